Context: an optimization exercise on an open-source flow, tuned for small area, a short achievable clock period and few clock cycles per item. The choices shown serve that exercise and are no tape-out recipe.
At most, simulation tests tie the RTL to the original design; equivalence was not proved.
Order is by start time. A run may have started before the one above it ended, and the first run may already hold edits.
The series may have gaps, and a smaller design here may also do less where the tests do not look.
Function not checked in runs 5, 12 to 14, 20, 29 and 33: the RTL went through the layout flow alone.

`design/flow/config.mk`:
```
export PLATFORM = sky130hd
export DESIGN_NAME = square_root_float
export DESIGN_NICKNAME = square_root_float
export VERILOG_FILES = /design/flow/design.v
export SDC_FILE = /design/flow/constraint.sdc
export NUM_CORES = 4
export LEC_CHECK = 0
export CAP_MARGIN = 20
export CORE_MARGIN = 2
export CORE_UTILIZATION = 40
export SLEW_MARGIN = 20
```
`design/flow/constraint.sdc`:
```
create_clock -name core_clock -period 11.0 [get_ports {clk}]
set_input_delay 2.2000 -clock core_clock [delete_from_list [all_inputs] [get_ports {clk}]]
set_output_delay 2.2000 -clock core_clock [all_outputs]
set_load 0.01 [all_outputs]
```
`design/flow/design.v`:
```
module register_param #(
    parameter BIT_LENGTH = 2048
) (
    input clk, rst,
    input load,
    input [BIT_LENGTH - 1 : 0] parIn,
    output reg [BIT_LENGTH - 1 : 0] parOut
);
    always@(posedge clk, posedge rst) begin
        if (rst == 1)
            parOut <= 0;
        else begin
            if (load == 1)
                parOut <= parIn;
        end
    end
endmodule
module adder #(
    parameter BIT_LENGTH = 32
) (
    input signed [BIT_LENGTH - 1 : 0] in1, in2,
    input mode,  
    output signed [BIT_LENGTH - 1 : 0] out
);
    assign out = (mode == 1) ? (in1 + in2) : (in1 - in2);
endmodule
module square_root_cordic_DP #(
    parameter NUM_ITER = 16
) (
    input clk, rst,
    input [31:0] u,
    input loadS, loadE, loadM,
    input loadE_out,
    input [1:0] src_x,
    input src_y,
    input loadX, loadY,
    input init_cnt, en_cnt,
    output [31:0] out,
    output co, repeat_iter, neg, zero_flag, one_flag
);
    wire [7:0] E_val, E_in;
    wire [8:0] shift_E;
    wire [8:0] out_sub_E;
    assign E_in = u[30:23];
    register_param #(.BIT_LENGTH(8)) E_Reg(
        .clk(clk),
        .rst(rst),
        .load(loadE),
        .parIn(E_in),
        .parOut(E_val)
    );
    wire [7:0] E_out;
    register_param #(.BIT_LENGTH(8)) E_out_Reg(
        .clk(clk),
        .rst(rst),
        .load(loadE_out),
        .parIn(shift_E[7:0]),
        .parOut(E_out)
    );
    assign out_sub_E = $unsigned(9'd127) + $unsigned(E_val);
    assign shift_E = out_sub_E >> 1;
    wire [22:0] M_val, M_in;
    assign M_in = u[22:0];
    register_param #(.BIT_LENGTH(23)) M_Reg(
        .clk(clk),
        .rst(rst),
        .load(loadM),
        .parIn(M_in),
        .parOut(M_val)
    );
    wire S_val, S_in;
    assign S_in = u[31];
    register_param #(.BIT_LENGTH(1)) S_Reg(
        .clk(clk),
        .rst(rst),
        .load(loadS),
        .parIn(S_in),
        .parOut(S_val)
    );
    assign neg = (S_val == 1'b1) ? 1'b1 : 1'b0;
    wire signed [26:0] x_y_in, x_0, y_0;
    assign x_y_in = (E_val[0] == 1) ? {4'b0001, M_val} : {3'b001, M_val, 1'b0};
    assign x_0 = x_y_in + {5'b0, 1'b1, 21'b0};  
    assign y_0 = x_y_in - {5'b0, 1'b1, 21'b0};  
    assign one_flag = (x_y_in == {4'b0001, 23'b0}) ? 1'b1 : 1'b0;
    wire signed [26:0] x_in, y_in, x_val, y_val;
    register_param #(.BIT_LENGTH(27)) X_Reg(
        .clk(clk),
        .rst(rst),
        .load(loadX),
        .parIn(x_in),
        .parOut(x_val)
    );
    register_param #(.BIT_LENGTH(27)) Y_Reg(
        .clk(clk),
        .rst(rst),
        .load(loadY),
        .parIn(y_in),
        .parOut(y_val)
    );
    wire phi_vector; 
    assign phi_vector = (y_val[26] == 1) ? 1'b1 : 1'b0;
    wire signed [26:0] x_shift, y_shift, out_adder_x, out_adder_y;
    adder #(.BIT_LENGTH(27)) X_Adder(
        .in1(x_val),
        .in2(y_shift),
        .mode(phi_vector),
        .out(out_adder_x)
    );
    adder #(.BIT_LENGTH(27)) Y_Adder(
        .in1(y_val),
        .in2(x_shift),
        .mode(phi_vector),
        .out(out_adder_y)
    );
    reg [$clog2(NUM_ITER) : 0] iter;
    always @(posedge clk, posedge rst) begin
        if (rst == 1)
            iter <= 0;
        else begin
            if (init_cnt == 1)
                iter <= 1;
            else if (en_cnt == 1)
                iter <= iter + 1;
        end
    end
    assign co = (iter == NUM_ITER) ? 1'b1 : 1'b0;
    assign repeat_iter = (iter == 4 || iter == 13) ? 1'b1 : 1'b0;
    assign x_shift = x_val >>> iter;
    assign y_shift = y_val >>> iter;
    wire signed [26:0] x_scaled;
    wire signed [53:0] product;
    assign product = x_val * {27'b0001_0011_0101_0001_1110_1000_100};
    assign x_scaled = product[49:23];
    assign x_in = (src_x == 2'b00) ? x_0 :
                  (src_x == 2'b01) ? out_adder_x :
                  (src_x == 2'b10) ? x_scaled :
                  27'b0;
    assign y_in = (src_y == 1'b0) ? y_0 : out_adder_y;
    assign zero_flag = ({S_val, E_val, M_val} == 0) ? 1 : 0;
    assign out[31] = S_val;
    assign out[30:23] = (zero_flag == 1) ? E_val : E_out;
    assign out[22:0] = (zero_flag == 1 || one_flag == 1) ? M_val : x_val[22:0];
endmodule
module square_root_cordic_CU (
    input clk, rst,
    input start,
    input co, repeat_iter, neg, zero_flag, one_flag,
    output reg loadS, loadE, loadM,
    output reg loadE_out,
    output reg [1:0] src_x,
    output reg src_y,
    output reg loadX, loadY,
    output reg init_cnt, en_cnt,
    output reg done, neg_flag
);
    parameter [3:0] IDLE = 0, INIT = 1, EXP = 2, NEG = 3, CALC = 4, REPEAT = 5, SCALE = 6, DONE = 7, ONE = 8;
    reg [3:0] ps, ns;
    always @(ps, start, neg, repeat_iter, co, zero_flag, one_flag) begin
        case (ps)
            IDLE: ns = (start == 1) ? INIT : IDLE;
            INIT: ns = (start == 1) ? INIT : EXP;
            EXP: ns = (neg == 1) ? NEG :
                      (zero_flag == 1) ? DONE : 
                      (one_flag == 1) ? ONE : CALC;
            NEG: ns = IDLE;
            ONE: ns = DONE;
            CALC: ns = (co == 1) ? SCALE :(repeat_iter == 1 ? REPEAT : CALC);
            REPEAT: ns = CALC;
            SCALE: ns = DONE;
            DONE: ns = IDLE; 
            default: ns = IDLE;
        endcase
    end
    always @(ps, repeat_iter) begin
        loadS = 0;
        loadE = 0;
        loadM = 0;
        loadE_out = 0;
        src_x = 0;
        src_y = 0;
        loadX = 0;
        loadY = 0;
        init_cnt = 0;
        en_cnt = 0;
        done = 0;
        neg_flag = 0;
        case (ps)
            IDLE: ;
            INIT: begin
                loadS = 1;
                loadE = 1;
                loadM = 1;
            end
            EXP: begin
                src_x = 2'b00;
                src_y = 0;
                loadX = 1;
                loadY = 1;
                init_cnt = 1;
            end 
            NEG: begin
                done = 1;
                neg_flag = 1;
            end
            CALC: begin
                en_cnt = ~repeat_iter;
                src_x = 2'b01;
                src_y = 1;
                loadX = 1;
                loadY = 1;
            end
            REPEAT: begin
                en_cnt = 1;
                src_x = 2'b01;
                src_y = 1;
                loadX = 1;
                loadY = 1;
            end
            SCALE: begin
                src_x = 2'b10;
                loadX = 1;
                loadE_out = 1;
            end
            ONE: begin
                loadE_out = 1;
            end
            DONE: done = 1;
            default: ;
        endcase
    end
    always @(posedge clk or posedge rst) begin
        if (rst == 1)
            ps <= IDLE;
        else 
            ps <= ns;
    end
endmodule
module square_root_float #(
    parameter NUM_ITER = 16
) (
    input clk, rst,
    input start,
    input [31:0] u,
    output [31:0] out,
    output done, neg_flag
);
    wire loadS, loadE, loadM;
    wire loadE_out;
    wire [1:0] src_x;
    wire src_y;
    wire loadX, loadY;
    wire init_cnt, en_cnt;
    wire co, repeat_iter, neg, zero_flag, one_flag;
    square_root_cordic_DP #(.NUM_ITER(NUM_ITER) ) DP (
        .clk(clk),
        .rst(rst),
        .u(u),
        .loadS(loadS),
        .loadE(loadE),
        .loadM(loadM),
        .loadE_out(loadE_out),
        .src_x(src_x),
        .src_y(src_y),
        .loadX(loadX),
        .loadY(loadY),
        .init_cnt(init_cnt),
        .en_cnt(en_cnt),
        .out(out),
        .co(co),
        .repeat_iter(repeat_iter),
        .neg(neg),
        .zero_flag(zero_flag),
        .one_flag(one_flag)
    );
    square_root_cordic_CU CU (
        .clk(clk),
        .rst(rst),
        .start(start),
        .co(co),
        .repeat_iter(repeat_iter),
        .neg(neg),
        .zero_flag(zero_flag),
        .one_flag(one_flag),
        .loadS(loadS),
        .loadE(loadE),
        .loadM(loadM),
        .loadE_out(loadE_out),
        .src_x(src_x),
        .src_y(src_y),
        .loadX(loadX),
        .loadY(loadY),
        .init_cnt(init_cnt),
        .en_cnt(en_cnt),
        .done(done),
        .neg_flag(neg_flag)
    );
endmodule
```
`design/flow/run.sh`:
```
#!/bin/bash
# synth_recipe.tcl (not shown) runs the flow's synth.tcl, then flattens the netlist and writes it again
# the make line also repeats each setting of config.mk as NAME=value (left out here)
make -C /OpenROAD-flow-scripts/flow DESIGN_CONFIG=/design/flow/config.mk WORK_HOME=/design/flow/orfs CLKGATE_MAP_FILE= SYNTH_SCRIPT=/design/flow/synth_recipe.tcl finish
```
==> flow_summary.yaml, run 1 <==
setup_path:
  cp-start-kind: "register"
  critPathTopFamily: "adder cells"
  reg2reg_from: "DP.X_Reg.parOut[10]"
  cp_slowest_cell: "dfrtp_1"
  cpPeakStageDelay_ns: 0.93
  critPathBufInv: 4
  crit_chain: "ha_1, inv_1, fa_1, fa_1, inv_1, ha_1, inv_1, fa_1, inv_1, fa_1, ha_1, ha_1, a21oi_1, o21ai_0, a211oi_1, o21a_1, a21oi_1, a31oi_1, o21ai_0, a221oi_1, mux2i_1, o211ai_1"
  end_kind: "register"
  reg2reg_to: "DP.X_Reg.parOut[26]"
  cp_max_fo: 17
  path_class: "reg -> reg"
  reg2reg_slack_ns: 3.35
  cp_data_required_time_ns: 11.25
  reg2reg_depth: 22
  cp.arrival_ns: 7.90
route:
  drt_pass1_iterations: 5
  via_count: 17300
  postRouteAntennaNets: 0
  avgRoutedWirePerCell_um: 22.5
  routed_wl_mm: 67.1
  via_per_inst: 5.80
  remaining_drc_errors: 0
  drtIter0Drc: 1502
finish:
  area_delta_synth_final_pct: 8.10
  num_antenna_cells: 0
  nets: 2831
  finish.utilization: 0.435
  drive_gt1_frac: 0.0760
  fillers: 5193
die:
  ioPinCount: 69
  die_area_um2: 54500
  die_h_um: 233
  die_x_um: 233
  core.rowCount: 84
  start_util: 0.402
  core-area_um2: 52300
clock_tree:
  postCtsHoldBufs: 0
  htree_levels: 3
  cts_resized: 0
  cts_root_buf: "clkbuf_16"
  numCtsBuffers: 9
  clkLatencyLatePin_ns: 0.39
  post-cts-setup-buffer-count: 0
  clkTransAtPathRegs_ns: 0.08
  cts_tree: "built"
  cts.sinks: 103
  clk_path_buf_depth: 2
place:
  pre_cts_ws_ns: 3.30
  dp_hpwl_mm: 53.5
  place.gp.congestion: 1.01
  io_buffers: 68
synth:
  synth_edf_count: 0
  yosys.cell_types.count: 87
  avgSynthCellArea_um2: 9.29
  synth.largest_area_cell: "fa_1"
  postSynth.asyncResetShare: 1.00
  syn_nets: 2813
  synth_area_leaders: "fa_1 (20%), ha_1 (18%), dfrtp_1 (12%)"
  yosys_warnings: 6
  netlist_area_um2: 21100
  yosysTopAreaCellShare: 0.199
  seq_area_frac_synth: 0.122
  synth-seq-cells: 103
  postSynthCellCount: 2267
  ys.flop_type: "dfrtp_1"
global_routing:
  gr-total-overflow: 0
  grt_start_max_net_pins: 75
  grt_pass1_wl_mm: 105
  grt_antenna_before_repair: 0
  grt_use_total: 0.253
  met2_usage: 0.416
  grt_pass1_vias: 17800
  use_met3: 0.0331
  grt_busiest_layer: "met2"
  gr-usage-met1: 0.339
sta:
  period_share: 0.696
  finClkSkew_ns: 0.0169
  fin_ws_ns: 3.35
  worst_pin_slew_ns: 1.23
  finalSetupTns_ns: 0
  whs_ns: 0.521
  rsz0062_at_grt: "no"
  finalHoldViolCount: 0
  max_slew_margin: 0.177
  finalCriticalPeriod_ns: 7.65
  fmax_ghz: 0.131
  setup_viol: 0
  drv_slew: 0
hold_path:
  min-delay-start: "DP.E_out_Reg.parOut[6]"
  hold_end: "DP.E_out_Reg.parOut[6]"
  hp-class: "reg -> reg"
  whs_path_depth: 1
run:
  cap_viol_max_count: 0
outcome:
  status: "finished clean"
==> cell usage in the layout, fill, tap and decap left out, types with 22 or more instances in the layout <==
| master | count |
|---|---|
| a31oi_1 | 28 |
| fa_1 | 209 |
| o21ai_0 | 101 |
| dfrtp_1 | 100 |
| nor2_1 | 131 |
| mux4_2 | 50 |
| nor3_1 | 24 |
| xor2_1 | 47 |
| buf_4 | 28 |
| and2_1 | 39 |
| a21o_1 | 45 |
| nand2_1 | 119 |
| mux2_2 | 42 |
| nor2b_1 | 28 |
| ha_1 | 302 |
| a21oi_1 | 130 |
| xnor2_1 | 71 |
| o211ai_1 | 27 |
| mux2i_1 | 67 |
| a211oi_1 | 22 |
| inv_1 | 303 |
| clkdlybuf4s50_1 | 68 |
==> worst reg2reg max path: cells and delay by family (launching register included) <==
kind	cells	cell delay, ns
fa+ha+maj	8	3.12
compound gates	9	2.91
flops	1	0.93
buf+inv	4	0.29
mux	1	0.28
==> kinds of logic after synthesis <==
family | after synthesis | share of synthesized area
adder cells (fa/ha/maj) | 511 | 0.378
XOR/XNOR | 118 | 0.0491
flip-flops | 103 | 0.122
AND/OR/NAND/NOR | 470 | 0.111
buffers and inverters | 397 | 0.0746
AO/OA/AOI/OAI | 506 | 0.156
multiplexers | 162 | 0.110
==> state kept, by name, summed over array words and instances (netlist names) <==
register and count:
DP.X_Reg.parOut 27, DP.Y_Reg.parOut 27, DP.M_Reg.parOut 23, DP.E_Reg.parOut 8, DP.E_out_Reg.parOut 8, DP.iter 5, CU.ps 4, DP.S_Reg.parOut 1
==> worst max-delay path by stage <==
stage	startpoint	to	slack (ns)	cells after the start
after floorplan	DP.X_Reg.parOut[9]	DP.X_Reg.parOut[23]	4.88	19
after global placement	DP.X_Reg.parOut[11]	DP.X_Reg.parOut[26]	3.33	20
after detailed placement	DP.X_Reg.parOut[10]	DP.X_Reg.parOut[26]	3.30	22
after CTS	DP.X_Reg.parOut[10]	DP.X_Reg.parOut[26]	3.27	22
after global routing	DP.X_Reg.parOut[8]	DP.X_Reg.parOut[26]	2.81	22
final	DP.X_Reg.parOut[10]	DP.X_Reg.parOut[26]	3.35	22
==> Yosys cell counts, drive strengths merged (17+ instances only) <==
library cell	n
a211oi	23
a21o	45
a21oi	132
a31oi	28
and2	39
and3	17
buf	39
clkbuf	50
dfrtp	103
fa	209
ha	302
inv	304
mux2	43
mux2i	69
mux4	50
nand2	119
nand2b	17
nand3	19
nor2	133
nor2b	29
nor3	27
o211ai	27
o21a	17
o21ai	107
or3	17
xnor2	71
xor2	47
==> per-layer routing <==
layer	vias to the layer above	wire length, µm
li1	7978	-
met1	8580	29000
met2	615	31100
met3	114	4060
met4	0	2920
met5	-	0
==> through the flow <==
stage,cell area [µm²],cells
2_1_floorplan,21100,2267
3_3_place_gp,22400,2962
3_5_place_dp,22400,2962
4_1_cts,22800,2978
5_1_grt,22800,2978
6_report,22800,2978
==> final cells by class <==
class | instances | area, µm² | share of cell area
tap | 688 | 861 | 0.0378
inverter | 308 | 1160 | 0.0509
multi-input combinational | 1767 | 17000 | 0.745
timing repair buffer | 96 | 891 | 0.0391
clock inverter | 7 | 90.1 | 0.00396
clock buffer | 9 | 225 | 0.00989
sequential | 103 | 2580 | 0.113
Testbench counts, summed over its fixed seeds: cycles 36,800, items 1,600.
Power of run 1 is not shown: default switching activity piles up to over one toggle a cycle in this logic, so the estimate is an artifact.
==> inputs of run 2 (changes only) <==
==> design/flow/design.v (replaced) <==
module square_root_float (
    input clk, rst,
    input start,
    input [31:0] u,
    output [31:0] out,
    output done, neg_flag
);
    reg        busy;
    reg  [4:0] cnt;
    reg  [3:0] sh;           
    reg [25:0] X;            
    reg [25:0] Y;            
    reg  [7:0] e_out;
    reg        sgn, spec;
    wire [7:0]  E = u[30:23];
    wire [22:0] M = u[22:0];
    wire        m_zero = (M == 23'd0);
    wire        zero = (E == 8'd0) & m_zero;
    wire        one  = E[0] & m_zero;
    wire [8:0]  e_sum = 9'd127 + {1'b0, E};
    always @(posedge clk) begin
        sgn   <= u[31];
        spec  <= zero | one;
        e_out <= zero ? 8'd0 : e_sum[8:1];
    end
    wire [25:0] v  = E[0] ? {3'b001, M} : {2'b01, M, 1'b0};
    wire [25:0] x0 = v + 26'h020_0000;
    wire [25:0] y0 = v - 26'h020_0000;
    wire horner = (cnt >= 5'd19);
    wire copy   = (cnt >= 5'd18);
    wire fin    = (cnt == 5'd27) | ((cnt == 5'd1) & (sgn | spec));
    assign done     = busy & fin;
    assign neg_flag = sgn;
    assign out      = {sgn, e_out, Y[22:0] & {23{~spec}}};
    wire [4:0] cnt_n = busy ? cnt + 5'd1 : 5'd1;
    reg [3:0] sh_n;
    always @(*) begin
        case (cnt_n)
            5'd1:  sh_n = 4'd0;    
            5'd2:  sh_n = 4'd1;
            5'd3:  sh_n = 4'd2;
            5'd4:  sh_n = 4'd3;
            5'd5:  sh_n = 4'd3;    
            5'd6:  sh_n = 4'd4;
            5'd7:  sh_n = 4'd5;
            5'd8:  sh_n = 4'd6;
            5'd9:  sh_n = 4'd7;
            5'd10: sh_n = 4'd8;
            5'd11: sh_n = 4'd9;
            5'd12: sh_n = 4'd10;
            5'd13: sh_n = 4'd11;
            5'd14: sh_n = 4'd12;
            5'd15: sh_n = 4'd12;   
            5'd16: sh_n = 4'd13;
            5'd17: sh_n = 4'd14;
            5'd18: sh_n = 4'd15;   
            5'd19: sh_n = 4'd3;    
            5'd20: sh_n = 4'd1;    
            5'd21: sh_n = 4'd3;    
            5'd22: sh_n = 4'd2;    
            default: sh_n = 4'd1;  
        endcase
    end
    reg h_inv;
    always @(*) begin
        case (cnt)
            5'd20, 5'd21, 5'd24, 5'd25: h_inv = 1'b1;
            default: h_inv = 1'b0;
        endcase
    end
    always @(posedge clk, posedge rst) begin
        if (rst) begin
            busy <= 1'b0;
            cnt  <= 5'd0;
        end else begin
            cnt <= cnt_n;
            if (!busy)
                busy <= start;
            else if (fin)
                busy <= 1'b0;
        end
    end
    always @(posedge clk)
        sh <= sh_n;
    wire        ysgn = Y[25];
    wire        sub  = ~ysgn;
    wire signed [25:0] y_h = {Y[25], Y[25:1]};
    wire [25:0] x_h  = {1'b0, X[25:1]};
    wire [25:0] y_sh = y_h >>> sh;
    wire [25:0] x_sh = x_h >> sh;
    wire        x_inv = horner ? h_inv : sub;
    wire        x_cin = horner ? 1'b0  : sub;
    wire [25:0] xadd = X + (y_sh ^ {26{x_inv}}) + {25'd0, x_cin};
    wire [25:0] yadd = Y + (x_sh ^ {26{sub}}) + {25'd0, sub};
    always @(posedge clk) begin
        if (!busy) begin
            X <= x0;
            Y <= y0;
        end else begin
            X <= horner ? X : xadd;
            Y <= copy ? xadd : yadd;
        end
    end
endmodule
==> flow_summary.yaml, run 2 <==
global_routing:
  grt_antenna_before_repair: 0
  grt_pass1_wl_mm: 40.6
  use_met3: 0.0394
  met2_usage: 0.349
  gr-usage-met1: 0.362
  grt_start_max_net_pins: 66
  grt_use_total: 0.238
  grt_busiest_layer: "met1"
  grt_pass1_vias: 7187
  gr-total-overflow: 0
place:
  dp.cells: 1312
  dp_hpwl_mm: 20.0
  io_buffers: 68
  place.gp.congestion: 0.932
synth:
  synth_edf_count: 26
  synth.largest_area_cell: "dfxtp_1"
  synth_compound_area_frac: 0.234
  yosys.area_share.adder: 0.101
  muxShareOfSynthArea: 0.138
  ys_top_cells_by_count: "a21oi_1 (105), nand2_1 (88), nor2_1 (82)"
  synth_area_leaders: "dfxtp_1 (9.5%), ha_1 (9.4%), edfxtp_1 (9.3%)"
  postSynth.asyncResetShare: 0.0833
  synth.most_common_cell: "a21oi_1"
  yosys.cell_types.count: 78
  yosys_warnings: 1
  postSynthCellCount: 1021
  netlist_area_um2: 8390
  synth_top_family_by_area: "compound AO/OA/AOI/OAI gates"
  avgSynthCellArea_um2: 8.21
  synthXorXnorAreaFrac: 0.109
  syn_nets: 1122
  seq_area_frac_synth: 0.207
  yosysTopAreaCellShare: 0.0955
  synth-simple-area-share: 0.173
  synth-seq-cells: 72
  ys.flop_type: "dfxtp_1"
setup_path:
  cp_slowest_cell: "dfxtp_2"
  crit_chain: "inv_2, mux4_2, nor2_1, a21oi_1, xor2_1, fa_1, fa_1, nor2b_1, o211ai_1, a21oi_1, a211oi_1, o21ai_1, a311o_1, a21o_1, a21oi_1, xnor2_1, a221o_1"
  reg2reg_slack_ns: 5.63
  reg2reg_from: "sh[0]"
  cpPeakStageDelay_ns: 0.96
  end_kind: "register"
  critPathTopFamily: "compound AO/OA/AOI/OAI gates"
  path_class: "reg -> reg"
  cp_data_required_time_ns: 11.22
  critPathBufInv: 1
  reg2reg_depth: 17
  cp.arrival_ns: 5.59
  cp_common_cell: "a21oi_1"
  crit_end: "Y[24]"
  cp.depth: 17
  crit_start: "sh[0]"
  reg2reg_to: "Y[24]"
  cp-start-kind: "register"
  cp_max_fo: 43
finish:
  num_antenna_cells: 0
  final_common_cell: "a21oi_1"
  area_delta_synth_final_pct: 13.9
  fillers: 2061
  largest_registers: "X: 26 flops, Y: 26 flops, e_out: 8 flops"
  finish.utilization: 0.468
  final_cells: 1328
  nets: 1154
  final_cell_mix: "a21oi_1 (105), nand2_1 (88), nor2_1 (82)"
  drive_gt1_frac: 0.0728
route:
  drt_pass1_iterations: 5
  avgRoutedWirePerCell_um: 19.5
  drtIter0Drc: 654
  remaining_drc_errors: 0
  via_per_inst: 5.79
  via_count: 7683
  routed_wl_mm: 25.9
  postRouteAntennaNets: 0
sta:
  setup_viol: 0
  whs_ns: 0.651
  max_slew_margin: 0.306
  finalHoldViolCount: 0
  fmax_ghz: 0.186
  drv_slew: 0
  worst_pin_slew_ns: 1.04
  finalCriticalPeriod_ns: 5.37
  period_share: 0.488
  finalSetupTns_ns: 0
  rsz0062_at_grt: "no"
  finClkSkew_ns: 0.0101
outcome:
  status: "finished clean"
clock_tree:
  cts.sinks: 72
  cts_resized: 0
  clkTransAtPathRegs_ns: 0.07
  clkLatencyLatePin_ns: 0.34
  numCtsBuffers: 9
  htree_levels: 3
  post-cts-setup-buffer-count: 0
  clk_path_buf_depth: 2
  cts_root_buf: "clkbuf_16"
  cts_tree: "built"
  postCtsHoldBufs: 0
die:
  core-area_um2: 20400
  core.rowCount: 52
  start_util: 0.410
  ioPinCount: 69
  die_area_um2: 22100
  die_x_um: 149
  die_h_um: 149
hold_path:
  min-delay-start: "busy"
  hp-class: "reg -> reg"
run:
  cap_viol_max_count: 0
==> run 2: cell types whose count changed in the layout (fill, tap and decap cells not counted), sizes merged, moves of 25 or more <==
| cell | before | now |
|---|---|---|
| a21oi | 132 | 107 |
| nor2 | 133 | 82 |
| edfxtp | 0 | 26 |
| mux4 | 50 | 17 |
| ha | 302 | 63 |
| inv | 307 | 25 |
| dfrtp | 103 | 6 |
| mux2 | 43 | 10 |
| nand2 | 119 | 88 |
| fa | 209 | 3 |
| o21ai | 107 | 69 |
| dfxtp | 0 | 40 |
==> run 2: worst min-delay path: cells and delay by family (launching register included) <==
family	cells	cell delay (ns)
buf+inv	1	0.07
flops	1	0.40
simple gates	2	0.15
==> run 2: area by class of cell <==
cell class / count / area (µm²) / share of cell area
clock buffer: 10 / 229 / 0.0240
sequential: 72 / 1740 / 0.182
inverter: 25 / 93.8 / 0.00982
clock inverter: 6 / 68.8 / 0.00720
timing repair buffer: 78 / 756 / 0.0791
tap: 270 / 338 / 0.0354
multi-input combinational: 867 / 6330 / 0.663
==> run 2: kinds of logic (layout without fill, tap and decap cells) <==
kind of cell             after synthesis  after routing
XOR/XNOR                             104            104
flip-flops                            72             72
buffers and inverters                 82            119
AO/OA/AOI/OAI                        307            307
AND/OR/NAND/NOR                      297            297
adder cells (fa/ha/maj)               66             66
multiplexers                          93             93
==> run 2: worst min path at each step <==
| stage | to | slack (ns) | cells past startpoint |
|---|---|---|---|
| after CTS | busy | 0.66 | 3 |
| after global placement | busy | 0.64 | 3 |
| after floorplan | cnt[0] | 0.57 | 1 |
| final | busy | 0.65 | 3 |
| after detailed placement | busy | 0.64 | 3 |
| after global routing | busy | 0.72 | 3 |
==> run 2: metal layers <==
| layer | part of all wire | vias up |
|---|---|---|
| met3 | 0.086 | 23 |
| li1 | - | 3790 |
| met4 | 0.015 | 0 |
| met1 | 0.48 | 3586 |
| met5 | 0 | - |
| met2 | 0.42 | 284 |
==> run 2: stage by stage <==
step | instance area (µm²) | setup WS [ns]
final | 9550 | 5.63
after global routing | 9550 | 5.24
after CTS | 9550 | 4.78
after detailed placement | 9260 | 4.80
after global placement | 9260 | 4.92
after floorplan | 8390 | 6.33
Testbench counts for the RTL of run 2, summed over its fixed seeds: cycles 44,800, items 1,600.
Power of run 2 is left out for the same reason.
==> inputs of run 3 (changes only) <==
--- a/design/flow/design.v
+++ b/design/flow/design.v
@@ -8,6 +8,13 @@
     reg        busy;
-    reg  [4:0] cnt;
-    reg  [3:0] sh;           
-    reg [25:0] X;            
-    reg [25:0] Y;            
+    reg  [4:0] cnt;          
+    reg        hor;          
+    reg        cpy;          
+    reg  [3:0] shx;          
+    reg  [3:0] shy_b;        
+    reg        xinv, xcin;   
+    reg        yinv;         
+    reg        fill;         
+    reg [24:0] X;
+    reg        X25;
+    reg [24:0] Y;
     reg  [7:0] e_out;
@@ -28,5 +35,22 @@
     wire [25:0] y0 = v - 26'h020_0000;
-    wire horner = (cnt >= 5'd19);
-    wire copy   = (cnt >= 5'd18);
-    wire fin    = (cnt == 5'd27) | ((cnt == 5'd1) & (sgn | spec));
+    wire signed [24:0] y_h  = {fill, Y[24:1]};
+    wire        [24:0] x_h  = {X25, X[24:1]};
+    wire        [24:0] y_sh = y_h >>> shx;
+    wire        [24:0] x_sh = x_h >> (~shy_b);
+    wire [25:0] xs = {X, 1'b1} + {y_sh ^ {25{xinv}}, xcin};
+    wire [25:0] ys = {Y, 1'b1} + {x_sh ^ {25{yinv}}, yinv};
+    wire [24:0] xadd = xs[25:1];
+    wire [24:0] yadd = ys[25:1];
+    always @(posedge clk) begin
+        if (!busy) begin
+            X   <= x0[24:0];
+            X25 <= x0[25];
+            Y   <= y0[24:0];
+        end else begin
+            X   <= hor ? X : xadd;
+            X25 <= 1'b0;
+            Y   <= cpy ? xadd : yadd;
+        end
+    end
+    wire fin = (cnt == 5'd27) | ((cnt == 5'd1) & (sgn | spec));
     assign done     = busy & fin;
@@ -35,4 +59,8 @@
     wire [4:0] cnt_n = busy ? cnt + 5'd1 : 5'd1;
+    wire       hor_n = (cnt_n >= 5'd19);
+    wire       cpy_n = (cnt_n >= 5'd18);
     reg [3:0] sh_n;
+    reg       hinv_n;
     always @(*) begin
+        hinv_n = 1'b0;
         case (cnt_n)
@@ -57,5 +85,8 @@
             5'd19: sh_n = 4'd3;    
-            5'd20: sh_n = 4'd1;    
-            5'd21: sh_n = 4'd3;    
+            5'd20: begin sh_n = 4'd1; hinv_n = 1'b1; end   
+            5'd21: begin sh_n = 4'd3; hinv_n = 1'b1; end   
             5'd22: sh_n = 4'd2;    
+            5'd23: sh_n = 4'd1;    
+            5'd24: begin sh_n = 4'd1; hinv_n = 1'b1; end   
+            5'd25: begin sh_n = 4'd1; hinv_n = 1'b1; end   
             default: sh_n = 4'd1;  
@@ -63,8 +94,12 @@
     end
-    reg h_inv;
-    always @(*) begin
-        case (cnt)
-            5'd20, 5'd21, 5'd24, 5'd25: h_inv = 1'b1;
-            default: h_inv = 1'b0;
-        endcase
+    wire yneg_n = busy & yadd[24];
+    always @(posedge clk) begin
+        hor   <= hor_n;
+        cpy   <= cpy_n;
+        shx   <= sh_n;
+        shy_b <= ~sh_n;
+        xinv  <= hor_n ? hinv_n : ~yneg_n;
+        xcin  <= ~hor_n & ~yneg_n;
+        yinv  <= ~yneg_n;
+        fill  <= ~hor_n & yneg_n;
     end
@@ -82,23 +117,2 @@
     end
-    always @(posedge clk)
-        sh <= sh_n;
-    wire        ysgn = Y[25];
-    wire        sub  = ~ysgn;
-    wire signed [25:0] y_h = {Y[25], Y[25:1]};
-    wire [25:0] x_h  = {1'b0, X[25:1]};
-    wire [25:0] y_sh = y_h >>> sh;
-    wire [25:0] x_sh = x_h >> sh;
-    wire        x_inv = horner ? h_inv : sub;
-    wire        x_cin = horner ? 1'b0  : sub;
-    wire [25:0] xadd = X + (y_sh ^ {26{x_inv}}) + {25'd0, x_cin};
-    wire [25:0] yadd = Y + (x_sh ^ {26{sub}}) + {25'd0, sub};
-    always @(posedge clk) begin
-        if (!busy) begin
-            X <= x0;
-            Y <= y0;
-        end else begin
-            X <= horner ? X : xadd;
-            Y <= copy ? xadd : yadd;
-        end
-    end
 endmodule
==> flow_summary.yaml, run 3 <==
finish:
  nets: 1244
  area_delta_synth_final_pct: 13.0
  final_cell_mix: "nand2_1 (99), a21oi_1 (95), o21ai_0 (81)"
  final_common_cell: "nand2_1"
  fillers: 2211
  num_antenna_cells: 0
  drive_gt1_frac: 0.0672
  largest_registers: "X: 25 flops, Y: 25 flops, e_out: 8 flops"
synth:
  postSynthCellCount: 1117
  synth_area_leaders: "dfxtp_1 (11%), ha_1 (9.4%), edfxtp_1 (8.4%)"
  synth_edf_count: 25
  ys.flop_type: "dfxtp_1"
  yosys_warnings: 1
  avgSynthCellArea_um2: 8.00
  synth.most_common_cell: "nand2_1"
  syn_nets: 1220
  postSynth.asyncResetShare: 0.0741
  ys_top_cells_by_count: "nand2_1 (99), a21oi_1 (95), o21ai_0 (81)"
  seq_area_frac_synth: 0.213
  yosysTopAreaCellShare: 0.112
  synth.largest_area_cell: "dfxtp_1"
  netlist_area_um2: 8940
  yosys.cell_types.count: 76
  synth-seq-cells: 81
die:
  core.rowCount: 54
  die_x_um: 153
  start_util: 0.408
  die_area_um2: 23600
  ioPinCount: 69
  die_h_um: 153
  core-area_um2: 21900
setup_path:
  cp_slowest_cell: "dfxtp_1"
  cp_data_required_time_ns: 11.07
  cp.arrival_ns: 5.16
  end_kind: "register"
  cpPeakStageDelay_ns: 0.77
  reg2reg_slack_ns: 5.91
  cp-start-kind: "register"
  crit_chain: "inv_1, nor2_1, a21oi_1, mux2_2, mux2i_1, xnor2_1, ha_1, nand4_1, a2111oi_0, o21ai_0, a2111oi_0, or3_1, o31a_1, xnor2_1, a21oi_1"
  cp_max_fo: 23
  path_class: "reg -> reg"
run:
  cap_viol_max_count: 0
sta:
  drv_slew: 0
  setup_viol: 0
  finClkSkew_ns: 0.0161
  rsz0062_at_grt: "no"
  worst_pin_slew_ns: 1.02
  period_share: 0.463
  max_slew_margin: 0.319
  finalCriticalPeriod_ns: 5.09
  finalSetupTns_ns: 0
  whs_ns: 0.624
  fmax_ghz: 0.196
  finalHoldViolCount: 0
place:
  dp_hpwl_mm: 22.1
  io_buffers: 68
  place.gp.congestion: 1.01
clock_tree:
  postCtsHoldBufs: 0
  cts_root_buf: "clkbuf_16"
  cts_resized: 0
  numCtsBuffers: 9
  post-cts-setup-buffer-count: 0
  clkLatencyLatePin_ns: 0.35
  clkTransAtPathRegs_ns: 0.07
  clk_path_buf_depth: 2
  cts_tree: "built"
  cts.sinks: 81
  htree_levels: 3
hold_path:
  hp-class: "reg -> reg"
route:
  via_per_inst: 5.88
  postRouteAntennaNets: 0
  routed_wl_mm: 27.9
  remaining_drc_errors: 0
  avgRoutedWirePerCell_um: 19.6
  drt_pass1_iterations: 6
  via_count: 8391
  drtIter0Drc: 652
global_routing:
  grt_use_total: 0.234
  grt_start_max_net_pins: 70
  grt_pass1_vias: 7639
  grt_pass1_wl_mm: 43.8
  grt_antenna_before_repair: 0
  gr-total-overflow: 0
outcome:
  status: "finished clean"
run 3: path summary, 6_finish.rpt:
check | from | end | cells after the start
worst min register to register | cnt[2] | busy | 2
max in group asynchronous | rst | busy | 2
min in group asynchronous | rst | cnt[0] | 2
worst max-delay path | shx[0] | X[21] | 15
worst max register to register | shx[0] | X[21] | 15
worst min-delay path | cnt[2] | busy | 2
run 3: area by class of cell:
cell class | instances | area (µm²) | area share
Clock inverter | 6 | 71.3 | 0.00706
Clock buffer | 10 | 239 | 0.0237
Timing Repair Buffer | 78 | 756 | 0.0748
Tap cell | 280 | 350 | 0.0347
Inverter | 40 | 150 | 0.0149
Multi-Input combinational cell | 931 | 6630 | 0.656
Sequential cell | 81 | 1900 | 0.188
run 3: kinds of logic after synthesis:
family,share of synthesized area
adder cells (fa/ha/maj),0.0960
multiplexers,0.131
AND/OR/NAND/NOR,0.174
XOR/XNOR,0.0990
buffers and inverters,0.0455
AO/OA/AOI/OAI,0.241
flip-flops,0.213
run 3: critical path: cells and delay by family (launching register included):
| kind | cells | cell delay, ns |
|---|---|---|
| DFF | 1 | 0.77 |
| muxes | 2 | 0.50 |
| buffers and inverters | 1 | 0.50 |
| adders and majority gates | 1 | 0.42 |
| xor gates and xnor gates | 2 | 0.25 |
| AOI/OAI and AO/OA | 6 | 1.71 |
| and+or+nand+nor | 3 | 0.65 |
run 3: routing by layer:
| layer | track usage | vias to the layer above | share of wire |
|---|---|---|---|
| li1 | - | 4122 | - |
| met1 | 0.352 | 3984 | 0.49 |
| met2 | 0.357 | 258 | 0.43 |
| met3 | 0.0354 | 27 | 0.067 |
| met4 | 0.0454 | 0 | 0.013 |
| met5 | 0 | - | 0 |
run 3: per-stage QoR:
stage | util | std cells | cell area [µm²] | setup WS (ns)
2_1_floorplan | - | 1117 | 8940 | 6.76
3_3_place_gp | 0.447 | 1410 | 9790 | 6.05
3_5_place_dp | 0.447 | 1410 | 9790 | 6.06
4_1_cts | 0.461 | 1426 | 10100 | 5.88
5_1_grt | 0.461 | 1426 | 10100 | 5.56
6_report | 0.461 | 1426 | 10100 | 5.91
Testbench counts for the RTL of run 3, summed over its fixed seeds: cycles 44,800, items 1,600.
Power of run 3 is left out for the same reason.
==> inputs of run 4 (changes only) <==
--- a/design/flow/config.mk
+++ b/design/flow/config.mk
@@ -7,2 +7,3 @@
 export LEC_CHECK = 0
+export ABC_CLOCK_PERIOD_IN_PS = 3000
 export CAP_MARGIN = 20
==> flow_summary.yaml, run 4 <==
die:
  start_util: 0.408
  die_area_um2: 23600
  core-area_um2: 21900
  die_x_um: 153
  die_h_um: 153
  ioPinCount: 69
  core.rowCount: 54
synth:
  syn_nets: 1220
  synth_compound_area_frac: 0.241
  synth.largest_area_cell: "dfxtp_1"
  ys.flop_type: "dfxtp_1"
  yosys.cell_types.count: 76
  synthXorXnorAreaFrac: 0.0990
  postSynthCellCount: 1117
  netlist_area_um2: 8940
  ys_top_cells_by_count: "nand2_1 (99), a21oi_1 (95), o21ai_0 (81)"
  synth.most_common_cell: "nand2_1"
  muxShareOfSynthArea: 0.131
  yosys_warnings: 1
  yosys.area_share.adder: 0.0960
  yosysTopAreaCellShare: 0.112
  synth_area_leaders: "dfxtp_1 (11%), ha_1 (9.4%), edfxtp_1 (8.4%)"
  avgSynthCellArea_um2: 8.00
  synth_edf_count: 25
  postSynth.asyncResetShare: 0.0741
  synth_top_family_by_area: "compound AO/OA/AOI/OAI gates"
  synth-seq-cells: 81
  seq_area_frac_synth: 0.213
  synth-simple-area-share: 0.174
hold_path:
  whs_path_depth: 2
  hp-class: "reg -> reg"
  min-delay-start: "cnt[2]"
  hold_end: "busy"
sta:
  rsz0062_at_grt: "no"
  finalSetupTns_ns: 0
  max_slew_margin: 0.319
  drv_slew: 0
  period_share: 0.463
  finClkSkew_ns: 0.0161
  finalHoldViolCount: 0
  fmax_ghz: 0.196
  setup_viol: 0
  finalCriticalPeriod_ns: 5.09
  worst_pin_slew_ns: 1.02
clock_tree:
  clkLatencyLatePin_ns: 0.35
  clkTransAtPathRegs_ns: 0.07
  cts_root_buf: "clkbuf_16"
  cts.sinks: 81
  cts_tree: "built"
  post-cts-setup-buffer-count: 0
  numCtsBuffers: 9
  htree_levels: 3
  postCtsHoldBufs: 0
  cts_resized: 0
  clk_path_buf_depth: 2
place:
  dp_hpwl_mm: 22.1
  placed_area_um2: 9790
  place.gp.congestion: 1.01
  io_buffers: 68
outcome:
  status: "finished clean"
finish:
  fillers: 2211
  finish.utilization: 0.461
  area_delta_synth_final_pct: 13.0
  ff_latch_area_um2: 1900
  drive_gt1_frac: 0.0672
  nets: 1244
  final_common_cell: "nand2_1"
  num_antenna_cells: 0
  final_cell_mix: "nand2_1 (99), a21oi_1 (95), o21ai_0 (81)"
  largest_registers: "X: 25 flops, Y: 25 flops, e_out: 8 flops"
  design_area_um2: 10100
  multi_input_area_um2: 6630
global_routing:
  grt_start_max_net_pins: 70
  grt_use_total: 0.234
  grt_antenna_before_repair: 0
  grt_pass1_wl_mm: 43.8
  gr-total-overflow: 0
  grt_pass1_vias: 7639
route:
  via_per_inst: 5.88
  avgRoutedWirePerCell_um: 19.6
  postRouteAntennaNets: 0
  via_count: 8391
  routed_wl_mm: 27.9
  drt_pass1_iterations: 6
  remaining_drc_errors: 0
  drtIter0Drc: 652
setup_path:
  reg2reg_from: "shx[0]"
  reg2reg_slack_ns: 5.91
  reg2reg_to: "X[21]"
  cp_data_required_time_ns: 11.07
  end_kind: "register"
  cp_max_fo: 23
  path_class: "reg -> reg"
  cp.arrival_ns: 5.16
  reg2reg_depth: 15
  cp-start-kind: "register"
run:
  cap_viol_max_count: 0
run 4: cell counts after synthesis:
Identical to the previous run, type by type.
run 4: how the worst max path moves through the flow:
stage	from	endpoint	slack [ns]	cells after the start
3_5_place_dp	shx[0]	X[21]	6.06	13
6_report	shx[0]	X[21]	5.91	15
4_1_cts	busy	done	5.88	4
3_3_place_gp	shx[0]	X[21]	6.05	13
5_1_grt	shx[0]	X[21]	5.56	16
2_1_floorplan	shx[1]	X[21]	6.76	19
run 4: cell families (layout without fill, tap and decap cells):
logic type | after synthesis | count (layout)
AO/OA/AOI/OAI | 337 | 337
XOR/XNOR | 101 | 101
adder cells (fa/ha/maj) | 68 | 68
multiplexers | 99 | 99
buffers and inverters | 105 | 134
AND/OR/NAND/NOR | 326 | 326
flip-flops | 81 | 81
run 4: critical path: stages (launching register included):
cell and delay, ns:
dfxtp_1 0.77, inv_1 0.50, nor2_1 0.21, a21oi_1 0.07, mux2_2 0.31, mux2i_1 0.19
xnor2_1 0.12, ha_1 0.42, nand4_1 0.17, a2111oi_0 0.38, o21ai_0 0.25, a2111oi_0 0.75
or3_1 0.27, o31a_1 0.18, xnor2_1 0.13, a21oi_1 0.08
run 4: final cells by class:
| class | instances | area share |
|---|---|---|
| multi-input combinational | 931 | 0.656 |
| sequential | 81 | 0.188 |
| timing repair buffer | 78 | 0.0748 |
| tap | 280 | 0.0347 |
| clock buffer | 10 | 0.0237 |
| inverter | 40 | 0.0149 |
| clock inverter | 6 | 0.00706 |
run 4: metrics by stage:
step	hold slack [ns]	setup slack, ns	instances
6_report	0.624	5.91	1426
5_1_grt	0.682	5.56	1426
4_1_cts	0.632	5.88	1426
3_5_place_dp	0.612	6.06	1410
3_3_place_gp	0.610	6.05	1410
2_1_floorplan	0.567	6.76	1117
run 4: per-layer routing:
| metal | vias to the layer above | track usage | part of all wire |
|---|---|---|---|
| met1 | 3984 | 0.352 | 0.49 |
| met5 | - | 0 | 0 |
| met2 | 258 | 0.357 | 0.43 |
| met4 | 0 | 0.0454 | 0.013 |
| met3 | 27 | 0.0354 | 0.067 |
| li1 | 4122 | - | - |
Power of run 4 is left out for the same reason.
==> inputs of run 5 (changes only) <==
--- a/design/flow/design.v
+++ b/design/flow/design.v
@@ -11,7 +11,8 @@
     reg        cpy;          
-    reg  [3:0] shx;          
-    reg  [3:0] shy_b;        
-    reg        xinv, xcin;   
-    reg        yinv;         
-    reg        fill;         
+    reg  [3:0] shx_a, shx_b;    
+    reg  [3:0] shy_a, shy_b;    
+    reg        xinv_a, xinv_b;  
+    reg        xcin;            
+    reg        yinv_a, yinv_b;  
+    reg        fill;            
     reg [24:0] X;
@@ -37,6 +38,12 @@
     wire        [24:0] x_h  = {X25, X[24:1]};
-    wire        [24:0] y_sh = y_h >>> shx;
-    wire        [24:0] x_sh = x_h >> (~shy_b);
-    wire [25:0] xs = {X, 1'b1} + {y_sh ^ {25{xinv}}, xcin};
-    wire [25:0] ys = {Y, 1'b1} + {x_sh ^ {25{yinv}}, yinv};
+    wire        [24:0] y_sh_a = y_h >>> shx_a;
+    wire        [24:0] y_sh_b = y_h >>> (~shx_b);
+    wire        [24:0] x_sh_a = x_h >> shy_a;
+    wire        [24:0] x_sh_b = x_h >> (~shy_b);
+    wire        [24:0] y_sh = {y_sh_a[24:12], y_sh_b[11:0]};
+    wire        [24:0] x_sh = {x_sh_a[24:12], x_sh_b[11:0]};
+    wire        [24:0] xmask = {{13{xinv_a}}, {12{~xinv_b}}};
+    wire        [24:0] ymask = {{13{yinv_a}}, {12{~yinv_b}}};
+    wire [25:0] xs = {X, 1'b1} + {y_sh ^ xmask, xcin};
+    wire [25:0] ys = {Y, 1'b1} + {x_sh ^ ymask, yinv_a};
     wire [24:0] xadd = xs[25:1];
@@ -98,8 +105,12 @@
         cpy   <= cpy_n;
-        shx   <= sh_n;
-        shy_b <= ~sh_n;
-        xinv  <= hor_n ? hinv_n : ~yneg_n;
-        xcin  <= ~hor_n & ~yneg_n;
-        yinv  <= ~yneg_n;
-        fill  <= ~hor_n & yneg_n;
+        shx_a  <= sh_n;
+        shx_b  <= ~sh_n;
+        shy_a  <= sh_n;
+        shy_b  <= ~sh_n;
+        xinv_a <= hor_n ? hinv_n : ~yneg_n;
+        xinv_b <= hor_n ? ~hinv_n : yneg_n;
+        xcin   <= ~hor_n & ~yneg_n;
+        yinv_a <= ~yneg_n;
+        yinv_b <= yneg_n;
+        fill   <= ~hor_n & yneg_n;
     end
--- a/design/flow/config.mk
+++ b/design/flow/config.mk
@@ -7,3 +7,2 @@
 export LEC_CHECK = 0
-export ABC_CLOCK_PERIOD_IN_PS = 3000
 export CAP_MARGIN = 20
==> flow_summary.yaml, run 5 <==
outcome:
  status: "finished clean"
hold_path:
  whs_path_depth: 2
  hp-class: "reg -> reg"
synth:
  yosys.cell_types.count: 72
  synth_top_family_by_area: "compound AO/OA/AOI/OAI gates"
  synth_area_leaders: "dfxtp_1 (11%), mux4_2 (9.8%), ha_1 (8.7%)"
  seq_area_frac_synth: 0.202
  yosys.area_share.adder: 0.0913
  ys_top_cells_by_count: "a21oi_1 (113), nor2_1 (97), nand2_1 (74)"
  ys.flop_type: "dfxtp_1"
  netlist_area_um2: 9620
  yosysTopAreaCellShare: 0.108
  syn_nets: 1246
  synth-simple-area-share: 0.167
  synth.most_common_cell: "a21oi_1"
  postSynthCellCount: 1142
  postSynth.asyncResetShare: 0.0723
  synth_compound_area_frac: 0.223
  yosys_warnings: 1
  synth-seq-cells: 83
  muxShareOfSynthArea: 0.178
  synthXorXnorAreaFrac: 0.0920
  synth_edf_count: 25
  avgSynthCellArea_um2: 8.42
  synth.largest_area_cell: "dfxtp_1"
route:
  avgRoutedWirePerCell_um: 21.8
  routed_wl_mm: 32.4
  via_count: 9001
  remaining_drc_errors: 0
  drt_pass1_iterations: 5
  postRouteAntennaNets: 0
  via_per_inst: 6.06
  drtIter0Drc: 988
global_routing:
  grt_antenna_before_repair: 0
  grt_pass1_wl_mm: 49.3
  gr-total-overflow: 0
  grt_use_total: 0.250
  grt_start_max_net_pins: 68
  grt_pass1_vias: 8444
die:
  start_util: 0.409
  die_area_um2: 25300
  die_h_um: 159
  core-area_um2: 23500
  die_x_um: 159
  core.rowCount: 56
  ioPinCount: 69
setup_path:
  cp_data_required_time_ns: 11.26
  cp.arrival_ns: 5.50
  cp_max_fo: 50
  reg2reg_depth: 16
  end_kind: "register"
  cp-start-kind: "register"
  path_class: "reg -> reg"
finish:
  num_antenna_cells: 0
  ff_latch_area_um2: 1950
  multi_input_area_um2: 7220
  drive_gt1_frac: 0.106
  fillers: 2343
  final_common_cell: "a21oi_1"
  final_cell_mix: "a21oi_1 (113), nor2_1 (97), nand2_1 (74)"
  area_delta_synth_final_pct: 12.6
  largest_registers: "X: 25 flops, Y: 25 flops, e_out: 8 flops"
  final_cells: 1486
  nets: 1266
sta:
  drv_slew: 0
  setup_viol: 0
  worst_pin_slew_ns: 0.954
  finClkSkew_ns: 0.0124
  fmax_ghz: 0.191
  finalSetupTns_ns: 0
  whs_ns: 0.656
  finalCriticalPeriod_ns: 5.24
  period_share: 0.477
  rsz0062_at_grt: "no"
  max_slew_margin: 0.363
  finalHoldViolCount: 0
clock_tree:
  post-cts-setup-buffer-count: 0
  cts_resized: 0
  postCtsHoldBufs: 0
  numCtsBuffers: 9
  cts.sinks: 83
  clk_path_buf_depth: 2
  cts_tree: "built"
  htree_levels: 3
  clkLatencyLatePin_ns: 0.35
  cts_root_buf: "clkbuf_16"
  clkTransAtPathRegs_ns: 0.07
place:
  place.gp.congestion: 0.897
  io_buffers: 68
  dp_hpwl_mm: 24.7
  dp.cells: 1470
run:
  cap_viol_max_count: 0
[run 5: worst max-delay path: stages (launching register included)]
cell      delay (ns)
dfxtp_2         0.92
inv_1           0.71
nor3_1          0.35
a21oi_1         0.10
mux2_2          0.32
o21ai_0         0.20
xor2_1          0.25
inv_1           0.09
fa_1            0.38
nand2b_1        0.20
a21oi_1         0.25
o21ai_1         0.21
o21a_1          0.25
o21ai_0         0.29
a21oi_1         0.17
xor2_1          0.18
a221oi_1        0.28
[run 5: area by class of cell]
class / count / area share
multi-input combinational: 949 / 0.667
sequential: 83 / 0.180
timing repair buffer: 80 / 0.0712
tap: 319 / 0.0368
clock buffer: 9 / 0.0208
inverter: 39 / 0.0135
clock inverter: 7 / 0.0114
[run 5: metal layers]
layer / GRT usage / up-vias / routed length (µm)
met5: 0 / - / 0
met4: 0.0756 / 0 / 928
met2: 0.383 / 392 / 14200
met1: 0.352 / 4309 / 14300
met3: 0.0547 / 56 / 2950
li1: - / 4244 / -
[run 5: cell families after synthesis]
logic type,after synthesis
xor gates and xnor gates,101
adders and majority gates,69
and+or+nand+nor,331
DFF,83
muxes,115
buffers and inverters,110
AOI/OAI and AO/OA,333
[run 5: worst paths after layout]
| kind | startpoint | endpoint | slack [ns] |
|---|---|---|---|
| worst max-delay path | shy_b[1] | Y[19] | 5.76 |
| worst min-delay path | cnt[2] | busy | 0.66 |
| worst max register to register | shy_b[1] | Y[19] | 5.76 |
| worst min register to register | cnt[2] | busy | 0.66 |
| max in group asynchronous | rst | busy | 8.70 |
| min in group asynchronous | rst | cnt[0] | 2.09 |
[run 5: metrics by stage]
step	utilization	cell area (µm²)	worst slack (ns)
global route	0.460	10800	5.35
CTS	0.460	10800	5.92
detailed placement	0.445	10500	5.94
global placement	0.445	10500	6.05
floorplan	-	9620	6.93
finish	0.460	10800	5.76
Power of run 5 is left out for the same reason.
==> inputs of run 6 (changes only) <==
--- a/design/flow/design.v
+++ b/design/flow/design.v
@@ -11,8 +11,7 @@
     reg        cpy;          
-    reg  [3:0] shx_a, shx_b;    
-    reg  [3:0] shy_a, shy_b;    
-    reg        xinv_a, xinv_b;  
-    reg        xcin;            
-    reg        yinv_a, yinv_b;  
-    reg        fill;            
+    reg  [3:0] shx;          
+    reg  [3:0] shy_b;        
+    reg        xinv, xcin;   
+    reg        yinv;         
+    reg        fill;         
     reg [24:0] X;
@@ -38,12 +37,6 @@
     wire        [24:0] x_h  = {X25, X[24:1]};
-    wire        [24:0] y_sh_a = y_h >>> shx_a;
-    wire        [24:0] y_sh_b = y_h >>> (~shx_b);
-    wire        [24:0] x_sh_a = x_h >> shy_a;
-    wire        [24:0] x_sh_b = x_h >> (~shy_b);
-    wire        [24:0] y_sh = {y_sh_a[24:12], y_sh_b[11:0]};
-    wire        [24:0] x_sh = {x_sh_a[24:12], x_sh_b[11:0]};
-    wire        [24:0] xmask = {{13{xinv_a}}, {12{~xinv_b}}};
-    wire        [24:0] ymask = {{13{yinv_a}}, {12{~yinv_b}}};
-    wire [25:0] xs = {X, 1'b1} + {y_sh ^ xmask, xcin};
-    wire [25:0] ys = {Y, 1'b1} + {x_sh ^ ymask, yinv_a};
+    wire        [24:0] y_sh = y_h >>> shx;
+    wire        [24:0] x_sh = x_h >> (~shy_b);
+    wire [25:0] xs = {X, 1'b1} + {y_sh ^ {25{xinv}}, xcin};
+    wire [25:0] ys = {Y, 1'b1} + {x_sh ^ {25{yinv}}, yinv};
     wire [24:0] xadd = xs[25:1];
@@ -105,12 +98,8 @@
         cpy   <= cpy_n;
-        shx_a  <= sh_n;
-        shx_b  <= ~sh_n;
-        shy_a  <= sh_n;
-        shy_b  <= ~sh_n;
-        xinv_a <= hor_n ? hinv_n : ~yneg_n;
-        xinv_b <= hor_n ? ~hinv_n : yneg_n;
-        xcin   <= ~hor_n & ~yneg_n;
-        yinv_a <= ~yneg_n;
-        yinv_b <= yneg_n;
-        fill   <= ~hor_n & yneg_n;
+        shx   <= sh_n;
+        shy_b <= ~sh_n;
+        xinv  <= hor_n ? hinv_n : ~yneg_n;
+        xcin  <= ~hor_n & ~yneg_n;
+        yinv  <= ~yneg_n;
+        fill  <= ~hor_n & yneg_n;
     end
--- a/design/flow/config.mk
+++ b/design/flow/config.mk
@@ -7,5 +7,5 @@
 export LEC_CHECK = 0
-export CAP_MARGIN = 20
+export CAP_MARGIN = 50
 export CORE_MARGIN = 2
 export CORE_UTILIZATION = 40
-export SLEW_MARGIN = 20
+export SLEW_MARGIN = 70
==> flow_summary.yaml, run 6 <==
outcome:
  status: "finished clean"
synth:
  yosysTopAreaCellShare: 0.112
  ys.flop_type: "dfxtp_1"
  ys_top_cells_by_count: "nand2_1 (99), a21oi_1 (95), o21ai_0 (81)"
  netlist_area_um2: 8940
  seq_area_frac_synth: 0.213
  yosys_warnings: 1
  synth_area_leaders: "dfxtp_1 (11%), ha_1 (9.4%), edfxtp_1 (8.4%)"
  synth.largest_area_cell: "dfxtp_1"
  synth.most_common_cell: "nand2_1"
  yosys.cell_types.count: 76
  avgSynthCellArea_um2: 8.00
  synth-seq-cells: 81
  syn_nets: 1220
  postSynthCellCount: 1117
  postSynth.asyncResetShare: 0.0741
  synth_edf_count: 25
sta:
  rsz0062_at_grt: "no"
  max_slew_margin: 0.655
  finalHoldViolCount: 0
  period_share: 0.430
  setup_viol: 0
  worst_pin_slew_ns: 0.513
  whs_ns: 0.634
  finClkSkew_ns: 0.0123
  finalSetupTns_ns: 0
  finalCriticalPeriod_ns: 4.73
  fmax_ghz: 0.211
  drv_slew: 0
setup_path:
  path_class: "reg -> reg"
  cp.arrival_ns: 5.01
  crit_end: "Y[24]"
  end_kind: "register"
  cp_max_fo: 31
  cp_data_required_time_ns: 11.28
  reg2reg_depth: 13
  crit_start: "shy_b[0]"
  reg2reg_slack_ns: 6.27
  reg2reg_to: "Y[24]"
  cp-start-kind: "register"
  reg2reg_from: "shy_b[0]"
finish:
  area_delta_synth_final_pct: 15.1
  largest_registers: "X: 25 flops, Y: 25 flops, e_out: 8 flops"
  final_common_cell: "nand2_1"
  num_antenna_cells: 0
  nets: 1245
  final_cell_mix: "nand2_1 (98), a21oi_1 (95), nor2_1 (77)"
  drive_gt1_frac: 0.0968
  finish.utilization: 0.470
route:
  drt-met1-wl_mm: 13.3
  wl_met3_mm: 1.99
  drt_pass1_iterations: 5
  routed_wl_mm: 28.1
  via_per_inst: 5.91
  highest_layer: "met4"
  drtIter0Drc: 608
  remaining_drc_errors: 0
  postRouteAntennaNets: 0
  via_count: 8437
  avgRoutedWirePerCell_um: 19.7
  route.met2.wl_mm: 12.2
global_routing:
  grt_antenna_before_repair: 0
  grt_start_max_net_pins: 70
  grt_pass1_vias: 7753
  gr-total-overflow: 0
  grt_pass1_wl_mm: 43.5
  grt_use_total: 0.233
hold_path:
  min-delay-start: "cnt[2]"
  hp-class: "reg -> reg"
run:
  cap_viol_max_count: 0
die:
  start_util: 0.408
  die_x_um: 153
  die_h_um: 153
  die_area_um2: 23600
  ioPinCount: 69
  core.rowCount: 54
  core-area_um2: 21900
clock_tree:
  cts_tree: "built"
  post-cts-setup-buffer-count: 0
  cts_root_buf: "clkbuf_16"
  clkTransAtPathRegs_ns: 0.07
  clk_path_buf_depth: 2
  clkLatencyLatePin_ns: 0.35
  cts_resized: 0
  htree_levels: 3
  postCtsHoldBufs: 0
  cts.sinks: 81
  numCtsBuffers: 9
place:
  dp_hpwl_mm: 22.2
  place.gp.congestion: 1.01
  io_buffers: 68
-- run 6: worst min-delay path by stage --
stage | end | slack [ns] | depth (start not counted)
global route | cnt[0] | 0.71 | 1
global placement | busy | 0.61 | 2
CTS | busy | 0.65 | 2
finish | busy | 0.63 | 2
floorplan | cnt[0] | 0.57 | 1
detailed placement | busy | 0.63 | 2
-- run 6: cells by family after synthesis --
| logic type | after synthesis | share of synthesized area |
|---|---|---|
| and+or+nand+nor | 326 | 0.174 |
| buffers and inverters | 105 | 0.0455 |
| muxes | 99 | 0.131 |
| AOI/OAI and AO/OA | 337 | 0.241 |
| DFF | 81 | 0.213 |
| adders and majority gates | 68 | 0.0960 |
| xor gates and xnor gates | 101 | 0.0990 |
-- run 6: routing by layer --
layer,global-route usage,vias to the layer above
met4,0.0594,0
li1,-,4131
met3,0.0371,26
met5,0,-
met2,0.353,278
met1,0.345,4002
-- run 6: worst max-delay path, stage by stage, from the launching register on --
cell      delay, ns
dfxtp_1        0.32
buf_6          0.27
mux4_1         0.67
mux4_2         0.56
xor2_1         0.17
ha_1           0.33
a211oi_1       0.36
o21ai_0        0.22
a32o_1         0.32
a221o_1        0.41
a21oi_1        0.30
nor3_2         0.14
or4_1          0.48
o211ai_1       0.09
-- run 6: layout make-up --
| cell class | count | area, µm² |
|---|---|---|
| multi-input combinational | 931 | 6780 |
| sequential | 81 | 1920 |
| fill | 2218 | 11600 |
| clock buffer | 10 | 239 |
| tap | 280 | 350 |
| inverter | 40 | 158 |
| clock inverter | 6 | 47.5 |
| timing repair buffer | 79 | 795 |
-- run 6: per-stage QoR --
| step | instances | cell area (µm²) | worst slack [ns] |
|---|---|---|---|
| after global placement | 1410 | 9790 | 6.05 |
| after global routing | 1427 | 10300 | 6.01 |
| after detailed placement | 1410 | 9900 | 6.22 |
| after floorplan | 1117 | 8940 | 6.76 |
| after CTS | 1426 | 10200 | 6.21 |
| final | 1427 | 10300 | 6.27 |
Testbench counts for the RTL of run 6, summed over its fixed seeds: cycles 44,800, items 1,600.
Power of run 6 is left out for the same reason.
==> inputs of run 7 (changes only) <==
--- a/design/flow/config.mk
+++ b/design/flow/config.mk
@@ -7,5 +7,5 @@
 export LEC_CHECK = 0
-export CAP_MARGIN = 50
+export CAP_MARGIN = 80
 export CORE_MARGIN = 2
 export CORE_UTILIZATION = 40
-export SLEW_MARGIN = 70
+export SLEW_MARGIN = 90
==> flow_summary.yaml, run 7 <==
synth:
  postSynth.asyncResetShare: 0.0741
  seq_area_frac_synth: 0.213
  ys.flop_type: "dfxtp_1"
  postSynthCellCount: 1117
  ys_top_cells_by_count: "nand2_1 (99), a21oi_1 (95), o21ai_0 (81)"
  yosys.cell_types.count: 76
  synth-seq-cells: 81
  synth_area_leaders: "dfxtp_1 (11%), ha_1 (9.4%), edfxtp_1 (8.4%)"
  synth.most_common_cell: "nand2_1"
  yosys_warnings: 1
  syn_nets: 1220
  yosysTopAreaCellShare: 0.112
  avgSynthCellArea_um2: 8.00
  synth.largest_area_cell: "dfxtp_1"
  netlist_area_um2: 8940
  synth_edf_count: 25
die:
  core.rowCount: 54
  start_util: 0.408
  ioPinCount: 69
  die_h_um: 153
  die_x_um: 153
outcome:
  error: "[ERROR DPL-0038] Utilization greater than 100%, impossible to legalize"
  status: "aborted with a tool error"
  lastStage: "detailed placement"
place:
  place.gp.congestion: 1.01
  io_buffers: 68
-- run 7: worst min path at each step --
stage | from | to | slack [ns] | cells past startpoint
global placement | cnt[2] | busy | 0.61 | 2
floorplan | cnt[0] | cnt[0] | 0.57 | 1
-- run 7: cells by family after synthesis --
kind of cell | Yosys count | synth area share
AOI/OAI and AO/OA | 337 | 0.241
and+or+nand+nor | 326 | 0.174
buffers and inverters | 105 | 0.0455
xor gates and xnor gates | 101 | 0.0990
muxes | 99 | 0.131
DFF | 81 | 0.213
adders and majority gates | 68 | 0.0960
-- run 7: metrics by stage --
stage             cell area, µm²  cells  hold WS, ns
floorplan                   8940   1117        0.567
global placement            9790   1410        0.610
==> inputs of run 8 (changes only) <==
--- a/design/flow/config.mk
+++ b/design/flow/config.mk
@@ -7,5 +7,5 @@
 export LEC_CHECK = 0
-export CAP_MARGIN = 80
+export CAP_MARGIN = 50
 export CORE_MARGIN = 2
 export CORE_UTILIZATION = 40
-export SLEW_MARGIN = 90
+export SLEW_MARGIN = 80
==> flow_summary.yaml, run 8 <==
die:
  start_util: 0.408
  die_area_um2: 23600
  ioPinCount: 69
  core-area_um2: 21900
  die_x_um: 153
  die_h_um: 153
  core.rowCount: 54
synth:
  synth_edf_count: 25
  synth-seq-cells: 81
  postSynth.asyncResetShare: 0.0741
  yosysTopAreaCellShare: 0.112
  netlist_area_um2: 8940
  seq_area_frac_synth: 0.213
  synth.largest_area_cell: "dfxtp_1"
  syn_nets: 1220
  synth_area_leaders: "dfxtp_1 (11%), ha_1 (9.4%), edfxtp_1 (8.4%)"
  ys.flop_type: "dfxtp_1"
  avgSynthCellArea_um2: 8.00
  yosys_warnings: 1
  synth.most_common_cell: "nand2_1"
  postSynthCellCount: 1117
  yosys.cell_types.count: 76
  ys_top_cells_by_count: "nand2_1 (99), a21oi_1 (95), o21ai_0 (81)"
setup_path:
  cp-start-kind: "register"
  reg2reg_slack_ns: 5.22
  end_kind: "register"
  cp_data_required_time_ns: 11.10
  reg2reg_from: "shx[1]"
  path_class: "reg -> reg"
  cp_max_fo: 31
  cp.arrival_ns: 5.88
  crit_start: "shx[1]"
hold_path:
  min-delay-start: "cnt[0]"
  hp-class: "reg -> reg"
route:
  drt_pass1_iterations: 5
  avgRoutedWirePerCell_um: 19.8
  drtIter0Drc: 619
  remaining_drc_errors: 0
  via_per_inst: 5.90
  via_count: 8573
  postRouteAntennaNets: 0
  routed_wl_mm: 28.8
finish:
  multi_input_area_um2: 7220
  area_delta_synth_final_pct: 23.4
  final_cell_mix: "nand2_1 (94), a21oi_1 (90), nor2_1 (75), clkdlybuf4s50_1 (75), xnor2_1 (62)"
  nets: 1271
  num_antenna_cells: 0
  largest_registers: "X: 25 flops, Y: 25 flops, e_out: 8 flops"
  drive_gt1_frac: 0.170
  fillers: 2112
  final_common_cell: "nand2_1"
  ff_latch_area_um2: 1930
run:
  cap_viol_max_count: 0
clock_tree:
  cts_tree: "built"
  htree_levels: 3
  post-cts-setup-buffer-count: 0
  postCtsHoldBufs: 0
  clkLatencyLatePin_ns: 0.35
  numCtsBuffers: 9
  cts.sinks: 81
  clk_path_buf_depth: 2
  clkTransAtPathRegs_ns: 0.07
  cts_resized: 0
  cts_root_buf: "clkbuf_16"
sta:
  worst_pin_slew_ns: 0.336
  finalSetupTns_ns: 0
  finalHoldViolCount: 0
  finClkSkew_ns: 0.0114
  rsz0062_at_grt: "no"
  period_share: 0.526
  max_slew_margin: 0.776
  fmax_ghz: 0.173
  finalCriticalPeriod_ns: 5.79
  setup_viol: 0
  drv_slew: 0
outcome:
  status: "finished clean"
global_routing:
  grt_start_max_net_pins: 39
  grt_antenna_before_repair: 0
  grt_pass1_vias: 7903
  grt_pass1_wl_mm: 44.8
  grt_use_total: 0.239
  gr-total-overflow: 0
place:
  dp_hpwl_mm: 22.9
  io_buffers: 68
  place.gp.congestion: 1.01
==> run 8: cells by family after synthesis <==
logic type	share of synthesized area
buf+inv	0.0455
simple gates	0.174
compound gates	0.241
fa+ha+maj	0.0960
mux	0.131
xor+xnor	0.0990
flops	0.213
==> run 8: layout make-up <==
cell class              instances  share of cell area
multi-input cells             931               0.654
flip-flops and latches         81               0.175
repair buffers                105              0.0971
well taps                     280              0.0318
clock buffers                  10              0.0217
inverters                      40              0.0154
clock inverters                 6             0.00420
==> run 8: layer usage <==
metal / GRT usage / wire, µm
met5: 0 / 0
met4: 0.0507 / 478
met3: 0.0261 / 1800
met2: 0.369 / 12700
met1: 0.360 / 13700
==> run 8: final timing paths <==
path                               end  depth (start not counted)
worst max-delay path             X[21]                         20
worst min-delay path            cnt[0]                          1
worst max register to register   X[21]                         20
worst min register to register  cnt[0]                          1
max in group asynchronous         busy                          2
min in group asynchronous       cnt[0]                          2
==> run 8: worst max-delay path, cell delays in order (launching register included) <==
cell,delay (ns)
dfxtp_1,0.32
clkbuf_8,0.27
mux2_2,0.38
nor2_1,0.09
a21oi_1,0.06
mux2_2,0.29
mux2i_1,0.20
xnor2_1,0.10
ha_1,0.42
nand4_1,0.24
a2111oi_4,0.36
clkdlybuf4s50_1,0.54
o21ai_2,0.10
a2111oi_4,0.30
clkdlybuf4s50_1,0.54
clkdlybuf4s50_1,0.48
clkdlybuf4s25_1,0.27
or3_1,0.19
o31a_1,0.18
xnor2_1,0.12
a21oi_1,0.08
==> run 8: per-stage QoR <==
stage,instances,setup WS [ns],instance area (µm²),hold WS (ns),util
after floorplan,1117,6.76,8940,0.567,-
after global placement,1410,6.05,9790,0.610,0.447
after detailed placement,1432,5.35,10400,0.602,0.477
after CTS,1448,5.33,10700,0.612,0.490
after global routing,1453,4.95,11000,0.659,0.504
final,1453,5.22,11000,0.600,0.504
Power of run 8 is left out for the same reason.
==> inputs of run 9 (changes only) <==
--- a/design/flow/config.mk
+++ b/design/flow/config.mk
@@ -7,5 +7,5 @@
 export LEC_CHECK = 0
-export CAP_MARGIN = 50
+export CAP_MARGIN = 70
 export CORE_MARGIN = 2
 export CORE_UTILIZATION = 40
-export SLEW_MARGIN = 80
+export SLEW_MARGIN = 70
==> flow_summary.yaml, run 9 <==
sta:
  worst_pin_slew_ns: 0.513
  fin_ws_ns: 6.27
  fmax_ghz: 0.211
  period_share: 0.430
  drv_slew: 0
  finalCriticalPeriod_ns: 4.73
  setup_viol: 0
  max_slew_margin: 0.655
  finalHoldViolCount: 0
  finalSetupTns_ns: 0
  finClkSkew_ns: 0.0123
  rsz0062_at_grt: "no"
die:
  ioPinCount: 69
  core.rowCount: 54
  core-area_um2: 21900
  start_util: 0.408
  die_x_um: 153
  die_area_um2: 23600
  die_h_um: 153
synth:
  postSynthCellCount: 1117
  avgSynthCellArea_um2: 8.00
  ys.flop_type: "dfxtp_1"
  postSynth.asyncResetShare: 0.0741
  synth_area_leaders: "dfxtp_1 (11%), ha_1 (9.4%), edfxtp_1 (8.4%)"
  ys_top_cells_by_count: "nand2_1 (99), a21oi_1 (95), o21ai_0 (81)"
  syn_nets: 1220
  synth-seq-cells: 81
  yosysTopAreaCellShare: 0.112
  netlist_area_um2: 8940
  yosys_warnings: 1
  yosys.cell_types.count: 76
  seq_area_frac_synth: 0.213
  synth.largest_area_cell: "dfxtp_1"
  synth_edf_count: 25
  synth.most_common_cell: "nand2_1"
global_routing:
  grt_start_max_net_pins: 70
  gr-total-overflow: 0
  grt_antenna_before_repair: 0
  grt_use_total: 0.233
  grt_pass1_wl_mm: 43.5
  grt_pass1_vias: 7753
setup_path:
  reg2reg_depth: 13
  cp_max_fo: 31
  reg2reg_from: "shy_b[0]"
  path_class: "reg -> reg"
  end_kind: "register"
  reg2reg_to: "Y[24]"
  cpPeakStageDelay_ns: 0.67
  reg2reg_slack_ns: 6.27
  cp_slowest_cell: "mux4_1"
  crit_chain: "buf_6, mux4_1, mux4_2, xor2_1, ha_1, a211oi_1, o21ai_0, a32o_1, a221o_1, a21oi_1, nor3_2, or4_1, o211ai_1"
  cp_data_required_time_ns: 11.28
  cp.arrival_ns: 5.01
  cp-start-kind: "register"
finish:
  num_antenna_cells: 0
  finish.utilization: 0.470
  drive_gt1_frac: 0.0968
  design_area_um2: 10300
  area_delta_synth_final_pct: 15.1
  final_common_cell: "nand2_1"
  largest_registers: "X: 25 flops, Y: 25 flops, e_out: 8 flops"
  final_cell_mix: "nand2_1 (98), a21oi_1 (95), nor2_1 (77)"
  nets: 1245
  fillers: 2218
clock_tree:
  clkTransAtPathRegs_ns: 0.07
  cts_root_buf: "clkbuf_16"
  postCtsHoldBufs: 0
  clkLatencyLatePin_ns: 0.35
  cts.sinks: 81
  numCtsBuffers: 9
  cts_tree: "built"
  post-cts-setup-buffer-count: 0
  clk_path_buf_depth: 2
  htree_levels: 3
  cts_resized: 0
route:
  drtIter0Drc: 608
  postRouteAntennaNets: 0
  routed_wl_mm: 28.1
  remaining_drc_errors: 0
  drt_pass1_iterations: 5
  via_count: 8437
  via_per_inst: 5.91
  avgRoutedWirePerCell_um: 19.7
hold_path:
  hold_end: "busy"
  min-delay-start: "cnt[2]"
  hp-class: "reg -> reg"
  whs_path_depth: 2
run:
  cap_viol_max_count: 0
place:
  placed_area_um2: 9900
  place.gp.congestion: 1.01
  pre_cts_ws_ns: 6.22
  dp_hpwl_mm: 22.2
  io_buffers: 68
outcome:
  status: "finished clean"
==> run 9: cell counts after synthesis <==
Identical to the previous run, type by type.
==> run 9: worst max-delay path by stage <==
stage | start | endpoint | slack, ns
global route | shy_b[0] | Y[24] | 6.01
CTS | shy_b[0] | Y[24] | 6.21
detailed placement | shy_b[0] | Y[24] | 6.22
floorplan | shx[1] | X[21] | 6.76
global placement | shx[0] | X[21] | 6.05
finish | shy_b[0] | Y[24] | 6.27
==> run 9: kinds of logic after synthesis <==
logic type                 Yosys count  share of synthesized area
AOI/OAI and AO/OA                  337                      0.241
and+or+nand+nor                    326                      0.174
buffers and inverters              105                     0.0455
xor gates and xnor gates           101                     0.0990
muxes                               99                      0.131
DFF                                 81                      0.213
adders and majority gates           68                     0.0960
==> run 9: worst max-delay path, delay by kind of cell (launching register included) <==
family | cells | cell delay (ns)
AND/OR/NAND/NOR | 2 | 0.62
XOR/XNOR | 1 | 0.17
adder cells (fa/ha/maj) | 1 | 0.33
flip-flops | 1 | 0.32
AO/OA/AOI/OAI | 6 | 1.70
buffers and inverters | 1 | 0.27
multiplexers | 2 | 1.23
==> run 9: final cells by class <==
class | instances | area, µm² | share of cell area
clock buffer | 10 | 239 | 0.0232
clock inverter | 6 | 47.5 | 0.00462
inverter | 40 | 158 | 0.0153
multi-input combinational | 931 | 6780 | 0.659
sequential | 81 | 1920 | 0.186
tap | 280 | 350 | 0.0341
timing repair buffer | 79 | 795 | 0.0772
==> run 9: per-layer routing <==
metal | share of wire | track usage | wire, µm | vias to the layer above
li1 | - | - | - | 4131
met1 | 0.47 | 0.345 | 13300 | 4002
met2 | 0.43 | 0.353 | 12200 | 278
met3 | 0.071 | 0.0371 | 1990 | 26
met4 | 0.020 | 0.0594 | 569 | 0
met5 | 0 | 0 | 0 | -
==> run 9: stage by stage <==
step	hold WS, ns	std cells
after CTS	0.647	1426
after detailed placement	0.628	1410
after global routing	0.707	1427
after global placement	0.610	1410
final	0.634	1427
after floorplan	0.567	1117
Power of run 9 is left out for the same reason.
==> inputs of run 10 (changes only) <==
==> design/flow/flow/run.sh (new file) <==
#!/bin/bash
# Standard ORFS layout (standard.sh, unchanged synthesis), with the
# timing repair after floorplan, CTS and global routing asked to leave a
# setup slack margin, so that it sizes and buffers the critical paths.
set -euo pipefail
bash standard.sh SETUP_SLACK_MARGIN=7 finish > standard.log 2>&1
==> design/flow/standard.sh (new file) <==
#!/bin/bash
# synth_recipe.tcl (not shown) runs the flow's synth.tcl, then flattens the netlist and writes it again
# the make line also repeats each setting of config.mk as NAME=value (left out here)
make -C /OpenROAD-flow-scripts/flow DESIGN_CONFIG=/design/flow/config.mk WORK_HOME=/design/flow/orfs CLKGATE_MAP_FILE= SYNTH_SCRIPT=/design/flow/synth_recipe.tcl "${@:-finish}"
--- a/design/flow/config.mk
+++ b/design/flow/config.mk
@@ -7,3 +7,3 @@
 export LEC_CHECK = 0
-export CAP_MARGIN = 70
+export CAP_MARGIN = 50
 export CORE_MARGIN = 2
removed: design/flow/run.sh
==> flow_summary.yaml, run 10 <==
die:
  start_util: 0.408
  die_area_um2: 23600
  core.rowCount: 54
  die_x_um: 153
  core-area_um2: 21900
  die_h_um: 153
  ioPinCount: 69
sta:
  setup_viol: 0
  drv_slew: 0
  max_slew_margin: 0.669
  finClkSkew_ns: 0.0111
  finalHoldViolCount: 0
  worst_pin_slew_ns: 0.492
  finalCriticalPeriod_ns: 4.18
  fmax_ghz: 0.239
  rsz0062_at_grt: "yes"
  finalSetupTns_ns: 0
  period_share: 0.380
hold_path:
  hp-class: "reg -> reg"
synth:
  ys.flop_type: "dfxtp_1"
  avgSynthCellArea_um2: 8.00
  netlist_area_um2: 8940
  synth_edf_count: 25
  ys_top_cells_by_count: "nand2_1 (99), a21oi_1 (95), o21ai_0 (81)"
  syn_nets: 1220
  yosys.cell_types.count: 76
  synth_area_leaders: "dfxtp_1 (11%), ha_1 (9.4%), edfxtp_1 (8.4%)"
  yosys_warnings: 1
  seq_area_frac_synth: 0.213
  synth.most_common_cell: "nand2_1"
  synth.largest_area_cell: "dfxtp_1"
  postSynthCellCount: 1117
  postSynth.asyncResetShare: 0.0741
  yosysTopAreaCellShare: 0.112
  synth-seq-cells: 81
finish:
  num_antenna_cells: 0
  area_delta_synth_final_pct: 27.0
  final_cells: 1464
  final_common_cell: "nand2_1"
  final_cell_mix: "nand2_1 (97), a21oi_1 (80), nor2_1 (75)"
  finish.utilization: 0.519
  largest_registers: "X: 25 flops, Y: 25 flops, e_out: 8 flops"
  drive_gt1_frac: 0.210
  nets: 1282
  fillers: 2078
setup_path:
  reg2reg_to: "Y[20]"
  crit_end: "Y[20]"
  path_class: "reg -> reg"
  reg2reg_depth: 12
  cp_data_required_time_ns: 11.22
  reg2reg_slack_ns: 6.82
  cp-start-kind: "register"
  end_kind: "register"
  crit_chain: "mux4_2, mux4_2, xor2_1, ha_1, a211oi_2, o21ai_2, a32o_2, a221o_2, a31oi_4, o311ai_0, a31oi_1, a211oi_1"
  reg2reg_from: "X[15]"
  cp.arrival_ns: 4.41
  cp_slowest_cell: "mux4_2"
  crit_start: "X[15]"
  cp_max_fo: 5
  cp_common_cell: "mux4_2"
  cpPeakStageDelay_ns: 0.54
global_routing:
  grt_start_max_net_pins: 39
  grt_use_total: 0.246
  grt_pass1_wl_mm: 45.5
  grt_pass1_vias: 7985
  grt_antenna_before_repair: 0
  gr-total-overflow: 0
place:
  io_buffers: 68
  dp_hpwl_mm: 22.3
  dp.cells: 1410
  place.gp.congestion: 0.952
route:
  remaining_drc_errors: 0
  drtIter0Drc: 593
  drt_pass1_iterations: 5
  avgRoutedWirePerCell_um: 20.6
  via_count: 8659
  postRouteAntennaNets: 0
  routed_wl_mm: 30.2
  via_per_inst: 5.91
clock_tree:
  cts.sinks: 81
  htree_levels: 3
  clk_path_buf_depth: 2
  clkLatencyLatePin_ns: 0.35
  numCtsBuffers: 9
  cts_root_buf: "clkbuf_16"
  cts_tree: "built"
  clkTransAtPathRegs_ns: 0.08
run:
  cap_viol_max_count: 0
outcome:
  status: "finished clean"
-- run 10: stage by stage --
stage | cell area [µm²] | setup slack [ns] | hold WS (ns)
after floorplan | 8950 | 7.03 | 0.567
after global placement | 9790 | 6.12 | 0.609
after detailed placement | 9920 | 6.36 | 0.626
after CTS | 10900 | 6.91 | 0.627
after global routing | 11400 | 6.71 | 0.731
final | 11400 | 6.82 | 0.681
-- run 10: cell type report --
type,instances,area [µm²],share of cell area
Timing Repair Buffer,116,1210,0.107
Tap cell,280,350,0.0309
Inverter,40,164,0.0144
Clock inverter,7,52.6,0.00463
Clock buffer,9,225,0.0198
Sequential cell,81,1930,0.170
Multi-Input combinational cell,931,7410,0.653
-- run 10: logic make-up (layout without fill, tap and decap cells) --
group           count (synthesis)  count (layout)  share of synthesized area
compound gates                337             337                      0.241
xor+xnor                      101             101                     0.0990
fa+ha+maj                      68              68                     0.0960
buf+inv                       105             172                     0.0455
flops                          81              81                      0.213
mux                            99              99                      0.131
simple gates                  326             326                      0.174
-- run 10: metal layers --
| metal | global-route usage | routed length, µm |
|---|---|---|
| met4 | 0.0568 | 587 |
| met2 | 0.382 | 13400 |
| met3 | 0.0337 | 2060 |
| met1 | 0.363 | 14200 |
| met5 | 0 | 0 |
-- run 10: worst min-delay path by stage --
| stage | startpoint | end | slack [ns] | cells after the start |
|---|---|---|---|---|
| after floorplan | cnt[0] | cnt[0] | 0.57 | 1 |
| after global placement | cnt[2] | busy | 0.61 | 2 |
| after detailed placement | cnt[2] | busy | 0.63 | 2 |
| after CTS | cnt[2] | busy | 0.63 | 2 |
| after global routing | cnt[0] | cnt[0] | 0.73 | 1 |
| final | cnt[0] | cnt[0] | 0.68 | 1 |
-- run 10: timing repair --
action | CTS | global route
pin swaps | 40 | 50
gates cloned | 5 | 0
gates resized for setup | 102 | 76
setup buffers | 22 | 11
endpoints found under the setup margin | 30 | 41
hold buffers | 0 | 0
-- run 10: worst max-delay path, delay by kind of cell (launching register included) --
| kind | cells | cell delay (ns) |
|---|---|---|
| xor+xnor | 1 | 0.17 |
| compound gates | 8 | 1.96 |
| flops | 1 | 0.52 |
| fa+ha+maj | 1 | 0.34 |
| mux | 2 | 1.06 |
Power of run 10 is left out for the same reason.
==> inputs of run 11 (changes only) <==
--- a/design/flow/flow/run.sh
+++ b/design/flow/flow/run.sh
@@ -5,2 +5,2 @@
 set -euo pipefail
-bash standard.sh SETUP_SLACK_MARGIN=7 finish > standard.log 2>&1
+bash standard.sh SETUP_SLACK_MARGIN=6.3 finish > standard.log 2>&1
==> flow_summary.yaml, run 11 <==
hold_path:
  hp-class: "reg -> reg"
  min-delay-start: "cnt[2]"
  hold_end: "busy"
  whs_path_depth: 2
global_routing:
  grt_antenna_before_repair: 0
  grt_pass1_vias: 7764
  grt_start_max_net_pins: 70
  grt_use_total: 0.234
  gr-total-overflow: 0
  grt_pass1_wl_mm: 43.6
clock_tree:
  htree_levels: 3
  clkTransAtPathRegs_ns: 0.07
  cts.sinks: 81
  cts_tree: "built"
  clkLatencyLatePin_ns: 0.35
  numCtsBuffers: 9
  cts_root_buf: "clkbuf_16"
  postCtsHoldBufs: 0
  clk_path_buf_depth: 2
die:
  core-area_um2: 21900
  die_area_um2: 23600
  core.rowCount: 54
  die_h_um: 153
  ioPinCount: 69
  die_x_um: 153
  start_util: 0.408
route:
  avgRoutedWirePerCell_um: 19.7
  via_per_inst: 5.91
  remaining_drc_errors: 0
  drt_pass1_iterations: 5
  via_count: 8431
  routed_wl_mm: 28.1
  drtIter0Drc: 632
  postRouteAntennaNets: 0
setup_path:
  reg2reg_from: "shy_b[0]"
  cp_max_fo: 31
  cp_data_required_time_ns: 8.80
  reg2reg_to: "Y[22]"
  cp-start-kind: "register"
  reg2reg_slack_ns: 6.52
  cp.arrival_ns: 2.29
  crit_start: "busy"
  end_kind: "primary output"
  reg2reg_depth: 13
  path_class: "reg -> out"
synth:
  yosys_warnings: 1
  yosysTopAreaCellShare: 0.112
  synth.largest_area_cell: "dfxtp_1"
  postSynth.asyncResetShare: 0.0741
  ys_top_cells_by_count: "nand2_1 (99), a21oi_1 (95), o21ai_0 (81)"
  synth-seq-cells: 81
  synth_edf_count: 25
  avgSynthCellArea_um2: 8.00
  ys.flop_type: "dfxtp_1"
  synth.most_common_cell: "nand2_1"
  yosys.cell_types.count: 76
  synth_area_leaders: "dfxtp_1 (11%), ha_1 (9.4%), edfxtp_1 (8.4%)"
  postSynthCellCount: 1117
  seq_area_frac_synth: 0.213
  netlist_area_um2: 8940
  syn_nets: 1220
sta:
  finalSetupTns_ns: 0
  worst_pin_slew_ns: 0.497
  fmax_ghz: 0.223
  rsz0062_at_grt: "no"
  max_slew_margin: 0.666
  finalCriticalPeriod_ns: 4.49
  finClkSkew_ns: 0.0142
  finalHoldViolCount: 0
  drv_slew: 0
  period_share: 0.408
  setup_viol: 0
run:
  cap_viol_max_count: 0
outcome:
  status: "finished clean"
finish:
  drive_gt1_frac: 0.101
  ff_latch_area_um2: 1920
  num_antenna_cells: 0
  multi_input_area_um2: 6810
  area_delta_synth_final_pct: 15.5
  fillers: 2213
  final_cell_mix: "nand2_1 (98), a21oi_1 (94), nor2_1 (77)"
  final_common_cell: "nand2_1"
  nets: 1245
  largest_registers: "X: 25 flops, Y: 25 flops, e_out: 8 flops"
place:
  place.gp.congestion: 1.01
  dp_hpwl_mm: 22.2
  io_buffers: 68
==> run 11: cell type report <==
cell class                      count  share of cell area
Inverter                           40              0.0153
Tap cell                          280              0.0339
Clock inverter                      6             0.00460
Clock buffer                       10              0.0231
Multi-Input combinational cell    931               0.659
Sequential cell                    81               0.186
Timing Repair Buffer               79              0.0782
==> run 11: per-layer routing <==
layer	global-route usage	share of wire	vias to the layer above
met5	0	0	-
met4	0.0594	0.020	0
met3	0.0371	0.062	26
met2	0.354	0.43	241
met1	0.345	0.48	4040
li1	-	-	4124
==> run 11: cells by family (layout without fill, tap and decap cells) <==
logic type | after synthesis | in the layout | synth area share
fa+ha+maj | 68 | 68 | 0.0960
xor+xnor | 101 | 101 | 0.0990
simple gates | 326 | 326 | 0.174
compound gates | 337 | 337 | 0.241
buf+inv | 105 | 135 | 0.0455
flops | 81 | 81 | 0.213
mux | 99 | 99 | 0.131
==> run 11: worst max-delay path by stage <==
| stage | cells after the start | slack [ns] | to |
|---|---|---|---|
| 2_1_floorplan | 19 | 6.76 | X[21] |
| 3_3_place_gp | 13 | 6.05 | X[21] |
| 3_5_place_dp | 13 | 6.22 | Y[24] |
| 4_1_cts | 4 | 6.39 | done |
| 5_1_grt | 13 | 6.31 | Y[22] |
| 6_report | 4 | 6.51 | done |
==> run 11: critical path, stage by stage (launching register included) <==
cell and delay (ns):
dfrtp_2 0.36, buf_8 0.21, clkinv_2 0.35, a211oi_1 0.41
clkdlybuf4s50_1 0.60
==> run 11: per-stage QoR <==
stage / std cells / setup slack (ns) / hold slack, ns / instance area, µm² / util
detailed placement: 1410 / 6.22 / 0.628 / 9900 / 0.452
finish: 1427 / 6.51 / 0.635 / 10300 / 0.472
global route: 1427 / 6.31 / 0.707 / 10300 / 0.472
floorplan: 1117 / 6.76 / 0.567 / 8940 / -
global placement: 1410 / 6.05 / 0.610 / 9790 / 0.447
CTS: 1426 / 6.39 / 0.647 / 10200 / 0.466
==> run 11: timing repair <==
item                       CTS  global route
gates resized for setup      2             8
pin swaps                    0             0
setup endpoints to repair    5             9
setup buffers                0             0
Power of run 11 is left out for the same reason.
==> inputs of run 12 (changes only) <==
--- a/design/flow/design.v
+++ b/design/flow/design.v
@@ -17,3 +17,2 @@
     reg [24:0] X;
-    reg        X25;
     reg [24:0] Y;
@@ -32,7 +31,9 @@
     end
-    wire [25:0] v  = E[0] ? {3'b001, M} : {2'b01, M, 1'b0};
-    wire [25:0] x0 = v + 26'h020_0000;
-    wire [25:0] y0 = v - 26'h020_0000;
+    wire [24:0] c_odd  = {3'b001, M[22:1]} + {24'd0, M[0]};
+    wire [24:0] c_even = {2'b01, M};
+    wire [24:0] c  = E[0] ? c_odd : c_even;
+    wire [24:0] x1 = {c[24:20] + 5'd3, c[19:0]};
+    wire [24:0] y1 = {c[24:20] - 5'd3, c[19:0]};
     wire signed [24:0] y_h  = {fill, Y[24:1]};
-    wire        [24:0] x_h  = {X25, X[24:1]};
+    wire        [24:0] x_h  = {1'b0, X[24:1]};
     wire        [24:0] y_sh = y_h >>> shx;
@@ -45,8 +46,6 @@
         if (!busy) begin
-            X   <= x0[24:0];
-            X25 <= x0[25];
-            Y   <= y0[24:0];
+            X   <= x1;
+            Y   <= y1;
         end else begin
             X   <= hor ? X : xadd;
-            X25 <= 1'b0;
             Y   <= cpy ? xadd : yadd;
@@ -54,3 +53,3 @@
     end
-    wire fin = (cnt == 5'd27) | ((cnt == 5'd1) & (sgn | spec));
+    wire fin = (cnt == 5'd26) | ((cnt == 5'd1) & (sgn | spec));
     assign done     = busy & fin;
@@ -59,4 +58,4 @@
     wire [4:0] cnt_n = busy ? cnt + 5'd1 : 5'd1;
-    wire       hor_n = (cnt_n >= 5'd19);
-    wire       cpy_n = (cnt_n >= 5'd18);
+    wire       hor_n = (cnt_n >= 5'd18);
+    wire       cpy_n = (cnt_n >= 5'd17);
     reg [3:0] sh_n;
@@ -66,27 +65,26 @@
         case (cnt_n)
-            5'd1:  sh_n = 4'd0;    
-            5'd2:  sh_n = 4'd1;
-            5'd3:  sh_n = 4'd2;
-            5'd4:  sh_n = 4'd3;
-            5'd5:  sh_n = 4'd3;    
-            5'd6:  sh_n = 4'd4;
-            5'd7:  sh_n = 4'd5;
-            5'd8:  sh_n = 4'd6;
-            5'd9:  sh_n = 4'd7;
-            5'd10: sh_n = 4'd8;
-            5'd11: sh_n = 4'd9;
-            5'd12: sh_n = 4'd10;
-            5'd13: sh_n = 4'd11;
+            5'd1: sh_n = 4'd1;    
+            5'd2: sh_n = 4'd2;
+            5'd3: sh_n = 4'd3;
+            5'd4: sh_n = 4'd3;    
+            5'd5: sh_n = 4'd4;
+            5'd6: sh_n = 4'd5;
+            5'd7: sh_n = 4'd6;
+            5'd8: sh_n = 4'd7;
+            5'd9: sh_n = 4'd8;
+            5'd10: sh_n = 4'd9;
+            5'd11: sh_n = 4'd10;
+            5'd12: sh_n = 4'd11;
+            5'd13: sh_n = 4'd12;    
             5'd14: sh_n = 4'd12;
-            5'd15: sh_n = 4'd12;   
-            5'd16: sh_n = 4'd13;
-            5'd17: sh_n = 4'd14;
-            5'd18: sh_n = 4'd15;   
-            5'd19: sh_n = 4'd3;    
-            5'd20: begin sh_n = 4'd1; hinv_n = 1'b1; end   
-            5'd21: begin sh_n = 4'd3; hinv_n = 1'b1; end   
-            5'd22: sh_n = 4'd2;    
-            5'd23: sh_n = 4'd1;    
+            5'd15: sh_n = 4'd13;
+            5'd16: sh_n = 4'd14;
+            5'd17: sh_n = 4'd15;    
+            5'd18: sh_n = 4'd3;    
+            5'd19: begin sh_n = 4'd1; hinv_n = 1'b1; end   
+            5'd20: begin sh_n = 4'd3; hinv_n = 1'b1; end   
+            5'd21: sh_n = 4'd2;    
+            5'd22: sh_n = 4'd1;    
+            5'd23: begin sh_n = 4'd1; hinv_n = 1'b1; end   
             5'd24: begin sh_n = 4'd1; hinv_n = 1'b1; end   
-            5'd25: begin sh_n = 4'd1; hinv_n = 1'b1; end   
             default: sh_n = 4'd1;  
==> flow_summary.yaml, run 12 <==
outcome:
  status: "finished clean"
route:
  wl_met3_mm: 1.68
  route.met2.wl_mm: 12.3
  remaining_drc_errors: 0
  postRouteAntennaNets: 0
  routed_wl_mm: 28.2
  drt-met1-wl_mm: 13.9
  via_per_inst: 5.84
  drt_pass1_iterations: 5
  highest_layer: "met4"
  via_count: 8581
  avgRoutedWirePerCell_um: 19.2
  drtIter0Drc: 644
synth:
  yosys.cell_types.count: 75
  synth_area_leaders: "dfxtp_1 (11%), ha_1 (9.9%), edfxtp_1 (8.2%)"
  seq_area_frac_synth: 0.206
  synth.most_common_cell: "nand2_1"
  syn_nets: 1259
  netlist_area_um2: 9120
  synth-seq-cells: 80
  synth.largest_area_cell: "dfxtp_1"
  avgSynthCellArea_um2: 7.93
  yosysTopAreaCellShare: 0.108
  ys.flop_type: "dfxtp_1"
  postSynthCellCount: 1151
  synth_edf_count: 25
  postSynth.asyncResetShare: 0.0750
  ys_top_cells_by_count: "nand2_1 (114), a21oi_1 (98), nor2_1 (88)"
  yosys_warnings: 1
setup_path:
  crit_start: "u[4]"
  crit_end: "Y[24]"
  cp-start-kind: "input port"
  reg2reg_from: "shx[1]"
  path_class: "in -> reg"
  reg2reg_depth: 16
  reg2reg_to: "Y[11]"
  reg2reg_slack_ns: 6.54
  cp_max_fo: 8
  end_kind: "register"
  cp_data_required_time_ns: 11.30
  cp.arrival_ns: 4.95
clock_tree:
  cts_root_buf: "clkbuf_16"
  numCtsBuffers: 9
  clkTransAtPathRegs_ns: 0.06
  clk_path_buf_depth: 2
  cts.sinks: 80
  cts_tree: "built"
  htree_levels: 3
  clkLatencyLatePin_ns: 0.36
  postCtsHoldBufs: 0
global_routing:
  grt_antenna_before_repair: 0
  gr-total-overflow: 0
  grt_pass1_vias: 7948
  grt_pass1_wl_mm: 44.0
  grt_use_total: 0.234
  grt_start_max_net_pins: 68
place:
  placed_area_um2: 10100
  io_buffers: 68
  dp.cells: 1448
  pre_cts_ws_ns: 5.64
  place.gp.congestion: 0.963
  dp_hpwl_mm: 22.5
run:
  cap_viol_max_count: 0
sta:
  rsz0062_at_grt: "yes"
  period_share: 0.423
  setup_viol: 0
  finalCriticalPeriod_ns: 4.65
  finalSetupTns_ns: 0
  drv_slew: 0
  finalHoldViolCount: 0
  fmax_ghz: 0.215
  finClkSkew_ns: 0.00986
  worst_pin_slew_ns: 0.440
  max_slew_margin: 0.703
  fin_ws_ns: 6.35
die:
  start_util: 0.405
  core-area_um2: 22500
  die_h_um: 155
  core.rowCount: 55
  ioPinCount: 69
  die_x_um: 155
  die_area_um2: 24000
finish:
  area_delta_synth_final_pct: 16.2
  final_cells: 1470
  drive_gt1_frac: 0.0979
  num_antenna_cells: 0
  final_common_cell: "nand2_1"
  largest_registers: "X: 25 flops, Y: 25 flops, e_out: 8 flops"
  final_cell_mix: "nand2_1 (114), a21oi_1 (94), nor2_1 (85)"
  nets: 1288
  design_area_um2: 10600
hold_path:
  hp-class: "reg -> reg"
[run 12: metal layers]
| metal | GRT usage | up-vias |
|---|---|---|
| met3 | 0.0290 | 26 |
| li1 | - | 4245 |
| met1 | 0.346 | 4035 |
| met2 | 0.364 | 275 |
| met4 | 0.0538 | 0 |
| met5 | 0 | - |
[run 12: critical path, cell delays in order]
cell             delay [ns]
clkdlybuf4s50_1        0.62
and4_4                 0.30
nand3_4                0.11
buf_12                 0.17
nor4_4                 0.34
a21oi_1                0.11
a211o_1                0.35
ha_2                   0.22
nor4_2                 0.27
a21oi_1                0.06
a21bo_2                0.20
[run 12: cells by family after synthesis]
family	share of synthesized area
DFF	0.206
xor gates and xnor gates	0.106
adders and majority gates	0.101
muxes	0.116
and+or+nand+nor	0.174
AOI/OAI and AO/OA	0.249
buffers and inverters	0.0475
[run 12: cell type report]
class	count	area [µm²]
Timing Repair Buffer	84	876
Clock buffer	12	258
Clock inverter	4	27.5
Multi-Input combinational cell	964	7030
Tap cell	285	357
Fill cell	2215	11900
Sequential cell	80	1900
Inverter	41	159
[run 12: worst min-delay path by stage]
stage	startpoint	cells past startpoint	to	slack, ns
final	cnt[2]	2	busy	0.63
after global routing	cnt[2]	2	busy	0.69
after CTS	cnt[2]	2	busy	0.64
after detailed placement	cnt[2]	2	busy	0.62
after global placement	cnt[2]	2	busy	0.62
after floorplan	cpy	2	Y[22]	0.56
[run 12: metrics by stage]
step	hold WS (ns)	utilization
floorplan	0.564	-
global placement	0.617	0.442
detailed placement	0.623	0.447
CTS	0.639	0.461
global route	0.692	0.471
finish	0.631	0.471
[run 12: repair_timing]
| item | 4_1_cts | 5_1_grt |
|---|---|---|
| endpoints found under the setup margin | 8 | 13 |
| gates resized for setup | 10 | 30 |
| pin swaps | 2 | 9 |
| setup buffers | 0 | 4 |
Power of run 12 is left out for the same reason.
==> inputs of run 13 (changes only) <==
==> design/flow/design.v (replaced) <==
module adder #(
    parameter W = 25
) (
    input  [W - 1 : 0] a, b,
    input              cin,
    output [W - 1 : 0] s
);
    localparam L = $clog2(W);
    wire [W - 1 : 0] p0 = a ^ b;
    wire [W - 1 : 0] g  [0 : L];
    wire [W - 1 : 0] p  [0 : L];
    assign g[0] = {a[W - 1 : 1] & b[W - 1 : 1], (a[0] & b[0]) | (p0[0] & cin)};
    assign p[0] = p0;
    genvar l, i;
    generate
        for (l = 0; l < L; l = l + 1) begin : lvl
            for (i = 0; i < W; i = i + 1) begin : col
                if ((i >> l) % 2 == 1) begin : cmb
                    assign g[l + 1][i] = g[l][i] | (p[l][i] & g[l][((i >> l) << l) - 1]);
                    assign p[l + 1][i] = p[l][i] & p[l][((i >> l) << l) - 1];
                end else begin : thru
                    assign g[l + 1][i] = g[l][i];
                    assign p[l + 1][i] = p[l][i];
                end
            end
        end
    endgenerate
    assign s = p0 ^ {g[L][W - 2 : 0], cin};
endmodule
module square_root_float (
    input clk, rst,
    input start,
    input [31:0] u,
    output [31:0] out,
    output done, neg_flag
);
    reg        busy;
    reg  [4:0] cnt;          
    reg        hor;          
    reg        cpy;          
    reg  [3:0] sh;           
    reg        xinv, xcin;   
    reg        fill;         
    reg [24:0] X;
    reg        X25;
    reg [24:0] Y;
    reg  [7:0] e_out;
    reg        sgn, spec;
    wire [7:0]  E = u[30:23];
    wire [22:0] M = u[22:0];
    wire        m_zero = (M == 23'd0);
    wire        zero = (E == 8'd0) & m_zero;
    wire        one  = E[0] & m_zero;
    wire [8:0]  e_sum = 9'd127 + {1'b0, E};
    always @(posedge clk) begin
        sgn   <= u[31];
        spec  <= zero | one;
        e_out <= zero ? 8'd0 : e_sum[8:1];
    end
    wire [25:0] v  = E[0] ? {3'b001, M} : {2'b01, M, 1'b0};
    wire [25:0] x0 = v + 26'h020_0000;
    wire [25:0] y0 = v - 26'h020_0000;
    wire signed [24:0] y_h  = {fill, Y[24:1]};
    wire        [24:0] x_h  = {X25, X[24:1]};
    wire        [24:0] y_sh = y_h >>> sh;
    wire        [24:0] x_sh = x_h >> sh;
    wire [24:0] xadd, yadd;
    adder #(.W(25)) X_Adder (.a(X), .b(y_sh ^ {25{xinv}}), .cin(xcin), .s(xadd));
    adder #(.W(25)) Y_Adder (.a(Y), .b(x_sh ^ {25{xinv}}), .cin(xinv), .s(yadd));
    always @(posedge clk) begin
        if (!busy) begin
            X   <= x0[24:0];
            X25 <= x0[25];
            Y   <= y0[24:0];
        end else begin
            X   <= hor ? X : xadd;
            X25 <= 1'b0;
            Y   <= cpy ? xadd : yadd;
        end
    end
    wire fin = (cnt == 5'd27) | ((cnt == 5'd1) & (sgn | spec));
    assign done     = busy & fin;
    assign neg_flag = sgn;
    assign out      = {sgn, e_out, Y[22:0] & {23{~spec}}};
    wire [4:0] cnt_n = busy ? cnt + 5'd1 : 5'd1;
    wire       hor_n = (cnt_n >= 5'd19);
    wire       cpy_n = (cnt_n >= 5'd18);
    reg [3:0] sh_n;
    reg       hinv_n;
    always @(*) begin
        hinv_n = 1'b0;
        case (cnt_n)
            5'd1:  sh_n = 4'd0;    
            5'd2:  sh_n = 4'd1;
            5'd3:  sh_n = 4'd2;
            5'd4:  sh_n = 4'd3;
            5'd5:  sh_n = 4'd3;    
            5'd6:  sh_n = 4'd4;
            5'd7:  sh_n = 4'd5;
            5'd8:  sh_n = 4'd6;
            5'd9:  sh_n = 4'd7;
            5'd10: sh_n = 4'd8;
            5'd11: sh_n = 4'd9;
            5'd12: sh_n = 4'd10;
            5'd13: sh_n = 4'd11;
            5'd14: sh_n = 4'd12;
            5'd15: sh_n = 4'd12;   
            5'd16: sh_n = 4'd13;
            5'd17: sh_n = 4'd14;
            5'd18: sh_n = 4'd15;   
            5'd19: sh_n = 4'd3;    
            5'd20: begin sh_n = 4'd1; hinv_n = 1'b1; end   
            5'd21: begin sh_n = 4'd3; hinv_n = 1'b1; end   
            5'd22: sh_n = 4'd2;    
            5'd23: sh_n = 4'd1;    
            5'd24: begin sh_n = 4'd1; hinv_n = 1'b1; end   
            5'd25: begin sh_n = 4'd1; hinv_n = 1'b1; end   
            default: sh_n = 4'd1;  
        endcase
    end
    wire yneg_n = busy & yadd[24];
    always @(posedge clk) begin
        hor   <= hor_n;
        cpy   <= cpy_n;
        sh    <= sh_n;
        xinv  <= hor_n ? hinv_n : ~yneg_n;
        xcin  <= ~hor_n & ~yneg_n;
        fill  <= ~hor_n & yneg_n;
    end
    always @(posedge clk, posedge rst) begin
        if (rst) begin
            busy <= 1'b0;
            cnt  <= 5'd0;
        end else begin
            cnt <= cnt_n;
            if (!busy)
                busy <= start;
            else if (fin)
                busy <= 1'b0;
        end
    end
endmodule
==> flow_summary.yaml, run 13 <==
outcome:
  status: "finished clean"
finish:
  nets: 1127
  fillers: 2038
  final_common_cell: "nand2_1"
  num_antenna_cells: 0
  largest_registers: "X: 25 flops, Y: 25 flops, e_out: 8 flops"
  area_delta_synth_final_pct: 17.5
  drive_gt1_frac: 0.108
  final_cell_mix: "nand2_1 (100), a21oi_1 (84), nor2_1 (78)"
die:
  start_util: 0.405
  die_h_um: 147
  core-area_um2: 20200
  core.rowCount: 52
  die_area_um2: 21600
  die_x_um: 147
  ioPinCount: 69
synth:
  ys_top_cells_by_count: "nand2_1 (101), a21oi_1 (85), nor2_1 (78)"
  yosys_warnings: 2
  seq_area_frac_synth: 0.220
  synth.largest_area_cell: "dfxtp_1"
  yosysTopAreaCellShare: 0.110
  avgSynthCellArea_um2: 8.30
  postSynthCellCount: 985
  netlist_area_um2: 8170
  ys.flop_type: "dfxtp_1"
  yosys.cell_types.count: 76
  synth_edf_count: 25
  synth-seq-cells: 76
  syn_nets: 1091
  synth_area_leaders: "dfxtp_1 (11%), edfxtp_1 (9.2%), ha_1 (9.2%)"
  synth.most_common_cell: "nand2_1"
  postSynth.asyncResetShare: 0.0789
clock_tree:
  clkLatencyLatePin_ns: 0.35
  htree_levels: 3
  clk_path_buf_depth: 2
  cts.sinks: 76
  postCtsHoldBufs: 0
  numCtsBuffers: 9
  cts_tree: "built"
  clkTransAtPathRegs_ns: 0.06
  cts_root_buf: "clkbuf_16"
hold_path:
  hold_end: "busy"
  whs_path_depth: 2
  min-delay-start: "cnt[2]"
  hp-class: "reg -> reg"
setup_path:
  end_kind: "register"
  reg2reg_slack_ns: 6.57
  reg2reg_to: "Y[24]"
  cp.arrival_ns: 4.67
  cp_max_fo: 44
  cp-start-kind: "register"
  reg2reg_from: "sh[0]"
  path_class: "reg -> reg"
  reg2reg_depth: 15
  cp_data_required_time_ns: 11.24
global_routing:
  grt_use_total: 0.223
  gr-total-overflow: 0
  grt_start_max_net_pins: 63
  grt_pass1_vias: 6780
  grt_antenna_before_repair: 0
  grt_pass1_wl_mm: 37.4
route:
  via_count: 7325
  remaining_drc_errors: 0
  drt_pass1_iterations: 5
  avgRoutedWirePerCell_um: 18.6
  postRouteAntennaNets: 0
  via_per_inst: 5.66
  routed_wl_mm: 24.0
  drtIter0Drc: 544
sta:
  setup_viol: 0
  drv_slew: 0
  rsz0062_at_grt: "no"
  finClkSkew_ns: 0.0117
  fmax_ghz: 0.226
  finalSetupTns_ns: 0
  finalHoldViolCount: 0
  max_slew_margin: 0.704
  period_share: 0.403
  worst_pin_slew_ns: 0.441
  finalCriticalPeriod_ns: 4.43
run:
  cap_viol_max_count: 0
place:
  dp_hpwl_mm: 18.9
  io_buffers: 68
  place.gp.congestion: 0.925
-- run 13: cell count changes after synthesis, sizes merged, moves of 11 or more --
cell | before | now
a211oi | 18 | 33
nand2 | 114 | 101
a21o | 51 | 16
nor2b | 30 | 43
o21ai | 88 | 58
xnor2 | 74 | 58
a21oi | 98 | 86
clkbuf | 50 | 39
nand3 | 28 | 10
nand4 | 14 | 3
ha | 72 | 60
-- run 13: cells by family after synthesis --
logic type / share of synthesized area
simple gates: 0.177
compound gates: 0.198
buf+inv: 0.0493
xor+xnor: 0.101
mux: 0.135
flops: 0.220
fa+ha+maj: 0.119
-- run 13: how the worst max path moves through the flow --
stage,from,end,slack (ns),depth (start not counted)
6_report,sh[0],Y[24],6.57,15
5_1_grt,sh[0],Y[17],6.31,16
4_1_cts,sh[2],Y[24],6.44,16
3_5_place_dp,sh[2],Y[24],6.46,16
3_3_place_gp,sh[0],Y[24],6.29,15
2_1_floorplan,sh[1],X[9],6.75,20
-- run 13: critical path, stage by stage (launching register included) --
cell,delay (ns)
dfxtp_2,0.32
clkbuf_8,0.33
mux4_2,0.56
nand2_1,0.09
o21ai_0,0.16
a21oi_1,0.38
mux2i_1,0.16
fa_1,0.42
nor2b_2,0.18
o2111ai_2,0.15
and3_4,0.23
o211ai_4,0.25
a21oi_1,0.16
or3_1,0.44
and2_0,0.18
a211o_1,0.29
-- run 13: metal layers --
metal / up-vias / track usage / part of all wire
met5: - / 0 / 0
met4: 0 / 0.0702 / 0.022
met3: 33 / 0.0441 / 0.081
met2: 276 / 0.323 / 0.41
met1: 3427 / 0.333 / 0.49
li1: 3589 / - / -
-- run 13: layout make-up --
type / instances / area, µm² / share of cell area
clock inverters: 4 / 46.3 / 0.00482
inverters: 39 / 154 / 0.0160
multi-input cells: 808 / 6050 / 0.630
clock buffers: 11 / 264 / 0.0275
well taps: 270 / 338 / 0.0352
repair buffers: 87 / 936 / 0.0975
flip-flops and latches: 76 / 1810 / 0.189
-- run 13: timing repair --
item,CTS,global route
setup endpoints to repair,0,21
setup buffers,0,4
gates resized for setup,0,8
-- run 13: through the flow --
step / cell area, µm² / std cells / setup WS [ns] / hold WS (ns) / utilization
floorplan: 8170 / 985 / 6.75 / 0.603 / -
global route: 9600 / 1295 / 6.31 / 0.690 / 0.476
finish: 9600 / 1295 / 6.57 / 0.632 / 0.476
global placement: 9010 / 1271 / 6.29 / 0.610 / 0.447
detailed placement: 9150 / 1273 / 6.46 / 0.618 / 0.454
CTS: 9460 / 1288 / 6.44 / 0.637 / 0.469
Power of run 13 is left out for the same reason.
==> inputs of run 14 (changes only) <==
--- a/design/flow/design.v
+++ b/design/flow/design.v
@@ -44,3 +44,2 @@
     reg [24:0] X;
-    reg        X25;
     reg [24:0] Y;
@@ -59,7 +58,9 @@
     end
-    wire [25:0] v  = E[0] ? {3'b001, M} : {2'b01, M, 1'b0};
-    wire [25:0] x0 = v + 26'h020_0000;
-    wire [25:0] y0 = v - 26'h020_0000;
+    wire [24:0] c_odd  = {3'b001, M[22:1]} + {24'd0, M[0]};
+    wire [24:0] c_even = {2'b01, M};
+    wire [24:0] c  = E[0] ? c_odd : c_even;
+    wire [24:0] x1 = {c[24:20] + 5'd3, c[19:0]};
+    wire [24:0] y1 = {c[24:20] - 5'd3, c[19:0]};
     wire signed [24:0] y_h  = {fill, Y[24:1]};
-    wire        [24:0] x_h  = {X25, X[24:1]};
+    wire        [24:0] x_h  = {1'b0, X[24:1]};
     wire        [24:0] y_sh = y_h >>> sh;
@@ -71,8 +72,6 @@
         if (!busy) begin
-            X   <= x0[24:0];
-            X25 <= x0[25];
-            Y   <= y0[24:0];
+            X   <= x1;
+            Y   <= y1;
         end else begin
             X   <= hor ? X : xadd;
-            X25 <= 1'b0;
             Y   <= cpy ? xadd : yadd;
@@ -80,3 +79,3 @@
     end
-    wire fin = (cnt == 5'd27) | ((cnt == 5'd1) & (sgn | spec));
+    wire fin = (cnt == 5'd26) | ((cnt == 5'd1) & (sgn | spec));
     assign done     = busy & fin;
@@ -85,4 +84,4 @@
     wire [4:0] cnt_n = busy ? cnt + 5'd1 : 5'd1;
-    wire       hor_n = (cnt_n >= 5'd19);
-    wire       cpy_n = (cnt_n >= 5'd18);
+    wire       hor_n = (cnt_n >= 5'd18);
+    wire       cpy_n = (cnt_n >= 5'd17);
     reg [3:0] sh_n;
@@ -92,27 +91,26 @@
         case (cnt_n)
-            5'd1:  sh_n = 4'd0;    
-            5'd2:  sh_n = 4'd1;
-            5'd3:  sh_n = 4'd2;
-            5'd4:  sh_n = 4'd3;
-            5'd5:  sh_n = 4'd3;    
-            5'd6:  sh_n = 4'd4;
-            5'd7:  sh_n = 4'd5;
-            5'd8:  sh_n = 4'd6;
-            5'd9:  sh_n = 4'd7;
-            5'd10: sh_n = 4'd8;
-            5'd11: sh_n = 4'd9;
-            5'd12: sh_n = 4'd10;
-            5'd13: sh_n = 4'd11;
+            5'd1: sh_n = 4'd1;    
+            5'd2: sh_n = 4'd2;
+            5'd3: sh_n = 4'd3;
+            5'd4: sh_n = 4'd3;    
+            5'd5: sh_n = 4'd4;
+            5'd6: sh_n = 4'd5;
+            5'd7: sh_n = 4'd6;
+            5'd8: sh_n = 4'd7;
+            5'd9: sh_n = 4'd8;
+            5'd10: sh_n = 4'd9;
+            5'd11: sh_n = 4'd10;
+            5'd12: sh_n = 4'd11;
+            5'd13: sh_n = 4'd12;    
             5'd14: sh_n = 4'd12;
-            5'd15: sh_n = 4'd12;   
-            5'd16: sh_n = 4'd13;
-            5'd17: sh_n = 4'd14;
-            5'd18: sh_n = 4'd15;   
-            5'd19: sh_n = 4'd3;    
-            5'd20: begin sh_n = 4'd1; hinv_n = 1'b1; end   
-            5'd21: begin sh_n = 4'd3; hinv_n = 1'b1; end   
-            5'd22: sh_n = 4'd2;    
-            5'd23: sh_n = 4'd1;    
+            5'd15: sh_n = 4'd13;
+            5'd16: sh_n = 4'd14;
+            5'd17: sh_n = 4'd15;    
+            5'd18: sh_n = 4'd3;    
+            5'd19: begin sh_n = 4'd1; hinv_n = 1'b1; end   
+            5'd20: begin sh_n = 4'd3; hinv_n = 1'b1; end   
+            5'd21: sh_n = 4'd2;    
+            5'd22: sh_n = 4'd1;    
+            5'd23: begin sh_n = 4'd1; hinv_n = 1'b1; end   
             5'd24: begin sh_n = 4'd1; hinv_n = 1'b1; end   
-            5'd25: begin sh_n = 4'd1; hinv_n = 1'b1; end   
             default: sh_n = 4'd1;  
==> flow_summary.yaml, run 14 <==
outcome:
  status: "finished clean"
synth:
  netlist_area_um2: 8470
  yosys_warnings: 2
  seq_area_frac_synth: 0.210
  ys.flop_type: "dfxtp_1"
  synth_edf_count: 25
  yosys.area_share.adder: 0.115
  avgSynthCellArea_um2: 8.18
  synth.largest_area_cell: "dfxtp_1"
  synthXorXnorAreaFrac: 0.100
  muxShareOfSynthArea: 0.125
  postSynthCellCount: 1035
  postSynth.asyncResetShare: 0.0800
  ys_top_cells_by_count: "nand2_1 (113), a21oi_1 (84), nor2_1 (79)"
  synth-simple-area-share: 0.183
  yosysTopAreaCellShare: 0.104
  synth_top_family_by_area: "compound AO/OA/AOI/OAI gates"
  synth-seq-cells: 75
  synth_area_leaders: "dfxtp_1 (10%), edfxtp_1 (8.9%), ha_1 (8.9%)"
  synth.most_common_cell: "nand2_1"
  syn_nets: 1141
  synth_compound_area_frac: 0.219
  yosys.cell_types.count: 81
die:
  die_x_um: 150
  die_area_um2: 22400
  die_h_um: 150
  start_util: 0.406
  core-area_um2: 20900
  ioPinCount: 69
  core.rowCount: 53
finish:
  drive_gt1_frac: 0.105
  fillers: 2034
  multi_input_area_um2: 6400
  ff_latch_area_um2: 1790
  largest_registers: "X: 25 flops, Y: 25 flops, e_out: 8 flops"
  final_cell_mix: "nand2_1 (112), a21oi_1 (82), nor2_1 (76)"
  nets: 1184
  final_common_cell: "nand2_1"
  area_delta_synth_final_pct: 18.1
clock_tree:
  numCtsBuffers: 9
  postCtsHoldBufs: 0
  cts_tree: "built"
  cts_root_buf: "clkbuf_16"
  clk_path_buf_depth: 2
  cts.sinks: 75
  clkTransAtPathRegs_ns: 0.06
  htree_levels: 3
  clkLatencyLatePin_ns: 0.35
place:
  dp_hpwl_mm: 19.6
  place.gp.congestion: 0.930
  io_buffers: 68
sta:
  finClkSkew_ns: 0.0101
  rsz0062_at_grt: "yes"
  finalCriticalPeriod_ns: 4.52
  fmax_ghz: 0.221
  worst_pin_slew_ns: 0.406
  period_share: 0.411
  max_slew_margin: 0.722
  setup_viol: 0
  finalSetupTns_ns: 0
  finalHoldViolCount: 0
  drv_slew: 0
route:
  drtIter0Drc: 603
  via_count: 7798
  drt_pass1_iterations: 5
  avgRoutedWirePerCell_um: 18.7
  postRouteAntennaNets: 0
  via_per_inst: 5.74
  remaining_drc_errors: 0
  routed_wl_mm: 25.5
setup_path:
  cpPeakStageDelay_ns: 0.58
  reg2reg_depth: 17
  cp_slowest_cell: "clkdlybuf4s50_1"
  cp_max_fo: 6
  cp_data_required_time_ns: 11.09
  cp-start-kind: "input port"
  cp.depth: 10
  end_kind: "register"
  critPathBufInv: 2
  cp.arrival_ns: 4.60
  critPathTopFamily: "simple AND/OR/NAND/NOR gates"
  crit_chain: "clkdlybuf4s50_1, nand3_2, or3_4, or4_4, o221ai_2, inv_1, ha_1, xnor2_1, nor2_1, a21oi_1"
  path_class: "in -> reg"
hold_path:
  whs_path_depth: 2
  hp-class: "reg -> reg"
global_routing:
  grt_start_max_net_pins: 49
  grt_use_total: 0.232
  grt_antenna_before_repair: 0
  grt_pass1_vias: 7378
  gr-total-overflow: 0
  grt_pass1_wl_mm: 40.1
run:
  cap_viol_max_count: 0
## run 14: cell types whose count changed after synthesis, moves of 6 or more
cell and delta:
a21o_1 +17, nor2b_1 -13, nand2_1 +12, a211oi_1 -11
nor3_1 +9, o21ai_0 +8, mux2i_1 -7, mux2_2 -6
o21ai_1 +6, o21bai_1 +6
## run 14: per-layer routing
| layer | up-vias | wire [µm] | track usage |
|---|---|---|---|
| met5 | - | 0 | 0 |
| met4 | 0 | 465 | 0.0619 |
| met3 | 32 | 2000 | 0.0463 |
| met2 | 270 | 10800 | 0.349 |
| met1 | 3672 | 12200 | 0.337 |
| li1 | 3824 | - | - |
## run 14: layout make-up
cell class                      instances  share of cell area
Tap cell                              275              0.0344
Inverter                               41              0.0159
Sequential cell                        75               0.179
Timing Repair Buffer                   91              0.0993
Clock inverter                          3             0.00438
Multi-Input combinational cell        860               0.640
Clock buffer                           13              0.0271
Antenna cell                            1            0.000250
## run 14: cell families (layout without fill, tap and decap cells)
kind of cell | count (synthesis) | count (layout)
fa+ha+maj | 71 | 71
other cells | 0 | 1
mux | 79 | 79
flops | 75 | 75
simple gates | 322 | 322
compound gates | 291 | 291
buf+inv | 100 | 148
xor+xnor | 97 | 97
## run 14: path summary, 6_finish.rpt
kind / from / to / slack, ns
hold / removal: cnt[2] / busy / 0.63
max in group asynchronous: rst / busy / 8.72
min in group asynchronous: rst / cnt[0] / 2.07
setup / recovery: u[15] / X[22] / 6.48
setup reg to reg: sh[1] / Y[17] / 6.52
hold reg to reg: cnt[2] / busy / 0.63
## run 14: worst register-to-register path, delay by kind of cell (launching register included)
| family | cells | cell delay [ns] |
|---|---|---|
| AO/OA/AOI/OAI | 6 | 1.25 |
| XOR/XNOR | 1 | 0.23 |
| adder cells (fa/ha/maj) | 2 | 0.82 |
| buffers and inverters | 2 | 0.48 |
| flip-flops | 1 | 0.33 |
| multiplexers | 3 | 0.80 |
| AND/OR/NAND/NOR | 3 | 0.45 |
## run 14: repair_timing
action / in CTS / in global routing
gates resized for setup: 0 / 12
setup endpoints to repair: 0 / 25
buffers inserted: 0 / 4
## run 14: stage by stage
step                      cells  setup slack [ns]   util  hold slack (ns)  area [µm²]
after CTS                  1351              6.34  0.471            0.633        9850
after floorplan            1035              6.80      -            0.590        8470
after global placement     1330              6.02  0.447            0.615        9330
final                      1359              6.48  0.479            0.635       10000
after detailed placement   1335              5.96  0.456            0.616        9530
after global routing       1358              6.18  0.479            0.696       10000
Power of run 14 is left out for the same reason.
==> inputs of run 15 (changes only) <==
--- a/design/flow/design.v
+++ b/design/flow/design.v
@@ -58,7 +58,5 @@
     end
-    wire [24:0] c_odd  = {3'b001, M[22:1]} + {24'd0, M[0]};
-    wire [24:0] c_even = {2'b01, M};
-    wire [24:0] c  = E[0] ? c_odd : c_even;
-    wire [24:0] x1 = {c[24:20] + 5'd3, c[19:0]};
-    wire [24:0] y1 = {c[24:20] - 5'd3, c[19:0]};
+    wire [4:0]  top_o = {2'b01, M[22:20]};
+    wire [24:0] x_st = E[0] ? {top_o + 5'd2, M[19:0]} : {top_o + 5'd3, M[19:0]};
+    wire [24:0] y_st = E[0] ? {top_o - 5'd2, M[19:0]} : {top_o - 5'd3, M[19:0]};
     wire signed [24:0] y_h  = {fill, Y[24:1]};
@@ -72,4 +70,4 @@
         if (!busy) begin
-            X   <= x1;
-            Y   <= y1;
+            X   <= x_st;
+            Y   <= y_st;
         end else begin
@@ -79,3 +77,3 @@
     end
-    wire fin = (cnt == 5'd26) | ((cnt == 5'd1) & (sgn | spec));
+    wire fin = (cnt == 5'd27) | ((cnt == 5'd1) & (sgn | spec));
     assign done     = busy & fin;
@@ -83,35 +81,39 @@
     assign out      = {sgn, e_out, Y[22:0] & {23{~spec}}};
-    wire [4:0] cnt_n = busy ? cnt + 5'd1 : 5'd1;
-    wire       hor_n = (cnt_n >= 5'd18);
-    wire       cpy_n = (cnt_n >= 5'd17);
-    reg [3:0] sh_n;
-    reg       hinv_n;
+    wire [4:0] cnt_i = cnt + 5'd1;
+    wire [4:0] cnt_n = busy ? cnt_i : {3'd0, ~E[0], E[0]};
+    wire       hor_n = busy & (cnt_i >= 5'd19);
+    wire       cpy_n = busy & (cnt_i >= 5'd18);
+    wire [3:0] sh_n  = busy ? sh_i : {3'd0, ~E[0]};
+    wire       hinv_n = hinv_i;
+    reg [3:0] sh_i;
+    reg       hinv_i;
     always @(*) begin
-        hinv_n = 1'b0;
-        case (cnt_n)
-            5'd1: sh_n = 4'd1;    
-            5'd2: sh_n = 4'd2;
-            5'd3: sh_n = 4'd3;
-            5'd4: sh_n = 4'd3;    
-            5'd5: sh_n = 4'd4;
-            5'd6: sh_n = 4'd5;
-            5'd7: sh_n = 4'd6;
-            5'd8: sh_n = 4'd7;
-            5'd9: sh_n = 4'd8;
-            5'd10: sh_n = 4'd9;
-            5'd11: sh_n = 4'd10;
-            5'd12: sh_n = 4'd11;
-            5'd13: sh_n = 4'd12;    
-            5'd14: sh_n = 4'd12;
-            5'd15: sh_n = 4'd13;
-            5'd16: sh_n = 4'd14;
-            5'd17: sh_n = 4'd15;    
-            5'd18: sh_n = 4'd3;    
-            5'd19: begin sh_n = 4'd1; hinv_n = 1'b1; end   
-            5'd20: begin sh_n = 4'd3; hinv_n = 1'b1; end   
-            5'd21: sh_n = 4'd2;    
-            5'd22: sh_n = 4'd1;    
-            5'd23: begin sh_n = 4'd1; hinv_n = 1'b1; end   
-            5'd24: begin sh_n = 4'd1; hinv_n = 1'b1; end   
-            default: sh_n = 4'd1;  
+        hinv_i = 1'b0;
+        case (cnt_i)
+            5'd1:  sh_i = 4'd0;    
+            5'd2:  sh_i = 4'd1;
+            5'd3:  sh_i = 4'd2;
+            5'd4:  sh_i = 4'd3;
+            5'd5:  sh_i = 4'd3;    
+            5'd6:  sh_i = 4'd4;
+            5'd7:  sh_i = 4'd5;
+            5'd8:  sh_i = 4'd6;
+            5'd9:  sh_i = 4'd7;
+            5'd10: sh_i = 4'd8;
+            5'd11: sh_i = 4'd9;
+            5'd12: sh_i = 4'd10;
+            5'd13: sh_i = 4'd11;
+            5'd14: sh_i = 4'd12;
+            5'd15: sh_i = 4'd12;   
+            5'd16: sh_i = 4'd13;
+            5'd17: sh_i = 4'd14;
+            5'd18: sh_i = 4'd15;   
+            5'd19: sh_i = 4'd3;    
+            5'd20: begin sh_i = 4'd1; hinv_i = 1'b1; end   
+            5'd21: begin sh_i = 4'd3; hinv_i = 1'b1; end   
+            5'd22: sh_i = 4'd2;    
+            5'd23: sh_i = 4'd1;    
+            5'd24: begin sh_i = 4'd1; hinv_i = 1'b1; end   
+            5'd25: begin sh_i = 4'd1; hinv_i = 1'b1; end   
+            default: sh_i = 4'd1;  
         endcase
==> flow_summary.yaml, run 15 <==
outcome:
  status: "finished clean"
synth:
  yosys_warnings: 2
  avgSynthCellArea_um2: 8.44
  synth.largest_area_cell: "dfxtp_1"
  ys.flop_type: "dfxtp_1"
  synth_edf_count: 25
  seq_area_frac_synth: 0.222
  syn_nets: 1061
  ys_top_cells_by_count: "a21oi_1 (91), nand2_1 (91), nor2_1 (86)"
  synth_area_leaders: "dfxtp_1 (11%), ha_1 (10%), edfxtp_1 (9.4%)"
  synth-seq-cells: 75
  postSynth.asyncResetShare: 0.0800
  netlist_area_um2: 8020
  postSynthCellCount: 950
  yosysTopAreaCellShare: 0.110
  yosys.cell_types.count: 61
setup_path:
  cp-start-kind: "register"
  cpPeakStageDelay_ns: 0.56
  cp_common_cell: "inv_1"
  end_kind: "primary output"
  cp_data_required_time_ns: 8.80
  crit_start: "cnt[1]"
  cp_slowest_cell: "clkdlybuf4s50_1"
  reg2reg_from: "sh[1]"
  path_class: "reg -> out"
  cp_max_fo: 5
  cp.arrival_ns: 2.33
  crit_chain: "inv_1, ha_1, inv_1, o41ai_1, nor3b_2, clkdlybuf4s50_1"
finish:
  area_delta_synth_final_pct: 18.3
  final_cell_mix: "nand2_1 (90), a21oi_1 (89), nor2_1 (84)"
  drive_gt1_frac: 0.121
  nets: 1099
  final_common_cell: "nand2_1"
  num_antenna_cells: 0
  largest_registers: "X: 25 flops, Y: 25 flops, e_out: 8 flops"
  fillers: 1941
  ff_latch_area_um2: 1790
  multi_input_area_um2: 6010
hold_path:
  min-delay-start: "cnt[0]"
  hp-class: "reg -> reg"
place:
  io_buffers: 68
  place.gp.congestion: 0.885
  dp_hpwl_mm: 18.4
global_routing:
  gr-total-overflow: 0
  grt_start_max_net_pins: 62
  grt_pass1_wl_mm: 37.4
  grt_antenna_before_repair: 0
  grt_use_total: 0.222
  grt_pass1_vias: 6756
die:
  die_area_um2: 21200
  core-area_um2: 19600
  ioPinCount: 69
  core.rowCount: 51
  start_util: 0.409
  die_h_um: 146
  die_x_um: 146
route:
  postRouteAntennaNets: 0
  avgRoutedWirePerCell_um: 18.9
  routed_wl_mm: 23.8
  drt_pass1_iterations: 5
  drtIter0Drc: 576
  via_per_inst: 5.62
  remaining_drc_errors: 0
  via_count: 7075
sta:
  rsz0062_at_grt: "no"
  finalSetupTns_ns: 0
  finClkSkew_ns: 0.0103
  worst_pin_slew_ns: 0.534
  finalCriticalPeriod_ns: 4.53
  drv_slew: 0
  period_share: 0.412
  fmax_ghz: 0.221
  setup_viol: 0
  max_slew_margin: 0.642
  finalHoldViolCount: 0
clock_tree:
  cts_tree: "built"
  cts.sinks: 75
  cts_root_buf: "clkbuf_16"
  numCtsBuffers: 9
  clkLatencyLatePin_ns: 0.35
  clkTransAtPathRegs_ns: 0.05
  htree_levels: 3
  clk_path_buf_depth: 2
run:
  cap_viol_max_count: 0
run 15: kinds of logic after synthesis:
kind of cell               synth area share
and+or+nand+nor                       0.159
AOI/OAI and AO/OA                     0.176
muxes                                 0.161
xor gates and xnor gates              0.106
buffers and inverters                0.0469
adders and majority gates             0.129
DFF                                   0.222
run 15: path summary, 6_finish.rpt:
path / slack [ns] / depth (start not counted) / end
setup reg to reg: 6.58 / 17 / X[17]
hold reg to reg: 0.60 / 1 / cnt[0]
max in group asynchronous: 8.75 / 2 / busy
setup / recovery: 6.47 / 6 / done
hold / removal: 0.60 / 1 / cnt[0]
min in group asynchronous: 2.06 / 2 / cnt[4]
run 15: worst max-delay path, delay by kind of cell (launching register included):
| family | cells | cell delay (ns) |
|---|---|---|
| AO/OA/AOI/OAI | 1 | 0.33 |
| adder cells (fa/ha/maj) | 1 | 0.22 |
| AND/OR/NAND/NOR | 1 | 0.24 |
| buffers and inverters | 3 | 0.75 |
| flip-flops | 1 | 0.43 |
run 15: cell type report:
class	instances	area share
tap	265	0.0349
multi-input combinational	780	0.634
clock inverter	3	0.00185
timing repair buffer	82	0.0943
inverter	40	0.0166
sequential	75	0.189
clock buffer	13	0.0297
run 15: per-layer routing:
| metal | track usage | share of wire | up-vias |
|---|---|---|---|
| li1 | - | - | 3442 |
| met1 | 0.327 | 0.48 | 3379 |
| met4 | 0.0480 | 0.015 | 0 |
| met2 | 0.331 | 0.43 | 227 |
| met5 | 0 | 0 | - |
| met3 | 0.0505 | 0.080 | 27 |
run 15: repair_timing:
item | 4_1_cts | 5_1_grt
setup buffers | 0 | 0
hold buffers | 0 | 0
gates resized for setup | 0 | 11
setup endpoints to repair | 0 | 15
run 15: through the flow:
stage | util | setup slack, ns | cells | area [µm²] | hold slack [ns]
after floorplan | - | 6.59 | 950 | 8020 | 0.538
final | 0.484 | 6.47 | 1258 | 9490 | 0.598
after CTS | 0.477 | 6.33 | 1256 | 9340 | 0.603
after detailed placement | 0.461 | 6.36 | 1240 | 9040 | 0.595
after global placement | 0.453 | 5.66 | 1236 | 8870 | 0.586
after global routing | 0.484 | 6.26 | 1258 | 9490 | 0.670
Testbench counts for the RTL of run 15, summed over its fixed seeds: cycles 43,995, items 1,600.
Power of run 15 is left out for the same reason.
==> inputs of run 16 (changes only) <==
--- a/design/flow/flow/run.sh
+++ b/design/flow/flow/run.sh
@@ -5,2 +5,2 @@
 set -euo pipefail
-bash standard.sh SETUP_SLACK_MARGIN=6.3 finish > standard.log 2>&1
+bash standard.sh SETUP_SLACK_MARGIN=6.7 finish > standard.log 2>&1
==> flow_summary.yaml, run 16 <==
setup_path:
  path_class: "reg -> reg"
  cp_max_fo: 19
  reg2reg_from: "sh[0]"
  cpPeakStageDelay_ns: 0.49
  cp-start-kind: "register"
  reg2reg_slack_ns: 6.73
  crit_start: "sh[0]"
  end_kind: "register"
  crit_chain: "buf_16, buf_16, inv_16, mux4_2, nor2_1, a21oi_1, xnor2_1, fa_2, inv_1, fa_1, nand2b_4, a21oi_4, buf_4, nand2b_1, a21oi_2, o21ai_2, fa_2, mux2_2"
  cp_data_required_time_ns: 11.10
  cp_slowest_cell: "mux4_2"
  cp.arrival_ns: 4.36
synth:
  synth-seq-cells: 75
  synth-simple-area-share: 0.159
  synth.largest_area_cell: "dfxtp_1"
  yosys.cell_types.count: 61
  postSynthCellCount: 950
  yosysTopAreaCellShare: 0.110
  ys_top_cells_by_count: "a21oi_1 (91), nand2_1 (91), nor2_1 (86)"
  syn_nets: 1061
  postSynth.asyncResetShare: 0.0800
  muxShareOfSynthArea: 0.161
  synth_compound_area_frac: 0.176
  synth_edf_count: 25
  synth_area_leaders: "dfxtp_1 (11%), ha_1 (10%), edfxtp_1 (9.4%)"
  avgSynthCellArea_um2: 8.44
  netlist_area_um2: 8020
  seq_area_frac_synth: 0.222
  ys.flop_type: "dfxtp_1"
  synth_top_family_by_area: "compound AO/OA/AOI/OAI gates"
  synthXorXnorAreaFrac: 0.106
  yosys_warnings: 2
  yosys.area_share.adder: 0.129
global_routing:
  grt_pass1_vias: 6926
  gr-total-overflow: 0
  grt_start_max_net_pins: 62
  grt_use_total: 0.226
  grt_pass1_wl_mm: 37.8
  grt_antenna_before_repair: 0
finish:
  drive_gt1_frac: 0.148
  nets: 1108
  largest_registers: "X: 25 flops, Y: 25 flops, e_out: 8 flops"
  area_delta_synth_final_pct: 21.2
  fillers: 1884
  num_antenna_cells: 0
  final_cell_mix: "nand2_1 (90), a21oi_1 (84), nor2_1 (84)"
  final_common_cell: "nand2_1"
  design_area_um2: 9720
sta:
  finalSetupTns_ns: 0
  worst_pin_slew_ns: 0.457
  setup_viol: 0
  rsz0062_at_grt: "yes"
  drv_slew: 0
  finalHoldViolCount: 0
  fmax_ghz: 0.234
  max_slew_margin: 0.693
  finalCriticalPeriod_ns: 4.27
  period_share: 0.388
  finClkSkew_ns: 0.00910
  whs_ns: 0.593
clock_tree:
  postCtsHoldBufs: 0
  cts_root_buf: "clkbuf_16"
  htree_levels: 3
  cts_tree: "built"
  numCtsBuffers: 9
  clkTransAtPathRegs_ns: 0.06
  clk_path_buf_depth: 2
  clkLatencyLatePin_ns: 0.35
  cts.sinks: 75
place:
  io_buffers: 68
  place.gp.congestion: 0.905
  placed_area_um2: 9040
  dp_hpwl_mm: 18.3
route:
  routed_wl_mm: 23.9
  drtIter0Drc: 516
  via_per_inst: 5.58
  remaining_drc_errors: 0
  avgRoutedWirePerCell_um: 18.9
  via_count: 7076
  postRouteAntennaNets: 0
  drt_pass1_iterations: 5
run:
  cap_viol_max_count: 0
outcome:
  status: "finished clean"
die:
  die_h_um: 146
  ioPinCount: 69
  start_util: 0.409
  core-area_um2: 19600
  die_x_um: 146
  core.rowCount: 51
  die_area_um2: 21200
hold_path:
  hp-class: "reg -> reg"
  min-delay-start: "cnt[0]"
run 16: timing repair:
| item | in CTS | in global routing |
|---|---|---|
| gates cloned | 4 | 0 |
| pin swaps | 6 | 13 |
| setup endpoints to repair | 25 | 26 |
| gates resized for setup | 21 | 24 |
| buffers inserted | 3 | 4 |
run 16: through the flow:
step	setup slack [ns]	std cells	util
5_1_grt	6.62	1267	0.496
6_report	6.73	1267	0.496
3_5_place_dp	6.39	1240	0.461
4_1_cts	6.71	1263	0.487
2_1_floorplan	6.71	950	-
3_3_place_gp	5.66	1236	0.453
run 16: cell families (layout without fill, tap and decap cells):
| logic type | count (synthesis) | count (layout) |
|---|---|---|
| flip-flops | 75 | 75 |
| multiplexers | 105 | 105 |
| AND/OR/NAND/NOR | 277 | 277 |
| XOR/XNOR | 97 | 97 |
| AO/OA/AOI/OAI | 225 | 225 |
| adder cells (fa/ha/maj) | 76 | 76 |
| buffers and inverters | 95 | 147 |
run 16: worst paths after layout:
check                      endpoint  cells past startpoint
max                            X[8]                     18
min reg2reg                  cnt[0]                      1
max in group asynchronous      busy                      2
min                          cnt[0]                      1
min in group asynchronous    cnt[0]                      2
max reg2reg                    X[8]                     18
run 16: per-layer routing:
metal	global-route usage	wire length [µm]	vias up
li1	-	-	3463
met2	0.351	10500	216
met3	0.0433	1620	35
met5	0	0	-
met1	0.318	11300	3362
met4	0.0686	514	0
run 16: critical path, delay by kind of cell (launching register included):
kind	cells	cell delay [ns]
compound gates	4	0.46
xor+xnor	1	0.23
fa+ha+maj	3	1.09
buf+inv	5	0.62
flops	1	0.37
mux	2	0.76
simple gates	3	0.46
run 16: layout make-up:
cell class                      count  area [µm²]  share of cell area
Multi-Input combinational cell    780        6110               0.629
Sequential cell                    75        1800               0.185
Timing Repair Buffer               90        1000               0.103
Tap cell                          265         332              0.0341
Clock buffer                       11         243              0.0250
Inverter                           40         171              0.0176
Clock inverter                      5        57.6             0.00592
Timing Repair inverter              1        8.76            0.000901
Power of run 16 is left out for the same reason.
==> inputs of run 17 (changes only) <==
--- a/design/flow/flow/run.sh
+++ b/design/flow/flow/run.sh
@@ -5,2 +5,2 @@
 set -euo pipefail
-bash standard.sh SETUP_SLACK_MARGIN=6.7 finish > standard.log 2>&1
+bash standard.sh SETUP_SLACK_MARGIN=7.0 finish > standard.log 2>&1
==> flow_summary.yaml, run 17 <==
setup_path:
  critPathTopFamily: "compound AO/OA/AOI/OAI gates"
  reg2reg_depth: 19
  end_kind: "register"
  reg2reg_slack_ns: 6.94
  cp.arrival_ns: 4.15
  reg2reg_from: "sh[1]"
  path_class: "reg -> reg"
  cp_max_fo: 7
  critPathBufInv: 4
  cp_data_required_time_ns: 11.09
  cp_common_cell: "fa_2"
  cp.depth: 19
  crit_chain: "buf_12, clkbuf_16, mux2i_1, mux4_2, nor2_2, a21oi_2, xnor2_2, fa_2, inv_2, fa_2, nand2b_4, a21oi_4, o21ai_4, o41ai_4, nor4_2, buf_4, o31ai_4, xor2_1, a21oi_1"
  cpPeakStageDelay_ns: 0.48
  cp_slowest_cell: "mux4_2"
  reg2reg_to: "X[24]"
  cp-start-kind: "register"
sta:
  worst_pin_slew_ns: 0.490
  finClkSkew_ns: 0.0116
  finalCriticalPeriod_ns: 4.06
  fmax_ghz: 0.246
  finalHoldViolCount: 0
  max_slew_margin: 0.671
  finalSetupTns_ns: 0
  drv_slew: 0
  fin_ws_ns: 6.94
  setup_viol: 0
  period_share: 0.369
  rsz0062_at_grt: "yes"
global_routing:
  gr-total-overflow: 0
  grt_pass1_wl_mm: 38.5
  grt_start_max_net_pins: 62
  grt_pass1_vias: 6876
  grt_use_total: 0.231
  grt_antenna_before_repair: 0
route:
  via_count: 7336
  routed_wl_mm: 25.6
  drtIter0Drc: 596
  via_per_inst: 5.66
  drt_pass1_iterations: 5
  postRouteAntennaNets: 0
  remaining_drc_errors: 0
  avgRoutedWirePerCell_um: 19.8
synth:
  synth.largest_area_cell: "dfxtp_1"
  synth-seq-cells: 75
  ys_top_cells_by_count: "a21oi_1 (91), nand2_1 (91), nor2_1 (86)"
  avgSynthCellArea_um2: 8.44
  postSynth.asyncResetShare: 0.0800
  yosys.cell_types.count: 61
  synth_area_leaders: "dfxtp_1 (11%), ha_1 (10%), edfxtp_1 (9.4%)"
  synth_edf_count: 25
  syn_nets: 1061
  yosysTopAreaCellShare: 0.110
  seq_area_frac_synth: 0.222
  yosys_warnings: 2
  netlist_area_um2: 8020
  postSynthCellCount: 950
  ys.flop_type: "dfxtp_1"
hold_path:
  min-delay-start: "cnt[0]"
  whs_path_depth: 1
  hp-class: "reg -> reg"
  hold_end: "cnt[0]"
finish:
  fillers: 1833
  num_antenna_cells: 0
  ff_latch_area_um2: 1800
  area_delta_synth_final_pct: 28.6
  drive_gt1_frac: 0.215
  nets: 1138
  multi_input_area_um2: 6420
  design_area_um2: 10300
  final_cells: 1297
  largest_registers: "X: 25 flops, Y: 25 flops, e_out: 8 flops"
  final_cell_mix: "nand2_1 (88), nor2_1 (80), a21oi_1 (79)"
  final_common_cell: "nand2_1"
place:
  io_buffers: 68
  placed_area_um2: 9070
  dp.cells: 1240
  place.gp.congestion: 0.912
  pre_cts_ws_ns: 6.51
  dp_hpwl_mm: 18.7
clock_tree:
  cts_root_buf: "clkbuf_16"
  htree_levels: 3
  clkTransAtPathRegs_ns: 0.07
  clkLatencyLatePin_ns: 0.35
  cts.sinks: 75
  clk_path_buf_depth: 2
  cts_tree: "built"
  numCtsBuffers: 9
die:
  die_area_um2: 21200
  ioPinCount: 69
  core.rowCount: 51
  die_h_um: 146
  core-area_um2: 19600
  start_util: 0.409
  die_x_um: 146
outcome:
  status: "finished clean"
run:
  cap_viol_max_count: 0
[run 17: how the worst max path moves through the flow]
stage                from        to
floorplan           sh[1]     X[17]
global placement    sh[0]      Y[9]
detailed placement  u[21]  e_out[4]
CTS                 sh[1]     X[17]
global route        sh[1]     X[24]
finish              sh[1]     X[24]
[run 17: kinds of logic after synthesis]
family / Yosys count / share of synthesized area
AO/OA/AOI/OAI: 225 / 0.176
XOR/XNOR: 97 / 0.106
adder cells (fa/ha/maj): 76 / 0.129
buffers and inverters: 95 / 0.0469
flip-flops: 75 / 0.222
multiplexers: 105 / 0.161
AND/OR/NAND/NOR: 277 / 0.159
[run 17: per-stage QoR]
step                hold slack [ns]  utilization
finish                        0.595        0.527
global route                  0.610        0.527
CTS                           0.590        0.492
detailed placement            0.619        0.463
global placement              0.587        0.455
floorplan                     0.538            -
[run 17: cell type report]
class / instances / share of cell area
clock buffers: 10 / 0.0232
clock inverters: 6 / 0.00534
inverters: 40 / 0.0164
multi-input cells: 780 / 0.622
flip-flops and latches: 75 / 0.174
well taps: 265 / 0.0321
repair buffers: 121 / 0.127
[run 17: timing repair]
item / 4_1_cts / 5_1_grt
pin swaps: 9 / 26
cloned: 3 / 3
setup buffers: 7 / 28
setup endpoints to repair: 40 / 33
resized for setup: 35 / 82
hold buffers: 0 / 0
[run 17: worst reg2reg max path, stage by stage (launching register included)]
cell       delay (ns)
dfxtp_4          0.36
buf_12           0.14
clkbuf_16        0.16
mux2i_1          0.12
mux4_2           0.48
nor2_2           0.10
a21oi_2          0.05
xnor2_2          0.20
fa_2             0.22
inv_2            0.04
fa_2             0.33
nand2b_4         0.16
a21oi_4          0.19
o21ai_4          0.10
o41ai_4          0.39
nor4_2           0.07
buf_4            0.18
o31ai_4          0.23
xor2_1           0.18
a21oi_1          0.08
[run 17: per-layer routing]
layer  share of wire  GRT usage  wire [µm]
met1            0.46      0.327      11700
met2            0.46      0.358      11700
met3           0.074     0.0458       1900
met4           0.012     0.0642        307
met5               0          0          0
Power of run 17 is left out for the same reason.
==> inputs of run 18 (changes only) <==
--- a/design/flow/flow/run.sh
+++ b/design/flow/flow/run.sh
@@ -5,2 +5,2 @@
 set -euo pipefail
-bash standard.sh SETUP_SLACK_MARGIN=7.0 finish > standard.log 2>&1
+bash standard.sh SETUP_SLACK_MARGIN=6.7 finish > standard.log 2>&1
--- a/design/flow/config.mk
+++ b/design/flow/config.mk
@@ -10,2 +10,3 @@
 export CORE_UTILIZATION = 40
+export CTS_BUF_LIST = sky130_fd_sc_hd__clkbuf_8
 export SLEW_MARGIN = 70
==> flow_summary.yaml, run 18 <==
outcome:
  status: "finished clean"
setup_path:
  reg2reg_depth: 17
  cp-start-kind: "register"
  cp_data_required_time_ns: 11.14
  reg2reg_slack_ns: 6.84
  cp_max_fo: 30
  end_kind: "register"
  path_class: "reg -> reg"
  cp.arrival_ns: 4.30
sta:
  max_slew_margin: 0.706
  rsz0062_at_grt: "yes"
  finalHoldViolCount: 0
  fmax_ghz: 0.240
  finClkSkew_ns: 0.0153
  period_share: 0.378
  worst_pin_slew_ns: 0.437
  finalCriticalPeriod_ns: 4.16
  setup_viol: 0
  finalSetupTns_ns: 0
  drv_slew: 0
route:
  via_per_inst: 5.53
  drt_pass1_iterations: 5
  avgRoutedWirePerCell_um: 18.7
  postRouteAntennaNets: 0
  drtIter0Drc: 509
  routed_wl_mm: 23.8
  remaining_drc_errors: 0
  via_count: 7038
clock_tree:
  cts_root_buf: "clkbuf_8"
  htree_levels: 3
  clkLatencyLatePin_ns: 0.38
  cts.sinks: 75
  clk_path_buf_depth: 2
  cts_tree: "built"
  numCtsBuffers: 9
  clkTransAtPathRegs_ns: 0.09
place:
  placed_area_um2: 9040
  io_buffers: 68
  place.gp.congestion: 0.905
  dp_hpwl_mm: 18.3
die:
  core.rowCount: 51
  die_h_um: 146
  die_x_um: 146
  ioPinCount: 69
  start_util: 0.409
  die_area_um2: 21200
  core-area_um2: 19600
global_routing:
  grt_pass1_wl_mm: 37.3
  grt_start_max_net_pins: 62
  gr-total-overflow: 0
  grt_pass1_vias: 6844
  grt_antenna_before_repair: 0
  grt_use_total: 0.223
synth:
  yosys.cell_types.count: 61
  yosys_warnings: 2
  syn_nets: 1061
  netlist_area_um2: 8020
  synth_edf_count: 25
  postSynth.asyncResetShare: 0.0800
  synth_area_leaders: "dfxtp_1 (11%), ha_1 (10%), edfxtp_1 (9.4%)"
  synth.largest_area_cell: "dfxtp_1"
  seq_area_frac_synth: 0.222
  postSynthCellCount: 950
  ys_top_cells_by_count: "a21oi_1 (91), nand2_1 (91), nor2_1 (86)"
  synth-seq-cells: 75
  yosysTopAreaCellShare: 0.110
  avgSynthCellArea_um2: 8.44
  ys.flop_type: "dfxtp_1"
finish:
  drive_gt1_frac: 0.149
  nets: 1113
  design_area_um2: 9630
  largest_registers: "X: 25 flops, Y: 25 flops, e_out: 8 flops"
  final_common_cell: "nand2_1"
  area_delta_synth_final_pct: 20.1
  multi_input_area_um2: 6090
  num_antenna_cells: 0
  fillers: 1897
  ff_latch_area_um2: 1800
  final_cell_mix: "nand2_1 (90), a21oi_1 (87), nor2_1 (83)"
hold_path:
  whs_path_depth: 1
  hp-class: "reg -> reg"
run:
  cap_viol_max_count: 0
[run 18: changes by cell type in the layout (fill, tap and decap cells not counted), moves of 6 or more]
cell | before | now
buf_4 | 33 | 15
clkbuf_16 | 12 | 2
o21ai_0 | 37 | 47
a21oi_2 | 11 | 2
clkbuf_8 | 1 | 10
a21oi_1 | 79 | 87
mux2i_1 | 50 | 57
mux2i_2 | 8 | 2
[run 18: cells by family after synthesis]
family | Yosys count | synth area share
multiplexers | 105 | 0.161
AND/OR/NAND/NOR | 277 | 0.159
XOR/XNOR | 97 | 0.106
flip-flops | 75 | 0.222
buffers and inverters | 95 | 0.0469
AO/OA/AOI/OAI | 225 | 0.176
adder cells (fa/ha/maj) | 76 | 0.129
[run 18: path summary, 6_finish.rpt]
path | startpoint | endpoint
worst min register to register | cnt[0] | cnt[0]
worst max-delay path | sh[0] | X[17]
worst min-delay path | cnt[0] | cnt[0]
min in group asynchronous | rst | cnt[0]
max in group asynchronous | rst | busy
worst max register to register | sh[0] | X[17]
[run 18: repair_timing]
item / in CTS / in global routing
buffers inserted: 3 / 10
gates resized for setup: 14 / 29
pin swaps: 3 / 15
hold buffers: 0 / 0
endpoints found under the setup margin: 24 / 23
gates cloned: 1 / 2
[run 18: final cells by class]
cell class / instances / area share
timing repair buffer: 96 / 0.107
inverter: 40 / 0.0188
multi-input combinational: 780 / 0.632
sequential: 75 / 0.186
clock buffer: 10 / 0.0143
clock inverter: 6 / 0.00636
tap: 265 / 0.0344
[run 18: per-layer routing]
metal / vias up / GRT usage / routed length (µm)
met5: - / 0 / 0
li1: 3478 / - / -
met4: 0 / 0.0618 / 470
met2: 204 / 0.346 / 10500
met3: 30 / 0.0467 / 1580
met1: 3326 / 0.314 / 11300
[run 18: stage by stage]
stage                     utilization  cells  hold WS, ns  setup slack [ns]
after CTS                       0.477   1260        0.602              6.68
after global routing            0.492   1272        0.636              6.62
after detailed placement        0.461   1240        0.593              6.39
final                           0.492   1272        0.599              6.84
after global placement          0.453   1236        0.576              5.66
after floorplan                     -    950        0.538              6.71
[run 18: worst max-delay path, stage by stage, from the launching register on]
cell and delay [ns]:
dfxtp_4 0.37, buf_16 0.16, buf_16 0.16, clkinv_16 0.09, mux4_2 0.50, nor2_2 0.10, a21oi_1 0.06, xnor2_1 0.21
fa_2 0.23, inv_1 0.05, fa_2 0.33, nand2b_4 0.16, a21oi_4 0.21, o21ai_4 0.11, o31a_1 0.39, fa_2 0.36
xnor2_1 0.14, mux2_2 0.28
Power of run 18 is left out for the same reason.
==> inputs of run 19 (changes only) <==
--- a/design/flow/design.v
+++ b/design/flow/design.v
@@ -40,3 +40,3 @@
     reg        cpy;          
-    reg  [3:0] sh;           
+    reg  [3:0] s0, s1;       
     reg        xinv, xcin;   
@@ -63,4 +63,14 @@
     wire        [24:0] x_h  = {1'b0, X[24:1]};
-    wire        [24:0] y_sh = y_h >>> sh;
-    wire        [24:0] x_sh = x_h >> sh;
+    wire        [27:0] y_e0 = {{3{fill}}, y_h};
+    wire        [24:0] y_l1 = ({25{s0[0]}} & y_e0[24:0]) | ({25{s0[1]}} & y_e0[25:1]) |
+                              ({25{s0[2]}} & y_e0[26:2]) | ({25{s0[3]}} & y_e0[27:3]);
+    wire        [36:0] y_e1 = {{12{fill}}, y_l1};
+    wire        [24:0] y_sh = ({25{s1[0]}} & y_e1[24:0]) | ({25{s1[1]}} & y_e1[28:4]) |
+                              ({25{s1[2]}} & y_e1[32:8]) | ({25{s1[3]}} & y_e1[36:12]);
+    wire        [27:0] x_e0 = {3'b000, x_h};
+    wire        [24:0] x_l1 = ({25{s0[0]}} & x_e0[24:0]) | ({25{s0[1]}} & x_e0[25:1]) |
+                              ({25{s0[2]}} & x_e0[26:2]) | ({25{s0[3]}} & x_e0[27:3]);
+    wire        [36:0] x_e1 = {12'd0, x_l1};
+    wire        [24:0] x_sh = ({25{s1[0]}} & x_e1[24:0]) | ({25{s1[1]}} & x_e1[28:4]) |
+                              ({25{s1[2]}} & x_e1[32:8]) | ({25{s1[3]}} & x_e1[36:12]);
     wire [24:0] xadd, yadd;
@@ -124,3 +134,4 @@
         cpy   <= cpy_n;
-        sh    <= sh_n;
+        s0    <= 4'b0001 << sh_n[1:0];
+        s1    <= 4'b0001 << sh_n[3:2];
         xinv  <= hor_n ? hinv_n : ~yneg_n;
--- a/design/flow/flow/run.sh
+++ b/design/flow/flow/run.sh
@@ -5,2 +5,2 @@
 set -euo pipefail
-bash standard.sh SETUP_SLACK_MARGIN=6.7 finish > standard.log 2>&1
+bash standard.sh SETUP_SLACK_MARGIN=7.0 finish > standard.log 2>&1
==> flow_summary.yaml, run 19 <==
outcome:
  status: "finished clean"
synth:
  yosys.cell_types.count: 65
  synth.most_common_cell: "a22oi_1"
  yosysTopAreaCellShare: 0.122
  syn_nets: 1070
  netlist_area_um2: 7910
  postSynth.asyncResetShare: 0.0759
  ys_top_cells_by_count: "a22oi_1 (115), nand2_1 (108), ha_1 (65), nor2_1 (65), xnor2_1 (56)"
  synth_area_leaders: "dfxtp_1 (12%), a22oi_1 (11%), ha_1 (10%)"
  synth-seq-cells: 79
  postSynthCellCount: 959
  synth_edf_count: 25
  synth.largest_area_cell: "dfxtp_1"
  avgSynthCellArea_um2: 8.24
  ys.flop_type: "dfxtp_1"
  seq_area_frac_synth: 0.236
  yosys_warnings: 2
route:
  via_count: 7752
  drt_pass1_iterations: 6
  via_per_inst: 5.98
  postRouteAntennaNets: 0
  remaining_drc_errors: 0
  routed_wl_mm: 26.1
  avgRoutedWirePerCell_um: 20.1
  drtIter0Drc: 1018
place:
  place.gp.congestion: 0.868
  dp_hpwl_mm: 18.4
  io_buffers: 68
clock_tree:
  htree_levels: 3
  cts_root_buf: "clkbuf_8"
  clk_path_buf_depth: 2
  clkLatencyLatePin_ns: 0.39
  clkTransAtPathRegs_ns: 0.09
  cts_tree: "built"
  numCtsBuffers: 9
  cts.sinks: 79
setup_path:
  cp.arrival_ns: 4.11
  path_class: "reg -> reg"
  cp_data_required_time_ns: 11.15
  cp_max_fo: 24
  cp-start-kind: "register"
  end_kind: "register"
finish:
  drive_gt1_frac: 0.179
  fillers: 1903
  largest_registers: "X: 25 flops, Y: 25 flops, e_out: 8 flops"
  num_antenna_cells: 0
  final_cell_mix: "a22oi_1 (100), nand2_1 (97), clkdlybuf4s50_1 (65)"
  area_delta_synth_final_pct: 25.1
  nets: 1138
  final_common_cell: "a22oi_1"
global_routing:
  gr-total-overflow: 0
  grt_antenna_before_repair: 1
  grt_use_total: 0.242
  grt_pass1_vias: 7064
  grt_start_max_net_pins: 68
  grt_pass1_wl_mm: 38.9
die:
  die_h_um: 145
  ioPinCount: 69
  core.rowCount: 51
  die_x_um: 145
  die_area_um2: 20900
  core-area_um2: 19400
  start_util: 0.408
sta:
  finalHoldViolCount: 0
  finalCriticalPeriod_ns: 3.95
  setup_viol: 0
  max_slew_margin: 0.682
  fmax_ghz: 0.253
  rsz0062_at_grt: "yes"
  finClkSkew_ns: 0.00899
  period_share: 0.359
  drv_slew: 0
  finalSetupTns_ns: 0
  worst_pin_slew_ns: 0.474
run:
  cap_viol_max_count: 0
hold_path:
  hp-class: "reg -> reg"
-- run 19: cell types whose count changed in the layout (fill, tap and decap cells not counted), sizes merged, moves of 13 or more --
| cell | delta |
|---|---|
| o21ai | -20 |
| a22o | +16 |
| buf | +31 |
| a21oi | -43 |
| nor2 | -21 |
| mux2i | -50 |
| mux4 | -16 |
| a221oi | +20 |
| a22oi | +115 |
| nand2 | +17 |
| mux2 | -13 |
-- run 19: area by class of cell --
type                    count  area (µm²)  share of cell area
clock inverters             7         105              0.0106
clock buffers               9         124              0.0125
inverters                  35         134              0.0135
flip-flops and latches     79        1880               0.190
well taps                 265         332              0.0335
repair buffers            124        1240               0.126
multi-input cells         778        6070               0.614
-- run 19: worst paths after layout --
kind / start / endpoint / slack, ns / cells after the start
max: s0[0] / X[24] / 7.05 / 15
min: cnt[0] / cnt[0] / 0.59 / 1
max reg2reg: s0[0] / X[24] / 7.05 / 15
min reg2reg: cnt[0] / cnt[0] / 0.59 / 1
max in group asynchronous: rst / cnt[0] / 8.77 / 2
min in group asynchronous: rst / cnt[4] / 2.01 / 2
-- run 19: metrics by stage --
step	worst slack, ns	hold slack [ns]	util	area [µm²]	cells
4_1_cts	6.94	0.594	0.480	9310	1266
6_report	7.05	0.586	0.510	9890	1297
2_1_floorplan	7.01	0.578	-	7920	959
5_1_grt	6.91	0.626	0.510	9890	1297
3_3_place_gp	6.13	0.603	0.451	8750	1236
3_5_place_dp	6.39	0.599	0.460	8910	1242
-- run 19: what timing repair did --
item / CTS / global route
buffers inserted: 8 / 28
hold buffers: 0 / 0
cloned: 0 / 2
setup endpoints to repair: 18 / 31
pin swaps: 11 / 40
resized for setup: 24 / 72
-- run 19: per-layer routing --
layer  track usage  part of all wire  up-vias
li1              -                 -     3698
met1         0.351              0.46     3706
met2         0.368              0.44      310
met3        0.0430             0.077       38
met4        0.0649             0.018        0
met5             0                 0        -
-- run 19: critical path, cell delays in order (launching register included) --
cell,delay (ns)
dfxtp_4,0.41
buf_16,0.18
a22oi_2,0.17
nand2_2,0.13
a22o_1,0.22
a221oi_2,0.25
xnor2_1,0.13
ha_1,0.37
a21oi_2,0.17
o21bai_1,0.09
a221o_1,0.42
a221oi_4,0.30
a21oi_2,0.10
o32a_1,0.40
mux2i_1,0.15
a31o_1,0.22
-- run 19: kinds of logic (layout without fill, tap and decap cells) --
| family | Yosys count | count (layout) | share of synthesized area |
|---|---|---|---|
| buf+inv | 102 | 175 | 0.0489 |
| mux | 26 | 26 | 0.0356 |
| fa+ha+maj | 76 | 76 | 0.131 |
| simple gates | 266 | 266 | 0.157 |
| xor+xnor | 92 | 92 | 0.102 |
| flops | 79 | 79 | 0.236 |
| compound gates | 318 | 318 | 0.291 |
Testbench counts for the RTL of run 19, summed over its fixed seeds: cycles 43,995, items 1,600.
Power of run 19 is left out for the same reason.
==> inputs of run 20 (changes only) <==
--- a/design/flow/design.v
+++ b/design/flow/design.v
@@ -41,3 +41,5 @@
     reg  [3:0] s0, s1;       
+    reg  [3:0] t0, t1;       
     reg        xinv, xcin;   
+    reg        yinv;         
     reg        fill;         
@@ -70,10 +72,10 @@
     wire        [27:0] x_e0 = {3'b000, x_h};
-    wire        [24:0] x_l1 = ({25{s0[0]}} & x_e0[24:0]) | ({25{s0[1]}} & x_e0[25:1]) |
-                              ({25{s0[2]}} & x_e0[26:2]) | ({25{s0[3]}} & x_e0[27:3]);
+    wire        [24:0] x_l1 = ({25{t0[0]}} & x_e0[24:0]) | ({25{t0[1]}} & x_e0[25:1]) |
+                              ({25{t0[2]}} & x_e0[26:2]) | ({25{t0[3]}} & x_e0[27:3]);
     wire        [36:0] x_e1 = {12'd0, x_l1};
-    wire        [24:0] x_sh = ({25{s1[0]}} & x_e1[24:0]) | ({25{s1[1]}} & x_e1[28:4]) |
-                              ({25{s1[2]}} & x_e1[32:8]) | ({25{s1[3]}} & x_e1[36:12]);
+    wire        [24:0] x_sh = ({25{t1[0]}} & x_e1[24:0]) | ({25{t1[1]}} & x_e1[28:4]) |
+                              ({25{t1[2]}} & x_e1[32:8]) | ({25{t1[3]}} & x_e1[36:12]);
     wire [24:0] xadd, yadd;
     adder #(.W(25)) X_Adder (.a(X), .b(y_sh ^ {25{xinv}}), .cin(xcin), .s(xadd));
-    adder #(.W(25)) Y_Adder (.a(Y), .b(x_sh ^ {25{xinv}}), .cin(xinv), .s(yadd));
+    adder #(.W(25)) Y_Adder (.a(Y), .b(x_sh ^ {25{yinv}}), .cin(yinv), .s(yadd));
     always @(posedge clk) begin
@@ -136,2 +138,5 @@
         s1    <= 4'b0001 << sh_n[3:2];
+        t0    <= hor_n ? 4'b0000 : 4'b0001 << sh_n[1:0];
+        t1    <= hor_n ? 4'b0000 : 4'b0001 << sh_n[3:2];
+        yinv  <= ~hor_n & ~yneg_n;
         xinv  <= hor_n ? hinv_n : ~yneg_n;
--- a/design/flow/flow/run.sh
+++ b/design/flow/flow/run.sh
@@ -5,2 +5,2 @@
 set -euo pipefail
-bash standard.sh SETUP_SLACK_MARGIN=7.0 finish > standard.log 2>&1
+bash standard.sh SETUP_SLACK_MARGIN=6.7 finish > standard.log 2>&1
==> flow_summary.yaml, run 20 <==
die:
  die_h_um: 146
  ioPinCount: 69
  core-area_um2: 19600
  core.rowCount: 51
  start_util: 0.410
  die_x_um: 146
  die_area_um2: 21200
outcome:
  status: "finished clean"
sta:
  fin_ws_ns: 6.83
  whs_ns: 0.561
  setup_viol: 0
  worst_pin_slew_ns: 0.473
  rsz0062_at_grt: "no"
  finalSetupTns_ns: 0
  fmax_ghz: 0.240
  drv_slew: 0
  max_slew_margin: 0.684
  period_share: 0.379
  finalHoldViolCount: 0
  finClkSkew_ns: 0.0146
  finalCriticalPeriod_ns: 4.17
clock_tree:
  clkTransAtPathRegs_ns: 0.10
  cts.sinks: 87
  numCtsBuffers: 9
  cts_root_buf: "clkbuf_8"
  clkLatencyLatePin_ns: 0.40
  htree_levels: 3
  cts_tree: "built"
  clk_path_buf_depth: 2
setup_path:
  crit_chain: "clkdlybuf4s50_1, inv_1, ha_1, nor4b_2, nand4_1, nor4_2, buf_1, and3_1, nor2_1"
  end_kind: "register"
  cp_data_required_time_ns: 11.29
  cpPeakStageDelay_ns: 0.50
  cp-start-kind: "input port"
  critPathTopFamily: "simple AND/OR/NAND/NOR gates"
  cp_slowest_cell: "clkdlybuf4s50_1"
  cp_max_fo: 8
  critPathBufInv: 3
  cp.arrival_ns: 4.46
  path_class: "in -> reg"
route:
  drtIter0Drc: 791
  via_per_inst: 5.93
  drt_pass1_iterations: 6
  routed_wl_mm: 25.9
  avgRoutedWirePerCell_um: 20.4
  postRouteAntennaNets: 0
  via_count: 7552
  remaining_drc_errors: 0
synth:
  ys_top_cells_by_count: "a22oi_1 (117), nand2_1 (115), nor2_1 (69)"
  synth.largest_area_cell: "dfxtp_1"
  netlist_area_um2: 8030
  synth_area_leaders: "dfxtp_1 (14%), a22oi_1 (11%), ha_1 (10%)"
  synth-seq-cells: 87
  ys.flop_type: "dfxtp_1"
  avgSynthCellArea_um2: 8.31
  postSynth.asyncResetShare: 0.0690
  synth_edf_count: 25
  syn_nets: 1077
  postSynthCellCount: 966
  yosys_warnings: 2
  synth.most_common_cell: "a22oi_1"
  yosysTopAreaCellShare: 0.140
  seq_area_frac_synth: 0.252
  yosys.cell_types.count: 70
place:
  pre_cts_ws_ns: 6.32
  place.gp.congestion: 0.890
  dp_hpwl_mm: 19.3
  io_buffers: 68
global_routing:
  grt_pass1_wl_mm: 40.0
  gr-total-overflow: 0
  grt_start_max_net_pins: 41
  grt_pass1_vias: 7273
  use_met3: 0.0420
  grt_use_total: 0.238
  grt_busiest_layer: "met2"
  gr-usage-met1: 0.310
  met2_usage: 0.400
  grt_antenna_before_repair: 0
finish:
  final_cell_mix: "a22oi_1 (117), nand2_1 (115), nor2_1 (67)"
  drive_gt1_frac: 0.0952
  largest_registers: "X: 25 flops, Y: 25 flops, e_out: 8 flops"
  final_common_cell: "a22oi_1"
  num_antenna_cells: 0
  nets: 1114
  area_delta_synth_final_pct: 16.6
hold_path:
  hp-class: "reg -> reg"
run:
  cap_viol_max_count: 0
-- run 20: cell families after synthesis --
group,after synthesis,share of synthesized area
AOI/OAI and AO/OA,303,0.276
adders and majority gates,76,0.129
and+or+nand+nor,294,0.170
xor gates and xnor gates,92,0.101
DFF,87,0.252
muxes,21,0.0282
buffers and inverters,93,0.0439
-- run 20: repair_timing --
action / in CTS / in global routing
gates resized for setup: 2 / 2
setup endpoints to repair: 1 / 1
hold buffers: 0 / 0
buffers inserted: 0 / 0
hold endpoints to repair: 0 / 0
-- run 20: path summary, 6_finish.rpt --
path | start | slack (ns) | cells after the start | end
min | cnt[0] | 0.56 | 1 | cnt[0]
min reg2reg | cnt[0] | 0.56 | 1 | cnt[0]
min in group asynchronous | rst | 2.01 | 2 | cnt[4]
max in group asynchronous | rst | 8.78 | 2 | cnt[0]
max reg2reg | X[16] | 6.93 | 15 | Y[16]
max | u[21] | 6.83 | 9 | e_out[4]
-- run 20: metrics by stage --
| stage | instance area, µm² | util | instances |
|---|---|---|---|
| finish | 9360 | 0.478 | 1273 |
| global route | 9360 | 0.478 | 1273 |
| CTS | 9270 | 0.473 | 1271 |
| detailed placement | 9070 | 0.463 | 1255 |
| global placement | 8910 | 0.455 | 1252 |
| floorplan | 8030 | - | 966 |
-- run 20: metal layers --
layer | vias up | share of wire
met4 | 0 | 0.028
met5 | - | 0
met2 | 269 | 0.48
met3 | 43 | 0.073
met1 | 3594 | 0.42
li1 | 3646 | -
-- run 20: final cells by class --
| class | count | area, µm² |
|---|---|---|
| clock inverter | 7 | 73.8 |
| inverter | 35 | 131 |
| timing repair buffer | 84 | 842 |
| fill | 1942 | 10200 |
| sequential | 87 | 2060 |
| multi-input combinational | 786 | 5800 |
| tap | 265 | 332 |
| clock buffer | 9 | 124 |
Power of run 20 is left out for the same reason.
==> inputs of run 21 (changes only) <==
--- a/design/flow/design.v
+++ b/design/flow/design.v
@@ -41,5 +41,3 @@
     reg  [3:0] s0, s1;       
-    reg  [3:0] t0, t1;       
     reg        xinv, xcin;   
-    reg        yinv;         
     reg        fill;         
@@ -72,10 +70,10 @@
     wire        [27:0] x_e0 = {3'b000, x_h};
-    wire        [24:0] x_l1 = ({25{t0[0]}} & x_e0[24:0]) | ({25{t0[1]}} & x_e0[25:1]) |
-                              ({25{t0[2]}} & x_e0[26:2]) | ({25{t0[3]}} & x_e0[27:3]);
+    wire        [24:0] x_l1 = ({25{s0[0]}} & x_e0[24:0]) | ({25{s0[1]}} & x_e0[25:1]) |
+                              ({25{s0[2]}} & x_e0[26:2]) | ({25{s0[3]}} & x_e0[27:3]);
     wire        [36:0] x_e1 = {12'd0, x_l1};
-    wire        [24:0] x_sh = ({25{t1[0]}} & x_e1[24:0]) | ({25{t1[1]}} & x_e1[28:4]) |
-                              ({25{t1[2]}} & x_e1[32:8]) | ({25{t1[3]}} & x_e1[36:12]);
+    wire        [24:0] x_sh = ({25{s1[0]}} & x_e1[24:0]) | ({25{s1[1]}} & x_e1[28:4]) |
+                              ({25{s1[2]}} & x_e1[32:8]) | ({25{s1[3]}} & x_e1[36:12]);
     wire [24:0] xadd, yadd;
     adder #(.W(25)) X_Adder (.a(X), .b(y_sh ^ {25{xinv}}), .cin(xcin), .s(xadd));
-    adder #(.W(25)) Y_Adder (.a(Y), .b(x_sh ^ {25{yinv}}), .cin(yinv), .s(yadd));
+    adder #(.W(25)) Y_Adder (.a(Y), .b(x_sh ^ {25{xinv}}), .cin(xinv), .s(yadd));
     always @(posedge clk) begin
@@ -138,5 +136,2 @@
         s1    <= 4'b0001 << sh_n[3:2];
-        t0    <= hor_n ? 4'b0000 : 4'b0001 << sh_n[1:0];
-        t1    <= hor_n ? 4'b0000 : 4'b0001 << sh_n[3:2];
-        yinv  <= ~hor_n & ~yneg_n;
         xinv  <= hor_n ? hinv_n : ~yneg_n;
==> flow_summary.yaml, run 21 <==
clock_tree:
  cts_root_buf: "clkbuf_8"
  htree_levels: 3
  postCtsHoldBufs: 0
  cts_tree: "built"
  clkTransAtPathRegs_ns: 0.08
  numCtsBuffers: 9
  clk_path_buf_depth: 2
  cts.sinks: 79
  clkLatencyLatePin_ns: 0.38
setup_path:
  cp-start-kind: "register"
  path_class: "reg -> reg"
  end_kind: "register"
  cp_slowest_cell: "fa_1"
  cp.arrival_ns: 4.30
  cpPeakStageDelay_ns: 0.40
  cp_data_required_time_ns: 11.13
  cp_max_fo: 31
  crit_chain: "buf_4, buf_16, a22oi_1, nand2_1, a22o_1, a221oi_1, xnor2_1, ha_1, o21ai_0, a211oi_1, o31a_1, nor2_1, nor2b_1, nor2_1, fa_1, xnor2_1, mux2_2"
die:
  ioPinCount: 69
  core.rowCount: 51
  start_util: 0.408
  core-area_um2: 19400
  die_area_um2: 20900
  die_x_um: 145
  die_h_um: 145
global_routing:
  grt_pass1_wl_mm: 38.4
  grt_antenna_before_repair: 0
  gr-total-overflow: 0
  grt_pass1_vias: 6927
  grt_start_max_net_pins: 68
  grt_use_total: 0.239
place:
  io_buffers: 68
  place.gp.congestion: 0.889
  dp_hpwl_mm: 18.4
route:
  drt_pass1_iterations: 8
  via_per_inst: 5.96
  remaining_drc_errors: 0
  postRouteAntennaNets: 0
  avgRoutedWirePerCell_um: 19.6
  routed_wl_mm: 24.7
  drtIter0Drc: 912
  via_count: 7537
synth:
  postSynthCellCount: 959
  seq_area_frac_synth: 0.236
  synth_edf_count: 25
  postSynth.asyncResetShare: 0.0759
  synth.most_common_cell: "a22oi_1"
  ys.flop_type: "dfxtp_1"
  yosys.cell_types.count: 65
  avgSynthCellArea_um2: 8.24
  synth-seq-cells: 79
  yosysTopAreaCellShare: 0.122
  netlist_area_um2: 7910
  synth_area_leaders: "dfxtp_1 (12%), a22oi_1 (11%), ha_1 (10%)"
  synth.largest_area_cell: "dfxtp_1"
  syn_nets: 1070
  ys_top_cells_by_count: "a22oi_1 (115), nand2_1 (108), ha_1 (65), nor2_1 (65), xnor2_1 (56)"
  yosys_warnings: 2
finish:
  largest_registers: "X: 25 flops, Y: 25 flops, e_out: 8 flops"
  final_common_cell: "a22oi_1"
  area_delta_synth_final_pct: 18.1
  final_cell_mix: "a22oi_1 (113), nand2_1 (104), clkdlybuf4s50_1 (66)"
  nets: 1105
  fillers: 1934
  drive_gt1_frac: 0.0971
  num_antenna_cells: 0
sta:
  finClkSkew_ns: 0.0115
  drv_slew: 0
  finalCriticalPeriod_ns: 4.16
  rsz0062_at_grt: "yes"
  finalSetupTns_ns: 0
  period_share: 0.379
  fmax_ghz: 0.240
  worst_pin_slew_ns: 0.460
  max_slew_margin: 0.691
  setup_viol: 0
  finalHoldViolCount: 0
outcome:
  status: "finished clean"
run:
  cap_viol_max_count: 0
hold_path:
  hp-class: "reg -> reg"
## run 21: layer usage
| layer | global-route usage | wire [µm] | vias up |
|---|---|---|---|
| met5 | 0 | 0 | - |
| met4 | 0.0593 | 428 | 0 |
| met3 | 0.0490 | 2010 | 31 |
| met2 | 0.362 | 10800 | 289 |
| met1 | 0.348 | 11500 | 3586 |
| li1 | - | - | 3631 |
## run 21: final cells by class
type | count | area (µm²) | area share
Multi-Input combinational cell | 778 | 5800 | 0.621
Sequential cell | 79 | 1870 | 0.200
Timing Repair Buffer | 91 | 937 | 0.100
Tap cell | 265 | 332 | 0.0355
Clock inverter | 7 | 136 | 0.0146
Inverter | 35 | 134 | 0.0143
Clock buffer | 9 | 124 | 0.0133
## run 21: cell families (layout without fill, tap and decap cells)
family                     count (synthesis)  after routing  synth area share
muxes                                     26             26            0.0356
adders and majority gates                 76             76             0.131
and+or+nand+nor                          266            266             0.157
AOI/OAI and AO/OA                        318            318             0.291
DFF                                       79             79             0.236
xor gates and xnor gates                  92             92             0.102
buffers and inverters                    102            142            0.0489
## run 21: critical path, delay by kind of cell, from the launching register on
family | cells | cell delay (ns)
DFF | 1 | 0.30
buffers and inverters | 2 | 0.39
and+or+nand+nor | 4 | 0.44
muxes | 1 | 0.27
AOI/OAI and AO/OA | 6 | 1.46
xor gates and xnor gates | 2 | 0.32
adders and majority gates | 2 | 0.74
## run 21: through the flow
stage                     std cells  setup slack, ns  hold WS, ns  instance area [µm²]  utilization
after floorplan                 959             6.82        0.578                 7910            -
after global placement         1237             6.10        0.605                 8760        0.451
after detailed placement       1242             6.34        0.624                 8910        0.459
after CTS                      1259             6.74        0.643                 9180        0.473
after global routing           1264             6.65        0.704                 9340        0.481
final                          1264             6.84        0.665                 9340        0.481
## run 21: what timing repair did
item / in CTS / in global routing
pin swaps: 1 / 8
setup endpoints to repair: 2 / 31
buffers inserted: 1 / 3
resized for setup: 1 / 22
## run 21: worst paths after layout
| kind | start | slack (ns) | depth (start not counted) | endpoint |
|---|---|---|---|---|
| min in group asynchronous | rst | 2.04 | 2 | cnt[4] |
| max | s0[3] | 6.84 | 17 | X[17] |
| max in group asynchronous | rst | 8.75 | 2 | busy |
| min reg2reg | cnt[2] | 0.67 | 2 | busy |
| max reg2reg | s0[3] | 6.84 | 17 | X[17] |
| min | cnt[2] | 0.67 | 2 | busy |
Testbench counts for the RTL of run 21, summed over its fixed seeds: cycles 43,995, items 1,600.
Power of run 21 is left out for the same reason.
==> inputs of run 22 (changes only) <==
--- a/design/flow/config.mk
+++ b/design/flow/config.mk
@@ -9,3 +9,3 @@
 export CORE_MARGIN = 2
-export CORE_UTILIZATION = 40
+export CORE_UTILIZATION = 55
 export CTS_BUF_LIST = sky130_fd_sc_hd__clkbuf_8
==> flow_summary.yaml, run 22 <==
sta:
  max_slew_margin: 0.682
  fmax_ghz: 0.235
  setup_viol: 0
  finalCriticalPeriod_ns: 4.26
  finClkSkew_ns: 0.0197
  worst_pin_slew_ns: 0.474
  rsz0062_at_grt: "yes"
  period_share: 0.387
  finalSetupTns_ns: 0
  drv_slew: 0
  finalHoldViolCount: 0
route:
  routed_wl_mm: 25.1
  drt_pass1_iterations: 6
  via_per_inst: 6.70
  via_count: 7876
  avgRoutedWirePerCell_um: 21.3
  drtIter0Drc: 1141
  postRouteAntennaNets: 0
  remaining_drc_errors: 0
hold_path:
  hp-class: "reg -> reg"
global_routing:
  grt_pass1_vias: 7268
  grt_use_total: 0.330
  grt_start_max_net_pins: 68
  grt_pass1_wl_mm: 38.8
  grt_antenna_before_repair: 0
  gr-total-overflow: 0
die:
  start_util: 0.567
  ioPinCount: 69
  core.rowCount: 43
  die_h_um: 124
  die_x_um: 124
  core-area_um2: 13900
  die_area_um2: 15300
clock_tree:
  clkLatencyLatePin_ns: 0.37
  cts.sinks: 79
  cts_root_buf: "clkbuf_8"
  clk_path_buf_depth: 2
  htree_levels: 3
  numCtsBuffers: 9
  clkTransAtPathRegs_ns: 0.09
  cts_tree: "built"
finish:
  final_common_cell: "a22oi_1"
  largest_registers: "X: 25 flops, Y: 25 flops, e_out: 8 flops"
  nets: 1101
  num_antenna_cells: 0
  drive_gt1_frac: 0.0874
  area_delta_synth_final_pct: 16.2
  ff_latch_area_um2: 1870
  final_cell_mix: "a22oi_1 (115), nand2_1 (107), clkdlybuf4s50_1 (66)"
  fillers: 1158
  multi_input_area_um2: 5800
synth:
  synth-seq-cells: 79
  netlist_area_um2: 7910
  synth.most_common_cell: "a22oi_1"
  yosys_warnings: 2
  synth_area_leaders: "dfxtp_1 (12%), a22oi_1 (11%), ha_1 (10%)"
  yosys.cell_types.count: 65
  yosysTopAreaCellShare: 0.122
  postSynth.asyncResetShare: 0.0759
  ys.flop_type: "dfxtp_1"
  postSynthCellCount: 959
  synth.largest_area_cell: "dfxtp_1"
  synth_edf_count: 25
  avgSynthCellArea_um2: 8.24
  ys_top_cells_by_count: "a22oi_1 (115), nand2_1 (108), ha_1 (65), nor2_1 (65), xnor2_1 (56)"
  seq_area_frac_synth: 0.236
  syn_nets: 1070
setup_path:
  cp-start-kind: "register"
  end_kind: "register"
  path_class: "reg -> reg"
  cp_data_required_time_ns: 11.13
  cp_max_fo: 52
  cp.arrival_ns: 4.40
run:
  cap_viol_max_count: 0
outcome:
  status: "finished clean"
place:
  dp_hpwl_mm: 18.4
  place.gp.congestion: 0.921
  io_buffers: 68
run 22: cell types whose count changed in the layout (fill, tap and decap cells not counted), sizes merged:
cell,previous run,this run
clkinv,0,1
inv,38,36
buf,23,18
dlymetal6s2s,1,2
dlygate4sd2,0,1
clkinvlp,0,1
bufinv,4,3
run 22: layout make-up:
class	instances	area share
Tap cell	180	0.0245
Multi-Input combinational cell	778	0.631
Clock buffer	10	0.0150
Clock inverter	6	0.0125
Inverter	35	0.0146
Timing Repair Buffer	87	0.0982
Sequential cell	79	0.204
run 22: cells by family (layout without fill, tap and decap cells):
logic type / count (synthesis) / in the layout / share of synthesized area
XOR/XNOR: 92 / 92 / 0.102
multiplexers: 26 / 26 / 0.0356
flip-flops: 79 / 79 / 0.236
AO/OA/AOI/OAI: 318 / 318 / 0.291
adder cells (fa/ha/maj): 76 / 76 / 0.131
AND/OR/NAND/NOR: 266 / 266 / 0.157
buffers and inverters: 102 / 138 / 0.0489
run 22: worst paths after layout:
| check | start | endpoint | slack [ns] | cells past startpoint |
|---|---|---|---|---|
| setup / recovery | s0[0] | X[17] | 6.74 | 16 |
| hold / removal | cnt[0] | cnt[0] | 0.67 | 1 |
| setup reg to reg | s0[0] | X[17] | 6.74 | 16 |
| hold reg to reg | cnt[0] | cnt[0] | 0.67 | 1 |
| max in group asynchronous | rst | busy | 8.74 | 2 |
| min in group asynchronous | rst | cnt[1] | 2.04 | 2 |
run 22: metal layers:
layer,part of all wire,vias up,track usage
li1,-,3616,-
met1,0.43,3727,0.460
met2,0.45,480,0.520
met3,0.10,53,0.0650
met4,0.027,0,0.0909
met5,0,-,0
run 22: metrics by stage:
step	util	instances	hold WS, ns	setup slack, ns	area [µm²]
4_1_cts	0.646	1168	0.625	6.73	9000
2_1_floorplan	-	959	0.578	6.82	7910
5_1_grt	0.659	1175	0.706	6.59	9190
3_5_place_dp	0.628	1152	0.604	6.39	8750
3_3_place_gp	0.620	1150	0.588	6.24	8630
6_report	0.659	1175	0.666	6.74	9190
run 22: critical path, cell delays in order (launching register included):
cell      delay (ns)
dfxtp_1         0.32
buf_6           0.22
a22oi_1         0.22
nand2_1         0.16
a22o_1          0.28
a221oi_1        0.28
xnor2_1         0.18
ha_1            0.37
o21ai_0         0.14
a211oi_1        0.32
o31a_1          0.35
nor2_1          0.12
nor2b_1         0.12
nor2_1          0.07
fa_1            0.44
xnor2_2         0.16
mux2_2          0.27
run 22: repair_timing:
action	4_1_cts	5_1_grt
hold buffers	0	0
resized for setup	2	12
setup buffers	0	3
endpoints found under the setup margin	2	26
pin swaps	0	3
Power of run 22 is left out for the same reason.
==> inputs of run 23 (changes only) <==
--- a/design/flow/config.mk
+++ b/design/flow/config.mk
@@ -9,4 +9,4 @@
 export CORE_MARGIN = 2
-export CORE_UTILIZATION = 55
+export CORE_UTILIZATION = 40
 export CTS_BUF_LIST = sky130_fd_sc_hd__clkbuf_8
-export SLEW_MARGIN = 70
+export SLEW_MARGIN = 60
==> flow_summary.yaml, run 23 <==
global_routing:
  gr-total-overflow: 0
  grt_pass1_wl_mm: 38.3
  grt_use_total: 0.237
  grt_start_max_net_pins: 68
  grt_antenna_before_repair: 0
  gr-usage-met1: 0.350
  met2_usage: 0.366
  grt_pass1_vias: 6911
  use_met3: 0.0364
  grt_busiest_layer: "met2"
route:
  via_per_inst: 5.97
  drt_pass1_iterations: 6
  via_count: 7504
  postRouteAntennaNets: 0
  avgRoutedWirePerCell_um: 19.7
  drtIter0Drc: 857
  remaining_drc_errors: 0
  routed_wl_mm: 24.8
finish:
  nets: 1099
  fillers: 1974
  largest_registers: "X: 25 flops, Y: 25 flops, e_out: 8 flops"
  final_cell_mix: "a22oi_1 (112), nand2_1 (105), clkdlybuf4s50_1 (66)"
  num_antenna_cells: 0
  final_common_cell: "a22oi_1"
  area_delta_synth_final_pct: 15.4
  drive_gt1_frac: 0.0816
die:
  die_x_um: 145
  die_h_um: 145
  ioPinCount: 69
  die_area_um2: 20900
  core.rowCount: 51
  start_util: 0.408
  core-area_um2: 19400
run:
  cap_viol_max_count: 0
sta:
  finalSetupTns_ns: 0
  finClkSkew_ns: 0.0172
  finalHoldViolCount: 0
  period_share: 0.376
  fmax_ghz: 0.242
  rsz0062_at_grt: "no"
  setup_viol: 0
  max_slew_margin: 0.564
  finalCriticalPeriod_ns: 4.14
  drv_slew: 0
  worst_pin_slew_ns: 0.647
synth:
  netlist_area_um2: 7910
  avgSynthCellArea_um2: 8.24
  postSynthCellCount: 959
  seq_area_frac_synth: 0.236
  synth.most_common_cell: "a22oi_1"
  postSynth.asyncResetShare: 0.0759
  yosys.cell_types.count: 65
  syn_nets: 1070
  yosys_warnings: 2
  synth_edf_count: 25
  ys.flop_type: "dfxtp_1"
  yosysTopAreaCellShare: 0.122
  synth_area_leaders: "dfxtp_1 (12%), a22oi_1 (11%), ha_1 (10%)"
  ys_top_cells_by_count: "a22oi_1 (115), nand2_1 (108), ha_1 (65), nor2_1 (65), xnor2_1 (56)"
  synth.largest_area_cell: "dfxtp_1"
  synth-seq-cells: 79
setup_path:
  path_class: "reg -> out"
  cp_max_fo: 3
  cp.arrival_ns: 1.94
  cp_data_required_time_ns: 8.80
  end_kind: "primary output"
  cp-start-kind: "register"
clock_tree:
  htree_levels: 3
  cts_root_buf: "clkbuf_8"
  clkTransAtPathRegs_ns: 0.08
  cts.sinks: 79
  postCtsHoldBufs: 0
  cts_tree: "built"
  clkLatencyLatePin_ns: 0.38
  clk_path_buf_depth: 2
  numCtsBuffers: 9
hold_path:
  hp-class: "reg -> reg"
outcome:
  status: "finished clean"
place:
  dp_hpwl_mm: 18.1
  io_buffers: 68
  place.gp.congestion: 0.889
-- run 23: critical path, stage by stage, from the launching register on --
cell and delay, ns:
dfrtp_1 0.40, inv_1 0.10, ha_1 0.20, nor3b_1 0.17, o21ai_0 0.13, a211oi_2 0.26
dlygate4sd2_1 0.30
-- run 23: cell type report --
cell class | count | area [µm²] | share of cell area
Clock buffer | 11 | 151 | 0.0166
Tap cell | 265 | 332 | 0.0363
Clock inverter | 5 | 61.3 | 0.00672
Multi-Input combinational cell | 778 | 5730 | 0.628
Timing Repair Buffer | 85 | 841 | 0.0921
Sequential cell | 79 | 1870 | 0.205
Inverter | 35 | 134 | 0.0147
-- run 23: worst paths after layout --
kind                         from     end  slack (ns)  cells after the start
min                        cnt[0]  cnt[0]        0.59                      1
max reg2reg                 s0[3]   X[15]        6.91                     18
max in group asynchronous     rst  cnt[0]        8.76                      2
min in group asynchronous     rst  cnt[4]        2.03                      2
max                        cnt[1]    done        6.86                      6
min reg2reg                cnt[0]  cnt[0]        0.59                      1
-- run 23: metrics by stage --
step / instances / setup WS (ns) / instance area (µm²) / hold WS, ns / util
global placement: 1237 / 6.10 / 8760 / 0.605 / 0.451
detailed placement: 1238 / 6.35 / 8790 / 0.615 / 0.453
floorplan: 959 / 6.82 / 7910 / 0.578 / -
CTS: 1254 / 6.71 / 9000 / 0.635 / 0.464
global route: 1258 / 6.70 / 9130 / 0.646 / 0.470
finish: 1258 / 6.86 / 9130 / 0.589 / 0.470
-- run 23: per-layer routing --
metal  up-vias  part of all wire
met2       282              0.44
met3        18             0.082
li1       3611                 -
met1      3593              0.46
met5         -                 0
met4         0             0.012
-- run 23: cell families (layout without fill, tap and decap cells) --
logic type / after synthesis / count (layout) / synth area share
fa+ha+maj: 76 / 76 / 0.131
xor+xnor: 92 / 92 / 0.102
mux: 26 / 26 / 0.0356
flops: 79 / 79 / 0.236
simple gates: 266 / 266 / 0.157
compound gates: 318 / 318 / 0.291
buf+inv: 102 / 136 / 0.0489
-- run 23: timing repair --
| action | in CTS | in global routing |
|---|---|---|
| pin swaps | 0 | 5 |
| buffers inserted | 0 | 4 |
| gates resized for setup | 2 | 16 |
| setup endpoints to repair | 2 | 24 |
Power of run 23 is left out for the same reason.
==> inputs of run 24 (changes only) <==
--- a/design/flow/config.mk
+++ b/design/flow/config.mk
@@ -11,2 +11,2 @@
 export CTS_BUF_LIST = sky130_fd_sc_hd__clkbuf_8
-export SLEW_MARGIN = 60
+export SLEW_MARGIN = 40
==> flow_summary.yaml, run 24 <==
synth:
  synth.largest_area_cell: "dfxtp_1"
  seq_area_frac_synth: 0.236
  ys_top_cells_by_count: "a22oi_1 (115), nand2_1 (108), ha_1 (65), nor2_1 (65), xnor2_1 (56)"
  yosysTopAreaCellShare: 0.122
  yosys.cell_types.count: 65
  yosys_warnings: 2
  syn_nets: 1070
  netlist_area_um2: 7910
  synth_edf_count: 25
  postSynth.asyncResetShare: 0.0759
  synth.most_common_cell: "a22oi_1"
  avgSynthCellArea_um2: 8.24
  synth_area_leaders: "dfxtp_1 (12%), a22oi_1 (11%), ha_1 (10%)"
  synth-seq-cells: 79
  postSynthCellCount: 959
  ys.flop_type: "dfxtp_1"
global_routing:
  use_met3: 0.0573
  grt_pass1_wl_mm: 38.3
  grt_start_max_net_pins: 68
  gr-usage-met1: 0.340
  grt_busiest_layer: "met2"
  grt_antenna_before_repair: 0
  met2_usage: 0.356
  gr-total-overflow: 0
  grt_use_total: 0.238
  grt_pass1_vias: 6920
clock_tree:
  cts.sinks: 79
  clk_path_buf_depth: 2
  clkTransAtPathRegs_ns: 0.09
  clkLatencyLatePin_ns: 0.38
  cts_root_buf: "clkbuf_8"
  numCtsBuffers: 9
  postCtsHoldBufs: 0
  htree_levels: 3
  cts_tree: "built"
die:
  core.rowCount: 51
  die_area_um2: 20900
  die_h_um: 145
  core-area_um2: 19400
  ioPinCount: 69
  start_util: 0.408
  die_x_um: 145
place:
  dp_hpwl_mm: 18.2
  place.gp.congestion: 0.889
  io_buffers: 68
  pre_cts_ws_ns: 6.09
route:
  routed_wl_mm: 24.7
  drt_pass1_iterations: 8
  remaining_drc_errors: 0
  avgRoutedWirePerCell_um: 19.6
  postRouteAntennaNets: 0
  drtIter0Drc: 856
  via_count: 7492
  via_per_inst: 5.95
sta:
  finalSetupTns_ns: 0
  finClkSkew_ns: 0.0139
  period_share: 0.376
  setup_viol: 0
  worst_pin_slew_ns: 0.727
  whs_ns: 0.616
  drv_slew: 0
  max_slew_margin: 0.515
  fin_ws_ns: 6.86
  finalCriticalPeriod_ns: 4.14
  finalHoldViolCount: 0
  fmax_ghz: 0.242
  rsz0062_at_grt: "no"
setup_path:
  cp_max_fo: 45
  cp_slowest_cell: "o31a_1"
  path_class: "reg -> reg"
  cp-start-kind: "register"
  crit_chain: "buf_6, a22oi_2, nand2_2, a22oi_1, nand2_1, xor2_1, fa_1, inv_1, fa_1, nand2b_1, a21oi_2, o31a_1, buf_4, o311ai_0, nand2_1, a21oi_1, xnor2_1, mux2_2"
  cp.arrival_ns: 4.28
  cp_data_required_time_ns: 11.14
  end_kind: "register"
  cpPeakStageDelay_ns: 0.39
finish:
  drive_gt1_frac: 0.0784
  area_delta_synth_final_pct: 15.6
  nets: 1101
  num_antenna_cells: 0
  largest_registers: "X: 25 flops, Y: 25 flops, e_out: 8 flops"
  final_common_cell: "a22oi_1"
  final_cell_mix: "a22oi_1 (113), nand2_1 (105), clkdlybuf4s50_1 (67)"
outcome:
  status: "finished clean"
run:
  cap_viol_max_count: 0
hold_path:
  hp-class: "reg -> reg"
-- run 24: logic make-up (layout without fill, tap and decap cells) --
logic type               after synthesis  count (layout)  synth area share
XOR/XNOR                              92              92             0.102
adder cells (fa/ha/maj)               76              76             0.131
AND/OR/NAND/NOR                      266             266             0.157
AO/OA/AOI/OAI                        318             318             0.291
multiplexers                          26              26            0.0356
flip-flops                            79              79             0.236
buffers and inverters                102             138            0.0489
-- run 24: per-layer routing --
layer,wire length [µm],part of all wire
met4,340,0.014
met2,10900,0.44
met3,2100,0.085
met1,11400,0.46
met5,0,0
-- run 24: final timing paths --
check | depth (start not counted) | endpoint | slack, ns | start
max | 18 | X[15] | 6.86 | s0[3]
min in group asynchronous | 2 | cnt[4] | 2.03 | rst
max in group asynchronous | 2 | busy | 8.75 | rst
min reg2reg | 2 | busy | 0.62 | cnt[2]
min | 2 | busy | 0.62 | cnt[2]
max reg2reg | 18 | X[15] | 6.86 | s0[3]
-- run 24: critical path, delay by kind of cell (launching register included) --
family	cells	cell delay [ns]
AOI/OAI and AO/OA	6	1.50
adders and majority gates	2	0.56
and+or+nand+nor	4	0.50
buffers and inverters	3	0.46
DFF	1	0.33
xor gates and xnor gates	2	0.27
muxes	1	0.27
-- run 24: stage by stage --
step | instances | util | instance area, µm²
after detailed placement | 1238 | 0.453 | 8790
after floorplan | 959 | - | 7910
final | 1260 | 0.471 | 9140
after CTS | 1254 | 0.465 | 9010
after global routing | 1260 | 0.471 | 9140
after global placement | 1237 | 0.451 | 8760
-- run 24: cell type report --
| cell class | instances | area (µm²) |
|---|---|---|
| clock buffers | 10 | 138 |
| clock inverters | 6 | 66.3 |
| multi-input cells | 778 | 5720 |
| fillers | 1967 | 10300 |
| flip-flops and latches | 79 | 1870 |
| repair buffers | 87 | 883 |
| well taps | 265 | 332 |
| inverters | 35 | 131 |
-- run 24: repair_timing --
item	4_1_cts	5_1_grt
pin swaps	0	6
buffers inserted	0	3
resized for setup	4	12
setup endpoints to repair	9	22
Power of run 24 is left out for the same reason.
==> inputs of run 25 (changes only) <==
--- a/design/flow/flow/run.sh
+++ b/design/flow/flow/run.sh
@@ -5,2 +5,2 @@
 set -euo pipefail
-bash standard.sh SETUP_SLACK_MARGIN=6.7 finish > standard.log 2>&1
+bash standard.sh SETUP_SLACK_MARGIN=6.4 finish > standard.log 2>&1
--- a/design/flow/config.mk
+++ b/design/flow/config.mk
@@ -11,2 +11,2 @@
 export CTS_BUF_LIST = sky130_fd_sc_hd__clkbuf_8
-export SLEW_MARGIN = 40
+export SLEW_MARGIN = 50
==> flow_summary.yaml, run 25 <==
outcome:
  status: "finished clean"
place:
  dp_hpwl_mm: 18.1
  place.gp.congestion: 0.889
  io_buffers: 68
clock_tree:
  cts_tree: "built"
  clk_path_buf_depth: 2
  post-cts-setup-buffer-count: 0
  clkLatencyLatePin_ns: 0.38
  cts_root_buf: "clkbuf_8"
  clkTransAtPathRegs_ns: 0.08
  numCtsBuffers: 9
  cts.sinks: 79
  htree_levels: 3
sta:
  max_slew_margin: 0.533
  fmax_ghz: 0.225
  finClkSkew_ns: 0.0186
  worst_pin_slew_ns: 0.694
  finalCriticalPeriod_ns: 4.44
  drv_slew: 0
  finalSetupTns_ns: 0
  period_share: 0.404
  finalHoldViolCount: 0
  setup_viol: 0
  rsz0062_at_grt: "no"
setup_path:
  cp.arrival_ns: 4.70
  reg2reg_depth: 18
  crit_end: "e_out[3]"
  path_class: "in -> reg"
  cp_data_required_time_ns: 11.26
  cpPeakStageDelay_ns: 0.55
  cp_slowest_cell: "nor4b_1"
  reg2reg_slack_ns: 6.68
  cp_max_fo: 7
  end_kind: "register"
  cp-start-kind: "input port"
  crit_chain: "clkdlybuf4s50_1, inv_1, ha_1, nor4b_1, nand4_1, nor4_1, and2_1, nor2_1"
  crit_start: "u[21]"
  reg2reg_from: "s0[3]"
  reg2reg_to: "X[17]"
synth:
  ys_top_cells_by_count: "a22oi_1 (115), nand2_1 (108), ha_1 (65), nor2_1 (65), xnor2_1 (56)"
  syn_nets: 1070
  synth_area_leaders: "dfxtp_1 (12%), a22oi_1 (11%), ha_1 (10%)"
  postSynthCellCount: 959
  yosys_warnings: 2
  synth_top_family_by_area: "compound AO/OA/AOI/OAI gates"
  synth_compound_area_frac: 0.291
  synth.largest_area_cell: "dfxtp_1"
  synth-seq-cells: 79
  muxShareOfSynthArea: 0.0356
  ys.flop_type: "dfxtp_1"
  avgSynthCellArea_um2: 8.24
  yosysTopAreaCellShare: 0.122
  postSynth.asyncResetShare: 0.0759
  synth.most_common_cell: "a22oi_1"
  synth_edf_count: 25
  synth-simple-area-share: 0.157
  netlist_area_um2: 7910
  yosys.cell_types.count: 65
  synthXorXnorAreaFrac: 0.102
  seq_area_frac_synth: 0.236
  yosys.area_share.adder: 0.131
die:
  die_x_um: 145
  ioPinCount: 69
  die_area_um2: 20900
  core.rowCount: 51
  core-area_um2: 19400
  die_h_um: 145
  start_util: 0.408
route:
  drt_pass1_iterations: 7
  routed_wl_mm: 24.6
  remaining_drc_errors: 0
  avgRoutedWirePerCell_um: 19.6
  postRouteAntennaNets: 0
  drtIter0Drc: 940
  via_count: 7444
  via_per_inst: 5.94
global_routing:
  gr-total-overflow: 0
  grt_use_total: 0.239
  grt_antenna_before_repair: 0
  grt_pass1_vias: 6904
  grt_pass1_wl_mm: 38.3
  grt_start_max_net_pins: 68
finish:
  final_cell_mix: "a22oi_1 (115), nand2_1 (108), clkdlybuf4s50_1 (66)"
  drive_gt1_frac: 0.0628
  largest_registers: "X: 25 flops, Y: 25 flops, e_out: 8 flops"
  multi_input_area_um2: 5670
  final_common_cell: "a22oi_1"
  fillers: 2003
  nets: 1094
  num_antenna_cells: 0
  ff_latch_area_um2: 1870
  area_delta_synth_final_pct: 13.6
hold_path:
  hp-class: "reg -> reg"
run:
  cap_viol_max_count: 0
## run 25: cell counts after synthesis
No cell type changed its count.
## run 25: per-layer routing
metal,GRT usage,vias to the layer above,share of wire
met5,0,-,0
met4,0.0613,0,0.016
met3,0.0391,21,0.071
met2,0.359,293,0.44
met1,0.354,3526,0.48
li1,-,3604,-
## run 25: timing repair
action | in CTS | in global routing
hold buffers | 0 | 0
endpoints found under the setup margin | 0 | 1
gates resized for setup | 0 | 2
## run 25: final cells by class
| type | instances | share of cell area |
|---|---|---|
| Inverter | 35 | 0.0146 |
| Sequential cell | 79 | 0.208 |
| Tap cell | 265 | 0.0369 |
| Multi-Input combinational cell | 778 | 0.631 |
| Clock inverter | 6 | 0.00752 |
| Clock buffer | 10 | 0.0153 |
| Timing Repair Buffer | 80 | 0.0864 |
## run 25: how the worst min path moves through the flow
stage	depth (start not counted)	from	endpoint
after CTS	2	cnt[2]	busy
final	2	cnt[2]	busy
after detailed placement	2	cnt[2]	busy
after global routing	2	cnt[2]	busy
after floorplan	1	cnt[0]	cnt[0]
after global placement	2	cnt[2]	busy
## run 25: cells by family after synthesis
kind of cell / Yosys count
xor gates and xnor gates: 92
muxes: 26
DFF: 79
and+or+nand+nor: 266
adders and majority gates: 76
AOI/OAI and AO/OA: 318
buffers and inverters: 102
## run 25: critical path: cells and delay by family
family | cells | cell delay [ns]
buffers and inverters | 2 | 0.68
and+or+nand+nor | 5 | 1.56
adders and majority gates | 1 | 0.25
## run 25: metrics by stage
stage	utilization	area (µm²)	instances	worst slack [ns]	hold slack [ns]
global route	0.463	8980	1253	6.40	0.673
detailed placement	0.452	8770	1237	6.12	0.614
global placement	0.451	8760	1237	6.10	0.605
CTS	0.463	8980	1253	6.44	0.635
finish	0.463	8980	1253	6.56	0.613
floorplan	-	7910	959	6.82	0.578
Power of run 25 is left out for the same reason.
==> inputs of run 26 (changes only) <==
--- a/design/flow/flow/run.sh
+++ b/design/flow/flow/run.sh
@@ -5,2 +5,2 @@
 set -euo pipefail
-bash standard.sh SETUP_SLACK_MARGIN=6.4 finish > standard.log 2>&1
+bash standard.sh SETUP_SLACK_MARGIN=7.0 finish > standard.log 2>&1
==> flow_summary.yaml, run 26 <==
place:
  place.gp.congestion: 0.868
  io_buffers: 68
  dp_hpwl_mm: 18.1
die:
  die_h_um: 145
  die_x_um: 145
  ioPinCount: 69
  core-area_um2: 19400
  start_util: 0.408
  core.rowCount: 51
  die_area_um2: 20900
route:
  drt_pass1_iterations: 7
  routed_wl_mm: 26.0
  drtIter0Drc: 914
  avgRoutedWirePerCell_um: 20.2
  via_per_inst: 6.03
  postRouteAntennaNets: 0
  via_count: 7762
  remaining_drc_errors: 0
clock_tree:
  clk_path_buf_depth: 2
  numCtsBuffers: 9
  postCtsHoldBufs: 0
  cts.sinks: 79
  htree_levels: 3
  cts_root_buf: "clkbuf_8"
  clkTransAtPathRegs_ns: 0.09
  clkLatencyLatePin_ns: 0.38
  cts_tree: "built"
sta:
  fmax_ghz: 0.254
  setup_viol: 0
  rsz0062_at_grt: "yes"
  worst_pin_slew_ns: 0.708
  finalSetupTns_ns: 0
  max_slew_margin: 0.528
  finalHoldViolCount: 0
  finalCriticalPeriod_ns: 3.94
  finClkSkew_ns: 0.0124
  drv_slew: 0
  period_share: 0.359
finish:
  final_cell_mix: "a22oi_1 (99), nand2_1 (96), clkdlybuf4s50_1 (66)"
  drive_gt1_frac: 0.165
  num_antenna_cells: 0
  area_delta_synth_final_pct: 22.5
  largest_registers: "X: 25 flops, Y: 25 flops, e_out: 8 flops"
  final_common_cell: "a22oi_1"
  nets: 1128
setup_path:
  cp-start-kind: "register"
  reg2reg_slack_ns: 7.06
  reg2reg_depth: 17
  end_kind: "register"
  reg2reg_from: "s0[0]"
  crit_end: "X[24]"
  cp_max_fo: 8
  reg2reg_to: "X[24]"
  crit_start: "s0[0]"
  cp_data_required_time_ns: 11.14
  cp.arrival_ns: 4.08
  path_class: "reg -> reg"
synth:
  netlist_area_um2: 7910
  yosys.cell_types.count: 65
  synthXorXnorAreaFrac: 0.102
  synth_area_leaders: "dfxtp_1 (12%), a22oi_1 (11%), ha_1 (10%)"
  postSynth.asyncResetShare: 0.0759
  synth-simple-area-share: 0.157
  synth.most_common_cell: "a22oi_1"
  yosys_warnings: 2
  synth_top_family_by_area: "compound AO/OA/AOI/OAI gates"
  synth-seq-cells: 79
  yosys.area_share.adder: 0.131
  synth_edf_count: 25
  yosysTopAreaCellShare: 0.122
  synth.largest_area_cell: "dfxtp_1"
  seq_area_frac_synth: 0.236
  synth_compound_area_frac: 0.291
  avgSynthCellArea_um2: 8.24
  muxShareOfSynthArea: 0.0356
  postSynthCellCount: 959
  ys.flop_type: "dfxtp_1"
  syn_nets: 1070
  ys_top_cells_by_count: "a22oi_1 (115), nand2_1 (108), ha_1 (65), nor2_1 (65), xnor2_1 (56)"
global_routing:
  grt_use_total: 0.243
  grt_start_max_net_pins: 68
  grt_pass1_vias: 6926
  grt_pass1_wl_mm: 38.9
  gr-total-overflow: 0
  grt_antenna_before_repair: 0
outcome:
  status: "finished clean"
hold_path:
  hp-class: "reg -> reg"
run:
  cap_viol_max_count: 0
==> run 26: cell counts after synthesis <==
No cell type changed its count.
==> run 26: cell type report <==
type / count / area [µm²]
Multi-Input combinational cell: 778 / 6000
Fill cell: 1927 / 9710
Timing Repair Buffer: 114 / 1150
Sequential cell: 79 / 1880
Clock inverter: 7 / 72.6
Tap cell: 265 / 332
Inverter: 35 / 131
Clock buffer: 9 / 124
==> run 26: worst min path at each step <==
stage / from / endpoint / slack [ns] / cells after the start
final: cnt[0] / cnt[0] / 0.54 / 1
after global routing: cnt[0] / cnt[0] / 0.57 / 1
after CTS: cnt[0] / cnt[0] / 0.59 / 1
after detailed placement: cnt[2] / busy / 0.60 / 2
after global placement: cnt[2] / busy / 0.60 / 2
after floorplan: cnt[0] / cnt[0] / 0.58 / 1
==> run 26: routing by layer <==
metal	GRT usage	routed length [µm]	up-vias
met1	0.355	11800	3690
met2	0.367	11300	360
met4	0.0542	507	0
met5	0	0	-
li1	-	-	3675
met3	0.0483	2400	37
==> run 26: per-stage QoR <==
| stage | worst slack, ns | area, µm² | std cells | hold WS (ns) | utilization |
|---|---|---|---|---|---|
| after floorplan | 7.01 | 7920 | 959 | 0.578 | - |
| after global placement | 6.13 | 8750 | 1236 | 0.603 | 0.451 |
| after detailed placement | 6.18 | 8770 | 1236 | 0.604 | 0.452 |
| after CTS | 7.00 | 9190 | 1263 | 0.590 | 0.474 |
| after global routing | 6.90 | 9690 | 1287 | 0.571 | 0.499 |
| final | 7.06 | 9690 | 1287 | 0.544 | 0.499 |
==> run 26: logic make-up after synthesis <==
family,after synthesis
DFF,79
AOI/OAI and AO/OA,318
buffers and inverters,102
xor gates and xnor gates,92
and+or+nand+nor,266
adders and majority gates,76
muxes,26
==> run 26: worst max-delay path, cell delays in order, from the launching register on <==
cell      delay [ns]
dfxtp_4         0.43
buf_4           0.17
a22oi_2         0.15
nand2_2         0.10
a22oi_1         0.20
nand2_1         0.11
xor2_2          0.16
fa_2            0.35
inv_1           0.08
fa_1            0.21
nand2b_4        0.14
a21oi_2         0.06
o31a_1          0.36
o211ai_1        0.34
a21oi_2         0.12
o32a_1          0.35
mux2i_1         0.16
a31o_1          0.22
==> run 26: repair_timing <==
item,4_1_cts,5_1_grt
resized for setup,28,71
pin swaps,7,44
setup endpoints to repair,28,29
gates cloned,1,1
buffers inserted,10,23
Power of run 26 is left out for the same reason.
==> inputs of run 27 (changes only) <==
--- a/design/flow/flow/run.sh
+++ b/design/flow/flow/run.sh
@@ -5,2 +5,2 @@
 set -euo pipefail
-bash standard.sh SETUP_SLACK_MARGIN=7.0 finish > standard.log 2>&1
+bash standard.sh SETUP_SLACK_MARGIN=6.7 finish > standard.log 2>&1
==> flow_summary.yaml, run 27 <==
die:
  die_h_um: 145
  core-area_um2: 19400
  die_area_um2: 20900
  ioPinCount: 69
  die_x_um: 145
  core.rowCount: 51
  start_util: 0.408
setup_path:
  cp.arrival_ns: 4.24
  cp_data_required_time_ns: 11.13
  path_class: "reg -> reg"
  cp_max_fo: 46
  end_kind: "register"
  cp-start-kind: "register"
synth:
  synth_area_leaders: "dfxtp_1 (12%), a22oi_1 (11%), ha_1 (10%)"
  synth.most_common_cell: "a22oi_1"
  syn_nets: 1070
  synth-seq-cells: 79
  seq_area_frac_synth: 0.236
  ys.flop_type: "dfxtp_1"
  synth.largest_area_cell: "dfxtp_1"
  synth_edf_count: 25
  postSynthCellCount: 959
  postSynth.asyncResetShare: 0.0759
  ys_top_cells_by_count: "a22oi_1 (115), nand2_1 (108), ha_1 (65), nor2_1 (65), xnor2_1 (56)"
  avgSynthCellArea_um2: 8.24
  yosysTopAreaCellShare: 0.122
  yosys.cell_types.count: 65
  netlist_area_um2: 7910
  yosys_warnings: 2
global_routing:
  grt_antenna_before_repair: 0
  grt_use_total: 0.239
  grt_pass1_wl_mm: 38.3
  grt_pass1_vias: 6918
  gr-total-overflow: 0
  grt_start_max_net_pins: 68
clock_tree:
  clkTransAtPathRegs_ns: 0.08
  cts.sinks: 79
  clk_path_buf_depth: 2
  cts_root_buf: "clkbuf_8"
  postCtsHoldBufs: 0
  htree_levels: 3
  clkLatencyLatePin_ns: 0.38
  numCtsBuffers: 9
  cts_tree: "built"
place:
  dp_hpwl_mm: 18.1
  place.gp.congestion: 0.889
  io_buffers: 68
route:
  routed_wl_mm: 25.0
  drtIter0Drc: 881
  drt_pass1_iterations: 7
  via_per_inst: 5.99
  avgRoutedWirePerCell_um: 19.9
  via_count: 7518
  postRouteAntennaNets: 0
  remaining_drc_errors: 0
outcome:
  status: "finished clean"
finish:
  num_antenna_cells: 0
  final_common_cell: "a22oi_1"
  nets: 1097
  final_cell_mix: "a22oi_1 (112), nand2_1 (105), clkdlybuf4s50_1 (66)"
  area_delta_synth_final_pct: 15.0
  largest_registers: "X: 25 flops, Y: 25 flops, e_out: 8 flops"
  fillers: 2002
  drive_gt1_frac: 0.0797
sta:
  whs_ns: 0.615
  setup_viol: 0
  finalSetupTns_ns: 0
  fmax_ghz: 0.244
  drv_slew: 0
  worst_pin_slew_ns: 0.688
  finalHoldViolCount: 0
  finClkSkew_ns: 0.0176
  finalCriticalPeriod_ns: 4.10
  period_share: 0.373
  rsz0062_at_grt: "yes"
  max_slew_margin: 0.537
run:
  cap_viol_max_count: 0
hold_path:
  hp-class: "reg -> reg"
run 27: cell count changes in the layout (fill, tap and decap cells not counted), sizes merged:
cell and delta:
bufbuf -1, inv -2, buf -30, clkinvlp +1, clkbuf +1
run 27: final cells by class:
class	count	area, µm²	share of cell area
Inverter	35	131	0.0144
Sequential cell	79	1870	0.206
Multi-Input combinational cell	778	5730	0.630
Clock buffer	10	138	0.0151
Tap cell	265	332	0.0365
Timing Repair Buffer	83	826	0.0908
Clock inverter	6	67.6	0.00743
run 27: worst paths after layout:
check	from	endpoint	slack [ns]	depth (start not counted)
max	s0[2]	X[24]	6.90	14
min	cnt[2]	busy	0.62	2
max reg2reg	s0[2]	X[24]	6.90	14
min reg2reg	cnt[2]	busy	0.62	2
max in group asynchronous	rst	busy	8.76	2
min in group asynchronous	rst	cnt[4]	2.03	2
run 27: timing repair:
action                     in CTS  in global routing
setup buffers                   0                  3
resized for setup               5                 17
gates cloned                    0                  0
setup endpoints to repair       9                 24
pin swaps                       0                  5
run 27: kinds of logic (layout without fill, tap and decap cells):
group / count (synthesis) / count (layout) / synth area share
buffers and inverters: 102 / 134 / 0.0489
and+or+nand+nor: 266 / 266 / 0.157
adders and majority gates: 76 / 76 / 0.131
DFF: 79 / 79 / 0.236
AOI/OAI and AO/OA: 318 / 318 / 0.291
muxes: 26 / 26 / 0.0356
xor gates and xnor gates: 92 / 92 / 0.102
run 27: through the flow:
step                area [µm²]  worst slack, ns  instances  utilization
floorplan                 7910             6.82        959            -
global placement          8760             6.10       1237        0.451
detailed placement        8770             6.12       1237        0.452
CTS                       8990             6.73       1253        0.464
global route              9090             6.69       1256        0.469
finish                    9090             6.90       1256        0.469
run 27: per-layer routing:
metal,share of wire,up-vias,GRT usage
li1,-,3615,-
met1,0.48,3581,0.354
met2,0.44,302,0.360
met3,0.068,20,0.0401
met4,0.016,0,0.0613
met5,0,-,0
run 27: critical path, cell delays in order (launching register included):
cell,delay (ns)
dfxtp_1,0.32
buf_6,0.21
a22oi_1,0.26
nand2_2,0.15
a22o_1,0.26
a221oi_2,0.24
xnor2_1,0.12
ha_1,0.37
and4_1,0.27
a221o_1,0.40
a221oi_4,0.32
a21oi_2,0.11
o32a_1,0.41
mux2i_1,0.16
a31o_1,0.24
Power of run 27 is left out for the same reason.
==> inputs of run 28 (changes only) <==
--- a/design/flow/config.mk
+++ b/design/flow/config.mk
@@ -11,2 +11,4 @@
 export CTS_BUF_LIST = sky130_fd_sc_hd__clkbuf_8
+export CTS_CLUSTER_DIAMETER = 150
+export CTS_CLUSTER_SIZE = 40
 export SLEW_MARGIN = 50
==> flow_summary.yaml, run 28 <==
global_routing:
  grt_use_total: 0.239
  grt_pass1_vias: 6918
  grt_pass1_wl_mm: 38.3
  gr-total-overflow: 0
  grt_antenna_before_repair: 0
  grt_start_max_net_pins: 68
finish:
  final_common_cell: "a22oi_1"
  nets: 1097
  num_antenna_cells: 0
  area_delta_synth_final_pct: 15.0
  drive_gt1_frac: 0.0797
  final_cell_mix: "a22oi_1 (112), nand2_1 (105), clkdlybuf4s50_1 (66)"
  largest_registers: "X: 25 flops, Y: 25 flops, e_out: 8 flops"
sta:
  rsz0062_at_grt: "yes"
  finalSetupTns_ns: 0
  finClkSkew_ns: 0.0176
  period_share: 0.373
  max_slew_margin: 0.537
  fmax_ghz: 0.244
  finalHoldViolCount: 0
  worst_pin_slew_ns: 0.688
  setup_viol: 0
  drv_slew: 0
  finalCriticalPeriod_ns: 4.10
clock_tree:
  numCtsBuffers: 9
  cts.sinks: 79
  cts_tree: "built"
  clkLatencyLatePin_ns: 0.38
  htree_levels: 3
  clk_path_buf_depth: 2
  clkTransAtPathRegs_ns: 0.08
  cts_root_buf: "clkbuf_8"
run:
  cap_viol_max_count: 0
place:
  io_buffers: 68
  dp_hpwl_mm: 18.1
  place.gp.congestion: 0.889
die:
  ioPinCount: 69
  die_area_um2: 20900
  core.rowCount: 51
  core-area_um2: 19400
  die_x_um: 145
  start_util: 0.408
  die_h_um: 145
synth:
  muxShareOfSynthArea: 0.0356
  synth.most_common_cell: "a22oi_1"
  netlist_area_um2: 7910
  yosys_warnings: 2
  synth_edf_count: 25
  yosys.cell_types.count: 65
  synth-seq-cells: 79
  synth-simple-area-share: 0.157
  synth_top_family_by_area: "compound AO/OA/AOI/OAI gates"
  synthXorXnorAreaFrac: 0.102
  ys.flop_type: "dfxtp_1"
  yosys.area_share.adder: 0.131
  yosysTopAreaCellShare: 0.122
  ys_top_cells_by_count: "a22oi_1 (115), nand2_1 (108), ha_1 (65), nor2_1 (65), xnor2_1 (56)"
  postSynthCellCount: 959
  synth_area_leaders: "dfxtp_1 (12%), a22oi_1 (11%), ha_1 (10%)"
  avgSynthCellArea_um2: 8.24
  postSynth.asyncResetShare: 0.0759
  synth_compound_area_frac: 0.291
  synth.largest_area_cell: "dfxtp_1"
  syn_nets: 1070
  seq_area_frac_synth: 0.236
route:
  avgRoutedWirePerCell_um: 19.9
  via_count: 7518
  routed_wl_mm: 25.0
  drt_pass1_iterations: 7
  postRouteAntennaNets: 0
  via_per_inst: 5.99
  remaining_drc_errors: 0
  drtIter0Drc: 881
setup_path:
  crit_chain: "buf_6, a22oi_1, nand2_2, a22o_1, a221oi_2, xnor2_1, ha_1, and4_1, a221o_1, a221oi_4, a21oi_2, o32a_1, mux2i_1, a31o_1"
  cp_max_fo: 46
  reg2reg_from: "s0[2]"
  cp-start-kind: "register"
  crit_start: "s0[2]"
  reg2reg_slack_ns: 6.90
  cp_slowest_cell: "o32a_1"
  cp.arrival_ns: 4.24
  reg2reg_depth: 14
  cp_data_required_time_ns: 11.13
  critPathTopFamily: "compound AO/OA/AOI/OAI gates"
  critPathBufInv: 1
  path_class: "reg -> reg"
  cpPeakStageDelay_ns: 0.41
  end_kind: "register"
  reg2reg_to: "X[24]"
hold_path:
  min-delay-start: "cnt[2]"
  hold_end: "busy"
  hp-class: "reg -> reg"
  whs_path_depth: 2
outcome:
  status: "finished clean"
[run 28: cell counts in the layout (fill, tap and decap cells not counted)]
No cell type changed its count.
[run 28: cell type report]
class	count	area, µm²
Fill cell	2002	10300
Clock inverter	6	67.6
Clock buffer	10	138
Inverter	35	131
Tap cell	265	332
Multi-Input combinational cell	778	5730
Timing Repair Buffer	83	826
Sequential cell	79	1870
[run 28: cells by family after synthesis]
group / after synthesis
buffers and inverters: 102
flip-flops: 79
AO/OA/AOI/OAI: 318
multiplexers: 26
adder cells (fa/ha/maj): 76
XOR/XNOR: 92
AND/OR/NAND/NOR: 266
[run 28: through the flow]
step	hold WS (ns)	util	instance area (µm²)	std cells	worst slack, ns
after floorplan	0.578	-	7910	959	6.82
after global placement	0.605	0.451	8760	1237	6.10
after detailed placement	0.614	0.452	8770	1237	6.12
after CTS	0.622	0.464	8990	1253	6.73
after global routing	0.671	0.469	9090	1256	6.69
final	0.615	0.469	9090	1256	6.90
[run 28: how the worst max path moves through the flow]
stage                to  slack, ns  cells past startpoint
2_1_floorplan     X[17]       6.82                     20
3_3_place_gp   e_out[3]       6.10                      8
3_5_place_dp   e_out[2]       6.12                      8
4_1_cts           X[17]       6.73                     18
5_1_grt           X[17]       6.69                     16
6_report          X[24]       6.90                     14
[run 28: per-layer routing]
metal,up-vias,global-route usage,wire length (µm)
met1,3581,0.354,12000
met2,302,0.360,10900
met4,0,0.0613,409
li1,3615,-,-
met5,-,0,0
met3,20,0.0401,1700
[run 28: what timing repair did]
action                                  in CTS  in global routing
endpoints found under the setup margin       9                 24
hold buffers                                 0                  0
pin swaps                                    0                  5
buffers inserted                             0                  3
resized for setup                            5                 17
[run 28: tightest hold or removal path: stages (launching register included)]
cell      delay [ns]
dfrtp_1         0.42
a211oi_2        0.06
nor2_1          0.10
Power of run 28 is left out for the same reason.
==> inputs of run 29 (changes only) <==
--- a/design/flow/design.v
+++ b/design/flow/design.v
@@ -83,3 +83,4 @@
         end else begin
-            X   <= hor ? X : xadd;
+            X[23:0] <= hor ? X[23:0] : xadd[23:0];
+            X[24]   <= 1'b0;
             Y   <= cpy ? xadd : yadd;
--- a/design/flow/config.mk
+++ b/design/flow/config.mk
@@ -11,4 +11,2 @@
 export CTS_BUF_LIST = sky130_fd_sc_hd__clkbuf_8
-export CTS_CLUSTER_DIAMETER = 150
-export CTS_CLUSTER_SIZE = 40
 export SLEW_MARGIN = 50
==> flow_summary.yaml, run 29 <==
sta:
  finalHoldViolCount: 0
  finalCriticalPeriod_ns: 4.16
  setup_viol: 0
  period_share: 0.379
  drv_slew: 0
  worst_pin_slew_ns: 0.652
  max_slew_margin: 0.554
  rsz0062_at_grt: "yes"
  fmax_ghz: 0.240
  finClkSkew_ns: 0.0139
  finalSetupTns_ns: 0
clock_tree:
  cts_tree: "built"
  cts_root_buf: "clkbuf_8"
  cts.sinks: 79
  clk_path_buf_depth: 2
  clkTransAtPathRegs_ns: 0.10
  htree_levels: 3
  clkLatencyLatePin_ns: 0.38
  numCtsBuffers: 9
finish:
  area_delta_synth_final_pct: 15.5
  final_cell_mix: "a22oi_1 (118), nand2_1 (105), clkdlybuf4s50_1 (66)"
  final_cells: 1248
  nets: 1089
  largest_registers: "X: 25 flops, Y: 25 flops, e_out: 8 flops"
  drive_gt1_frac: 0.0834
  num_antenna_cells: 0
  final_common_cell: "a22oi_1"
hold_path:
  hp-class: "reg -> reg"
synth:
  postSynthCellCount: 948
  synth.most_common_cell: "a22oi_1"
  yosys.cell_types.count: 67
  netlist_area_um2: 7850
  synth_edf_count: 24
  synth_area_leaders: "dfxtp_1 (12%), a22oi_1 (11%), ha_1 (10%)"
  yosysTopAreaCellShare: 0.125
  ys_top_cells_by_count: "a22oi_1 (118), nand2_1 (105), nor2_1 (66)"
  seq_area_frac_synth: 0.236
  ys.flop_type: "dfxtp_1"
  syn_nets: 1059
  synth-seq-cells: 79
  postSynth.asyncResetShare: 0.0759
  synth.largest_area_cell: "dfxtp_1"
  yosys_warnings: 2
  avgSynthCellArea_um2: 8.28
global_routing:
  grt_start_max_net_pins: 53
  grt_pass1_vias: 6891
  gr-total-overflow: 0
  grt_antenna_before_repair: 0
  grt_pass1_wl_mm: 39.6
  grt_use_total: 0.249
route:
  via_per_inst: 5.98
  avgRoutedWirePerCell_um: 20.4
  remaining_drc_errors: 0
  via_count: 7466
  postRouteAntennaNets: 0
  drtIter0Drc: 858
  drt_pass1_iterations: 6
  routed_wl_mm: 25.5
die:
  core.rowCount: 51
  die_x_um: 144
  die_area_um2: 20800
  die_h_um: 144
  start_util: 0.406
  core-area_um2: 19300
  ioPinCount: 69
setup_path:
  cp_max_fo: 52
  cp_data_required_time_ns: 11.28
  path_class: "reg -> reg"
  end_kind: "register"
  cp.arrival_ns: 4.44
  crit_chain: "buf_8, a22oi_1, nand2_1, a22o_1, a221oi_1, xnor2_1, ha_1, a211oi_1, nor2_1, a211oi_2, o22ai_2, o211a_1, or3_1, a31o_2"
  cpPeakStageDelay_ns: 0.47
  cp_slowest_cell: "or3_1"
  cp-start-kind: "register"
outcome:
  status: "finished clean"
place:
  io_buffers: 68
  dp.cells: 1229
  place.gp.congestion: 0.908
  dp_hpwl_mm: 18.9
run:
  cap_viol_max_count: 0
run 29: cell count changes in the layout (fill, tap and decap cells not counted), sizes merged, moves of 4 or more:
cell    change
a211oi      +4
a21o        +7
a221oi      -5
a31oi       -6
nand2b      +5
nand3       +6
nor2b       -7
nor3        -5
o21ai       -7
o221ai      +4
or3         +5
run 29: cell families (layout without fill, tap and decap cells):
kind of cell             Yosys count  in the layout  synth area share
buffers and inverters             98            133            0.0473
flip-flops                        79             79             0.236
XOR/XNOR                          93             93             0.104
multiplexers                      25             25            0.0344
adder cells (fa/ha/maj)           76             76             0.132
AND/OR/NAND/NOR                  262            262             0.153
AO/OA/AOI/OAI                    315            315             0.294
run 29: path summary, 6_finish.rpt:
path | from | end | slack, ns | cells after the start
setup / recovery | s0[0] | xcin | 6.84 | 14
hold / removal | cnt[0] | cnt[0] | 0.59 | 1
setup reg to reg | s0[0] | xcin | 6.84 | 14
hold reg to reg | cnt[0] | cnt[0] | 0.59 | 1
max in group asynchronous | rst | cnt[0] | 8.77 | 2
min in group asynchronous | rst | cnt[1] | 2.02 | 2
run 29: per-stage QoR:
stage	setup slack [ns]	util	hold WS, ns	instance area (µm²)
floorplan	6.73	-	0.577	7850
global placement	5.97	0.450	0.617	8710
detailed placement	6.25	0.452	0.610	8740
CTS	6.69	0.465	0.593	8980
global route	6.69	0.469	0.628	9070
finish	6.84	0.469	0.588	9070
run 29: layout make-up:
cell class	instances	area, µm²
fillers	1896	10300
multi-input cells	771	5720
flip-flops and latches	79	1860
repair buffers	84	822
well taps	265	332
clock buffers	9	124
inverters	33	124
clock inverters	7	83.8
run 29: routing by layer:
layer / GRT usage / share of wire
met1: 0.376 / 0.48
met2: 0.361 / 0.42
met3: 0.0421 / 0.077
met4: 0.0702 / 0.015
met5: 0 / 0
run 29: worst max-delay path: cells and delay by family, from the launching register on:
family,cells,cell delay (ns)
AND/OR/NAND/NOR,3,0.82
XOR/XNOR,1,0.19
adder cells (fa/ha/maj),1,0.23
buffers and inverters,1,0.20
flip-flops,1,0.33
AO/OA/AOI/OAI,8,2.25
run 29: what timing repair did:
action,CTS,global route
endpoints found under the setup margin,10,19
resized for setup,7,20
buffers inserted,1,2
pin swaps,1,6
hold buffers,0,0
Power of run 29 is left out for the same reason.
==> inputs of run 30 (changes only) <==
--- a/design/flow/design.v
+++ b/design/flow/design.v
@@ -83,4 +83,3 @@
         end else begin
-            X[23:0] <= hor ? X[23:0] : xadd[23:0];
-            X[24]   <= 1'b0;
+            X   <= hor ? X : xadd;
             Y   <= cpy ? xadd : yadd;
--- a/design/flow/config.mk
+++ b/design/flow/config.mk
@@ -7,2 +7,3 @@
 export LEC_CHECK = 0
+export ABC_AREA = 1
 export CAP_MARGIN = 50
==> flow_summary.yaml, run 30 <==
clock_tree:
  htree_levels: 3
  clkLatencyLatePin_ns: 0.38
  cts.sinks: 79
  clkTransAtPathRegs_ns: 0.08
  clk_path_buf_depth: 2
  numCtsBuffers: 9
  cts_tree: "built"
  cts_root_buf: "clkbuf_8"
setup_path:
  critPathTopFamily: "flip-flops"
  cp-start-kind: "register"
  cp_data_required_time_ns: 8.80
  cp_slowest_cell: "dfrtp_1"
  critPathBufInv: 2
  cp_max_fo: 5
  end_kind: "primary output"
  cpPeakStageDelay_ns: 0.44
  cp.arrival_ns: 1.87
  path_class: "reg -> out"
  crit_chain: "inv_1, ha_1, a31oi_1, a2111oi_2, dlygate4sd2_1"
place:
  pre_cts_ws_ns: 6.43
  io_buffers: 68
  dp_hpwl_mm: 21.9
  place.gp.congestion: 0.955
synth:
  ys.flop_type: "dfxtp_1"
  avgSynthCellArea_um2: 6.55
  netlist_area_um2: 8240
  yosys.cell_types.count: 53
  muxShareOfSynthArea: 0
  seq_area_frac_synth: 0.226
  synth_top_family_by_area: "simple AND/OR/NAND/NOR gates"
  synth_area_leaders: "nand2_1 (13%), dfxtp_1 (12%), ha_1 (9.9%)"
  postSynthCellCount: 1257
  synth.largest_area_cell: "nand2_1"
  yosys.area_share.adder: 0.125
  syn_nets: 1368
  synth.most_common_cell: "nand2_1"
  synth-simple-area-share: 0.256
  synth-seq-cells: 79
  synthXorXnorAreaFrac: 0.0709
  yosysTopAreaCellShare: 0.129
  yosys_warnings: 2
  postSynth.asyncResetShare: 0.0759
  synth_edf_count: 25
  ys_top_cells_by_count: "nand2_1 (284), inv_1 (179), nor2_1 (134)"
  synth_compound_area_frac: 0.206
die:
  core.rowCount: 52
  ioPinCount: 69
  die_area_um2: 21800
  die_h_um: 148
  core-area_um2: 20200
  start_util: 0.407
  die_x_um: 148
sta:
  worst_pin_slew_ns: 0.720
  drv_slew: 0
  rsz0062_at_grt: "no"
  finClkSkew_ns: 0.0179
  finalHoldViolCount: 0
  period_share: 0.370
  fmax_ghz: 0.246
  setup_viol: 0
  max_slew_margin: 0.520
  finalCriticalPeriod_ns: 4.07
  fin_ws_ns: 6.93
  whs_ns: 0.584
  finalSetupTns_ns: 0
route:
  routed_wl_mm: 28.6
  via_count: 8648
  postRouteAntennaNets: 0
  remaining_drc_errors: 0
  drt_pass1_iterations: 6
  via_per_inst: 5.49
  drtIter0Drc: 806
  avgRoutedWirePerCell_um: 18.2
run:
  cap_viol_max_count: 0
global_routing:
  gr-total-overflow: 0
  grt_pass1_wl_mm: 44.3
  grt_antenna_before_repair: 1
  grt_start_max_net_pins: 49
  grt_pass1_vias: 7982
  grt_use_total: 0.261
outcome:
  status: "finished clean"
hold_path:
  hp-class: "reg -> reg"
finish:
  num_antenna_cells: 0
  final_common_cell: "nand2_1"
  nets: 1412
  largest_registers: "X: 25 flops, Y: 25 flops, e_out: 8 flops"
  area_delta_synth_final_pct: 15.2
  finish.utilization: 0.469
  final_cell_mix: "nand2_1 (284), inv_1 (178), nor2_1 (134)"
  drive_gt1_frac: 0.0459
[run 30: cell count changes in the layout (fill, tap and decap cells not counted), sizes merged, moves of 46 or more]
cell	previous run	this run
nand2	105	288
inv	36	181
a22oi	118	8
nor2	66	135
o22ai	3	72
nand3	14	70
xnor2	55	9
[run 30: metal layers]
layer / track usage / share of wire / vias up
met5: 0 / 0.00045 / -
met4: 0.0813 / 0.017 / 2
met3: 0.0509 / 0.085 / 36
met2: 0.396 / 0.43 / 330
met1: 0.374 / 0.47 / 4026
li1: - / - / 4254
[run 30: logic make-up after synthesis]
| group | count (synthesis) |
|---|---|
| simple gates | 519 |
| compound gates | 283 |
| fa+ha+maj | 76 |
| buf+inv | 235 |
| xor+xnor | 65 |
| flops | 79 |
[run 30: final timing paths]
check | depth (start not counted) | startpoint | slack, ns | to
worst min-delay path | 1 | cnt[0] | 0.58 | cnt[0]
min in group asynchronous | 2 | rst | 2.03 | busy
worst min register to register | 1 | cnt[0] | 0.58 | cnt[0]
max in group asynchronous | 2 | rst | 8.75 | busy
worst max register to register | 22 | s0[2] | 7.02 | X[17]
worst max-delay path | 5 | cnt[1] | 6.93 | done
[run 30: through the flow]
step | cell area [µm²] | instances
4_1_cts | 9370 | 1573
3_5_place_dp | 9080 | 1554
2_1_floorplan | 8240 | 1257
5_1_grt | 9490 | 1576
3_3_place_gp | 9070 | 1554
6_report | 9490 | 1576
[run 30: layout make-up]
| cell class | count | area (µm²) |
|---|---|---|
| sequential | 79 | 1880 |
| timing repair inverter | 1 | 7.51 |
| timing repair buffer | 83 | 846 |
| clock inverter | 7 | 114 |
| multi-input combinational | 943 | 5450 |
| clock buffer | 9 | 124 |
| tap | 270 | 338 |
| inverter | 184 | 728 |
| fill | 2087 | 10700 |
[run 30: repair_timing]
| action | CTS | global route |
|---|---|---|
| hold buffers | 0 | 0 |
| pin swaps | 0 | 1 |
| setup buffers | 2 | 1 |
| cloned | 1 | 1 |
| endpoints found under the setup margin | 6 | 10 |
| resized for setup | 13 | 22 |
Testbench counts for the RTL of run 30, summed over its fixed seeds: cycles 43,995, items 1,600.
Power of run 30 is left out for the same reason.
==> inputs of run 31 (changes only) <==
--- a/design/flow/config.mk
+++ b/design/flow/config.mk
@@ -7,3 +7,2 @@
 export LEC_CHECK = 0
-export ABC_AREA = 1
 export CAP_MARGIN = 50
@@ -12,2 +11,3 @@
 export CTS_BUF_LIST = sky130_fd_sc_hd__clkbuf_8
+export PLACE_DENSITY = 0.8
 export SLEW_MARGIN = 50
==> flow_summary.yaml, run 31 <==
outcome:
  status: "finished clean"
synth:
  yosys.area_share.adder: 0.131
  synth_top_family_by_area: "compound AO/OA/AOI/OAI gates"
  yosys_warnings: 2
  seq_area_frac_synth: 0.236
  avgSynthCellArea_um2: 8.24
  muxShareOfSynthArea: 0.0356
  synth_area_leaders: "dfxtp_1 (12%), a22oi_1 (11%), ha_1 (10%)"
  ys.flop_type: "dfxtp_1"
  postSynth.asyncResetShare: 0.0759
  postSynthCellCount: 959
  synth-seq-cells: 79
  synth_edf_count: 25
  syn_nets: 1070
  yosys.cell_types.count: 65
  synth-simple-area-share: 0.157
  yosysTopAreaCellShare: 0.122
  netlist_area_um2: 7910
  synthXorXnorAreaFrac: 0.102
  ys_top_cells_by_count: "a22oi_1 (115), nand2_1 (108), ha_1 (65), nor2_1 (65), xnor2_1 (56)"
  synth.most_common_cell: "a22oi_1"
  synth_compound_area_frac: 0.291
  synth.largest_area_cell: "dfxtp_1"
route:
  drt_pass1_iterations: 7
  via_count: 7619
  drtIter0Drc: 953
  routed_wl_mm: 23.8
  postRouteAntennaNets: 0
  avgRoutedWirePerCell_um: 19.0
  remaining_drc_errors: 0
  via_per_inst: 6.07
setup_path:
  reg2reg_slack_ns: 6.84
  cp_data_required_time_ns: 11.25
  end_kind: "register"
  cpPeakStageDelay_ns: 0.51
  cp-start-kind: "input port"
  path_class: "in -> reg"
  critPathTopFamily: "simple AND/OR/NAND/NOR gates"
  reg2reg_depth: 18
  cp_slowest_cell: "clkdlybuf4s50_1"
  cp.arrival_ns: 4.44
  crit_chain: "clkdlybuf4s50_1, inv_1, ha_1, nor4b_2, nand4_1, nor4_2, and2_2, nor2_1"
  cp_max_fo: 7
  reg2reg_to: "X[17]"
  reg2reg_from: "s0[0]"
  critPathBufInv: 2
die:
  die_h_um: 145
  die_area_um2: 20900
  start_util: 0.408
  ioPinCount: 69
  core-area_um2: 19400
  die_x_um: 145
  core.rowCount: 51
global_routing:
  grt_antenna_before_repair: 0
  grt_pass1_vias: 7193
  grt_pass1_wl_mm: 36.9
  gr-total-overflow: 0
  grt_start_max_net_pins: 68
  grt_use_total: 0.226
sta:
  drv_slew: 0
  finalSetupTns_ns: 0
  max_slew_margin: 0.504
  finClkSkew_ns: 0.0142
  period_share: 0.381
  finalHoldViolCount: 0
  setup_viol: 0
  finalCriticalPeriod_ns: 4.19
  rsz0062_at_grt: "yes"
  fmax_ghz: 0.239
  worst_pin_slew_ns: 0.738
clock_tree:
  cts_root_buf: "clkbuf_8"
  clkLatencyLatePin_ns: 0.36
  clk_path_buf_depth: 2
  numCtsBuffers: 9
  cts.sinks: 79
  htree_levels: 3
  cts_tree: "built"
  clkTransAtPathRegs_ns: 0.08
finish:
  drive_gt1_frac: 0.0768
  final_common_cell: "a22oi_1"
  final_cell_mix: "a22oi_1 (114), nand2_1 (107), clkdlybuf4s50_1 (66)"
  num_antenna_cells: 0
  area_delta_synth_final_pct: 15.4
  largest_registers: "X: 25 flops, Y: 25 flops, e_out: 8 flops"
  nets: 1096
hold_path:
  hp-class: "reg -> reg"
  whs_path_depth: 1
  hold_end: "cnt[0]"
  min-delay-start: "cnt[0]"
place:
  io_buffers: 68
  dp_hpwl_mm: 17.4
  place.gp.congestion: 0.957
run:
  cap_viol_max_count: 0
==> run 31: cell types whose count changed after synthesis, moves of 19 or more <==
cell,change
nand2_1,-176
inv_1,-145
a22oi_1,+107
o22ai_1,-71
nor2_1,-69
nand3_1,-62
xnor2_1,+47
a21oi_1,-45
clkbuf_1,+34
nor2b_1,+32
o21ai_0,-22
buf_2,-19
==> run 31: per-stage QoR <==
stage	utilization	cells	area [µm²]	setup slack, ns	hold slack, ns
2_1_floorplan	-	959	7910	6.82	0.578
3_3_place_gp	0.450	1234	8730	5.99	0.601
3_5_place_dp	0.451	1234	8760	6.05	0.597
4_1_cts	0.465	1251	9020	6.71	0.662
5_1_grt	0.470	1255	9120	6.67	0.717
6_report	0.470	1255	9120	6.81	0.654
==> run 31: metal layers <==
layer / share of wire / routed length (µm) / up-vias / GRT usage
li1: - / - / 3598 / -
met1: 0.42 / 9910 / 3547 / 0.300
met2: 0.45 / 10700 / 424 / 0.360
met3: 0.10 / 2450 / 50 / 0.0510
met4: 0.029 / 701 / 0 / 0.0797
met5: 0 / 0 / - / 0
==> run 31: worst max-delay path by stage <==
stage               startpoint       end  depth (start not counted)
floorplan                s0[2]     X[17]                         20
global placement         u[21]  e_out[4]                          8
detailed placement       u[21]  e_out[6]                          8
CTS                      s0[3]     X[17]                         18
global route             s0[1]     X[17]                         18
finish                   u[21]  e_out[6]                          8
==> run 31: repair_timing <==
action	CTS	global route
gates resized for setup	5	20
endpoints found under the setup margin	9	27
cloned	0	0
pin swaps	1	8
buffers inserted	1	4
hold buffers	0	0
==> run 31: logic make-up after synthesis <==
kind of cell / after synthesis
AO/OA/AOI/OAI: 318
AND/OR/NAND/NOR: 266
buffers and inverters: 102
XOR/XNOR: 92
flip-flops: 79
adder cells (fa/ha/maj): 76
multiplexers: 26
==> run 31: final cells by class <==
cell class,count,area (µm²)
clock buffers,9,124
clock inverters,7,113
fillers,1891,10300
inverters,35,131
multi-input cells,778,5730
flip-flops and latches,79,1870
well taps,265,332
repair buffers,82,820
==> run 31: worst reg2reg max path, delay by kind of cell, from the launching register on <==
kind,cells,cell delay [ns]
compound gates,4,0.81
xor+xnor,2,0.33
fa+ha+maj,3,1.01
flops,1,0.33
mux,1,0.27
buf+inv,2,0.40
simple gates,6,0.79
Power of run 31 is left out for the same reason.
==> inputs of run 32 (changes only) <==
--- a/design/flow/design.v
+++ b/design/flow/design.v
@@ -61,3 +61,3 @@
     wire [24:0] y_st = E[0] ? {top_o - 5'd2, M[19:0]} : {top_o - 5'd3, M[19:0]};
-    wire signed [24:0] y_h  = {fill, Y[24:1]};
+    wire        [24:0] y_h  = {fill, Y[24:1]};
     wire        [24:0] x_h  = {1'b0, X[24:1]};
--- a/design/flow/config.mk
+++ b/design/flow/config.mk
@@ -11,3 +11,2 @@
 export CTS_BUF_LIST = sky130_fd_sc_hd__clkbuf_8
-export PLACE_DENSITY = 0.8
 export SLEW_MARGIN = 50
==> flow_summary.yaml, run 32 <==
outcome:
  status: "finished clean"
global_routing:
  grt_antenna_before_repair: 0
  grt_pass1_wl_mm: 38.3
  gr-total-overflow: 0
  grt_use_total: 0.239
  grt_start_max_net_pins: 68
  grt_pass1_vias: 6918
die:
  start_util: 0.408
  die_area_um2: 20900
  core.rowCount: 51
  ioPinCount: 69
  die_x_um: 145
  die_h_um: 145
  core-area_um2: 19400
route:
  routed_wl_mm: 25.0
  drtIter0Drc: 881
  drt_pass1_iterations: 7
  avgRoutedWirePerCell_um: 19.9
  via_count: 7518
  remaining_drc_errors: 0
  postRouteAntennaNets: 0
  via_per_inst: 5.99
setup_path:
  end_kind: "register"
  cp-start-kind: "register"
  crit_chain: "buf_6, a22oi_1, nand2_2, a22o_1, a221oi_2, xnor2_1, ha_1, and4_1, a221o_1, a221oi_4, a21oi_2, o32a_1, mux2i_1, a31o_1"
  path_class: "reg -> reg"
  cp.arrival_ns: 4.24
  critPathTopFamily: "compound AO/OA/AOI/OAI gates"
  cp_max_fo: 46
  cp_slowest_cell: "o32a_1"
  cp_data_required_time_ns: 11.13
  cpPeakStageDelay_ns: 0.41
  critPathBufInv: 1
synth:
  ys_top_cells_by_count: "a22oi_1 (115), nand2_1 (108), ha_1 (65), nor2_1 (65), xnor2_1 (56)"
  synth_edf_count: 25
  yosysTopAreaCellShare: 0.122
  netlist_area_um2: 7910
  postSynthCellCount: 959
  yosys.cell_types.count: 65
  ys.flop_type: "dfxtp_1"
  synth.largest_area_cell: "dfxtp_1"
  synth-seq-cells: 79
  postSynth.asyncResetShare: 0.0759
  synth.most_common_cell: "a22oi_1"
  synth_area_leaders: "dfxtp_1 (12%), a22oi_1 (11%), ha_1 (10%)"
  avgSynthCellArea_um2: 8.24
  seq_area_frac_synth: 0.236
  syn_nets: 1070
  yosys_warnings: 2
clock_tree:
  htree_levels: 3
  cts_tree: "built"
  clkLatencyLatePin_ns: 0.38
  clkTransAtPathRegs_ns: 0.08
  cts.sinks: 79
  postCtsHoldBufs: 0
  numCtsBuffers: 9
  clk_path_buf_depth: 2
  cts_root_buf: "clkbuf_8"
sta:
  rsz0062_at_grt: "yes"
  finalHoldViolCount: 0
  drv_slew: 0
  whs_ns: 0.615
  worst_pin_slew_ns: 0.688
  finalSetupTns_ns: 0
  finClkSkew_ns: 0.0176
  max_slew_margin: 0.537
  setup_viol: 0
  fmax_ghz: 0.244
  finalCriticalPeriod_ns: 4.10
  fin_ws_ns: 6.90
  period_share: 0.373
hold_path:
  hp-class: "reg -> reg"
run:
  cap_viol_max_count: 0
finish:
  num_antenna_cells: 0
  final_common_cell: "a22oi_1"
  area_delta_synth_final_pct: 15.0
  final_cell_mix: "a22oi_1 (112), nand2_1 (105), clkdlybuf4s50_1 (66)"
  drive_gt1_frac: 0.0797
  fillers: 2002
  final_cells: 1256
  nets: 1097
  largest_registers: "X: 25 flops, Y: 25 flops, e_out: 8 flops"
place:
  dp.cells: 1237
  place.gp.congestion: 0.889
  dp_hpwl_mm: 18.1
  pre_cts_ws_ns: 6.12
  io_buffers: 68
[run 32: kinds of logic after synthesis]
group	share of synthesized area
xor+xnor	0.102
compound gates	0.291
fa+ha+maj	0.131
buf+inv	0.0489
flops	0.236
mux	0.0356
simple gates	0.157
[run 32: what timing repair did]
item                       in CTS  in global routing
pin swaps                       0                  5
setup endpoints to repair       9                 24
gates resized for setup         5                 17
buffers inserted                0                  3
[run 32: final timing paths]
| kind | from | end | slack [ns] | depth (start not counted) |
|---|---|---|---|---|
| max in group asynchronous | rst | busy | 8.76 | 2 |
| max reg2reg | s0[2] | X[24] | 6.90 | 14 |
| min reg2reg | cnt[2] | busy | 0.62 | 2 |
| min | cnt[2] | busy | 0.62 | 2 |
| max | s0[2] | X[24] | 6.90 | 14 |
| min in group asynchronous | rst | cnt[4] | 2.03 | 2 |
[run 32: layout make-up]
| class | count | area, µm² | share of cell area |
|---|---|---|---|
| flip-flops and latches | 79 | 1870 | 0.206 |
| well taps | 265 | 332 | 0.0365 |
| inverters | 35 | 131 | 0.0144 |
| repair buffers | 83 | 826 | 0.0908 |
| multi-input cells | 778 | 5730 | 0.630 |
| clock buffers | 10 | 138 | 0.0151 |
| clock inverters | 6 | 67.6 | 0.00743 |
[run 32: routing by layer]
metal,global-route usage,wire (µm)
met3,0.0401,1700
met1,0.354,12000
met2,0.360,10900
met5,0,0
met4,0.0613,409
[run 32: worst min-delay path, stage by stage (launching register included)]
cell      delay, ns
dfrtp_1        0.42
a211oi_2       0.06
nor2_1         0.10
[run 32: per-stage QoR]
| stage | utilization | area [µm²] |
|---|---|---|
| after global placement | 0.451 | 8760 |
| after floorplan | - | 7910 |
| final | 0.469 | 9090 |
| after detailed placement | 0.452 | 8770 |
| after global routing | 0.469 | 9090 |
| after CTS | 0.464 | 8990 |
Testbench counts for the RTL of run 32, summed over its fixed seeds: cycles 43,995, items 1,600.
Power of run 32 is left out for the same reason.
==> inputs of run 33 (changes only) <==
--- a/design/flow/design.v
+++ b/design/flow/design.v
@@ -58,5 +58,11 @@
     end
-    wire [4:0]  top_o = {2'b01, M[22:20]};
-    wire [24:0] x_st = E[0] ? {top_o + 5'd2, M[19:0]} : {top_o + 5'd3, M[19:0]};
-    wire [24:0] y_st = E[0] ? {top_o - 5'd2, M[19:0]} : {top_o - 5'd3, M[19:0]};
+    wire [4:0]  top_e = {2'b01, M[22:20]};
+    wire [24:0] x_ev  = {top_e + 5'd3, M[19:0]};
+    wire [24:0] y_ev  = {top_e - 5'd3, M[19:0]};
+    wire        e_od  = M[0] & ~(M[2] & M[1]);
+    wire [1:0]  lo_od = M[2:1] + {1'b0, e_od};    
+    wire [24:0] x_od  = {5'd7 + {3'd0, M[22:21]}, M[20:3], lo_od};
+    wire [24:0] y_od  = {5'd1 + {3'd0, M[22:21]}, M[20:3], lo_od};
+    wire [24:0] x_st  = E[0] ? x_od : x_ev;
+    wire [24:0] y_st  = E[0] ? y_od : y_ev;
     wire        [24:0] y_h  = {fill, Y[24:1]};
@@ -87,3 +93,3 @@
     end
-    wire fin = (cnt == 5'd27) | ((cnt == 5'd1) & (sgn | spec));
+    wire fin = (cnt == 5'd27) | ((cnt == 5'd2) & (sgn | spec));
     assign done     = busy & fin;
@@ -92,6 +98,6 @@
     wire [4:0] cnt_i = cnt + 5'd1;
-    wire [4:0] cnt_n = busy ? cnt_i : {3'd0, ~E[0], E[0]};
+    wire [4:0] cnt_n = busy ? cnt_i : 5'd2;
     wire       hor_n = busy & (cnt_i >= 5'd19);
     wire       cpy_n = busy & (cnt_i >= 5'd18);
-    wire [3:0] sh_n  = busy ? sh_i : {3'd0, ~E[0]};
+    wire [3:0] sh_n  = busy ? sh_i : 4'd1;
     wire       hinv_n = hinv_i;
@@ -102,4 +108,3 @@
         case (cnt_i)
-            5'd1:  sh_i = 4'd0;    
-            5'd2:  sh_i = 4'd1;
+            5'd2:  sh_i = 4'd1;    
             5'd3:  sh_i = 4'd2;
==> flow_summary.yaml, run 33 <==
outcome:
  status: "finished clean"
setup_path:
  cp-start-kind: "register"
  cp_data_required_time_ns: 11.29
  end_kind: "register"
  reg2reg_from: "s0[1]"
  cp_slowest_cell: "fa_2"
  reg2reg_slack_ns: 6.86
  cp_max_fo: 47
  reg2reg_depth: 16
  reg2reg_to: "Y[16]"
  cp.arrival_ns: 4.43
  cp_common_cell: "a21oi_1"
  cpPeakStageDelay_ns: 0.49
  crit_chain: "buf_12, a22oi_1, nand2_1, a22o_1, a221oi_2, xnor2_2, ha_2, a21o_1, o21ai_1, o211ai_1, nor2_2, o21ai_2, a21oi_1, fa_2, mux2_2, a21oi_1"
  path_class: "reg -> reg"
clock_tree:
  clk_path_buf_depth: 2
  htree_levels: 3
  clkLatencyLatePin_ns: 0.37
  clkTransAtPathRegs_ns: 0.10
  cts_root_buf: "clkbuf_8"
  numCtsBuffers: 9
  cts.sinks: 79
  cts_tree: "built"
route:
  drtIter0Drc: 1041
  via_per_inst: 6.18
  routed_wl_mm: 27.6
  via_count: 8044
  postRouteAntennaNets: 0
  remaining_drc_errors: 0
  drt_pass1_iterations: 5
  avgRoutedWirePerCell_um: 21.2
hold_path:
  min-delay-start: "cnt[0]"
  hp-class: "reg -> reg"
  whs_path_depth: 1
  hold_end: "cnt[0]"
finish:
  design_area_um2: 9540
  nets: 1140
  final_cells: 1302
  fillers: 2003
  ff_latch_area_um2: 1870
  drive_gt1_frac: 0.0988
  area_delta_synth_final_pct: 16.7
  multi_input_area_um2: 6030
  num_antenna_cells: 0
  final_common_cell: "a22oi_1"
  largest_registers: "X: 25 flops, Y: 25 flops, e_out: 8 flops"
  final_cell_mix: "a22oi_1 (111), nand2_1 (99), clkdlybuf4s50_1 (67)"
synth:
  netlist_area_um2: 8170
  syn_nets: 1106
  avgSynthCellArea_um2: 8.23
  synth_top_family_by_area: "compound AO/OA/AOI/OAI gates"
  postSynth.asyncResetShare: 0.0759
  synth_area_leaders: "dfxtp_1 (12%), a22oi_1 (10%), ha_1 (10%)"
  synth.largest_area_cell: "dfxtp_1"
  seq_area_frac_synth: 0.228
  synth-seq-cells: 79
  muxShareOfSynthArea: 0.0188
  synth_compound_area_frac: 0.314
  yosys_warnings: 2
  yosys.cell_types.count: 75
  synth.most_common_cell: "a22oi_1"
  synthXorXnorAreaFrac: 0.0943
  synth-simple-area-share: 0.165
  synth_edf_count: 25
  yosys.area_share.adder: 0.130
  ys_top_cells_by_count: "a22oi_1 (114), nand2_1 (100), ha_1 (67)"
  ys.flop_type: "dfxtp_1"
  postSynthCellCount: 993
  yosysTopAreaCellShare: 0.118
place:
  placed_area_um2: 9030
  dp_hpwl_mm: 20.2
  io_buffers: 68
  dp.cells: 1276
  place.gp.congestion: 0.968
sta:
  setup_viol: 0
  finalHoldViolCount: 0
  max_slew_margin: 0.533
  worst_pin_slew_ns: 0.696
  finClkSkew_ns: 0.0147
  drv_slew: 0
  rsz0062_at_grt: "yes"
  period_share: 0.376
  finalCriticalPeriod_ns: 4.14
  finalSetupTns_ns: 0
  fmax_ghz: 0.242
global_routing:
  grt_pass1_vias: 7411
  grt_start_max_net_pins: 71
  gr-total-overflow: 0
  grt_antenna_before_repair: 0
  grt_use_total: 0.251
  grt_pass1_wl_mm: 42.7
die:
  die_h_um: 147
  core-area_um2: 20200
  start_util: 0.405
  die_x_um: 147
  core.rowCount: 52
  die_area_um2: 21600
  ioPinCount: 69
run:
  cap_viol_max_count: 0
-- run 33: cell count changes after synthesis, sizes merged, moves of 8 or more --
| cell | change |
|---|---|
| a211oi | +18 |
| or3 | +10 |
| a21oi | +19 |
| nand2 | -8 |
| mux2 | -14 |
-- run 33: worst max-delay path, delay by kind of cell (launching register included) --
kind                       cells  cell delay [ns]
and+or+nand+nor                2             0.37
DFF                            1             0.34
muxes                          1             0.28
xor gates and xnor gates       1             0.22
adders and majority gates      2             0.86
buffers and inverters          1             0.18
AOI/OAI and AO/OA              9             1.79
-- run 33: metrics by stage --
stage	setup slack [ns]	util	hold WS, ns
floorplan	6.79	-	0.503
global placement	6.47	0.448	0.558
detailed placement	6.50	0.448	0.569
global route	6.68	0.473	0.556
CTS	6.71	0.462	0.602
finish	6.86	0.473	0.538
-- run 33: kinds of logic after synthesis --
logic type / after synthesis
DFF: 79
AOI/OAI and AO/OA: 347
xor gates and xnor gates: 88
buffers and inverters: 108
and+or+nand+nor: 278
adders and majority gates: 78
muxes: 15
-- run 33: worst max-delay path by stage --
stage,startpoint,endpoint,cells after the start
6_report,s0[1],Y[16],16
3_5_place_dp,xinv,Y[17],16
5_1_grt,s0[2],Y[17],18
4_1_cts,s0[3],Y[17],20
3_3_place_gp,s0[0],Y[17],19
2_1_floorplan,s0[2],Y[17],22
-- run 33: final cells by class --
| type | count | area share |
|---|---|---|
| multi-input cells | 806 | 0.633 |
| clock inverters | 7 | 0.0114 |
| well taps | 270 | 0.0354 |
| clock buffers | 9 | 0.0130 |
| repair buffers | 92 | 0.0958 |
| inverters | 39 | 0.0154 |
| flip-flops and latches | 79 | 0.196 |
-- run 33: metal layers --
layer | up-vias | GRT usage | share of wire
li1 | 3772 | - | -
met1 | 3842 | 0.378 | 0.47
met2 | 403 | 0.380 | 0.43
met3 | 27 | 0.0447 | 0.087
met4 | 0 | 0.0466 | 0.012
met5 | - | 0 | 0
-- run 33: what timing repair did --
action                     4_1_cts  5_1_grt
pin swaps                        3        9
hold buffers                     0        0
setup buffers                    2        8
gates resized for setup         10       34
setup endpoints to repair        7       14
Power of run 33 is left out for the same reason.
==> inputs of run 34 (changes only) <==
--- a/design/flow/design.v
+++ b/design/flow/design.v
@@ -58,11 +58,5 @@
     end
-    wire [4:0]  top_e = {2'b01, M[22:20]};
-    wire [24:0] x_ev  = {top_e + 5'd3, M[19:0]};
-    wire [24:0] y_ev  = {top_e - 5'd3, M[19:0]};
-    wire        e_od  = M[0] & ~(M[2] & M[1]);
-    wire [1:0]  lo_od = M[2:1] + {1'b0, e_od};    
-    wire [24:0] x_od  = {5'd7 + {3'd0, M[22:21]}, M[20:3], lo_od};
-    wire [24:0] y_od  = {5'd1 + {3'd0, M[22:21]}, M[20:3], lo_od};
-    wire [24:0] x_st  = E[0] ? x_od : x_ev;
-    wire [24:0] y_st  = E[0] ? y_od : y_ev;
+    wire [4:0]  top_o = {2'b01, M[22:20]};
+    wire [24:0] x_st = E[0] ? {top_o + 5'd2, M[19:0]} : {top_o + 5'd3, M[19:0]};
+    wire [24:0] y_st = E[0] ? {top_o - 5'd2, M[19:0]} : {top_o - 5'd3, M[19:0]};
     wire        [24:0] y_h  = {fill, Y[24:1]};
@@ -93,3 +87,3 @@
     end
-    wire fin = (cnt == 5'd27) | ((cnt == 5'd2) & (sgn | spec));
+    wire fin = (cnt == 5'd27) | ((cnt == 5'd1) & (sgn | spec));
     assign done     = busy & fin;
@@ -98,6 +92,6 @@
     wire [4:0] cnt_i = cnt + 5'd1;
-    wire [4:0] cnt_n = busy ? cnt_i : 5'd2;
+    wire [4:0] cnt_n = busy ? cnt_i : {3'd0, ~E[0], E[0]};
     wire       hor_n = busy & (cnt_i >= 5'd19);
     wire       cpy_n = busy & (cnt_i >= 5'd18);
-    wire [3:0] sh_n  = busy ? sh_i : 4'd1;
+    wire [3:0] sh_n  = busy ? sh_i : {3'd0, ~E[0]};
     wire       hinv_n = hinv_i;
@@ -108,3 +102,4 @@
         case (cnt_i)
-            5'd2:  sh_i = 4'd1;    
+            5'd1:  sh_i = 4'd0;    
+            5'd2:  sh_i = 4'd1;
             5'd3:  sh_i = 4'd2;
--- a/design/flow/flow/run.sh
+++ b/design/flow/flow/run.sh
@@ -5,2 +5,2 @@
 set -euo pipefail
-bash standard.sh SETUP_SLACK_MARGIN=6.7 finish > standard.log 2>&1
+bash standard.sh SETUP_SLACK_MARGIN=6.8 finish > standard.log 2>&1
==> flow_summary.yaml, run 34 <==
die:
  core.rowCount: 51
  ioPinCount: 69
  start_util: 0.408
  die_x_um: 145
  core-area_um2: 19400
  die_area_um2: 20900
  die_h_um: 145
route:
  via_count: 7489
  via_per_inst: 5.95
  routed_wl_mm: 25.0
  postRouteAntennaNets: 0
  avgRoutedWirePerCell_um: 19.8
  drtIter0Drc: 816
  drt_pass1_iterations: 6
  remaining_drc_errors: 0
setup_path:
  cp.arrival_ns: 4.21
  critPathTopFamily: "compound AO/OA/AOI/OAI gates"
  cp_max_fo: 47
  end_kind: "register"
  cp_data_required_time_ns: 11.13
  path_class: "reg -> reg"
  cp-start-kind: "register"
  critPathBufInv: 1
  cp_slowest_cell: "o32a_1"
  reg2reg_slack_ns: 6.91
  cpPeakStageDelay_ns: 0.41
  crit_chain: "buf_6, a22oi_1, nand2_1, a22o_1, a221oi_1, xnor2_1, ha_1, and4_1, a221o_1, a221oi_4, a21oi_2, o32a_1, mux2i_1, a31o_1"
finish:
  fillers: 1988
  final_common_cell: "a22oi_1"
  drive_gt1_frac: 0.0856
  nets: 1099
  num_antenna_cells: 0
  finish.utilization: 0.471
  final_cell_mix: "a22oi_1 (112), nand2_1 (106), clkdlybuf4s50_1 (66)"
  design_area_um2: 9140
  area_delta_synth_final_pct: 15.7
  largest_registers: "X: 25 flops, Y: 25 flops, e_out: 8 flops"
  multi_input_area_um2: 5770
  ff_latch_area_um2: 1870
outcome:
  status: "finished clean"
synth:
  ys.flop_type: "dfxtp_1"
  yosys.cell_types.count: 65
  synth-seq-cells: 79
  synth_area_leaders: "dfxtp_1 (12%), a22oi_1 (11%), ha_1 (10%)"
  postSynth.asyncResetShare: 0.0759
  avgSynthCellArea_um2: 8.24
  synth_edf_count: 25
  netlist_area_um2: 7910
  yosys_warnings: 2
  seq_area_frac_synth: 0.236
  synth.most_common_cell: "a22oi_1"
  postSynthCellCount: 959
  syn_nets: 1070
  synth.largest_area_cell: "dfxtp_1"
  yosysTopAreaCellShare: 0.122
  ys_top_cells_by_count: "a22oi_1 (115), nand2_1 (108), ha_1 (65), nor2_1 (65), xnor2_1 (56)"
place:
  io_buffers: 68
  place.gp.congestion: 0.889
  placed_area_um2: 8770
  dp_hpwl_mm: 18.1
clock_tree:
  clkTransAtPathRegs_ns: 0.08
  cts.sinks: 79
  clkLatencyLatePin_ns: 0.38
  cts_tree: "built"
  clk_path_buf_depth: 2
  cts_root_buf: "clkbuf_8"
  numCtsBuffers: 9
  postCtsHoldBufs: 0
  htree_levels: 3
global_routing:
  grt_use_total: 0.239
  gr-total-overflow: 0
  grt_pass1_wl_mm: 38.4
  grt_pass1_vias: 6935
  grt_start_max_net_pins: 68
  grt_antenna_before_repair: 0
run:
  cap_viol_max_count: 0
sta:
  max_slew_margin: 0.525
  finalSetupTns_ns: 0
  whs_ns: 0.628
  rsz0062_at_grt: "yes"
  period_share: 0.371
  finalHoldViolCount: 0
  setup_viol: 0
  fmax_ghz: 0.245
  finClkSkew_ns: 0.0183
  drv_slew: 0
  worst_pin_slew_ns: 0.706
  finalCriticalPeriod_ns: 4.09
hold_path:
  hp-class: "reg -> reg"
## run 34: path summary, 6_finish.rpt
check | startpoint | endpoint | cells past startpoint
hold reg to reg | cnt[2] | busy | 2
setup reg to reg | s0[1] | X[24] | 14
hold / removal | cnt[2] | busy | 2
min in group asynchronous | rst | cnt[4] | 2
setup / recovery | s0[1] | X[24] | 14
max in group asynchronous | rst | busy | 2
## run 34: metal layers
| metal | track usage | routed length (µm) | vias to the layer above |
|---|---|---|---|
| li1 | - | - | 3613 |
| met1 | 0.353 | 11700 | 3564 |
| met2 | 0.362 | 10900 | 289 |
| met3 | 0.0397 | 1900 | 23 |
| met4 | 0.0613 | 395 | 0 |
| met5 | 0 | 0 | - |
## run 34: cell type report
type	instances	share of cell area
multi-input combinational	778	0.631
clock inverter	6	0.00739
sequential	79	0.204
tap	265	0.0363
clock buffer	10	0.0151
timing repair buffer	85	0.0920
inverter	35	0.0144
## run 34: worst register-to-register path, cell delays in order, from the launching register on
cell and delay [ns]:
dfxtp_1 0.32, buf_6 0.21, a22oi_1 0.25, nand2_1 0.19
a22o_1 0.27, a221oi_1 0.27, xnor2_1 0.12, ha_1 0.34
and4_1 0.25, a221o_1 0.40, a221oi_4 0.32, a21oi_2 0.11
o32a_1 0.41, mux2i_1 0.16, a31o_1 0.24
## run 34: cells by family (layout without fill, tap and decap cells)
logic type	after synthesis	after routing	share of synthesized area
buffers and inverters	102	136	0.0489
DFF	79	79	0.236
adders and majority gates	76	76	0.131
xor gates and xnor gates	92	92	0.102
muxes	26	26	0.0356
and+or+nand+nor	266	266	0.157
AOI/OAI and AO/OA	318	318	0.291
## run 34: repair_timing
item | in CTS | in global routing
pin swaps | 1 | 6
setup endpoints to repair | 10 | 26
hold endpoints to repair | 0 | 0
gates resized for setup | 7 | 20
buffers inserted | 1 | 4
## run 34: through the flow
step	cells	worst slack, ns
floorplan	959	6.82
global placement	1237	6.10
detailed placement	1237	6.12
CTS	1254	6.77
global route	1258	6.71
finish	1258	6.91
Testbench counts for the RTL of run 34, summed over its fixed seeds: cycles 43,995, items 1,600.
Power of run 34 is left out for the same reason.
==> inputs of run 35 (changes only) <==
--- a/design/flow/flow/run.sh
+++ b/design/flow/flow/run.sh
@@ -5,2 +5,2 @@
 set -euo pipefail
-bash standard.sh SETUP_SLACK_MARGIN=6.8 finish > standard.log 2>&1
+bash standard.sh SETUP_SLACK_MARGIN=6.7 finish > standard.log 2>&1
--- a/design/flow/config.mk
+++ b/design/flow/config.mk
@@ -11,2 +11,2 @@
 export CTS_BUF_LIST = sky130_fd_sc_hd__clkbuf_8
-export SLEW_MARGIN = 50
+export SLEW_MARGIN = 55
==> flow_summary.yaml, run 35 <==
sta:
  finalCriticalPeriod_ns: 4.11
  worst_pin_slew_ns: 0.613
  finClkSkew_ns: 0.0111
  rsz0062_at_grt: "yes"
  setup_viol: 0
  period_share: 0.373
  finalHoldViolCount: 0
  max_slew_margin: 0.587
  fmax_ghz: 0.244
  drv_slew: 0
  finalSetupTns_ns: 0
synth:
  avgSynthCellArea_um2: 8.24
  yosysTopAreaCellShare: 0.122
  yosys_warnings: 2
  postSynth.asyncResetShare: 0.0759
  synth-seq-cells: 79
  synth.largest_area_cell: "dfxtp_1"
  postSynthCellCount: 959
  synth.most_common_cell: "a22oi_1"
  syn_nets: 1070
  synth_area_leaders: "dfxtp_1 (12%), a22oi_1 (11%), ha_1 (10%)"
  ys_top_cells_by_count: "a22oi_1 (115), nand2_1 (108), ha_1 (65), nor2_1 (65), xnor2_1 (56)"
  netlist_area_um2: 7910
  ys.flop_type: "dfxtp_1"
  seq_area_frac_synth: 0.236
  yosys.cell_types.count: 65
  synth_edf_count: 25
setup_path:
  reg2reg_from: "s0[2]"
  crit_start: "s0[2]"
  cp.arrival_ns: 4.21
  critPathTopFamily: "compound AO/OA/AOI/OAI gates"
  cp-start-kind: "register"
  crit_end: "X[24]"
  path_class: "reg -> reg"
  end_kind: "register"
  reg2reg_depth: 14
  reg2reg_to: "X[24]"
  cp_max_fo: 46
  cp_slowest_cell: "a221o_1"
  critPathBufInv: 1
  cp_data_required_time_ns: 11.11
  reg2reg_slack_ns: 6.89
  cpPeakStageDelay_ns: 0.41
  crit_chain: "buf_6, a22oi_1, nand2_1, a22o_1, a221oi_2, xnor2_1, ha_1, and4_1, a221o_1, a221oi_4, a21oi_2, o32a_1, mux2i_1, a31o_1"
  cp.depth: 14
clock_tree:
  cts_tree: "built"
  numCtsBuffers: 9
  clk_path_buf_depth: 2
  clkTransAtPathRegs_ns: 0.08
  cts.sinks: 79
  clkLatencyLatePin_ns: 0.35
  htree_levels: 3
  cts_root_buf: "clkbuf_8"
finish:
  largest_registers: "X: 25 flops, Y: 25 flops, e_out: 8 flops"
  final_cell_mix: "a22oi_1 (114), nand2_1 (108), clkdlybuf4s50_1 (66)"
  drive_gt1_frac: 0.0736
  area_delta_synth_final_pct: 14.5
  nets: 1098
  num_antenna_cells: 0
  final_common_cell: "a22oi_1"
die:
  ioPinCount: 69
  core.rowCount: 51
  die_h_um: 145
  core-area_um2: 19400
  die_area_um2: 20900
  start_util: 0.408
  die_x_um: 145
run:
  cap_viol_max_count: 0
global_routing:
  gr-total-overflow: 0
  grt_use_total: 0.237
  grt_pass1_vias: 6979
  grt_pass1_wl_mm: 38.4
  grt_start_max_net_pins: 68
  grt_antenna_before_repair: 0
place:
  place.gp.congestion: 0.889
  io_buffers: 68
  dp_hpwl_mm: 18.1
route:
  routed_wl_mm: 24.7
  remaining_drc_errors: 0
  avgRoutedWirePerCell_um: 19.7
  postRouteAntennaNets: 0
  via_count: 7418
  drtIter0Drc: 732
  via_per_inst: 5.90
  drt_pass1_iterations: 9
outcome:
  status: "finished clean"
hold_path:
  hp-class: "reg -> reg"
run 35: worst min path at each step:
stage	startpoint	end	slack, ns	cells after the start
after floorplan	cnt[0]	cnt[0]	0.58	1
after global placement	cnt[2]	busy	0.61	2
after detailed placement	cnt[2]	busy	0.61	2
after CTS	cnt[2]	busy	0.63	2
after global routing	cnt[2]	busy	0.67	2
final	cnt[2]	busy	0.63	2
run 35: cell families after synthesis:
family,after synthesis,share of synthesized area
AO/OA/AOI/OAI,318,0.291
XOR/XNOR,92,0.102
adder cells (fa/ha/maj),76,0.131
buffers and inverters,102,0.0489
flip-flops,79,0.236
multiplexers,26,0.0356
AND/OR/NAND/NOR,266,0.157
run 35: layer usage:
layer	global-route usage	vias to the layer above	part of all wire
met3	0.0474	19	0.085
li1	-	3612	-
met1	0.343	3506	0.46
met5	0	-	0
met4	0.0567	0	0.015
met2	0.362	281	0.43
run 35: cell type report:
cell class | instances | area (µm²)
Clock inverter | 7 | 65.1
Clock buffer | 9 | 124
Tap cell | 265 | 332
Inverter | 35 | 131
Sequential cell | 79 | 1870
Multi-Input combinational cell | 778 | 5710
Timing Repair Buffer | 84 | 820
Fill cell | 1976 | 10300
run 35: per-stage QoR:
| stage | instances | utilization | hold WS [ns] | setup slack [ns] | instance area (µm²) |
|---|---|---|---|---|---|
| 2_1_floorplan | 959 | - | 0.578 | 6.82 | 7910 |
| 3_3_place_gp | 1237 | 0.451 | 0.605 | 6.10 | 8760 |
| 3_5_place_dp | 1238 | 0.453 | 0.615 | 6.10 | 8780 |
| 4_1_cts | 1255 | 0.463 | 0.633 | 6.73 | 8980 |
| 5_1_grt | 1257 | 0.467 | 0.673 | 6.63 | 9050 |
| 6_report | 1257 | 0.467 | 0.627 | 6.89 | 9050 |
run 35: repair_timing:
item | in CTS | in global routing
setup endpoints to repair | 9 | 26
buffers inserted | 1 | 2
pin swaps | 1 | 3
hold buffers | 0 | 0
gates resized for setup | 2 | 13
gates cloned | 0 | 0
run 35: tightest hold or removal path: stages, from the launching register on:
cell and delay, ns:
dfrtp_1 0.43, a211oi_2 0.06, nor2_1 0.10
Power of run 35 is left out for the same reason.

## afterwards: timing with drivers on the ports
Ports are ideal in the flow. The routed layouts listed here were re-timed in OpenROAD. Step 1: set_driving_cell puts a clkbuf_16 on clk and a buf_2 on each other input, an assumption about the parent block. Step 2 moves the port delays by t, midway between the first and last clock arrival at a register: inputs arrive t later, outputs are due t later. That takes back most of the time a late clock gives input paths. a / b / c = no drivers / after step 1 / after step 2; a / b = the first two.
| run | t, ns | slack for setup (ns) | worst setup path after step 2 | worst slew at a driven data input, ns |
|---|---|---|---|---|
| run 1 | 0.427 | 3.346 / 3.346 / 3.346 | register to register | 0.04 |
| run 2 | 0.381 | 5.631 / 5.631 / 5.631 | register to register | 0.04 |
| run 3 | 0.387 | 5.907 / 5.881 / 5.907 | register to register | 0.04 |
| run 4 | 0.387 | 5.907 / 5.881 / 5.907 | register to register | 0.04 |
| run 5 | 0.386 | 5.758 / 5.758 / 5.758 | register to register | 0.04 |
| run 6 | 0.388 | 6.267 / 6.267 / 6.267 | register to register | 0.04 |
| run 8 | 0.392 | 5.215 / 5.215 / 5.215 | register to register | 0.04 |
| run 9 | 0.388 | 6.267 / 6.267 / 6.267 | register to register | 0.04 |
| run 10 | 0.386 | 6.819 / 6.819 / 6.752 | input to register | 0.04 |
| run 11 | 0.385 | 6.511 / 6.469 / 6.517 | register to register | 0.04 |
| run 12 | 0.403 | 6.347 / 6.369 / 5.965 | input to register | 0.03 |
| run 13 | 0.389 | 6.571 / 6.571 / 6.571 | register to register | 0.04 |
| run 14 | 0.386 | 6.482 / 6.501 / 6.115 | input to register | 0.04 |
| run 15 | 0.387 | 6.472 / 6.431 / 6.576 | register to register | 0.04 |
| run 16 | 0.389 | 6.734 / 6.734 / 6.583 | input to register | 0.04 |
| run 17 | 0.390 | 6.936 / 6.936 / 6.800 | input to register | 0.04 |
| run 18 | 0.409 | 6.840 / 6.840 / 6.571 | input to register | 0.04 |
| run 19 | 0.426 | 7.047 / 7.047 / 6.732 | input to register | 0.03 |
| run 20 | 0.435 | 6.834 / 6.853 / 6.418 | input to register | 0.04 |
| run 21 | 0.413 | 6.835 / 6.835 / 6.525 | input to register | 0.04 |
| run 22 | 0.402 | 6.738 / 6.738 / 6.512 | input to register | 0.05 |
| run 23 | 0.410 | 6.864 / 6.828 / 6.565 | input to register | 0.04 |
| run 24 | 0.409 | 6.859 / 6.859 / 6.512 | input to register | 0.04 |
| run 25 | 0.414 | 6.561 / 6.579 / 6.164 | input to register | 0.04 |
| run 26 | 0.407 | 7.056 / 7.052 / 6.675 | input to register | 0.03 |
| run 27 | 0.414 | 6.896 / 6.886 / 6.523 | input to register | 0.04 |
| run 28 | 0.414 | 6.896 / 6.886 / 6.523 | input to register | 0.04 |
| run 29 | 0.418 | 6.836 / 6.836 / 6.478 | input to register | 0.04 |
| run 30 | 0.415 | 6.932 / 6.892 / 6.545 | input to register | 0.04 |
| run 31 | 0.390 | 6.811 / 6.819 / 6.433 | input to register | 0.04 |
| run 32 | 0.414 | 6.896 / 6.886 / 6.523 | input to register | 0.04 |
| run 33 | 0.397 | 6.859 / 6.859 / 6.683 | input to register | 0.04 |
| run 34 | 0.410 | 6.914 / 6.899 / 6.590 | input to register | 0.04 |
| run 35 | 0.383 | 6.895 / 6.895 / 6.572 | input to register | 0.04 |
After both steps setup and hold are still met in every run listed. The setup slack of run 20, which loses most, moves by +0.019 ns with the drivers and by -0.416 ns with both steps.
